From an optimization exercise on the open Yosys and OpenROAD flow, aimed at small area, a short achievable clock period and few clock cycles per item; shortcuts taken in it are not production practice.
Where RTL was checked, it was by simulation tests only, not by an equivalence proof against the original.
Runs are listed by start time; runs that overlapped did not see each other's results, and the first one shown may already differ from the original design.
Some runs may be left out. An edit can pass the tests and still lose a function that they never use.
For runs 4 to 7, 11 and 15, only the layout was checked, not whether the RTL still works.
No activity file was given, so power comes from the tool's default toggle rates.

==> design.v <==
parameter logic [2:0] MUL    = 3'b000;  
parameter logic [2:0] MULH   = 3'b001;  
parameter logic [2:0] MULHSU = 3'b010;  
parameter logic [2:0] MULHU  = 3'b011;  
parameter logic [2:0] DIV    = 3'b100;  
parameter logic [2:0] DIVU   = 3'b101;  
parameter logic [2:0] REM    = 3'b110;  
parameter logic [2:0] REMU   = 3'b111;  
parameter logic [6:0] OPCODE = 7'b0110011;  
parameter logic [6:0] FUNC7 = 7'b0000001;   
parameter logic [13:0] Q_LOGIC      = 14'd12289;   
parameter logic [6:0] OPCODE_CUSTOM = 7'b0001011;  
parameter logic [2:0] ADDMOD = 3'b000;  
parameter logic [2:0] SUBMOD = 3'b001;  
parameter logic [2:0] MULQ   = 3'b010;  
function logic [6:0] get_ir_opcode(input logic [31:0] ir);
    get_ir_opcode = ir[6:0];
endfunction
function logic [2:0] get_ir_func3(input logic [31:0] ir);
    get_ir_func3 = ir[14:12];
endfunction
function logic [6:0] get_ir_func7(input logic [31:0] ir);
    get_ir_func7 = ir[31:25];
endfunction
function logic is_mult(input logic [2:0] f3);
    is_mult = f3[2]==0;
endfunction
function logic is_div(input logic [2:0] f3);
    is_div = f3[2]==1 && f3[1]==0;
endfunction
function logic is_rem(input logic [2:0] f3);
    is_rem = f3[2]==1 && f3[1]==1;
endfunction
function logic is_negative(input logic [31:0] value);
    is_negative = value[31];
endfunction
module m_alu(
    input logic [1-1:0] mux_div_rem,
    input logic [ 2-1:0] mux_aluout,
    input logic [31:0] R,  
    input logic [62:0] D,  
    input logic [31:0] Z,  
    input logic signed [32:0] A,
    input logic signed [32:0] B,
    output logic sub_neg,
    output logic [31:0] sub_result,
    output logic [31:0] div_rem,
    output logic [31:0] div_rem_neg,
    output logic signed [65:0] alu_out
);
parameter logic [2:0] MUL    = 3'b000;  
parameter logic [2:0] MULH   = 3'b001;  
parameter logic [2:0] MULHSU = 3'b010;  
parameter logic [2:0] MULHU  = 3'b011;  
parameter logic [2:0] DIV    = 3'b100;  
parameter logic [2:0] DIVU   = 3'b101;  
parameter logic [2:0] REM    = 3'b110;  
parameter logic [2:0] REMU   = 3'b111;  
parameter logic [6:0] OPCODE = 7'b0110011;  
parameter logic [6:0] FUNC7 = 7'b0000001;   
parameter logic [13:0] Q_LOGIC      = 14'd12289;   
parameter logic [6:0] OPCODE_CUSTOM = 7'b0001011;  
parameter logic [2:0] ADDMOD = 3'b000;  
parameter logic [2:0] SUBMOD = 3'b001;  
parameter logic [2:0] MULQ   = 3'b010;  
function logic [6:0] get_ir_opcode(input logic [31:0] ir);
    get_ir_opcode = ir[6:0];
endfunction
function logic [2:0] get_ir_func3(input logic [31:0] ir);
    get_ir_func3 = ir[14:12];
endfunction
function logic [6:0] get_ir_func7(input logic [31:0] ir);
    get_ir_func7 = ir[31:25];
endfunction
function logic is_mult(input logic [2:0] f3);
    is_mult = f3[2]==0;
endfunction
function logic is_div(input logic [2:0] f3);
    is_div = f3[2]==1 && f3[1]==0;
endfunction
function logic is_rem(input logic [2:0] f3);
    is_rem = f3[2]==1 && f3[1]==1;
endfunction
function logic is_negative(input logic [31:0] value);
    is_negative = value[31];
endfunction
logic signed [63:0] sub_result_sign;
logic [62:0] sub_a, sub_b;
assign sub_a = {31'd0,R};  
assign sub_b = D;
assign sub_result_sign = sub_a - sub_b;  
assign sub_result = sub_result_sign[31:0];
assign sub_neg = sub_result_sign[63];
logic is_sub;
logic signed [16:0] sum_a, sum_b, sum_Q;
logic signed [17:0] sum;
logic signed [18:0] sum_corrected;
logic sum_greater_Q, sub_custom_neg;
logic signed [65:0] product;
always_comb begin
    sum = '0;  
    is_sub = (mux_aluout==2'd2);
    sum_a = {A[32],A[14:0],is_sub};
    sum_b = {B[32],B[14:0],1'b0};
    sum = sum_a + (is_sub ? ~sum_b : sum_b);
    sum[0] = 1'b1;  
    sum_Q[16:1] = is_sub ? {2'b00, Q_LOGIC} : {2'b11, ~Q_LOGIC};
    sum_Q[0] = ~is_sub;
    sum_corrected = sum + sum_Q; 
    product = A * B;  
    sum_greater_Q = sum[17:1] >= {3'b000, Q_LOGIC};
    sub_custom_neg = sum[17];
    case (mux_aluout)
        2'd0:  alu_out = product;
        2'd1: alu_out = sum_greater_Q  ? {48'd0, sum_corrected[18:1]} : {49'd0, sum[17:1]};
        2'd2: alu_out = sub_custom_neg ? {48'd0, sum_corrected[18:1]} : {49'd0, sum[17:1]};
        default:           alu_out = product;
    endcase
end
always_comb begin
    unique case(mux_div_rem)
        1'd0: div_rem = R;
        1'd1: div_rem = Z;
    endcase
    div_rem_neg = -div_rem;  
end
endmodule
module m_controller(
    input logic clk, resetn,
    input logic pcpi_valid,  
    input logic [31:0] instruction,  
    input logic [31:0] rs1, rs2,  
    input logic [31:0] R,  
    output logic [3-1:0] mux_R,  
    output logic [3-1:0] mux_D,  
    output logic [2-1:0] mux_Z,  
    output logic [2-1:0] mux_A,  
    output logic [2-1:0] mux_B,  
    output logic [1-1:0] mux_div_rem,  
    output logic [2-1:0] mux_aluout,  
    output logic [3-1:0] mux_out,  
    output logic pcpi_ready,
    output logic pcpi_wr,
    output logic pcpi_busy,
    output logic result_signed,
    output logic [31:0] rs1_neg, rs2_neg
);
parameter logic [2:0] MUL    = 3'b000;  
parameter logic [2:0] MULH   = 3'b001;  
parameter logic [2:0] MULHSU = 3'b010;  
parameter logic [2:0] MULHU  = 3'b011;  
parameter logic [2:0] DIV    = 3'b100;  
parameter logic [2:0] DIVU   = 3'b101;  
parameter logic [2:0] REM    = 3'b110;  
parameter logic [2:0] REMU   = 3'b111;  
parameter logic [6:0] OPCODE = 7'b0110011;  
parameter logic [6:0] FUNC7 = 7'b0000001;   
parameter logic [13:0] Q_LOGIC      = 14'd12289;   
parameter logic [6:0] OPCODE_CUSTOM = 7'b0001011;  
parameter logic [2:0] ADDMOD = 3'b000;  
parameter logic [2:0] SUBMOD = 3'b001;  
parameter logic [2:0] MULQ   = 3'b010;  
function logic [6:0] get_ir_opcode(input logic [31:0] ir);
    get_ir_opcode = ir[6:0];
endfunction
function logic [2:0] get_ir_func3(input logic [31:0] ir);
    get_ir_func3 = ir[14:12];
endfunction
function logic [6:0] get_ir_func7(input logic [31:0] ir);
    get_ir_func7 = ir[31:25];
endfunction
function logic is_mult(input logic [2:0] f3);
    is_mult = f3[2]==0;
endfunction
function logic is_div(input logic [2:0] f3);
    is_div = f3[2]==1 && f3[1]==0;
endfunction
function logic is_rem(input logic [2:0] f3);
    is_rem = f3[2]==1 && f3[1]==1;
endfunction
function logic is_negative(input logic [31:0] value);
    is_negative = value[31];
endfunction
logic [4:0] counter;
logic [4:0] counter_next;
logic [2:0] current_func, next_current_func;
logic [6:0] current_opcode, next_opcode;
logic next_result_signed;
logic rs1_smaller_rs2;
logic [31:0] abs_rs1, abs_rs2;
function logic rs1_is_signed(input logic [2:0] cur_func3);
    rs1_is_signed = (cur_func3==MULH || cur_func3==MULHSU || cur_func3==DIV || cur_func3==REM);
endfunction
function logic rs2_is_signed(input logic [2:0] cur_func3);
    rs2_is_signed = (cur_func3==MULH || cur_func3==DIV || cur_func3==REM);
endfunction
typedef enum logic [2:0] {
    IDLE   = 3'b000,
    DIVID  = 3'b001,
    SELECT = 3'b010,
    DONE   = 3'b011,
    MULTIP = 3'b100,
    SELECT_MULQ = 3'b101,
    SELECT_MULQDIV = 3'b110
} state_t;
state_t state, next_state;
assign rs1_neg = -rs1;
assign rs2_neg = -rs2;
always_comb begin
    abs_rs1[31:0] = (is_negative(rs1) && rs1_is_signed((state == DONE) ? current_func : next_current_func)) ? rs1_neg : rs1;
    abs_rs2[31:0] = (is_negative(rs2) && rs2_is_signed((state == DONE) ? current_func : next_current_func)) ? rs2_neg : rs2;
    rs1_smaller_rs2 = abs_rs1 < abs_rs2;
end
always_ff @(posedge clk, negedge resetn)  
begin
    if(~resetn) begin
        state <= IDLE;
        counter <= 5'b00000;
        current_func <= '0;
        current_opcode <= '0;
        result_signed <= '0;
    end
    else begin
        state <= next_state;
        counter <= counter_next;
        current_func <= next_current_func;
        current_opcode <= next_opcode;
        result_signed <= next_result_signed;
    end
end
always_comb
begin
    mux_R = 3'd0;
    mux_D = 3'd0;
    mux_Z = 2'd0;
    mux_A = 2'd3;
    mux_B = 2'd3;
    mux_div_rem = 1'd0;
    mux_out = 3'd0;
    mux_aluout = 2'd0;
    pcpi_ready = '0;
    pcpi_wr = '0;
    pcpi_busy = '0;
    next_current_func = current_func;
    next_opcode = current_opcode;
    counter_next = '0;
    next_result_signed = result_signed;
    next_state = state;
    unique case (state)
        IDLE: begin
            pcpi_ready = 1'b0;
            pcpi_wr = 1'b0;
            pcpi_busy = 1'b0;
            mux_A = 2'd2;
            mux_B = 2'd2;
            counter_next = 'd31;
            next_opcode = get_ir_opcode(instruction);
            next_current_func = get_ir_func3(instruction);
            if (pcpi_valid && (next_opcode == OPCODE) && (get_ir_func7(instruction) == FUNC7)) begin
                mux_Z = 2'd1;    
                if ((next_current_func == DIV || next_current_func == REM) 
                            && is_negative(rs1)) begin
                    mux_R = 3'd2;
                end else begin
                    mux_R = 3'd1;
                end
                if ((next_current_func == DIV || next_current_func == REM) 
                            && is_negative(rs2)) begin
                    mux_D = 3'd2;
                end else begin
                    mux_D = 3'd1;
                end
                if (is_div(next_current_func) || is_rem(next_current_func)) begin
                    if(rs2 == '0 || rs1_smaller_rs2) begin
                        mux_R = 3'd1;
                        next_state = DONE;
                    end else begin
                        next_state = DIVID;
                    end
                end else begin
                    next_state = SELECT;
                end
            end else begin
                if (pcpi_valid && (next_opcode == OPCODE_CUSTOM)) begin
                    mux_R = 3'd1;
                    mux_D = 3'd1;
                    mux_Z = 2'd1;  
                    next_state = SELECT;
                end else begin
                    next_state = IDLE;
                end
            end      
        end
        DIVID: begin
            pcpi_busy = 1'b1;
            mux_R = 3'd3;
            mux_D = 3'd3;
            mux_Z = 2'd2;
            if (counter > '0) begin
                next_state = DIVID;
                counter_next = counter - 5'b00001;
            end else begin
                next_state = (current_opcode == OPCODE_CUSTOM && current_func == MULQ) ? SELECT_MULQ : SELECT;
            end
        end
        SELECT: begin
            pcpi_busy = 1'b1;
            mux_div_rem = is_div(current_func) && (current_opcode == OPCODE) ? 1'd1 : 1'd0;
            if (is_mult(current_func) && (current_opcode == OPCODE)) begin
                unique case(current_func)
                    MULH: begin
                        mux_A = 2'd1;
                        mux_B = 2'd1;
                        next_result_signed = '1;
                    end
                    MULHSU: begin
                        mux_A = 2'd1;
                        mux_B = 2'd0;
                        next_result_signed = '1;
                    end
                    default: begin
                        mux_A = 2'd0;
                        mux_B = 2'd0;
                        next_result_signed = '0;
                    end
                endcase
                next_state = MULTIP;    
            end else begin
                if ((current_func == ADDMOD || current_func == SUBMOD) && current_opcode == OPCODE_CUSTOM) begin
                    mux_A = 2'd1;
                    mux_B = 2'd1;
                    next_state = MULTIP; 
                end else if (current_func == MULQ && current_opcode == OPCODE_CUSTOM) begin
                    mux_A = 2'd0;
                    mux_B = 2'd0;
                    next_state = MULTIP;
                end else begin
                    mux_A = 2'd0;
                    mux_B = 2'd0;
                    next_state = DONE;
                end                
            end
        end
        MULTIP: begin
            pcpi_busy = 1'b1;
            mux_R = 3'd4;
            mux_div_rem = 1'd0;
            if (current_opcode == OPCODE) begin
                if (current_func == MUL) begin
                    mux_R = 3'd4;
                    mux_div_rem = 1'd0;
                end else begin
                    mux_Z = 2'd3;
                    mux_div_rem = 1'd1;
                end
            end
            next_state = DONE;
            if (current_opcode == OPCODE_CUSTOM) begin
                if(current_func == MULQ) begin
                    mux_aluout = 2'd0;
                    mux_R = 3'd4;
                    mux_D = 3'd4;
                    next_state = SELECT_MULQDIV;                    
                end else begin
                    mux_aluout = (current_func == ADDMOD) ? 2'd1 : 2'd2;
                end
            end
        end
        SELECT_MULQDIV: begin
            pcpi_busy = 1'b1;
            if(R[27:0] < {14'd0,Q_LOGIC}) begin
                next_state = DONE;
            end else begin
                next_state = DIVID;
                counter_next = 'd27;
            end
        end
        SELECT_MULQ: begin
            pcpi_busy = 1'b1;
            next_state = DONE;
        end
        DONE: begin
            if (current_opcode == OPCODE_CUSTOM) begin
                mux_div_rem = 1'd0;
                mux_out = 3'd3;
            end else begin
                if (is_mult(current_func)) begin
                    if (current_func == MUL) begin
                        mux_div_rem = 1'd0;
                    end else begin
                        mux_div_rem = 1'd1;
                    end
                    mux_out = 3'd1;
                end else begin
                    mux_div_rem = is_div(current_func) ? 1'd1 : 1'd0;
                    if ((current_func == DIV && (is_negative(rs1) != is_negative(rs2)))
                            || (current_func == REM && is_negative(rs1))) begin
                        mux_out = 3'd2;
                    end else begin
                        mux_out = 3'd1;
                    end
                    if (rs2 == '0) begin  
                        if(is_rem(current_func)) begin
                            mux_out = 3'd1;
                        end else if (current_func == DIV) begin
                            mux_out = 3'd6;
                        end else if (current_func == DIVU) begin
                            mux_out = 3'd5;
                        end
                    end else if(rs1_smaller_rs2) begin
                        mux_out = is_div(current_func) ? 3'd0 : 3'd1;
                    end
                end
            end
            pcpi_ready = 1'b1;
            pcpi_wr = 1'b1;
            pcpi_busy = 1'b0;
            next_state = IDLE;
            next_current_func = '0;
            next_opcode = '0;
        end
        default:
            next_state = IDLE;
    endcase
end
endmodule
module m_registers(
    input logic clk, resetn,
    input logic [2-1:0]   mux_A,
    input logic [2-1:0]   mux_B,
    input logic sub_neg,
    input logic result_signed,
    input logic [3-1:0] mux_R,  
    input logic [3-1:0] mux_D,  
    input logic [2-1:0] mux_Z,  
    input logic [31:0] rs1, rs2,  
    input logic [31:0] rs1_neg, rs2_neg,
    input logic [31:0] sub_result,  
    input logic [65:0] alu_out,
    output logic signed [32:0] A,
    output logic signed [32:0] B,
    output logic [31:0] R,  
    output logic [62:0] D,  
    output logic [31:0] Z   
);
parameter logic [2:0] MUL    = 3'b000;  
parameter logic [2:0] MULH   = 3'b001;  
parameter logic [2:0] MULHSU = 3'b010;  
parameter logic [2:0] MULHU  = 3'b011;  
parameter logic [2:0] DIV    = 3'b100;  
parameter logic [2:0] DIVU   = 3'b101;  
parameter logic [2:0] REM    = 3'b110;  
parameter logic [2:0] REMU   = 3'b111;  
parameter logic [6:0] OPCODE = 7'b0110011;  
parameter logic [6:0] FUNC7 = 7'b0000001;   
parameter logic [13:0] Q_LOGIC      = 14'd12289;   
parameter logic [6:0] OPCODE_CUSTOM = 7'b0001011;  
parameter logic [2:0] ADDMOD = 3'b000;  
parameter logic [2:0] SUBMOD = 3'b001;  
parameter logic [2:0] MULQ   = 3'b010;  
function logic [6:0] get_ir_opcode(input logic [31:0] ir);
    get_ir_opcode = ir[6:0];
endfunction
function logic [2:0] get_ir_func3(input logic [31:0] ir);
    get_ir_func3 = ir[14:12];
endfunction
function logic [6:0] get_ir_func7(input logic [31:0] ir);
    get_ir_func7 = ir[31:25];
endfunction
function logic is_mult(input logic [2:0] f3);
    is_mult = f3[2]==0;
endfunction
function logic is_div(input logic [2:0] f3);
    is_div = f3[2]==1 && f3[1]==0;
endfunction
function logic is_rem(input logic [2:0] f3);
    is_rem = f3[2]==1 && f3[1]==1;
endfunction
function logic is_negative(input logic [31:0] value);
    is_negative = value[31];
endfunction
logic [31:0] next_R;  
logic [62:0] next_D;  
logic [31:0] next_Z;  
logic signed [32:0] next_A, next_B;  
always_ff @(posedge clk)  
begin
    if(~resetn)
    begin
        R <= '0;
        D <= '0;
        Z <= '0;
        A <= '0;
        B <= '0;
    end
    else
    begin
        R <= next_R;
        D <= next_D;
        Z <= next_Z;
        A <= next_A;
        B <= next_B;
    end
end
always_comb
begin
    next_R = R;
    next_D = D;
    next_Z = Z;
    next_A = {1'b0 , R};
    next_B = {1'b0 , D[62:31]};
    unique case (mux_R)
        3'd0:       next_R = R;
        3'd1:          next_R = rs1;
        3'd2:      next_R = rs1_neg;
        3'd3:   next_R = sub_neg ? R : sub_result;
        3'd4: next_R = alu_out[31:0];
    endcase;
    unique case (mux_D)
        3'd0:  next_D = D;
        3'd1:     next_D = {rs2,31'd0};
        3'd2: next_D = {rs2_neg,31'd0};
        3'd3:   next_D = {1'b0,D[62:1]};
        3'd4:     next_D = {22'd0,Q_LOGIC,27'd0};
    endcase
    unique case (mux_Z)
        2'd0:    next_Z = Z;
        2'd1:    next_Z = '0;
        2'd2: next_Z = {Z[30:0],~sub_neg};
        2'd3: next_Z = result_signed ? {alu_out[65], alu_out[62:32]} : alu_out[63:32];
    endcase
    unique case (mux_A)
        2'd0: next_A[32] = 1'b0;   
        2'd1  : next_A[32] = R[31];  
        2'd2      : next_A     = 33'd0;  
        2'd3      : next_A     = A;
    endcase
    unique case (mux_B)
        2'd0: next_B[32] = 1'b0;   
        2'd1  : next_B[32] = D[62];  
        2'd2      : next_B     = 33'd0;  
        2'd3      : next_B     = B;
    endcase
end
endmodule
module riscv_m_unit(
	input logic clk, 
	input logic resetn, 
	input logic valid,
	input logic[31:0] instruction,
	input logic[31:0] rs1,
	input logic[31:0] rs2,
	output logic wr,
	output logic[31:0] rd,
	output logic busy,
	output logic ready
	);
logic [31:0] rs1_neg, rs2_neg;
logic [31:0] R;  
logic [62:0] D;  
logic [31:0] Z;  
logic signed [32:0] A;
logic signed [32:0] B;
logic sub_neg;
logic [31:0] sub_result;   
logic [31:0] div_rem;      
logic [31:0] div_rem_neg;  
logic signed [65:0] alu_out;      
logic [3-1:0] mux_R;
logic [3-1:0] mux_D;
logic [2-1:0] mux_Z;
logic [2-1:0] mux_A;
logic [2-1:0] mux_B;
logic [1-1:0] mux_div_rem;
logic [3-1:0] mux_out;
logic [2-1:0] mux_aluout;
logic result_signed;
m_controller controller (
    .clk(clk), .resetn(resetn), .pcpi_valid(valid),  
    .instruction(instruction), .rs1(rs1), .rs2(rs2), .R(R),  
    .mux_R(mux_R), .mux_D(mux_D), .mux_Z(mux_Z), .mux_A(mux_A), .mux_B(mux_B),  
    .mux_div_rem(mux_div_rem), .mux_aluout(mux_aluout), .mux_out(mux_out), .pcpi_ready(ready), .pcpi_wr(wr), .pcpi_busy(busy),  .result_signed(result_signed), 
    .rs1_neg(rs1_neg), .rs2_neg(rs2_neg)  
);
m_registers registers(
    .clk(clk), .resetn(resetn), .mux_A(mux_A), .mux_B(mux_B), .sub_neg(sub_neg), .mux_R(mux_R), .mux_D(mux_D), .mux_Z(mux_Z), .result_signed(result_signed),  
    .rs1(rs1), .rs2(rs2), .rs1_neg(rs1_neg), .rs2_neg(rs2_neg), .sub_result(sub_result), .alu_out(alu_out),  
    .A(A), .B(B), .R(R), .D(D), .Z(Z)  
);
m_alu alu(
    .mux_div_rem(mux_div_rem), .mux_aluout(mux_aluout),  
    .R(R), .D(D), .Z(Z), .A(A), .B(B),  
    .sub_neg(sub_neg),  
    .sub_result(sub_result), .div_rem(div_rem), .div_rem_neg(div_rem_neg), .alu_out(alu_out)  
);
always_comb begin
    unique case (mux_out)
        3'd0:          rd = '0;
        3'd1:       rd = div_rem;
        3'd2:   rd = div_rem_neg;
        3'd3:  rd = div_rem;
        3'd4:  rd = alu_out[63:32];
        3'd5:          rd = {32{1'b1}};
        3'd6:       rd = -32'd1;
    endcase
end
endmodule
==> run.sh <==
#!/bin/bash
# synth_recipe.tcl (not shown) runs the flow's synth.tcl, then flattens the netlist and writes it again
# the make line also repeats each setting of config.mk as NAME=value (left out here)
make -C /OpenROAD-flow-scripts/flow DESIGN_CONFIG=/design/flow/config.mk WORK_HOME=/design/flow/orfs CLKGATE_MAP_FILE= SYNTH_SCRIPT=/design/flow/synth_recipe.tcl finish
==> config.mk <==
export PLATFORM = sky130hd
export DESIGN_NAME = riscv_m_unit
export DESIGN_NICKNAME = riscv_m_unit
export VERILOG_FILES = /design/flow/design.v
export SDC_FILE = /design/flow/constraint.sdc
export NUM_CORES = 4
export LEC_CHECK = 0
export CAP_MARGIN = 20
export CORE_MARGIN = 2
export CORE_UTILIZATION = 40
export SLEW_MARGIN = 20
==> constraint.sdc <==
create_clock -name core_clock -period 11.0 [get_ports {clk}]
set_input_delay 2.2000 -clock core_clock [delete_from_list [all_inputs] [get_ports {clk}]]
set_output_delay 2.2000 -clock core_clock [all_outputs]
set_load 0.01 [all_outputs]
==> reports/qor.csv, run 1 <==
stage,metric,value,unit
logic_synthesis,"Seq/Total Area, Yosys",7.702,%
sta,worst slew pin tran,1143,ps
die,Initial Utilization,40.33,%
sta,setup violators final,0,
run_status,status,finished clean,
finish,"commonest non-fill, non-tap cell in the layout",inv_1,
pwr,Sw Pwr,2393,uW
pwr,Comb pwr share,57.2,%
finish,most frequent cells in the layout,"inv_1 (1,241), fa_1 (1,146), nand2_1 (825)",
routing,DR DRC count,0,
sta,slew margin rel.,23.38,%
routing,Detailed Route Iter0 Violations,3545,
cts,CTS tree,done,
placed_design,dpl hpwl,138800,um
routing,First-pass DRT Iterations,9,
pwr,Clock power frac,18.3,%
die,row count,137,
worst_hold_path,hold path endpoint,registers.A[22]$_SDFFE_PN0P_,
finish,ant diodes,0,
routing,vias per cell,5.403,
logic_synthesis,flop and latch count out of synthesis,212,
sta,skew final,16.49,ps
worst_setup_path,crit-path max FO,13,
sta,worst hold margin,454.3,ps
worst_hold_path,hold_sp,registers.A[22]$_SDFFE_PN0P_,
die,die width,379.3,um
pwr,sw frac,50.24,%
routing,DR vias,45210,
worst_setup_path,Setup crit end kind,output port,
sta,"Slew Viols, Final",0,
worst_setup_path,Setup CP Type,in -> out,
finish,filler instances,13880,
logic_synthesis,Yosys cell types,94,
placed_design,cell total after placement,8319,
die,Die Y,379.3,um
worst_setup_path,depth of the most critical reg-to-reg path,27,
global_route,initial antenna violation count,4,
finish,fin cells,8368,
routing,"wirelength, routed",173800,um
sta,setup TNS,0,ps
global_route,vias in the first global route,46860,
sta,min Tclk post-route,10780,ps
cts,H-tree Lvls,1,
logic_synthesis,fraction of registers with async set/reset,8.962,%
cts,"Reg clk slew, reported paths",60,ps
pwr,P_int,2370,uW
global_route,largest net degree at the start of global routing,80,
die,placeable core region,139700,sq um
cts,"Clk Latency, worst-skew pair",560,ps
cts,CTS Buffer Depth,3,
die,Top Ports,134,
worst_setup_path,worst path arrival time,8580,ps
global_route,GRT Util Overall,24.73,%
placed_design,PortBufs,118,
placed_design,GP Congestion,0.9179,
pwr,Pleak,0.02984,uW
global_route,grt ovf,0,
flow_run,Max-Cap Viols,0,
routing,Routed wire per std cell,20.77,um
worst_setup_path,CP required,8800,ps
logic_synthesis,Ys Warns,4,
cts,count of hold-fix buffers inserted at cts,0,
worst_setup_path,reg2reg setup slack,1590,ps
pwr,Pwr per Cell Area,78.92,nW/um^2
die,overall die area,143900,sq um
finish,area grow syn2layout,7.120,%
worst_hold_path,HP Class,reg -> reg,
logic_synthesis,Mapped Cells,6579,
sta,post-route clock period utilization,97.95,%
pwr,total power,4763,uW
logic_synthesis,"Top FF cell, synth",dfxtp_1,
logic_synthesis,Synth Cell Area,56340,sq um
cts,TritonCTS buffer count,25,
worst_setup_path,worst r2r src,registers.A[6]$_SDFFE_PN0P_,
worst_hold_path,hold path depth,2,
pwr,Seq pwr share,24.5,%
cts,Clock Sinks,212,
logic_synthesis,Mapped Nets,8144,
pwr,maximum vdd drop,0.1619,mV
logic_synthesis,Post-synth EDFFs,0,
routing,Routed Antenna Nets,0,
sta,final hold violation count,0,
sta,f_max,92.81,MHz
logic_synthesis,Synth Area per Inst,8.563,sq um
global_route,first-pass GRT wire length,276200,um
cts,clock root buffer,clkbuf_16,
worst_setup_path,crit path launch type,primary input,
finish,fin nets,8038,
finish,share of layout cells above drive strength 1,4.020,%
worst_setup_path,worst flop-to-flop path endpoint,registers.Z[31]$_SDFFE_PN0P_,
worst max-delay path by stage:
stage           start      to  depth (start not counted)
2_1_floorplan  rs1[1]  rd[20]                         25
3_3_place_gp   rs2[8]  rd[26]                         20
3_5_place_dp   rs1[0]  rd[26]                         19
4_1_cts        rs1[0]  rd[26]                         19
5_1_grt        rs2[8]  rd[26]                         20
6_report       rs1[0]  rd[26]                         20
per-stage QoR:
stage	instance area [sq um]	util (%)	setup WS (ps)
floorplan	56340	-	1767
global placement	59420	42.54	247.7
detailed placement	59430	42.54	230.3
CTS	60260	43.14	195.7
global route	60350	43.20	-8.107
finish	60350	43.20	225.0
registers in the layout, indices dropped and copies added (netlist names):
| name | flops |
|---|---|
| controller.current_func | 3 |
| registers.Z | 32 |
| registers.A | 33 |
| registers.R | 32 |
| controller.counter | 5 |
| controller.current_opcode | 7 |
| controller.result_signed | 1 |
| registers.D | 63 |
| registers.B | 33 |
| controller.state | 3 |
area by class of cell:
class	count	area, sq um	share of cell area [%]
clock buffer	28	658.1	1.091
clock inverter	18	173.9	0.2882
inverter	1245	4676	7.748
multi-input combinational	4743	45970	76.18
sequential	212	4363	7.230
tap	1876	2347	3.890
timing repair buffer	246	2157	3.574
power by group through the flow:
stage | Sequential, uW | Combinational (uW) | Clock, uW
2_1_floorplan | 985 | 1880 | 0
3_3_place_gp | 1170 | 2620 | 0
3_5_place_dp | 1170 | 2610 | 0
4_1_cts | 1150 | 2630 | 878
5_1_grt | 1170 | 2930 | 910
6_report | 1170 | 2720 | 872
synthesized netlist by cell type (13+ instances only):
master / number / area share [%]
clkbuf_1: 358 / 2.4
nor4_1: 28 / 0.31
o211ai_1: 33 / 0.44
nor2b_1: 30 / 0.33
a21oi_1: 230 / 2.0
a311oi_1: 22 / 0.34
mux2i_1: 45 / 0.80
a22o_1: 14 / 0.22
nand2_1: 827 / 5.5
o21ai_0: 143 / 1.3
inv_1: 1241 / 8.3
nand4_1: 19 / 0.21
or3_1: 38 / 0.42
nand2b_1: 34 / 0.38
nor2_1: 276 / 1.8
o22ai_1: 31 / 0.34
o21bai_1: 20 / 0.27
dfrtp_1: 19 / 0.84
fa_1: 1146 / 41
a211oi_1: 32 / 0.43
xnor2_1: 114 / 1.8
a22oi_1: 56 / 0.75
nand3_1: 97 / 0.86
a221oi_1: 19 / 0.30
o31ai_1: 13 / 0.17
nor3_1: 82 / 0.73
o221ai_1: 19 / 0.30
and3_1: 43 / 0.48
and2_1: 561 / 6.2
dfxtp_1: 193 / 6.9
a21o_1: 75 / 1.0
a31oi_1: 30 / 0.33
o21a_1: 17 / 0.23
a222oi_1: 21 / 0.37
xor2_1: 120 / 1.9
ha_1: 320 / 7.1
cell families (layout without fill, tap and decap cells):
family          Yosys count  count (layout)  synth area share, %
simple gates           2109            2109                18.34
buf+inv                1625            1537                10.89
fa+ha+maj              1466            1466                47.83
compound gates          881             882                10.63
xor+xnor                234             234                3.638
flops                   212             212                7.702
mux                      52              52               0.9594
routing by layer:
layer	vias to the layer above	track usage, %	part of all wire [%]
met2	1656	39.23	45
met5	-	0	0
met3	228	3.535	7.4
met4	0	7.847	3.7
li1	20320	-	-
met1	23010	34.83	44
worst max-delay path, cell delays in order:
cell	delay (ps)
clkdlybuf4s50_1	490
or3_1	400
or3_1	420
nor3_1	280
nand3b_1	170
or3_1	360
or3_1	490
nor3_1	310
nor2_1	90
xor2_1	160
ha_1	310
and4_1	210
nand2_1	70
o41ai_2	370
a21boi_0	170
o32a_1	400
o31ai_4	660
a21boi_0	250
o221ai_1	190
clkdlybuf4s50_1	570
what timing repair did:
action,4_1_cts,5_1_grt
gates resized for setup,0,8
buffers inserted,0,0
setup endpoints to repair,0,31
Testbench counts, summed over its fixed seeds: cycles 57,083, items 4,800.
==> inputs of run 2 (changes only) <==
==> design.v (replaced) <==
module riscv_m_unit(
    input  logic        clk,
    input  logic        resetn,
    input  logic        valid,
    input  logic [31:0] instruction,
    input  logic [31:0] rs1,
    input  logic [31:0] rs2,
    output logic        wr,
    output logic [31:0] rd,
    output logic        busy,
    output logic        ready
);
localparam logic [32:0] QV = 33'd12289;
localparam logic [3:0] S_IDLE  = 4'd0,
                       S_START = 4'd1,
                       S_MUL   = 4'd2,
                       S_MFIN  = 4'd3,
                       S_NEGX  = 4'd4,
                       S_ALIGN = 4'd5,
                       S_DIV   = 4'd6,
                       S_FIN   = 4'd7,
                       S_FIXA  = 4'd8,
                       S_FIXS  = 4'd9,
                       S_MQ3   = 4'd10,
                       S_MQSUB = 4'd11,
                       S_DONE  = 4'd12;
function automatic [4:0] hipos(input logic [31:0] v);
    logic [7:0]  nz;
    logic [15:0] pos;
    logic [2:0]  hn;
    integer i;
    for (i = 0; i < 8; i = i + 1) begin
        nz[i] = |v[4*i +: 4];
        pos[2*i +: 2] = v[4*i+3] ? 2'd3 : v[4*i+2] ? 2'd2 : v[4*i+1] ? 2'd1 : 2'd0;
    end
    hn = 3'd0;
    for (i = 0; i < 8; i = i + 1)
        if (nz[i]) hn = i[2:0];
    hipos = {hn, pos[2*hn +: 2]};
endfunction
function automatic [16:0] div3(input logic [15:0] y);
    logic [1:0]  r;
    logic [2:0]  v;
    logic [14:0] q;
    integer i;
    r = 2'd0;
    q = 15'd0;
    for (i = 15; i >= 0; i = i - 1) begin
        v = {r, y[i]};
        if (v >= 3'd3) begin
            if (i < 15) q[i] = 1'b1;
            r = v - 3'd3;
        end else begin
            r = v[1:0];
        end
    end
    div3 = {r, q};
endfunction
logic [3:0]  st, nst;
logic        rdy_q, busy_q, rsel;
logic [32:0] H, X;
logic [31:0] L;
logic        prev, ext;
logic [4:0]  cnt;
logic [2:0]  f3;
logic        cust;
logic        sn, sd;
wire acc_m  = (instruction[6:0] == 7'b0110011) && (instruction[31:25] == 7'b0000001);
wire acc_c  = (instruction[6:0] == 7'b0001011);
wire accept = valid && (acc_m || acc_c);
wire op_mulq = cust & f3[1];
wire op_addm = cust & ~f3[1] & ~f3[0];
wire op_mul  = ~cust & ~f3[2];
wire op_div  = ~cust & f3[2];
wire div_q   = ~f3[1];           
wire div_sgn = ~f3[0];           
wire mul_lo  = ~cust & (f3 == 3'd0);
logic [34:0] add_a, add_b, S;
logic        add_inv;
wire         s_neg = S[34];
wire [2:0] bd     = {L[1:0], prev};
wire       b_zero = (bd == 3'b000) | (bd == 3'b111);
wire       b_two  = (bd == 3'b011) | (bd == 3'b100);
wire       b_neg  = bd[2];
wire [34:0] xs    = {{2{X[32]}}, X};
wire [34:0] bmul  = b_zero ? 35'd0 : (b_two ? {xs[33:0], 1'b0} : xs);
wire a_s   = ~cust & (f3 != 3'd3);        
wire b_s   = ~cust & ~f3[1];              
wire a_ng  = a_s & H[31];
wire b_ng  = b_s & X[31];
wire [4:0] pa = hipos(H[31:0] ^ {32{a_ng}});
wire [4:0] pb = hipos(X[31:0] ^ {32{b_ng}});
wire swap  = pb > pa;
wire sn_c = div_sgn & H[31];
wire sd_c = div_sgn & X[31];
wire [4:0] ph = hipos(H[31:0]);
wire [4:0] px = hipos(X[31:0]);
wire [5:0] sdiff = {1'b0, ph} - {1'b0, px};
wire dz  = (X[31:0] == 32'd0);
wire qz  = sdiff[5];
wire [31:0] xsh = X[31:0] << sdiff[4:0];
wire need_neg = div_q ? (sn ^ sd) : sn;
wire [8:0] sk   = {L[7:0], prev};
wire [4:0] lim  = op_mulq ? 5'd8 : 5'd16;
wire skip       = ((sk == 9'd0) | (sk == 9'h1ff)) & ({1'b0, cnt} + 6'd4 <= {1'b0, lim});
wire [4:0] cnt_n = cnt + (skip ? 5'd4 : 5'd1);
wire prev_n     = skip ? L[7] : L[1];
wire [16:0] d3 = div3({H[11:0], L[31:28]});
wire sn_e = (st == S_START) ? sn_c : sn;
wire align_now = (st == S_ALIGN) | ((st == S_START) & op_div & ~sn_c & ~sd_c);
always_comb begin
    nst     = st;
    add_a   = {{2{H[32]}}, H};
    add_b   = xs;
    add_inv = 1'b0;
    case (st)
        S_IDLE:  nst = accept ? S_START : S_IDLE;
        S_START: begin
            if (cust & ~f3[1]) begin
                add_inv = ~op_addm;
                nst = op_addm ? S_FIXA : (s_neg ? S_FIXS : S_DONE);
            end else if (~cust & f3[2]) begin
                if (sn_c) begin
                    add_a = 35'd0; add_b = {3'd0, H[31:0]}; add_inv = 1'b1;
                    nst = sd_c ? S_NEGX : S_ALIGN;
                end else if (sd_c) begin
                    add_a = 35'd0; add_b = {3'd0, X[31:0]}; add_inv = 1'b1;
                    nst = S_ALIGN;
                end
            end else begin
                nst = S_MUL;
            end
        end
        S_MUL: begin
            add_b = bmul;
            add_inv = b_neg & ~b_zero;
            if (cnt_n == lim)
                nst = op_mulq ? S_MQ3 : ((~mul_lo & ~ext & prev_n) ? S_MFIN : S_DONE);
        end
        S_MFIN:  nst = S_DONE;
        S_NEGX: begin
            add_a = 35'd0; add_b = {3'd0, X[31:0]}; add_inv = 1'b1;
            nst = S_ALIGN;
        end
        S_DIV: begin
            add_inv = 1'b1;
            if (cnt == 5'd0) nst = need_neg ? S_FIN : S_DONE;
        end
        S_FIN: begin
            add_a = 35'd0; add_b = {3'd0, div_q ? L : H[31:0]}; add_inv = 1'b1;
            nst = S_DONE;
        end
        S_FIXA: begin
            add_inv = 1'b1;
            nst = S_DONE;
        end
        S_FIXS:  nst = s_neg ? S_FIXS : S_DONE;
        S_MQ3:   nst = S_MQSUB;
        S_MQSUB: begin
            add_inv = 1'b1;
            nst = s_neg ? S_FIXS : S_DONE;
        end
        S_DONE:  nst = S_IDLE;
        default: nst = S_IDLE;
    endcase
    if (align_now) begin
        if (dz | qz) nst = (~div_q & sn_e) ? S_FIN : S_DONE;
        else nst = S_DIV;
    end
end
assign S = add_a + (add_b ^ {35{add_inv}}) + {34'd0, add_inv};
always_ff @(posedge clk or negedge resetn) begin
    if (!resetn) begin
        st     <= S_IDLE;
        rdy_q  <= 1'b0;
        busy_q <= 1'b0;
    end else begin
        st     <= nst;
        rdy_q  <= (nst == S_DONE);
        busy_q <= (nst != S_IDLE) && (nst != S_DONE);
    end
end
always_ff @(posedge clk)
    rsel <= mul_lo | (op_div & div_q & (st != S_FIN) & ~(~dz & need_neg & (st == S_DIV)));
always_ff @(posedge clk) begin
    case (st)
        S_IDLE: begin
            H    <= {1'b0, rs1};
            X    <= {1'b0, rs2};
            L    <= rs2;
            f3   <= instruction[14:12];
            cust <= instruction[3];
        end
        S_START: begin
            if (cust & ~f3[1]) begin
                H <= S[32:0];
                X <= QV;
            end else if (~cust & f3[2]) begin
                sn <= sn_c;
                sd <= sd_c;
                if (sn_c)      H <= {1'b0, S[31:0]};
                else if (sd_c) X <= {1'b0, S[31:0]};
            end else begin
                H    <= 33'd0;
                X    <= swap ? {b_ng, X[31:0]} : {a_ng, H[31:0]};
                L    <= swap ? H[31:0] : L;
                ext  <= swap ? a_ng : b_ng;
                prev <= 1'b0;
                cnt  <= 5'd0;
            end
        end
        S_MUL: begin
            cnt  <= cnt_n;
            prev <= prev_n;
            if (skip) begin
                H <= {{8{H[32]}}, H[32:8]};
                L <= {H[7:0], L[31:8]};
            end else begin
                H <= S[34:2];
                L <= {S[1:0], L[31:2]};
            end
        end
        S_MFIN:  H <= S[32:0];
        S_NEGX:  X <= {1'b0, S[31:0]};
        S_DIV: begin
            if (~s_neg) H <= S[32:0];
            L   <= {L[30:0], ~s_neg};
            X   <= {1'b0, X[32:1]};
            cnt <= cnt - 5'd1;
        end
        S_FIN:   H <= S[32:0];
        S_FIXA:  if (~s_neg) H <= S[32:0];
        S_FIXS:  H <= S[32:0];
        S_MQ3: begin
            H <= {19'd0, d3[16:15], L[27:16]};
            X <= {18'd0, d3[14:0]};
        end
        S_MQSUB: begin
            H <= S[32:0];
            X <= QV;
        end
        default: ;
    endcase
    if (align_now) begin
        L <= dz ? 32'hffffffff : 32'd0;
        if (~dz & ~qz) begin
            X   <= {1'b0, xsh};
            cnt <= sdiff[4:0];
        end
    end
end
assign rd    = rsel ? L : H[31:0];
assign ready = rdy_q;
assign wr    = rdy_q;
assign busy  = busy_q;
endmodule
==> run 2 against run 1 <==
  * Critical path type is now reg -> reg
  * Flip-flop and latch count is 94 lower
  * The layout now fails its checks (setup timing)
  * Non-clock buffer count rose by 47
  * Sequential share of layout area rose by 8.6 points
  * Synthesized cell count down 66%
  * Cell area decreased by 67%
  * Final cell count fell by 66%
  * Clock skew rose by 9.5 ps
  * Via count shrank 56%
  * First-iteration DRC count shrank 2.5%
  * Worst hold slack improved by 120 ps
==> reports/qor.csv, run 2 <==
stage,metric,value,unit,change
finish,largest registers,"H (33), X (33), L (32)",,
logic_synthesis,Mapped Cells,2239,,-66%
cts,"Clk Latency, worst-skew pair",470,ps,-90 ps
worst_setup_path,worst r2r src,H[10]$_DFFE_PP_,,
worst_hold_path,hold path endpoint,cnt[3]$_DFF_P_,,
worst_setup_path,crit-path max FO,6,,-7
sta,post-route clock period utilization,111.0,%,+13 points
die,placeable core region,40740,sq um,-71%
worst_setup_path,Crit path largest cell delay,390,ps,-270 ps
placed_design,GP Congestion,1.035,,+13%
cts,CTS Buffer Depth,2,,-1
finish,"commonest non-fill, non-tap cell in the layout",nand2_1,,
finish,most frequent cells in the layout,"nand2_1 (334), a21oi_1 (188), buf_4 (173)",,
finish,fin cells,2882,,-66%
cts,clock root buffer,clkbuf_16,,
logic_synthesis,Post-synth EDFFs,75,,+75
routing,DR vias,20030,,-56%
finish,fin nets,2503,,-69%
global_route,first-pass GRT wire length,121400,um,-56%
worst_setup_path,worst flop-to-flop path endpoint,H[13]$_DFFE_PP_,,
placed_design,PortBufs,118,,unchanged
flow_run,Max-Cap Viols,0,,unchanged
logic_synthesis,Synth top area share,13.70,%,-27 points
routing,"wirelength, routed",83240,um,-52%
run_status,violated checks,setup timing,,
finish,design area,19820,sq um,-67%
sta,final hold violation count,0,,unchanged
worst_setup_path,Setup crit end kind,flip-flop,,
finish,share of layout cells above drive strength 1,15.67,%,+12 points
routing,Detailed Route Iter0 Violations,3457,,-2.5%
sta,"Slew Viols, Final",0,,unchanged
logic_synthesis,Synth Cell Area,16440,sq um,-71%
worst_setup_path,depth of the most critical reg-to-reg path,78,,+190%
global_route,initial antenna violation count,4,,unchanged
die,row count,74,,-46%
logic_synthesis,fraction of registers with async set/reset,5.085,%,-3.9 points
sta,skew final,26.04,ps,+9.548 ps
global_route,grt ovf,0,,unchanged
worst_setup_path,Worst path most repeated cell,buf_4,,
worst_setup_path,worst path arrival time,12480,ps,+3900 ps
placed_design,cell total after placement,2800,,-66%
cts,count of hold-fix buffers inserted at cts,0,,unchanged
routing,Routed wire per std cell,28.88,um,+39%
global_route,largest net degree at the start of global routing,64,,-20%
global_route,vias in the first global route,18830,,-60%
cts,Clock Sinks,118,,-44%
worst_hold_path,hold_sp,cnt[3]$_DFF_P_,,
logic_synthesis,"Top FF cell, synth",edfxtp_1,,
logic_synthesis,Ys Warns,1,,-3
cts,"Reg clk slew, reported paths",60,ps,about the same
worst_setup_path,reg2reg setup slack,-1210,ps,-2800 ps
run_status,status,"complete, but fails checks",,
die,Top Ports,134,,unchanged
logic_synthesis,Synth Area per Inst,7.345,sq um,-14%
worst_setup_path,worst path buffer plus inverter count,22,,+20
worst_setup_path,CP required,11280,ps,+2480 ps
worst_hold_path,HP Class,reg -> reg,,
worst_setup_path,Top Family by Delay on Critical Path,compound AO/OA/AOI/OAI gates,,
logic_synthesis,most frequent cell after synthesis,nand2_1,,
logic_synthesis,flop and latch count out of synthesis,118,,-44%
logic_synthesis,Mapped Nets,2407,,-70%
logic_synthesis,top post-synthesis cells by count,"nand2_1 (337), clkbuf_1 (196), a21oi_1 (189)",,
worst_hold_path,hold path depth,2,,unchanged
die,die width,206.8,um,-45%
routing,vias per cell,6.949,,+29%
worst_setup_path,Slowest cell on crit path,edfxtp_1,,
worst_setup_path,Setup CP Type,reg -> reg,,
cts,CTS tree,done,,
placed_design,Post-DP Area,18700,sq um,-69%
sta,setup violators final,5,,+5
cts,H-tree Lvls,4,,+3
routing,DR DRC count,0,,unchanged
logic_synthesis,Synth area leader,edfxtp_1,,
die,Die Y,206.8,um,-45%
placed_design,dpl hpwl,59880,um,-57%
logic_synthesis,"Seq/Total Area, Yosys",19.11,%,+11 points
sta,slew margin rel.,24.42,%,+1.0 points
routing,Routed Antenna Nets,0,,unchanged
worst_setup_path,crit path launch type,flip-flop,,
logic_synthesis,Synth area leaders,"edfxtp_1 (14%), nand2_1 (7.7%), a21oi_1 (5.8%), a222oi_1 (5.1%), ha_1 (5.1%)",,
routing,First-pass DRT Iterations,10,,+1
logic_synthesis,Yosys cell types,103,,+9.6%
die,overall die area,42750,sq um,-70%
die,Initial Utilization,40.37,%,about the same
global_route,GRT Util Overall,38.42,%,+14 points
sta,RSZ-0062 raised after global routing,yes,,
finish,area grow syn2layout,20.51,%,
sta,"Worst Setup Slack, final",-1206,ps,-1431 ps
cts,TritonCTS buffer count,17,,-32%
sta,worst slew pin tran,1134,ps,-9.603 ps
sta,f_max,81.93,MHz,-12%
sta,min Tclk post-route,12210,ps,+1431 ps
-- run 2: worst max path at each step --
stage | slack [ps] | start | to | cells past startpoint
detailed placement | -1480 | H[10]$_DFFE_PP_ | H[13]$_DFFE_PP_ | 70
finish | -1210 | H[10]$_DFFE_PP_ | H[13]$_DFFE_PP_ | 78
CTS | -1140 | H[9]$_DFFE_PP_ | H[13]$_DFFE_PP_ | 70
floorplan | -1970 | H[10]$_DFFE_PP_ | H[13]$_DFFE_PP_ | 73
global placement | -1100 | H[10]$_DFFE_PP_ | H[13]$_DFFE_PP_ | 70
global route | -1820 | H[10]$_DFFE_PP_ | H[13]$_DFFE_PP_ | 71
-- run 2: metrics by stage --
| stage | util (%) | hold slack, ps | setup TNS, ps | setup WS [ps] |
|---|---|---|---|---|
| detailed placement | 45.91 | 562.8 | -5382 | -1484 |
| floorplan | - | 520.5 | -6907 | -1966 |
| global route | 48.63 | 598.7 | -7366 | -1818 |
| CTS | 48.41 | 571.2 | -4057 | -1138 |
| global placement | 45.91 | 557.7 | -3650 | -1098 |
| finish | 48.65 | 570.5 | -4610 | -1206 |
-- run 2: per-layer routing --
| layer | track usage [%] | vias up | share of wire, % |
|---|---|---|---|
| met1 | 51.15 | 9518 | 39 |
| met2 | 55.83 | 1510 | 41 |
| met3 | 10.88 | 288 | 14 |
| met4 | 21.25 | 4 | 6.1 |
| li1 | - | 8708 | - |
| met5 | 0 | - | 0.032 |
-- run 2: kinds of logic after synthesis --
family | synth area share, %
DFF | 19.11
muxes | 9.047
adders and majority gates | 5.341
and+or+nand+nor | 21.94
AOI/OAI and AO/OA | 34.12
buffers and inverters | 6.445
xor gates and xnor gates | 3.995
-- run 2: repair_timing --
item / 4_1_cts / 5_1_grt
pin swaps: 19 / 10
setup endpoints to repair: 5 / 5
resized for setup: 29 / 9
setup buffers: 42 / 7
-- run 2: cell type report --
cell class / instances / area (sq um)
fill: 4072 / 20920
multi-input combinational: 1843 / 12710
sequential: 118 / 3144
timing repair buffer: 293 / 2502
tap: 532 / 665.6
clock buffer: 22 / 485.5
inverter: 62 / 235.2
clock inverter: 10 / 68.82
antenna: 2 / 5.005
-- run 2: worst reg2reg max path: cells and delay by family (launching register included) --
kind	cells	cell delay, ps
adder cells (fa/ha/maj)	12	2200
AND/OR/NAND/NOR	20	2420
buffers and inverters	22	2030
multiplexers	5	1270
AO/OA/AOI/OAI	19	3710
flip-flops	1	390
Testbench counts for the RTL of run 2, summed over its fixed seeds: cycles 48,987, items 4,800.
Power of run 2 is left out: the tool's default activity adds up to more than one toggle a clock period on the data nets, which glitch-free logic cannot reach.
==> inputs of run 3 (changes only) <==
==> design.v (replaced) <==
module riscv_m_unit(
    input  logic        clk,
    input  logic        resetn,
    input  logic        valid,
    input  logic [31:0] instruction,
    input  logic [31:0] rs1,
    input  logic [31:0] rs2,
    output logic        wr,
    output logic [31:0] rd,
    output logic        busy,
    output logic        ready
);
localparam logic [36:0] QV = 37'd12289;
localparam logic [3:0] S_IDLE  = 4'd0,
                       S_START = 4'd1,
                       S_MUL   = 4'd2,
                       S_MFIN  = 4'd3,
                       S_NEGX  = 4'd4,
                       S_ALIGN = 4'd5,
                       S_DIV   = 4'd6,
                       S_FIN   = 4'd7,
                       S_RFIX  = 4'd8,
                       S_FIXS  = 4'd9,
                       S_MQ3   = 4'd10,
                       S_MQSUB = 4'd11,
                       S_DONE  = 4'd12;
function automatic [4:0] hipos(input logic [31:0] v);
    logic [7:0]  nz;
    logic [15:0] pos;
    logic [2:0]  hn;
    integer i;
    for (i = 0; i < 8; i = i + 1) begin
        nz[i] = |v[4*i +: 4];
        pos[2*i +: 2] = v[4*i+3] ? 2'd3 : v[4*i+2] ? 2'd2 : v[4*i+1] ? 2'd1 : 2'd0;
    end
    hn = 3'd0;
    for (i = 0; i < 8; i = i + 1)
        if (nz[i]) hn = i[2:0];
    hipos = {hn, pos[2*hn +: 2]};
endfunction
function automatic [1:0] m3add(input logic [1:0] a, input logic [1:0] b);
    case ({a, b})
        4'b0000: m3add = 2'd0;
        4'b0001: m3add = 2'd1;
        4'b0010: m3add = 2'd2;
        4'b0100: m3add = 2'd1;
        4'b0101: m3add = 2'd2;
        4'b0110: m3add = 2'd0;
        4'b1000: m3add = 2'd2;
        4'b1001: m3add = 2'd0;
        4'b1010: m3add = 2'd1;
        default: m3add = 2'bxx;
    endcase
endfunction
function automatic [16:0] div3(input logic [15:0] y);
    logic [1:0]  m [0:7];
    logic [1:0]  r [0:8];
    logic [1:0]  m54, m32, m10, m3210;
    logic [3:0]  v;
    logic [15:0] q;
    integer k;
    for (k = 0; k < 8; k = k + 1)
        m[k] = (y[2*k +: 2] == 2'd3) ? 2'd0 : y[2*k +: 2];
    m54   = m3add(m[5], m[4]);
    m32   = m3add(m[3], m[2]);
    m10   = m3add(m[1], m[0]);
    m3210 = m3add(m32, m10);
    r[8] = 2'd0;
    r[7] = m[7];
    r[6] = m3add(m[7], m[6]);
    r[5] = m3add(r[6], m[5]);
    r[4] = m3add(r[6], m54);
    r[3] = m3add(r[4], m[3]);
    r[2] = m3add(r[4], m32);
    r[1] = m3add(r[2], m[1]);
    r[0] = m3add(r[4], m3210);
    for (k = 0; k < 8; k = k + 1) begin
        v = {r[k+1], y[2*k +: 2]};
        case (v)
            4'd0, 4'd1, 4'd2:   q[2*k +: 2] = 2'd0;
            4'd3, 4'd4, 4'd5:   q[2*k +: 2] = 2'd1;
            4'd6, 4'd7, 4'd8:   q[2*k +: 2] = 2'd2;
            4'd9, 4'd10, 4'd11: q[2*k +: 2] = 2'd3;
            default:            q[2*k +: 2] = 2'bxx;
        endcase
    end
    div3 = {r[0], q[14:0]};
endfunction
function automatic [37:0] booth(input logic [2:0] d, input logic [36:0] x);
    logic [36:0] m;
    case (d)
        3'b001, 3'b010: m = x;
        3'b101, 3'b110: m = ~x;
        3'b011:         m = {x[35:0], 1'b0};
        3'b100:         m = ~{x[35:0], 1'b0};
        default:        m = 37'd0;
    endcase
    booth = {(d == 3'b100) | (d == 3'b101) | (d == 3'b110), m};
endfunction
localparam logic [3:0] OP_MUL  = 4'd0,
                       OP_MUL0 = 4'd1,    
                       OP_ADDM = 4'd2,    
                       OP_SUBM = 4'd3,    
                       OP_NEGH = 4'd4,    
                       OP_NEGX = 4'd5,    
                       OP_NEGL = 4'd6,    
                       OP_DIV  = 4'd7,    
                       OP_RFIX = 4'd8,    
                       OP_ADDQ = 4'd9,    
                       OP_MFIN = 4'd10;   
logic [3:0]  st, nst, op_n;
logic        rdy_q, busy_q, rsel;
logic [32:0] H, X;
logic [31:0] L;
logic        prev;
logic [4:0]  cnt;
logic [2:0]  f3;
logic        cust;
logic        sn, sd;
logic        k_mul, k_a0, k_q1, k_x, k_h, k_l, k_q, k_inv, k_div, k_rfix;
wire acc_m  = (instruction[6:0] == 7'b0110011) && (instruction[31:25] == 7'b0000001);
wire acc_c  = (instruction[6:0] == 7'b0001011);
wire accept = valid && (acc_m || acc_c);
wire op_mulq = cust & f3[1];
wire op_mulc = op_mulq | (~cust & ~f3[2]);     
wire op_div  = ~cust & f3[2];
wire div_q   = ~f3[1];           
wire mul_lo  = ~cust & (f3 == 3'd0);
wire mulhu   = ~cust & (f3 == 3'd3);
wire [4:0] ph = hipos(H[31:0]);
wire [4:0] px = hipos(X[31:0]);
wire [5:0] sdiff = {1'b0, ph} - {1'b0, px};
wire dz  = (X[31:0] == 32'd0);
wire qz  = sdiff[5];
wire [31:0] xsh = X[31:0] << sdiff[4:0];
wire need_neg = div_q ? (sn ^ sd) : sn;
wire align_now = (st == S_ALIGN) | ((st == S_START) & op_div & ~sn & ~sd);
wire        mul_now = (st == S_MUL) | ((st == S_START) & op_mulc);
wire [4:0]  lim     = op_mulq ? 5'd4 : 5'd8;
wire [4:0]  cnt_n   = cnt + 5'd1;
wire        mul_end = mul_now & (cnt_n == lim);
wire [36:0] xs      = {{4{X[32]}}, X};
wire [37:0] bt0     = booth({L[1:0], prev}, xs);
wire [37:0] bt1     = booth(L[3:1], xs);
wire [16:0] d3 = div3({H[11:0], L[31:28]});
wire         inv0   = k_inv | (k_div & ~H[32]);
wire         gx     = k_x & (~k_rfix | H[32]);
wire [36:0]  hs     = {{4{H[32]}}, H};
wire [36:0]  b0_plain = (xs & {37{gx}}) | ({5'd0, H[31:0]} & {37{k_h}})
                      | ({5'd0, L} & {37{k_l}}) | (QV & {37{k_q}});
wire [36:0]  add_a  = k_a0 ? 37'd0 : hs;
wire [36:0]  add_b0 = k_mul ? bt0[36:0] : (b0_plain ^ {37{inv0}});
wire [36:0]  add_b1 = k_mul ? {bt1[34:0], {2{bt1[37]}}} : (k_q1 ? ~QV : 37'd0);
wire         c0     = k_mul ? bt0[37] : inv0;
wire         c1     = k_mul ? bt1[37] : k_q1;
wire [36:0]  csa_s  = add_a ^ add_b0 ^ add_b1;
wire [36:0]  csa_c  = (add_a & add_b0) | (add_a & add_b1) | (add_b0 & add_b1);
wire [36:0]  S      = csa_s + {csa_c[35:0], c0} + {36'd0, c1};
wire         s_neg  = S[36];
always_comb begin
    nst = st;
    case (st)
        S_IDLE:  nst = accept ? S_START : S_IDLE;
        S_START: begin
            if (cust & ~f3[1])
                nst = s_neg ? S_FIXS : S_DONE;
            else if (op_div) begin
                if (sn) nst = sd ? S_NEGX : S_ALIGN;
                else if (sd) nst = S_ALIGN;
            end
        end
        S_MFIN:  nst = S_DONE;
        S_NEGX:  nst = S_ALIGN;
        S_DIV:   if (cnt == 5'd0) nst = div_q ? (need_neg ? S_FIN : S_DONE) : S_RFIX;
        S_RFIX:  nst = sn ? S_FIN : S_DONE;
        S_FIN:   nst = S_DONE;
        S_FIXS:  nst = s_neg ? S_FIXS : S_DONE;
        S_MQ3:   nst = S_MQSUB;
        S_MQSUB: nst = s_neg ? S_FIXS : S_DONE;
        S_DONE:  nst = S_IDLE;
        default: nst = S_IDLE;
    endcase
    if (mul_now)
        nst = mul_end ? (op_mulq ? S_MQ3 : ((mulhu & L[3]) ? S_MFIN : S_DONE)) : S_MUL;
    if (align_now) begin
        if (dz | qz) nst = (~div_q & sn) ? S_FIN : S_DONE;
        else nst = S_DIV;
    end
end
always_comb begin
    op_n = OP_ADDQ;
    case (st)
        S_IDLE: begin
            if (instruction[3])
                op_n = instruction[13] ? OP_MUL0 : (instruction[12] ? OP_SUBM : OP_ADDM);
            else if (~instruction[14])
                op_n = OP_MUL0;
            else
                op_n = (rs1[31] & ~instruction[12]) ? OP_NEGH : OP_NEGX;
        end
        S_START: begin
            if (cust & ~f3[1]) op_n = OP_ADDQ;
            else if (op_div)   op_n = (sn & sd) ? OP_NEGX : ((dz | qz) ? OP_NEGH : OP_DIV);
            else               op_n = OP_MUL;
        end
        S_MUL:   op_n = (mul_end & mulhu & L[3]) ? OP_MFIN : OP_MUL;
        S_ALIGN: op_n = (dz | qz) ? OP_NEGH : OP_DIV;
        S_DIV:   op_n = (cnt == 5'd0) ? (div_q ? OP_NEGL : OP_RFIX) : OP_DIV;
        S_RFIX:  op_n = OP_NEGH;
        S_MQ3:   op_n = OP_SUBM;
        default: op_n = OP_ADDQ;
    endcase
end
always_ff @(posedge clk) begin
    k_mul  <= (op_n == OP_MUL) | (op_n == OP_MUL0);
    k_a0   <= (op_n == OP_MUL0) | (op_n == OP_NEGH) | (op_n == OP_NEGX) | (op_n == OP_NEGL);
    k_q1   <= (op_n == OP_ADDM);
    k_x    <= (op_n == OP_ADDM) | (op_n == OP_SUBM) | (op_n == OP_NEGX) | (op_n == OP_DIV)
            | (op_n == OP_RFIX) | (op_n == OP_MFIN);
    k_h    <= (op_n == OP_NEGH);
    k_l    <= (op_n == OP_NEGL);
    k_q    <= (op_n == OP_ADDQ);
    k_inv  <= (op_n == OP_SUBM) | (op_n == OP_NEGH) | (op_n == OP_NEGX) | (op_n == OP_NEGL);
    k_div  <= (op_n == OP_DIV);
    k_rfix <= (op_n == OP_RFIX);
end
always_ff @(posedge clk or negedge resetn) begin
    if (!resetn) begin
        st     <= S_IDLE;
        rdy_q  <= 1'b0;
        busy_q <= 1'b0;
    end else begin
        st     <= nst;
        rdy_q  <= (nst == S_DONE);
        busy_q <= (nst != S_IDLE) && (nst != S_DONE);
    end
end
always_ff @(posedge clk)
    rsel <= mul_lo | (op_div & div_q & (st != S_FIN));
always_ff @(posedge clk) begin
    if (st == S_IDLE) begin
        H    <= {1'b0, rs1};
        X    <= {rs2[31] & ~instruction[14] & ~instruction[13] & ~instruction[3], rs2};
        L    <= rs1;
        f3   <= instruction[14:12];
        cust <= instruction[3];
        sn   <= rs1[31] & ~instruction[12];
        sd   <= rs2[31] & ~instruction[12];
        cnt  <= 5'd0;
        prev <= 1'b0;
    end
    if (mul_now) begin
        cnt  <= cnt_n;
        prev <= L[3];
        H    <= S[36:4];
        L    <= {S[3:0], L[31:4]};
    end
    if (align_now) begin
        L <= dz ? 32'hffffffff : 32'd0;
        if (~dz & ~qz) begin
            X   <= {1'b0, xsh};
            cnt <= sdiff[4:0];
        end
    end
    case (st)
        S_START: begin
            if (cust & ~f3[1])  H <= S[32:0];
            else if (op_div) begin
                if (sn)      H <= {1'b0, S[31:0]};
                else if (sd) X <= {1'b0, S[31:0]};
            end
        end
        S_NEGX:  X <= {1'b0, S[31:0]};
        S_DIV: begin
            H <= S[32:0];
            L <= {L[30:0], ~s_neg};
            if (cnt != 5'd0) begin
                X   <= {1'b0, X[32:1]};
                cnt <= cnt - 5'd1;
            end
        end
        S_MFIN, S_RFIX, S_FIN, S_FIXS, S_MQSUB: H <= S[32:0];
        S_MQ3: begin
            H <= {19'd0, d3[16:15], L[27:16]};
            X <= {18'd0, d3[14:0]};
        end
        default: ;
    endcase
end
assign rd    = rsel ? L : H[31:0];
assign ready = rdy_q;
assign wr    = rdy_q;
assign busy  = busy_q;
endmodule
==> run 3 against run 2 <==
  * The run now finishes clean
  * Non-clock buffer count fell by 126
  * Core utilization decreased by 3.1 points
  * Worst setup slack improved by 5300 ps
  * Critical path type unchanged
  * Critical endpoint is now X[31]$_DFF_P_
==> reports/qor.csv, run 3 <==
stage,metric,value,unit,change
finish,area of the multi-input gates,13050,sq um,+2.7%
worst_setup_path,CP required,11290,ps,about the same
routing,Detailed Route Iter0 Violations,2838,,-18%
logic_synthesis,Post-synth EDFFs,39,,-48%
sta,min Tclk post-route,6864,ps,-5342 ps
global_route,M1 GR Usage,47.12,%,-4.0 points
global_route,initial antenna violation count,2,,-2
global_route,met2 GRT Util,53.93,%,-1.9 points
cts,number of gates resized after CTS,0,,-100%
logic_synthesis,"Top FF cell, synth",dfxtp_1,,
logic_synthesis,"Seq/Total Area, Yosys",17.42,%,-1.7 points
finish,Seq. cell area,2968,sq um,-5.6%
sta,worst hold margin,575.9,ps,+5.411 ps
global_route,largest net degree at the start of global routing,108,,+69%
routing,DR vias,19110,,-4.6%
sta,slew margin rel.,25.87,%,+1.5 points
cts,count of hold-fix buffers inserted at cts,0,,unchanged
logic_synthesis,Yosys cell types,97,,-5.8%
run_status,status,finished clean,,
die,placeable core region,41950,sq um,+3.0%
worst_setup_path,Setup crit end kind,flip-flop,,
routing,vias per cell,6.714,,-3.4%
placed_design,PortBufs,118,,unchanged
die,Initial Utilization,40.55,%,+0.18 points
die,row count,75,,+1.4%
cts,CTS Buffer Depth,2,,unchanged
finish,fin nets,2508,,+0.20%
cts,H-tree Lvls,4,,unchanged
sta,"Slew Viols, Final",0,,unchanged
die,die width,210.2,um,+1.7%
worst_setup_path,worst path arrival time,7160,ps,-5320 ps
global_route,met3 Track Usage GR,7.971,%,-2.9 points
die,Top Ports,134,,unchanged
routing,DR DRC count,0,,unchanged
cts,Clock Sinks,127,,+7.6%
finish,area grow syn2layout,12.30,%,
routing,First-pass DRT Iterations,13,,+3
logic_synthesis,Synth Cell Area,17010,sq um,+3.4%
sta,post-route clock period utilization,62.40,%,-49 points
global_route,vias in the first global route,17930,,-4.8%
logic_synthesis,most frequent cell after synthesis,nand2_1,,
placed_design,GP Congestion,0.9593,,-7.3%
sta,worst slew pin tran,1112,ps,-21.77 ps
global_route,grt ovf,0,,unchanged
finish,ant diodes,0,,-2
logic_synthesis,Synth Area per Inst,7.341,sq um,about the same
die,overall die area,44190,sq um,+3.4%
cts,clock root buffer,clkbuf_16,,
cts,CTS tree,done,,
cts,"Clk Latency, worst-skew pair",480,ps,about the same
worst_hold_path,HP Class,reg -> reg,,
sta,setup violators final,0,,-5
cts,TritonCTS buffer count,17,,unchanged
finish,most frequent cells in the layout,"nand2_1 (381), nor2_1 (173), a21oi_1 (171)",,
sta,f_max,145.7,MHz,+78%
global_route,first-pass GRT wire length,117100,um,-3.6%
sta,final hold violation count,0,,unchanged
logic_synthesis,Synth area leaders,"dfxtp_1 (9.7%), nand2_1 (8.4%), edfxtp_1 (6.9%), ha_1 (5.6%), a21oi_1 (5.1%)",,
routing,Routed wire per std cell,28.10,um,-2.7%
logic_synthesis,fraction of registers with async set/reset,4.724,%,-0.36 points
global_route,busiest grt layer,met2,,
placed_design,dpl hpwl,57530,um,-3.9%
logic_synthesis,Synth top area share,9.651,%,-4.0 points
worst_setup_path,Setup CP Type,reg -> reg,,
finish,filler instances,4265,,+4.7%
worst_setup_path,reg2reg setup slack,4140,ps,+5340 ps
finish,"commonest non-fill, non-tap cell in the layout",nand2_1,,
finish,share of layout cells above drive strength 1,7.326,%,-8.3 points
worst_setup_path,crit path launch type,flip-flop,,
logic_synthesis,Mapped Cells,2317,,+3.5%
logic_synthesis,Ys Warns,3,,+2
flow_run,Max-Cap Viols,0,,unchanged
routing,"wirelength, routed",79970,um,-3.9%
routing,Routed Antenna Nets,0,,unchanged
logic_synthesis,Synth area leader,dfxtp_1,,
logic_synthesis,Mapped Nets,2531,,+5.2%
sta,skew final,18.14,ps,-7.898 ps
logic_synthesis,top post-synthesis cells by count,"nand2_1 (382), nor2_1 (179), clkbuf_1 (173)",,
global_route,GRT Util Overall,35.45,%,-3.0 points
worst_setup_path,crit-path max FO,41,,+35
die,Die Y,210.2,um,+1.7%
finish,largest registers,"H (33), X (33), L (32)",,
cts,"Reg clk slew, reported paths",70,ps,about the same
cts,postcts setup bufs,0,,-100%
sta,setup TNS,0,ps,+4610 ps
logic_synthesis,flop and latch count out of synthesis,127,,+7.6%
sta,RSZ-0062 raised after global routing,no,,
run 3: cell types whose count changed after synthesis, moves of 36 or more:
| cell | change |
|---|---|
| a222oi_1 | -53 |
| dfxtp_1 | +45 |
| nand2_1 | +45 |
| xor2_1 | +40 |
| a311oi_1 | +38 |
| and2_1 | -38 |
| fa_1 | +37 |
| edfxtp_1 | -36 |
run 3: final timing paths:
| check | startpoint | endpoint | depth (start not counted) |
|---|---|---|---|
| worst max-delay path | X[7]$_DFF_P_ | X[31]$_DFF_P_ | 20 |
| worst min-delay path | cnt[4]$_DFF_P_ | cnt[4]$_DFF_P_ | 2 |
| worst max register to register | X[7]$_DFF_P_ | X[31]$_DFF_P_ | 20 |
| worst min register to register | cnt[4]$_DFF_P_ | cnt[4]$_DFF_P_ | 2 |
| max in group asynchronous | resetn | st[1]$_DFF_PN0_ | 1 |
| min in group asynchronous | resetn | st[2]$_DFF_PN0_ | 1 |
run 3: cell families after synthesis:
family / after synthesis / share of synthesized area [%]
compound gates: 774 / 31.04
xor+xnor: 148 / 7.665
fa+ha+maj: 115 / 10.18
buf+inv: 280 / 6.385
flops: 127 / 17.42
mux: 102 / 7.033
simple gates: 771 / 20.27
run 3: worst max-delay path, cell delays in order (launching register included):
cell and delay, ps:
dfxtp_1 790, nor4_1 220, o21ai_0 270, a21oi_1 110
o21ai_1 590, inv_1 240, o311ai_0 410, o211ai_1 160
a221o_1 380, ha_1 240, fa_2 560, buf_4 480
mux2_2 410, o21ai_0 200, o21ai_0 210, mux2i_1 350
nor2_1 70, nor3_1 580, a311oi_1 110, a21oi_1 150
o21ai_0 130
run 3: cell type report:
type / count / share of cell area [%]
multi-input combinational: 1910 / 68.32
clock buffer: 17 / 2.227
sequential: 127 / 15.54
tap: 539 / 3.531
clock inverter: 15 / 0.8843
timing repair buffer: 167 / 8.110
inverter: 71 / 1.395
run 3: stage by stage:
stage | util, % | instance area, sq um | worst slack, ps | instances
after floorplan | - | 17010 | 5825 | 2317
after global placement | 44.12 | 18510 | 4532 | 2814
after detailed placement | 44.12 | 18510 | 4454 | 2814
after CTS | 45.54 | 19100 | 4445 | 2846
after global routing | 45.54 | 19100 | 3904 | 2846
final | 45.54 | 19100 | 4136 | 2846
run 3: per-layer routing:
layer  up-vias  part of all wire (%)  wire length, um
met4         0                   5.3             4253
met5         -                     0                0
met2      1267                    43            34290
met1      9198                    40            31770
met3       230                    12             9661
li1       8413                     -                -
Testbench counts for the RTL of run 3, summed over its fixed seeds: cycles 39,153, items 4,800.
Power of run 3 is left out for the same reason.
==> inputs of run 4 (changes only) <==
==> design.v (replaced) <==
module riscv_m_unit(
    input  logic        clk,
    input  logic        resetn,
    input  logic        valid,
    input  logic [31:0] instruction,
    input  logic [31:0] rs1,
    input  logic [31:0] rs2,
    output logic        wr,
    output logic [31:0] rd,
    output logic        busy,
    output logic        ready
);
localparam logic [36:0] QV = 37'd12289;
localparam logic [3:0] S_IDLE  = 4'd0,
                       S_START = 4'd1,
                       S_MUL   = 4'd2,
                       S_MFIN  = 4'd3,
                       S_NEGX  = 4'd4,
                       S_ALIGN = 4'd5,
                       S_DIV   = 4'd6,
                       S_FIN   = 4'd7,
                       S_RFIX  = 4'd8,
                       S_FIXS  = 4'd9,
                       S_MQ3   = 4'd10,
                       S_MQSUB = 4'd11,
                       S_DONE  = 4'd12;
function automatic [4:0] hipos(input logic [31:0] v);
    logic [7:0]  nz;
    logic [15:0] pos;
    logic [2:0]  hn;
    integer i;
    for (i = 0; i < 8; i = i + 1) begin
        nz[i] = |v[4*i +: 4];
        pos[2*i +: 2] = v[4*i+3] ? 2'd3 : v[4*i+2] ? 2'd2 : v[4*i+1] ? 2'd1 : 2'd0;
    end
    hn = 3'd0;
    for (i = 0; i < 8; i = i + 1)
        if (nz[i]) hn = i[2:0];
    hipos = {hn, pos[2*hn +: 2]};
endfunction
function automatic [2:0] m3add(input logic [2:0] a, input logic [2:0] b);
    m3add[0] = (a[0] & b[0]) | (a[1] & b[2]) | (a[2] & b[1]);
    m3add[1] = (a[0] & b[1]) | (a[1] & b[0]) | (a[2] & b[2]);
    m3add[2] = (a[0] & b[2]) | (a[1] & b[1]) | (a[2] & b[0]);
endfunction
function automatic [16:0] div3(input logic [15:0] y);
    logic [2:0]  m [0:7];
    logic [2:0]  r [0:8];
    logic [2:0]  m54, m32, m10, m3210;
    logic [1:0]  d;
    logic [15:0] q;
    integer k;
    for (k = 0; k < 8; k = k + 1) begin
        d = y[2*k +: 2];
        m[k] = {d == 2'd2, d == 2'd1, (d == 2'd0) | (d == 2'd3)};
    end
    m54   = m3add(m[5], m[4]);
    m32   = m3add(m[3], m[2]);
    m10   = m3add(m[1], m[0]);
    m3210 = m3add(m32, m10);
    r[8] = 3'b001;
    r[7] = m[7];
    r[6] = m3add(m[7], m[6]);
    r[5] = m3add(r[6], m[5]);
    r[4] = m3add(r[6], m54);
    r[3] = m3add(r[4], m[3]);
    r[2] = m3add(r[4], m32);
    r[1] = m3add(r[2], m[1]);
    r[0] = m3add(r[4], m3210);
    for (k = 0; k < 8; k = k + 1) begin
        d = y[2*k +: 2];
        q[2*k+1] = (r[k+1][1] & d[1]) | r[k+1][2];
        q[2*k]   = (r[k+1][0] & (d == 2'd3)) | (r[k+1][1] & ~d[1]) | (r[k+1][2] & (d != 2'd0));
    end
    div3 = {r[0][2], r[0][1], q[14:0]};
endfunction
function automatic [2:0] bsel(input logic [2:0] d);
    case (d)
        3'b001, 3'b010: bsel = 3'b100;
        3'b011:         bsel = 3'b010;
        3'b100:         bsel = 3'b011;
        3'b101, 3'b110: bsel = 3'b101;
        default:        bsel = 3'b000;
    endcase
endfunction
localparam logic [3:0] OP_MUL  = 4'd0,
                       OP_MUL0 = 4'd1,    
                       OP_ADDM = 4'd2,    
                       OP_SUBM = 4'd3,    
                       OP_NEGH = 4'd4,    
                       OP_NEGX = 4'd5,    
                       OP_NEGL = 4'd6,    
                       OP_DIV  = 4'd7,    
                       OP_RFIX = 4'd8,    
                       OP_ADDQ = 4'd9,    
                       OP_MFIN = 4'd10;   
logic [3:0]  st, nst, op_n;
logic        rdy_q, busy_q, rsel;
logic [33:0] H;
logic [32:0] X;
logic [31:0] L;
logic [4:0]  cnt;
logic [2:0]  f3;
logic        cust;
logic        sn, sd, dzq, qzq;
logic        k_dneg;         
logic        k_a0, k_q1, k_x, k_h, k_l, k_q, k_inv;
logic [2:0]  k_b0, k_b1;         
logic [2:0]  b0_n, b1_n;
wire acc_m  = (instruction[6:0] == 7'b0110011) && (instruction[31:25] == 7'b0000001);
wire acc_c  = (instruction[6:0] == 7'b0001011);
wire accept = valid && (acc_m || acc_c);
wire op_mulq = cust & f3[1];
wire op_mulc = op_mulq | (~cust & ~f3[2]);     
wire op_div  = ~cust & f3[2];
wire div_q   = ~f3[1];           
wire mul_lo  = ~cust & (f3 == 3'd0);
wire mulhu   = ~cust & (f3 == 3'd3);
wire [4:0] ph    = hipos(H[31:0] ^ {32{sn}});
wire [4:0] px    = hipos(X[31:0] ^ {32{sd}});
wire [5:0] sdiff = {1'b0, ph} + {5'd0, sn} - {1'b0, px};
wire dz  = (X[31:0] == 32'd0);
wire qz  = sdiff[5];
wire [32:0] xsh = {1'b0, X[31:0]} << cnt;
wire need_neg = div_q ? (sn ^ sd) : sn;
wire dstart = (st == S_START) & op_div;
wire        mul_now = (st == S_MUL) | ((st == S_START) & op_mulc);
wire [4:0]  lim     = op_mulq ? 5'd4 : 5'd8;
wire [4:0]  cnt_n   = cnt + 5'd1;
wire        mul_end = mul_now & (cnt_n == lim);
wire [36:0] xs      = {{4{X[32] & op_mulc}}, X};
wire [16:0] d3 = div3({H[11:0], L[31:28]});
wire         inv0   = k_inv | k_dneg | k_b0[0];
wire         gx     = k_x;
wire [36:0]  hs     = {{3{H[33]}}, H};
wire [36:0]  add_a  = k_a0 ? 37'd0 : hs;
wire [36:0]  add_b0 = ((xs & {37{gx | k_b0[2]}}) | ({xs[35:0], 1'b0} & {37{k_b0[1]}})
                     | ({5'd0, H[31:0]} & {37{k_h}}) | ({5'd0, L} & {37{k_l}})
                     | (QV & {37{k_q}})) ^ {37{inv0}};
wire [36:0]  add_b1 = (({xs[34:0], 2'b00} & {37{k_b1[2]}}) | ({xs[33:0], 3'b000} & {37{k_b1[1]}})
                     | (QV & {37{k_q1}})) ^ {37{k_b1[0] | k_q1}};
wire         c0     = inv0;
wire         c1     = k_b1[0] | k_q1;
wire [36:0]  csa_s  = add_a ^ add_b0 ^ add_b1;
wire [36:0]  csa_c  = (add_a & add_b0) | (add_a & add_b1) | (add_b0 & add_b1);
wire [36:0]  S      = csa_s + {csa_c[35:0], c0} + {36'd0, c1};
wire         s_neg  = S[36];
always_comb begin
    nst = st;
    case (st)
        S_IDLE:  nst = accept ? S_START : S_IDLE;
        S_START: begin
            if (cust & ~f3[1]) nst = s_neg ? S_FIXS : S_DONE;
            else if (op_div)   nst = S_ALIGN;
        end
        S_MFIN:  nst = S_DONE;
        S_ALIGN: nst = (dzq | qzq) ? S_DONE : S_DIV;
        S_DIV:   if (cnt == 5'd0) nst = div_q ? (need_neg ? S_FIN : S_DONE) : S_RFIX;
        S_RFIX:  nst = sn ? S_FIN : S_DONE;
        S_FIN:   nst = S_DONE;
        S_FIXS:  nst = s_neg ? S_FIXS : S_DONE;
        S_MQ3:   nst = S_MQSUB;
        S_MQSUB: nst = s_neg ? S_FIXS : S_DONE;
        S_DONE:  nst = S_IDLE;
        default: nst = S_IDLE;
    endcase
    if (mul_now)
        nst = mul_end ? (op_mulq ? S_MQ3 : ((mulhu & L[3]) ? S_MFIN : S_DONE)) : S_MUL;
end
always_comb begin
    op_n = OP_ADDQ;
    b0_n = 3'b000;
    b1_n = 3'b000;
    case (st)
        S_IDLE: begin
            if (instruction[3] ? instruction[13] : ~instruction[14]) begin
                op_n = OP_MUL0;
                b0_n = bsel({rs1[1:0], 1'b0});
                b1_n = bsel(rs1[3:1]);
            end else if (instruction[3])
                op_n = instruction[12] ? OP_SUBM : OP_ADDM;
            else
                op_n = OP_NEGX;
        end
        S_START: begin
            if (op_div)        op_n = OP_NEGH;
            else if (op_mulc) begin
                op_n = OP_MUL;
                b0_n = bsel(L[5:3]);
                b1_n = bsel(L[7:5]);
            end
        end
        S_MUL: begin
            if (mul_end) op_n = OP_MFIN;
            else begin
                op_n = OP_MUL;
                b0_n = bsel(L[5:3]);
                b1_n = bsel(L[7:5]);
            end
        end
        S_ALIGN: op_n = OP_DIV;
        S_DIV:   op_n = (cnt == 5'd0) ? (div_q ? OP_NEGL : OP_RFIX) : OP_DIV;
        S_RFIX:  op_n = OP_NEGH;
        S_MQ3:   op_n = OP_SUBM;
        default: op_n = OP_ADDQ;
    endcase
end
always_ff @(posedge clk) begin
    k_b0   <= b0_n;
    k_b1   <= b1_n;
    k_a0   <= (op_n == OP_MUL0) | (op_n == OP_NEGH) | (op_n == OP_NEGX) | (op_n == OP_NEGL);
    k_q1   <= (op_n == OP_ADDM);
    k_x    <= (op_n == OP_ADDM) | (op_n == OP_SUBM) | (op_n == OP_NEGX) | (op_n == OP_DIV)
            | ((op_n == OP_RFIX) & s_neg) | (op_n == OP_MFIN);
    k_h    <= (op_n == OP_NEGH);
    k_l    <= (op_n == OP_NEGL);
    k_q    <= (op_n == OP_ADDQ);
    k_inv  <= (op_n == OP_SUBM) | (op_n == OP_NEGH) | (op_n == OP_NEGX) | (op_n == OP_NEGL);
    k_dneg <= (op_n == OP_DIV) & ((st == S_DIV) ? ~s_neg : 1'b1);
end
always_ff @(posedge clk or negedge resetn) begin
    if (!resetn) begin
        st     <= S_IDLE;
        rdy_q  <= 1'b0;
        busy_q <= 1'b0;
    end else begin
        st     <= nst;
        rdy_q  <= (nst == S_DONE);
        busy_q <= (nst != S_IDLE) && (nst != S_DONE);
    end
end
always_ff @(posedge clk)
    rsel <= mul_lo | (op_div & div_q & (st != S_FIN));
always_ff @(posedge clk) begin
    if (st == S_IDLE) begin
        H    <= {2'b00, rs1};
        X    <= {rs2[31] & ~instruction[14] & ~instruction[13] & ~instruction[3], rs2};
        L    <= rs1;
        f3   <= instruction[14:12];
        cust <= instruction[3];
        sn   <= rs1[31] & ~instruction[12];
        sd   <= rs2[31] & ~instruction[12];
        cnt  <= 5'd0;
    end
    if (mul_now) begin
        cnt  <= cnt_n;
        H    <= {S[36], S[36:4]};
        L    <= {S[3:0], L[31:4]};
    end
    if (dstart) begin
        L   <= dz ? 32'hffffffff : 32'd0;
        dzq <= dz;
        qzq <= qz;
        cnt <= sdiff[4:0];
        if (sd) X <= {1'b0, S[31:0]};
    end
    case (st)
        S_START: if (cust & ~f3[1]) H <= S[33:0];
        S_ALIGN: begin
            X <= xsh;
            if (sn & ~dzq & ~qzq) H <= {2'b00, S[31:0]};
        end
        S_DIV: begin
            H <= S[33:0];
            L <= {L[30:0], ~s_neg};
            if (cnt != 5'd0) begin
                X   <= {1'b0, X[32:1]};
                cnt <= cnt - 5'd1;
            end
        end
        S_MFIN, S_RFIX, S_FIN, S_FIXS, S_MQSUB: H <= S[33:0];
        S_MQ3: begin
            H <= {20'd0, d3[16:15], L[27:16]};
            X <= {18'd0, d3[14:0]};
        end
        default: ;
    endcase
end
assign rd    = rsel ? L : H[31:0];
assign ready = rdy_q;
assign wr    = rdy_q;
assign busy  = busy_q;
endmodule
--- a/config.mk
+++ b/config.mk
@@ -6,6 +6,8 @@
 export NUM_CORES = 4
 export LEC_CHECK = 0
-export CAP_MARGIN = 20
+export CAP_MARGIN = 50
 export CORE_MARGIN = 2
 export CORE_UTILIZATION = 40
-export SLEW_MARGIN = 20
+export SETUP_SLACK_MARGIN = 5
+export SLEW_MARGIN = 70
+export TNS_END_PERCENT = 100
==> run 4 against run 3 <==
  * Still clean on timing, DRC and antenna
  * Core utilization grew 2.7 points
  * Synthesized cell count is 3.8% lower
  * Register-to-register slack better by 1300 ps
  * Worst setup slack improved by 1300 ps
  * Synthesized area is 2.8% lower
==> reports/qor.csv, run 4 <==
stage,metric,value,unit,change
global_route,vias in the first global route,16940,,-5.5%
flow_run,Max-Cap Viols,0,,unchanged
cts,"Reg clk slew, reported paths",60,ps,about the same
routing,Detailed Route Iter0 Violations,2766,,-2.5%
worst_setup_path,termination of the worst setup path,L[0]$_DFFE_PP_,,
worst_setup_path,Setup CP Type,reg -> reg,,
worst_setup_path,worst setup path start,k_b0[0]$_DFF_P_,,
sta,setup TNS,0,ps,unchanged
cts,number of gates resized after CTS,0,,unchanged
worst_setup_path,Top Family by Delay on Critical Path,simple AND/OR/NAND/NOR gates,,
logic_synthesis,Mapped Cells,2228,,-3.8%
logic_synthesis,Yosys cell types,83,,-14%
worst_setup_path,reg2reg setup slack,5390,ps,+1260 ps
global_route,initial antenna violation count,2,,unchanged
worst_setup_path,Worst path most repeated cell,fa_1,,
worst_hold_path,HP Class,reg -> reg,,
logic_synthesis,top post-synthesis cells by count,"nand2_1 (384), clkbuf_1 (177), a21oi_1 (172)",,
placed_design,GP Congestion,0.9593,,unchanged
worst_setup_path,crit-path cells,"nor3_1, buf_4, clkinv_1, clkbuf_8, xnor2_1, fa_1, fa_1, inv_1, fa_1, nor2b_1, o31a_1, o31a_1, o22a_1, a22o_1, nand4_1, and3_1, or2_2, a21o_1",,
logic_synthesis,fraction of registers with async set/reset,4.511,%,-0.21 points
finish,filler instances,4030,,-5.5%
placed_design,PortBufs,118,,unchanged
worst_hold_path,hold path depth,2,,unchanged
global_route,GRT Util Overall,33.24,%,-2.2 points
routing,DR DRC count,0,,unchanged
finish,ant diodes,0,,unchanged
run_status,status,finished clean,,
sta,f_max,178.4,MHz,+22%
finish,largest registers,"H (34), X (33), L (32)",,
worst_setup_path,Slowest cell on crit path,fa_1,,
die,overall die area,42970,sq um,-2.8%
finish,area grow syn2layout,19.17,%,
die,Initial Utilization,40.49,%,-0.063 points
sta,final hold violation count,0,,unchanged
die,Top Ports,134,,unchanged
worst_hold_path,hold_sp,H[32]$_DFF_P_,,
sta,skew final,13.68,ps,-4.462 ps
global_route,largest net degree at the start of global routing,64,,-41%
cts,CTS tree,done,,
global_route,first-pass GRT wire length,109600,um,-6.3%
worst_setup_path,Crit path largest cell delay,550,ps,-240 ps
die,row count,74,,-1.3%
sta,post-route clock period utilization,50.96,%,-11 points
routing,vias per cell,6.532,,-2.7%
logic_synthesis,most frequent cell after synthesis,nand2_1,,
finish,Biggest register,H,,
finish,max reg flops,34,,
die,Die Y,207.3,um,-1.4%
finish,"commonest non-fill, non-tap cell in the layout",nand2_1,,
logic_synthesis,Synth Area per Inst,7.420,sq um,+1.1%
cts,Clock Sinks,133,,+4.7%
routing,"wirelength, routed",73360,um,-8.3%
cts,postcts setup bufs,0,,unchanged
finish,fin nets,2458,,-2.0%
routing,Routed wire per std cell,26.34,um,-6.3%
placed_design,dpl hpwl,53930,um,-6.3%
worst_setup_path,worst path arrival time,5810,ps,-1350 ps
logic_synthesis,Mapped Nets,2446,,-3.4%
logic_synthesis,Synth Cell Area,16530,sq um,-2.8%
sta,worst slew pin tran,479.5,ps,-632.5 ps
logic_synthesis,Synth top area share,10.54,%,+0.88 points
cts,count of hold-fix buffers inserted at cts,0,,unchanged
logic_synthesis,"Seq/Total Area, Yosys",18.71,%,+1.3 points
sta,RSZ-0062 raised after global routing,no,,
worst_setup_path,CP required,11210,ps,-80 ps
logic_synthesis,Post-synth EDFFs,40,,+2.6%
cts,CTS Buffer Depth,2,,unchanged
sta,setup violators final,0,,unchanged
worst_setup_path,crit-path max FO,30,,-27%
logic_synthesis,"Top FF cell, synth",dfxtp_1,,
finish,most frequent cells in the layout,"nand2_1 (378), a21oi_1 (167), clkdlybuf4s50_1 (121)",,
global_route,grt ovf,0,,unchanged
worst_setup_path,worst path buffer plus inverter count,4,,+2
worst_setup_path,Setup crit end kind,flip-flop,,
worst_setup_path,crit path launch type,flip-flop,,
routing,Routed Antenna Nets,0,,unchanged
sta,min Tclk post-route,5605,ps,-1258 ps
sta,slew margin rel.,67.82,%,+42 points
logic_synthesis,flop and latch count out of synthesis,133,,+4.7%
sta,"Slew Viols, Final",0,,unchanged
worst_setup_path,worst r2r src,k_b0[0]$_DFF_P_,,
cts,H-tree Lvls,4,,unchanged
routing,DR vias,18190,,-4.8%
worst_setup_path,WP depth,18,,-10%
finish,share of layout cells above drive strength 1,12.38,%,+5.1 points
cts,TritonCTS buffer count,17,,unchanged
logic_synthesis,Ys Warns,3,,unchanged
cts,clock root buffer,clkbuf_16,,
die,die width,207.3,um,-1.4%
worst_setup_path,depth of the most critical reg-to-reg path,18,,-10%
worst_setup_path,worst flop-to-flop path endpoint,L[0]$_DFFE_PP_,,
logic_synthesis,Synth area leaders,"dfxtp_1 (11%), nand2_1 (8.7%), edfxtp_1 (7.3%), ha_1 (6.1%), a21oi_1 (5.2%)",,
logic_synthesis,Synth area leader,dfxtp_1,,
routing,First-pass DRT Iterations,9,,-4
die,placeable core region,40830,sq um,-2.7%
cts,"Clk Latency, worst-skew pair",460,ps,-20 ps
==> run 4: cell types whose count changed after synthesis, sizes merged, moves of 23 or more <==
| cell | before | now |
|---|---|---|
| nand3 | 24 | 56 |
| o21ai | 170 | 130 |
| a222oi | 31 | 54 |
| nor2 | 179 | 116 |
| a31oi | 47 | 24 |
| inv | 70 | 111 |
| mux2i | 61 | 36 |
| a221oi | 41 | 18 |
| xor2 | 84 | 27 |
| a22oi | 21 | 50 |
| xnor2 | 64 | 89 |
==> run 4: cell type report <==
cell class	instances	area, sq um	area share [%]
multi-input combinational	1788	12880	65.38
sequential	133	3153	16.01
timing repair buffer	187	1968	9.991
tap	532	665.6	3.379
clock buffer	21	481.7	2.445
inverter	113	430.4	2.185
clock inverter	11	121.4	0.6161
==> run 4: cells by family (layout without fill, tap and decap cells) <==
logic type	after synthesis	count (layout)	share of synthesized area, %
simple gates	765	765	20.94
mux	87	87	7.221
fa+ha+maj	119	119	10.78
compound gates	701	701	29.19
flops	133	133	18.71
xor+xnor	116	116	6.146
buf+inv	307	332	7.016
==> run 4: worst min path at each step <==
stage	endpoint
3_5_place_dp	H[32]$_DFF_P_
3_3_place_gp	H[32]$_DFF_P_
4_1_cts	H[32]$_DFF_P_
2_1_floorplan	H[32]$_DFF_P_
6_report	H[32]$_DFF_P_
5_1_grt	H[33]$_DFF_P_
==> run 4: tightest hold or removal path: stages (launching register included) <==
cell	delay, ps
dfxtp_1	330
nand3_1	70
o221ai_1	70
==> run 4: metal layers <==
| layer | part of all wire [%] | routed length (um) | global-route usage (%) | vias up |
|---|---|---|---|---|
| li1 | - | - | - | 8133 |
| met1 | 42 | 30750 | 46.82 | 8881 |
| met2 | 43 | 31670 | 49.33 | 1029 |
| met3 | 11 | 7828 | 6.974 | 148 |
| met4 | 4.2 | 3107 | 13.52 | 2 |
| met5 | 0.018 | 13 | 0 | - |
==> run 4: stage by stage <==
stage / std cells / utilization [%] / setup slack [ps] / area, sq um / hold slack (ps)
2_1_floorplan: 2228 / - / 5947 / 16530 / 445.1
3_3_place_gp: 2714 / 43.87 / 5384 / 17910 / 461.6
3_5_place_dp: 2745 / 46.06 / 5639 / 18810 / 480.2
4_1_cts: 2777 / 47.54 / 5621 / 19410 / 502.1
5_1_grt: 2785 / 48.25 / 5189 / 19700 / 527.1
6_report: 2785 / 48.25 / 5395 / 19700 / 505.3
Power of run 4 is left out for the same reason.
==> inputs of run 5 (changes only) <==
--- a/config.mk
+++ b/config.mk
@@ -6,8 +6,8 @@
 export NUM_CORES = 4
 export LEC_CHECK = 0
-export CAP_MARGIN = 50
+export CAP_MARGIN = 20
 export CORE_MARGIN = 2
 export CORE_UTILIZATION = 40
 export SETUP_SLACK_MARGIN = 5
-export SLEW_MARGIN = 70
+export SLEW_MARGIN = 20
 export TNS_END_PERCENT = 100
==> run 5 against run 4 <==
  * Still clean
  * Via count down 1.1%
  * Critical path depth unchanged
  * Synthesized area unchanged
  * First-iteration DRC count down 8.1%
  * Synthesized cell count unchanged
  * Clock skew up 3.7 ps
  * Die area unchanged
  * Global-route usage down 0.37 points
  * Routed wire length down 1.1%
  * Fmax down 2.2%
  * Final cell count down 1.3%
  * Critical path type unchanged
  * Highest routed layer unchanged
==> reports/qor.csv, run 5 <==
stage,metric,value,unit,change
sta,"Worst Setup Slack, final",5269,ps,-125.7 ps
logic_synthesis,top post-synthesis cells by count,"nand2_1 (384), clkbuf_1 (177), a21oi_1 (172)",,
routing,First-pass DRT Iterations,10,,+1
logic_synthesis,Synth top area share,10.54,%,unchanged
worst_setup_path,worst setup path start,k_b0[0]$_DFF_P_,,
cts,postcts setup bufs,0,,unchanged
finish,most frequent cells in the layout,"nand2_1 (382), a21oi_1 (172), clkdlybuf4s50_1 (118)",,
die,overall die area,42970,sq um,unchanged
cts,CTS Buffer Depth,2,,unchanged
finish,area of the multi-input gates,12320,sq um,-4.3%
die,Initial Utilization,40.49,%,unchanged
global_route,first-pass GRT wire length,108600,um,-0.99%
logic_synthesis,Ys Warns,3,,unchanged
finish,Biggest register,H,,
sta,"Slew Viols, Final",0,,unchanged
worst_setup_path,Worst path most repeated cell,fa_1,,
worst_setup_path,CP required,11290,ps,+80 ps
sta,setup violators final,0,,unchanged
logic_synthesis,Post-synth EDFFs,40,,unchanged
routing,Routed Antenna Nets,0,,unchanged
cts,number of gates resized after CTS,0,,unchanged
routing,"wirelength, routed",72520,um,-1.1%
logic_synthesis,flop and latch count out of synthesis,133,,unchanged
sta,f_max,174.5,MHz,-2.2%
logic_synthesis,most frequent cell after synthesis,nand2_1,,
routing,DR DRC count,0,,unchanged
worst_setup_path,Top Family by Delay on Critical Path,compound AO/OA/AOI/OAI gates,,
global_route,grt ovf,0,,unchanged
sta,final hold violation count,0,,unchanged
global_route,initial antenna violation count,3,,+1
logic_synthesis,Yosys cell types,83,,unchanged
cts,TritonCTS buffer count,17,,unchanged
placed_design,GP Congestion,0.9593,,unchanged
cts,"Clk Latency, worst-skew pair",460,ps,about the same
die,Die Y,207.3,um,unchanged
finish,filler instances,4128,,+2.4%
cts,"Reg clk slew, reported paths",70,ps,about the same
finish,largest registers,"H (34), X (33), L (32)",,
sta,RSZ-0062 raised after global routing,no,,
placed_design,PortBufs,118,,unchanged
sta,post-route clock period utilization,52.10,%,+1.1 points
finish,"commonest non-fill, non-tap cell in the layout",nand2_1,,
cts,clock root buffer,clkbuf_16,,
logic_synthesis,Synth area leaders,"dfxtp_1 (11%), nand2_1 (8.7%), edfxtp_1 (7.3%), ha_1 (6.1%), a21oi_1 (5.2%)",,
logic_synthesis,Synth area leader,dfxtp_1,,
worst_hold_path,hold_sp,H[32]$_DFF_P_,,
finish,share of layout cells above drive strength 1,6.772,%,-5.6 points
cts,count of hold-fix buffers inserted at cts,0,,unchanged
logic_synthesis,Synth Area per Inst,7.420,sq um,unchanged
worst_setup_path,crit-path cells,"nor3_1, buf_4, clkinv_1, buf_4, xnor2_1, fa_1, fa_1, inv_1, fa_1, nor2b_1, o31a_1, o31a_1, o22a_1, a22o_1, nand4_1, and3_1, o21ai_0, a21boi_0",,
sta,min Tclk post-route,5731,ps,+125.7 ps
worst_setup_path,Setup CP Type,reg -> reg,,
global_route,vias in the first global route,16670,,-1.6%
placed_design,pre-CTS setup slack,5307,ps,-332.8 ps
cts,CTS tree,done,,
finish,design area,18550,sq um,-5.8%
die,row count,74,,unchanged
logic_synthesis,Synth Cell Area,16530,sq um,unchanged
worst_setup_path,worst r2r src,k_b0[0]$_DFF_P_,,
global_route,largest net degree at the start of global routing,67,,+4.7%
worst_setup_path,Crit path largest cell delay,820,ps,+270 ps
logic_synthesis,Mapped Cells,2228,,unchanged
finish,fin nets,2421,,-1.5%
flow_run,Max-Cap Viols,0,,unchanged
run_status,status,finished clean,,
sta,skew final,17.36,ps,+3.681 ps
worst_setup_path,crit-path max FO,30,,unchanged
placed_design,dpl hpwl,52660,um,-2.4%
logic_synthesis,Mapped Nets,2446,,unchanged
worst_setup_path,worst path buffer plus inverter count,4,,unchanged
finish,Seq. cell area,3097,sq um,-1.8%
cts,H-tree Lvls,4,,unchanged
die,placeable core region,40830,sq um,unchanged
finish,max reg flops,34,,unchanged
worst_setup_path,Slowest cell on crit path,o21ai_0,,
sta,setup TNS,0,ps,unchanged
routing,Detailed Route Iter0 Violations,2541,,-8.1%
finish,area grow syn2layout,12.20,%,
die,Top Ports,134,,unchanged
cts,Clock Sinks,133,,unchanged
die,die width,207.3,um,unchanged
sta,slew margin rel.,26.02,%,-42 points
worst_setup_path,worst path arrival time,6020,ps,+210 ps
routing,Routed wire per std cell,26.39,um,+0.19%
logic_synthesis,fraction of registers with async set/reset,4.511,%,unchanged
worst_setup_path,crit path launch type,flip-flop,,
logic_synthesis,"Top FF cell, synth",dfxtp_1,,
worst_setup_path,Setup crit end kind,flip-flop,,
worst_hold_path,HP Class,reg -> reg,,
routing,DR vias,17990,,-1.1%
global_route,GRT Util Overall,32.87,%,-0.37 points
routing,vias per cell,6.548,,+0.23%
placed_design,Post-DP Area,17940,sq um,-4.6%
sta,worst slew pin tran,1106,ps,+626.1 ps
logic_synthesis,"Seq/Total Area, Yosys",18.71,%,unchanged
[run 5: layout make-up]
| cell class | count | area share [%] |
|---|---|---|
| diodes | 1 | 0.01349 |
| multi-input cells | 1788 | 66.43 |
| well taps | 532 | 3.589 |
| repair buffers | 150 | 7.758 |
| clock inverters | 12 | 0.8365 |
| inverters | 113 | 2.294 |
| clock buffers | 19 | 2.388 |
| flip-flops and latches | 133 | 16.70 |
[run 5: final timing paths]
| kind | end | slack (ps) | cells after the start |
|---|---|---|---|
| hold reg to reg | H[32]$_DFF_P_ | 500 | 2 |
| setup reg to reg | rdy_q$_DFF_PN0_ | 5270 | 18 |
| setup / recovery | rdy_q$_DFF_PN0_ | 5270 | 18 |
| max in group asynchronous | st[1]$_DFF_PN0_ | 8820 | 1 |
| min in group asynchronous | rdy_q$_DFF_PN0_ | 1980 | 1 |
| hold / removal | H[32]$_DFF_P_ | 500 | 2 |
[run 5: per-stage QoR]
stage          util [%]  hold slack [ps]  std cells
2_1_floorplan         -            445.1       2228
3_3_place_gp      43.87            461.6       2714
4_1_cts           45.40            494.0       2746
3_5_place_dp      43.94            477.3       2715
6_report          45.43            495.9       2748
5_1_grt           45.42            515.7       2747
[run 5: tightest hold or removal path: stages, from the launching register on]
cell,delay [ps]
dfxtp_1,330
nand3_1,60
o221ai_1,70
[run 5: cell families (layout without fill, tap and decap cells)]
family                     Yosys count  after routing  share of synthesized area (%)
buffers and inverters              307            294                          7.016
DFF                                133            133                          18.71
adders and majority gates          119            119                          10.78
other                                0              1                              0
xor gates and xnor gates           116            116                          6.146
muxes                               87             87                          7.221
AOI/OAI and AO/OA                  701            701                          29.19
and+or+nand+nor                    765            765                          20.94
[run 5: routing by layer]
layer | vias to the layer above | track usage [%] | share of wire, %
met5 | - | 0 | 0.018
met4 | 2 | 13.69 | 4.1
met3 | 164 | 7.368 | 11
met2 | 1092 | 48.61 | 43
met1 | 8666 | 46.02 | 42
li1 | 8069 | - | -
Power of run 5 is left out for the same reason.
==> inputs of run 6 (changes only) <==
==> flow/run.sh (new file) <==
#!/bin/bash
set -euo pipefail
bash standard.sh SETUP_SLACK_MARGIN=6.5 finish > standard_flow.log 2>&1
==> standard.sh (new file) <==
#!/bin/bash
# synth_recipe.tcl (not shown) runs the flow's synth.tcl, then flattens the netlist and writes it again
# the make line also repeats each setting of config.mk as NAME=value (left out here)
make -C /OpenROAD-flow-scripts/flow DESIGN_CONFIG=/design/flow/config.mk WORK_HOME=/design/flow/orfs CLKGATE_MAP_FILE= SYNTH_SCRIPT=/design/flow/synth_recipe.tcl "${@:-finish}"
--- a/config.mk
+++ b/config.mk
@@ -9,5 +9,4 @@
 export CORE_MARGIN = 2
 export CORE_UTILIZATION = 40
-export SETUP_SLACK_MARGIN = 5
 export SLEW_MARGIN = 20
 export TNS_END_PERCENT = 100
removed: run.sh
==> run 6 against run 5 <==
  * Still clean on timing, DRC and antenna
  * Sequential share of layout area fell by 0.84 points
  * Synthesized cell count is the same
  * First-iteration DRC count is 6.2% lower
  * Fmax up 27%
  * Routed wire length is 4.1% higher
  * Clock skew shrank 5.5 ps
  * Die area unchanged
  * Critical path depth did not move
  * Via count is 2.5% higher
  * Flip-flop and latch count stayed put
  * Worst hold slack better by 11 ps
  * Critical path type unchanged
  * Critical endpoint is now H[30]$_DFF_P_
  * Largest cell class unchanged
==> reports/qor.csv, run 6 <==
stage,metric,value,unit,change
run_status,status,finished clean,,
worst_setup_path,CP required,11320,ps,+30 ps
die,Die Y,207.3,um,unchanged
finish,filler instances,4056,,-1.7%
sta,min Tclk post-route,4525,ps,-1206 ps
routing,max layer used,met5,,
cts,"Clk Latency, worst-skew pair",470,ps,about the same
worst_setup_path,Setup crit end kind,flip-flop,,
die,die width,207.3,um,unchanged
logic_synthesis,Synth Cell Area,16530,sq um,unchanged
finish,design area,19700,sq um,+6.2%
sta,worst slew pin tran,1156,ps,+50.14 ps
worst_setup_path,Top Family by Delay on Critical Path,compound AO/OA/AOI/OAI gates,,
logic_synthesis,Ys Warns,3,,unchanged
finish,largest registers,"H (34), X (33), L (32)",,
logic_synthesis,Mapped Cells,2228,,unchanged
worst_setup_path,worst path buffer plus inverter count,3,,-1
sta,RSZ-0062 raised after global routing,yes,,
sta,setup TNS,0,ps,unchanged
cts,"Reg clk slew, reported paths",70,ps,about the same
flow_run,Max-Cap Viols,0,,unchanged
logic_synthesis,Synth area leaders,"dfxtp_1 (11%), nand2_1 (8.7%), edfxtp_1 (7.3%), ha_1 (6.1%), a21oi_1 (5.2%)",,
die,row count,74,,unchanged
logic_synthesis,flop and latch count out of synthesis,133,,unchanged
worst_hold_path,HP Class,reg -> reg,,
logic_synthesis,Yosys cell types,83,,unchanged
cts,clock root buffer,clkbuf_16,,
logic_synthesis,Synth Area per Inst,7.420,sq um,unchanged
logic_synthesis,"Seq/Total Area, Yosys",18.71,%,unchanged
global_route,first-pass GRT wire length,111400,um,+2.6%
routing,vias per cell,6.601,,+0.82%
cts,Clock Sinks,133,,unchanged
finish,most frequent cells in the layout,"nand2_1 (381), a21oi_1 (164), clkdlybuf4s50_1 (118)",,
finish,share of layout cells above drive strength 1,12.65,%,+5.9 points
sta,"Slew Viols, Final",0,,unchanged
sta,final hold violation count,0,,unchanged
routing,Routed wire per std cell,27.00,um,+2.3%
global_route,largest net degree at the start of global routing,66,,-1.5%
logic_synthesis,Synth top area share,10.54,%,unchanged
sta,skew final,11.89,ps,-5.475 ps
finish,area of the multi-input gates,12920,sq um,+4.9%
worst_setup_path,crit-path max FO,6,,-80%
finish,"commonest non-fill, non-tap cell in the layout",nand2_1,,
logic_synthesis,most frequent cell after synthesis,nand2_1,,
sta,post-route clock period utilization,41.14,%,-11 points
finish,max reg flops,34,,unchanged
cts,CTS Buffer Depth,2,,unchanged
worst_setup_path,Crit path largest cell delay,530,ps,-290 ps
die,Initial Utilization,40.49,%,unchanged
logic_synthesis,fraction of registers with async set/reset,4.511,%,unchanged
logic_synthesis,top post-synthesis cells by count,"nand2_1 (384), clkbuf_1 (177), a21oi_1 (172)",,
global_route,grt ovf,0,,unchanged
placed_design,GP Congestion,0.9855,,+2.7%
finish,fin nets,2466,,+1.9%
placed_design,dpl hpwl,52620,um,about the same
worst_setup_path,crit-path cells,"buf_12, a221o_1, a21oi_2, xnor2_2, fa_1, fa_2, inv_2, fa_2, nor2b_2, o31a_1, o31a_1, o22a_1, a22o_4, o41ai_4, buf_6, o21ai_4, xnor2_4, o221ai_1",,
cts,H-tree Lvls,4,,unchanged
routing,Routed Antenna Nets,0,,unchanged
worst_setup_path,crit path launch type,flip-flop,,
routing,wire length on met2,32300,um,+4.0%
routing,"wirelength, routed",75470,um,+4.1%
die,overall die area,42970,sq um,unchanged
logic_synthesis,"Top FF cell, synth",dfxtp_1,,
sta,setup violators final,0,,unchanged
worst_setup_path,worst path arrival time,4840,ps,-1180 ps
finish,Seq. cell area,3123,sq um,+0.85%
global_route,initial antenna violation count,2,,-1
cts,TritonCTS buffer count,17,,unchanged
cts,CTS tree,done,,
placed_design,PortBufs,118,,unchanged
finish,area grow syn2layout,19.18,%,
worst_setup_path,Slowest cell on crit path,fa_1,,
logic_synthesis,Synth area leader,dfxtp_1,,
cts,count of hold-fix buffers inserted at cts,0,,unchanged
placed_design,cell total after placement,2716,,+0.037%
global_route,GRT Util Overall,33.94,%,+1.1 points
routing,DR vias,18450,,+2.5%
routing,DRT met1 WL,29550,um,-3.9%
routing,Detailed Route Iter0 Violations,2383,,-6.2%
finish,fin cells,2795,,+1.7%
routing,First-pass DRT Iterations,7,,-3
sta,slew margin rel.,22.77,%,-3.3 points
logic_synthesis,Post-synth EDFFs,40,,unchanged
global_route,vias in the first global route,17490,,+4.9%
sta,worst hold margin,506.7,ps,+10.83 ps
finish,Biggest register,H,,
die,Top Ports,134,,unchanged
logic_synthesis,Mapped Nets,2446,,unchanged
routing,DR DRC count,0,,unchanged
placed_design,Post-DP Area,17940,sq um,unchanged
worst_setup_path,Setup CP Type,reg -> reg,,
routing,met3 wire length,9116,um,+18%
die,placeable core region,40830,sq um,unchanged
sta,f_max,221.0,MHz,+27%
run 6: logic make-up after synthesis:
family	count (synthesis)	synth area share [%]
flops	133	18.71
simple gates	765	20.94
xor+xnor	116	6.146
mux	87	7.221
buf+inv	307	7.016
fa+ha+maj	119	10.78
compound gates	701	29.19
run 6: worst register-to-register path, stage by stage, from the launching register on:
cell      delay, ps
dfxtp_4         370
buf_12          150
a221o_1         330
a21oi_2         150
xnor2_2         100
fa_1            530
fa_2            410
inv_2            60
fa_2            210
nor2b_2          50
o31a_1          260
o31a_1          280
o22a_1          240
a22o_4          280
o41ai_4         310
buf_6           180
o21ai_4          80
xnor2_4         250
o221ai_1        160
run 6: stage by stage:
step	util, %	setup WS [ps]
after detailed placement	43.94	5054
after global placement	43.94	5154
after CTS	46.91	6483
after floorplan	-	6518
after global routing	48.24	6329
final	48.25	6475
run 6: final cells by class:
cell class                 instances  share of cell area [%]
antenna                            2                 0.02540
inverter                         113                   2.166
multi-input combinational       1790                   65.57
tap                              532                   3.379
clock inverter                    14                  0.8320
timing repair buffer             193                   9.888
clock buffer                      18                   2.286
sequential                       133                   15.85
run 6: path summary, 6_finish.rpt:
path / startpoint / end / slack (ps) / cells past startpoint
max: k_h$_DFF_P_ / H[30]$_DFF_P_ / 6470 / 18
min in group asynchronous: resetn / busy_q$_DFF_PN0_ / 1970 / 1
min reg2reg: H[33]$_DFF_P_ / H[33]$_DFF_P_ / 510 / 2
min: H[33]$_DFF_P_ / H[33]$_DFF_P_ / 510 / 2
max in group asynchronous: resetn / st[3]$_DFF_PN0_ / 8820 / 1
max reg2reg: k_h$_DFF_P_ / H[30]$_DFF_P_ / 6470 / 18
run 6: routing by layer:
metal / vias to the layer above / GRT usage [%]
li1: 8156 / -
met1: 8885 / 44.63
met2: 1170 / 50.40
met3: 237 / 9.259
met4: 2 / 18.52
met5: - / 0
run 6: what timing repair did:
action / 4_1_cts / 5_1_grt
resized for setup: 67 / 72
setup endpoints to repair: 121 / 50
pin swaps: 23 / 27
endpoints found under the hold margin: 0 / 0
setup buffers: 21 / 17
cloned: 4 / 2
Power of run 6 is left out for the same reason.
==> inputs of run 7 (changes only) <==
==> flow/run.sh (replaced) <==
#!/bin/bash
set -euo pipefail
bash standard.sh SETUP_SLACK_MARGIN=7.5 finish > standard_flow.log 2>&1
==> run 7 against run 6 <==
  * Sequential share of layout area decreased by 0.96 points
  * Synthesized cell count unchanged
  * Flip-flop and latch count is the same
  * Non-clock buffer count increased by 77
  * Highest routed layer unchanged
==> reports/qor.csv, run 7 <==
stage,metric,value,unit,change
run_status,status,finished clean,,
logic_synthesis,"Top FF cell, synth",dfxtp_1,,
logic_synthesis,multiplexer share of the synthesized area,7.221,%,unchanged
worst_setup_path,Setup crit end kind,flip-flop,,
worst_setup_path,crit path launch type,flip-flop,,
routing,vias per cell,6.677,,+1.1%
logic_synthesis,Mapped Cells,2228,,unchanged
worst_setup_path,CP required,11300,ps,-20 ps
worst_setup_path,Setup CP Type,reg -> reg,,
cts,count of hold-fix buffers inserted at cts,0,,unchanged
die,placeable core region,40830,sq um,unchanged
die,Die Y,207.3,um,unchanged
sta,skew final,16.96,ps,+5.077 ps
worst_setup_path,depth of the most critical reg-to-reg path,18,,unchanged
sta,final hold violation count,0,,unchanged
global_route,first-pass GRT wire length,117200,um,+5.2%
routing,DR DRC count,0,,unchanged
sta,RSZ-0062 raised after global routing,yes,,
cts,Clock Sinks,133,,unchanged
global_route,grt ovf,0,,unchanged
sta,f_max,219.8,MHz,-0.56%
logic_synthesis,Synth Area per Inst,7.420,sq um,unchanged
logic_synthesis,most frequent cell after synthesis,nand2_1,,
logic_synthesis,Post-synth EDFFs,40,,unchanged
global_route,largest net degree at the start of global routing,82,,+24%
worst_setup_path,crit-path max FO,15,,+9
routing,Routed Antenna Nets,0,,unchanged
cts,H-tree Lvls,4,,unchanged
global_route,initial antenna violation count,4,,+2
finish,area grow syn2layout,29.94,%,
sta,min Tclk post-route,4551,ps,+25.28 ps
logic_synthesis,"Seq/Total Area, Yosys",18.71,%,unchanged
die,Top Ports,134,,unchanged
finish,most frequent cells in the layout,"nand2_1 (373), a21oi_1 (145), nor2_1 (107)",,
routing,Detailed Route Iter0 Violations,2715,,+14%
sta,slew margin rel.,20.07,%,-2.7 points
worst_hold_path,HP Class,reg -> reg,,
placed_design,PortBufs,118,,unchanged
routing,DR vias,19170,,+3.9%
cts,CTS tree,done,,
die,overall die area,42970,sq um,unchanged
die,row count,74,,unchanged
logic_synthesis,Synth Area in Compound Gates,29.19,%,unchanged
global_route,GRT Util Overall,35.99,%,+2.1 points
sta,worst slew pin tran,1196,ps,+40.38 ps
logic_synthesis,xor and xnor fraction of the mapped netlist area,6.146,%,unchanged
sta,setup violators final,0,,unchanged
finish,fin nets,2543,,+3.1%
routing,Routed wire per std cell,28.08,um,+4.0%
finish,Biggest register,H,,
logic_synthesis,Ys Warns,3,,unchanged
cts,CTS Buffer Depth,2,,unchanged
worst_setup_path,worst path arrival time,4850,ps,about the same
sta,post-route clock period utilization,41.37,%,+0.23 points
logic_synthesis,Post-Synth Adder-Cell Area,10.78,%,unchanged
cts,TritonCTS buffer count,17,,unchanged
logic_synthesis,fraction of registers with async set/reset,4.511,%,unchanged
logic_synthesis,Post-Synth Simple-Gate Area,20.94,%,unchanged
sta,setup TNS,0,ps,unchanged
logic_synthesis,Synth Cell Area,16530,sq um,unchanged
cts,"Reg clk slew, reported paths",70,ps,about the same
logic_synthesis,largest family of logic cells by synthesized area,compound AO/OA/AOI/OAI gates,,
cts,"Clk Latency, worst-skew pair",460,ps,about the same
cts,clock root buffer,clkbuf_16,,
die,Initial Utilization,40.49,%,unchanged
logic_synthesis,Mapped Nets,2446,,unchanged
logic_synthesis,Synth area leader,dfxtp_1,,
logic_synthesis,top post-synthesis cells by count,"nand2_1 (384), clkbuf_1 (177), a21oi_1 (172)",,
logic_synthesis,Yosys cell types,83,,unchanged
finish,max reg flops,34,,unchanged
global_route,vias in the first global route,17630,,+0.78%
finish,share of layout cells above drive strength 1,22.50,%,+9.8 points
logic_synthesis,flop and latch count out of synthesis,133,,unchanged
worst_hold_path,hold path depth,2,,unchanged
routing,First-pass DRT Iterations,10,,+3
die,die width,207.3,um,unchanged
logic_synthesis,Synth area leaders,"dfxtp_1 (11%), nand2_1 (8.7%), edfxtp_1 (7.3%), ha_1 (6.1%), a21oi_1 (5.2%)",,
finish,largest registers,"H (34), X (33), L (32)",,
finish,"commonest non-fill, non-tap cell in the layout",nand2_1,,
sta,"Slew Viols, Final",0,,unchanged
placed_design,dpl hpwl,53500,um,+1.7%
flow_run,Max-Cap Viols,0,,unchanged
routing,"wirelength, routed",80610,um,+6.8%
logic_synthesis,Synth top area share,10.54,%,unchanged
placed_design,GP Congestion,0.9599,,-2.6%
==> run 7: cell counts after synthesis <==
Identical to the previous run, type by type.
==> run 7: path summary, 6_finish.rpt <==
check / startpoint / endpoint / slack (ps)
worst max-delay path: k_inv$_DFF_P_ / H[30]$_DFF_P_ / 6450
max in group asynchronous: resetn / st[3]$_DFF_PN0_ / 8800
worst min-delay path: H[33]$_DFF_P_ / H[33]$_DFF_P_ / 500
worst max register to register: k_inv$_DFF_P_ / H[30]$_DFF_P_ / 6450
min in group asynchronous: resetn / busy_q$_DFF_PN0_ / 1980
worst min register to register: H[33]$_DFF_P_ / H[33]$_DFF_P_ / 500
==> run 7: per-stage QoR <==
stage	cell area (sq um)	std cells	utilization [%]	hold slack (ps)	setup slack, ps
3_5_place_dp	18070	2716	44.26	463.7	5065
6_report	21480	2871	52.60	496.5	6449
3_3_place_gp	18070	2716	44.26	464.5	5162
5_1_grt	21480	2871	52.60	507.4	6390
4_1_cts	20840	2846	51.03	486.2	6415
2_1_floorplan	16760	2228	-	445.1	6769
==> run 7: repair_timing <==
action,4_1_cts,5_1_grt
pin swaps,73,57
setup endpoints to repair,128,119
gates cloned,5,2
resized for setup,442,100
setup buffers,93,21
==> run 7: worst max-delay path, stage by stage, from the launching register on <==
cell,delay [ps]
dfxtp_2,330
nor3_4,230
buf_12,200
clkinv_16,120
xnor2_2,190
fa_1,460
fa_2,390
inv_2,70
fa_2,210
nor2b_2,50
o31a_1,300
o31a_1,310
o22a_2,250
a22o_4,280
o41ai_4,210
buf_4,200
o21ai_2,80
xnor2_2,310
o221ai_1,150
==> run 7: cell families (layout without fill, tap and decap cells) <==
family / count (synthesis) / after routing
and+or+nand+nor: 765 / 766
AOI/OAI and AO/OA: 701 / 701
buffers and inverters: 307 / 416
DFF: 133 / 133
adders and majority gates: 119 / 119
xor gates and xnor gates: 116 / 116
muxes: 87 / 87
other: 0 / 1
==> run 7: area by class of cell <==
cell class | count | area [sq um]
antenna | 1 | 2.502
tap | 532 | 665.6
fill | 3808 | 19350
clock inverter | 15 | 200.2
timing repair buffer | 270 | 2776
timing repair inverter | 1 | 16.27
multi-input combinational | 1789 | 13740
sequential | 133 | 3199
clock buffer | 17 | 425.4
inverter | 113 | 450.4
==> run 7: per-layer routing <==
metal,vias to the layer above,global-route usage (%),part of all wire (%)
met5,-,0,0.030
met4,4,18.10,6.1
met3,230,7.413,12
met2,1318,55.05,43
met1,9305,48.13,39
li1,8312,-,-
Power of run 7 is left out for the same reason.
==> inputs of run 8 (changes only) <==
--- a/design.v
+++ b/design.v
@@ -26,16 +26,8 @@
                        S_DONE  = 4'd12;
 function automatic [4:0] hipos(input logic [31:0] v);
-    logic [7:0]  nz;
-    logic [15:0] pos;
-    logic [2:0]  hn;
     integer i;
-    for (i = 0; i < 8; i = i + 1) begin
-        nz[i] = |v[4*i +: 4];
-        pos[2*i +: 2] = v[4*i+3] ? 2'd3 : v[4*i+2] ? 2'd2 : v[4*i+1] ? 2'd1 : 2'd0;
-    end
-    hn = 3'd0;
-    for (i = 0; i < 8; i = i + 1)
-        if (nz[i]) hn = i[2:0];
-    hipos = {hn, pos[2*hn +: 2]};
+    hipos = 5'd0;
+    for (i = 0; i < 32; i = i + 1)
+        if (v[i]) hipos = i[4:0];
 endfunction
 function automatic [2:0] m3add(input logic [2:0] a, input logic [2:0] b);
@@ -105,5 +97,5 @@
 logic        sn, sd, dzq, qzq;
 logic        k_dneg;         
-logic        k_a0, k_q1, k_x, k_h, k_l, k_q, k_inv;
+logic        k_q1, k_x, k_h, k_l, k_q, k_ainv, k_bn;
 logic [2:0]  k_b0, k_b1;         
 logic [2:0]  b0_n, b1_n;
@@ -131,19 +123,19 @@
 wire [36:0] xs      = {{4{X[32] & op_mulc}}, X};
 wire [16:0] d3 = div3({H[11:0], L[31:28]});
-wire         inv0   = k_inv | k_dneg | k_b0[0];
-wire         gx     = k_x;
+wire         inv0   = k_bn | k_dneg | k_b0[0];
 wire [36:0]  hs     = {{3{H[33]}}, H};
-wire [36:0]  add_a  = k_a0 ? 37'd0 : hs;
-wire [36:0]  add_b0 = ((xs & {37{gx | k_b0[2]}}) | ({xs[35:0], 1'b0} & {37{k_b0[1]}})
-                     | ({5'd0, H[31:0]} & {37{k_h}}) | ({5'd0, L} & {37{k_l}})
+wire [36:0]  add_a  = ((hs & {37{k_h}}) | ({5'd0, L} & {37{k_l}})) ^ {37{k_ainv}};
+wire [36:0]  add_b0 = ((xs & {37{k_x | k_b0[2]}}) | ({xs[35:0], 1'b0} & {37{k_b0[1]}})
                      | (QV & {37{k_q}})) ^ {37{inv0}};
 wire [36:0]  add_b1 = (({xs[34:0], 2'b00} & {37{k_b1[2]}}) | ({xs[33:0], 3'b000} & {37{k_b1[1]}})
                      | (QV & {37{k_q1}})) ^ {37{k_b1[0] | k_q1}};
-wire         c0     = inv0;
+wire         c0     = inv0 | k_ainv;
 wire         c1     = k_b1[0] | k_q1;
 wire [36:0]  csa_s  = add_a ^ add_b0 ^ add_b1;
 wire [36:0]  csa_c  = (add_a & add_b0) | (add_a & add_b1) | (add_b0 & add_b1);
-wire [36:0]  S      = csa_s + {csa_c[35:0], c0} + {36'd0, c1};
+wire [37:0]  sum_x  = {csa_s, c1} + {csa_c[35:0], c0, c1};
+wire [36:0]  S      = sum_x[37:1];
 wire         s_neg  = S[36];
+wire         q_neg  = S[16];
 always_comb begin
     nst = st;
@@ -151,5 +143,5 @@
         S_IDLE:  nst = accept ? S_START : S_IDLE;
         S_START: begin
-            if (cust & ~f3[1]) nst = s_neg ? S_FIXS : S_DONE;
+            if (cust & ~f3[1]) nst = q_neg ? S_FIXS : S_DONE;
             else if (op_div)   nst = S_ALIGN;
         end
@@ -159,7 +151,7 @@
         S_RFIX:  nst = sn ? S_FIN : S_DONE;
         S_FIN:   nst = S_DONE;
-        S_FIXS:  nst = s_neg ? S_FIXS : S_DONE;
+        S_FIXS:  nst = q_neg ? S_FIXS : S_DONE;
         S_MQ3:   nst = S_MQSUB;
-        S_MQSUB: nst = s_neg ? S_FIXS : S_DONE;
+        S_MQSUB: nst = q_neg ? S_FIXS : S_DONE;
         S_DONE:  nst = S_IDLE;
         default: nst = S_IDLE;
@@ -209,12 +201,12 @@
     k_b0   <= b0_n;
     k_b1   <= b1_n;
-    k_a0   <= (op_n == OP_MUL0) | (op_n == OP_NEGH) | (op_n == OP_NEGX) | (op_n == OP_NEGL);
+    k_h    <= (op_n != OP_MUL0) & (op_n != OP_NEGX) & (op_n != OP_NEGL);
     k_q1   <= (op_n == OP_ADDM);
     k_x    <= (op_n == OP_ADDM) | (op_n == OP_SUBM) | (op_n == OP_NEGX) | (op_n == OP_DIV)
             | ((op_n == OP_RFIX) & s_neg) | (op_n == OP_MFIN);
-    k_h    <= (op_n == OP_NEGH);
     k_l    <= (op_n == OP_NEGL);
     k_q    <= (op_n == OP_ADDQ);
-    k_inv  <= (op_n == OP_SUBM) | (op_n == OP_NEGH) | (op_n == OP_NEGX) | (op_n == OP_NEGL);
+    k_ainv <= (op_n == OP_NEGH) | (op_n == OP_NEGL);
+    k_bn   <= (op_n == OP_SUBM) | (op_n == OP_NEGX);
     k_dneg <= (op_n == OP_DIV) & ((st == S_DIV) ? ~s_neg : 1'b1);
 end
==> flow/run.sh (replaced) <==
#!/bin/bash
set -euo pipefail
bash standard.sh SETUP_SLACK_MARGIN=6.5 finish > standard_flow.log 2>&1
--- a/config.mk
+++ b/config.mk
@@ -8,5 +8,5 @@
 export CAP_MARGIN = 20
 export CORE_MARGIN = 2
-export CORE_UTILIZATION = 40
+export CORE_UTILIZATION = 60
 export SLEW_MARGIN = 20
 export TNS_END_PERCENT = 100
==> run 8 against run 7 <==
  * Cell area decreased by 12%
  * Core utilization grew 17 points
  * Final cell count shrank 9.4%
  * Synthesized area hardly changed
  * Register-to-register slack improved by 20 ps
  * Still clean
  * Critical path type unchanged
==> reports/qor.csv, run 8 <==
stage,metric,value,unit,change
run_status,status,finished clean,,
logic_synthesis,"Top FF cell, synth",dfxtp_1,,
routing,DR DRC count,0,,unchanged
sta,f_max,220.8,MHz,+0.47%
finish,filler instances,2286,,-40%
global_route,GRT Util Overall,45.09,%,+9.1 points
logic_synthesis,top post-synthesis cells by count,"nand2_1 (309), clkbuf_1 (166), a21oi_1 (149)",,
routing,DR vias,18750,,-2.2%
sta,skew final,21.22,ps,+4.254 ps
worst_setup_path,crit-path cells,"or2_4, buf_12, buf_12, buf_4, a22oi_1, xnor2_1, fa_1, inv_1, ha_1, nand4_1, nor2_2, buf_4, a221oi_2, o2111ai_2, a31oi_2, o21ba_2, o21bai_1, xnor2_2, o221ai_1",,
finish,most frequent cells in the layout,"nand2_1 (309), a21oi_1 (143), o21ai_0 (140)",,
die,overall die area,28870,sq um,-33%
worst_setup_path,Setup CP Type,reg -> reg,,
sta,"Slew Viols, Final",0,,unchanged
worst_setup_path,worst r2r src,k_x$_DFF_P_,,
sta,post-route clock period utilization,41.17,%,-0.20 points
logic_synthesis,"Seq/Total Area, Yosys",18.73,%,about the same
finish,Biggest register,H,,
logic_synthesis,Synth Cell Area,16520,sq um,about the same
die,die width,169.9,um,-18%
routing,vias per cell,7.210,,+8.0%
finish,share of layout cells above drive strength 1,9.171,%,-13 points
sta,setup TNS,0,ps,unchanged
global_route,grt ovf,0,,unchanged
sta,setup violators final,0,,unchanged
finish,fin nets,2462,,-3.2%
die,placeable core region,27030,sq um,-34%
worst_hold_path,hold path endpoint,H[33]$_DFF_P_,,
placed_design,dpl hpwl,47350,um,-12%
worst_setup_path,crit-path max FO,7,,-8
cts,"Clk Latency, worst-skew pair",440,ps,-20 ps
cts,"Reg clk slew, reported paths",70,ps,about the same
logic_synthesis,most frequent cell after synthesis,nand2_1,,
logic_synthesis,Synth area leader,dfxtp_1,,
cts,CTS Buffer Depth,2,,unchanged
logic_synthesis,Mapped Nets,2471,,+1.0%
finish,"commonest non-fill, non-tap cell in the layout",nand2_1,,
sta,worst slew pin tran,1238,ps,+42.12 ps
global_route,first-pass GRT wire length,99860,um,-15%
routing,Routed wire per std cell,26.04,um,-7.2%
worst_setup_path,Setup crit end kind,flip-flop,,
worst_setup_path,worst path arrival time,4810,ps,-40 ps
logic_synthesis,Yosys cell types,80,,-3.6%
global_route,largest net degree at the start of global routing,83,,+1.2%
worst_setup_path,worst path buffer plus inverter count,5,,+1
worst_setup_path,worst flop-to-flop path endpoint,H[29]$_DFF_P_,,
logic_synthesis,Post-synth EDFFs,40,,unchanged
sta,min Tclk post-route,4529,ps,-21.46 ps
cts,count of hold-fix buffers inserted at cts,0,,unchanged
logic_synthesis,Synth top area share,10.54,%,about the same
global_route,vias in the first global route,16910,,-4.1%
logic_synthesis,flop and latch count out of synthesis,133,,unchanged
die,Die Y,169.9,um,-18%
worst_setup_path,Top Family by Delay on Critical Path,compound AO/OA/AOI/OAI gates,,
die,row count,60,,-19%
sta,final hold violation count,0,,unchanged
placed_design,PortBufs,118,,unchanged
finish,largest registers,"H (34), X (33), L (32)",,
routing,Routed Antenna Nets,0,,unchanged
die,Top Ports,134,,unchanged
sta,slew margin rel.,16.69,%,-3.4 points
worst_setup_path,crit path launch type,flip-flop,,
cts,clock root buffer,clkbuf_16,,
finish,max reg flops,34,,unchanged
cts,CTS tree,done,,
cts,Clock Sinks,133,,unchanged
placed_design,GP Congestion,1.008,,+5.0%
logic_synthesis,Synth Area per Inst,7.331,sq um,-1.2%
flow_run,Max-Cap Viols,0,,unchanged
routing,First-pass DRT Iterations,20,,+10
worst_setup_path,Crit path largest cell delay,530,ps,+70 ps
finish,area grow syn2layout,14.23,%,
logic_synthesis,Ys Warns,3,,unchanged
worst_setup_path,depth of the most critical reg-to-reg path,19,,+1
worst_setup_path,Slowest cell on crit path,fa_1,,
cts,TritonCTS buffer count,17,,unchanged
worst_hold_path,HP Class,reg -> reg,,
cts,H-tree Lvls,4,,unchanged
worst_setup_path,CP required,11280,ps,-20 ps
sta,RSZ-0062 raised after global routing,yes,,
logic_synthesis,Mapped Cells,2253,,+1.1%
logic_synthesis,Synth area leaders,"dfxtp_1 (11%), edfxtp_1 (7.3%), nand2_1 (7.0%), ha_1 (6.1%), xnor2_1 (5.5%)",,
routing,Detailed Route Iter0 Violations,3019,,+11%
routing,"wirelength, routed",67710,um,-16%
global_route,initial antenna violation count,2,,-2
logic_synthesis,fraction of registers with async set/reset,4.511,%,unchanged
die,Initial Utilization,61.12,%,+21 points
worst_hold_path,hold path depth,2,,unchanged
worst_hold_path,hold_sp,H[33]$_DFF_P_,,
worst_setup_path,reg2reg setup slack,6470,ps,+20 ps
-- run 8: what timing repair did --
item                                    4_1_cts  5_1_grt
buffers inserted                              3       14
cloned                                        0        2
resized for setup                            19       69
pin swaps                                     2       10
endpoints found under the setup margin       37       40
-- run 8: layout make-up --
type / instances / area (sq um) / share of cell area, %
repair buffers: 168 / 1660 / 8.800
multi-input cells: 1785 / 12510 / 66.28
clock buffers: 19 / 464.2 / 2.460
flip-flops and latches: 133 / 3123 / 16.55
inverters: 139 / 526.8 / 2.792
diodes: 2 / 5.005 / 0.02653
clock inverters: 13 / 155.1 / 0.8223
well taps: 341 / 426.7 / 2.261
-- run 8: cells by family (layout without fill, tap and decap cells) --
family	Yosys count	count (layout)	synth area share, %
adder cells (fa/ha/maj)	119	119	10.74
AND/OR/NAND/NOR	708	709	19.18
other	0	2	0
flip-flops	133	133	18.73
AO/OA/AOI/OAI	719	719	29.13
XOR/XNOR	153	153	8.113
buffers and inverters	336	339	7.704
multiplexers	85	85	6.401
-- run 8: worst max path at each step --
stage	startpoint	end	slack, ps	cells past startpoint
finish	k_x$_DFF_P_	H[29]$_DFF_P_	6470	19
global route	k_x$_DFF_P_	H[29]$_DFF_P_	6350	19
CTS	X[7]$_DFF_P_	busy_q$_DFF_PN0_	6500	14
detailed placement	k_ainv$_DFF_P_	busy_q$_DFF_PN0_	5720	14
global placement	k_ainv$_DFF_P_	L[0]$_DFFE_PP_	5730	14
floorplan	k_b0[0]$_DFF_P_	H[19]$_DFF_P_	6540	16
-- run 8: metrics by stage --
step	cell area [sq um]	hold slack [ps]	utilization, %	cells	setup WS (ps)
3_5_place_dp	17670	456.3	65.37	2545	5717
2_1_floorplan	16520	432.9	-	2253	6542
4_1_cts	18410	476.4	68.13	2580	6500
3_3_place_gp	17670	446.6	65.37	2545	5731
6_report	18870	482.9	69.81	2600	6471
5_1_grt	18860	532.6	69.79	2598	6354
-- run 8: metal layers --
| metal | GRT usage [%] | vias to the layer above | routed length, um |
|---|---|---|---|
| met5 | 0 | - | 0 |
| met3 | 10.19 | 305 | 9288 |
| met2 | 69.26 | 1531 | 29090 |
| met4 | 21.78 | 0 | 4229 |
| met1 | 60.03 | 8764 | 25110 |
| li1 | - | 8146 | - |
-- run 8: worst reg2reg max path: cells and delay by family (launching register included) --
kind                     cells  cell delay (ps)
flip-flops                   1              360
buffers and inverters        5              590
adder cells (fa/ha/maj)      2              870
AND/OR/NAND/NOR              3              600
AO/OA/AOI/OAI                7             1560
XOR/XNOR                     2              370
Testbench counts for the RTL of run 8, summed over its fixed seeds: cycles 40,021, items 4,800.
Power of run 8 is left out for the same reason.
==> inputs of run 9 (changes only) <==
--- a/config.mk
+++ b/config.mk
@@ -8,5 +8,5 @@
 export CAP_MARGIN = 20
 export CORE_MARGIN = 2
-export CORE_UTILIZATION = 60
+export CORE_UTILIZATION = 40
 export SLEW_MARGIN = 20
 export TNS_END_PERCENT = 100
==> run 9 against run 8 <==
  * Core utilization down 23 points
  * First-iteration DRC count down 27%
  * Global-route usage shrank 14 points
  * Critical endpoint is now L[0]$_DFFE_PP_
  * Highest routed layer unchanged
==> reports/qor.csv, run 9 <==
stage,metric,value,unit,change
run_status,status,finished clean,,
sta,skew final,10.08,ps,-11.14 ps
die,Die Y,207.2,um,+22%
worst_setup_path,worst path buffer plus inverter count,3,,-2
die,placeable core region,40830,sq um,+51%
placed_design,dpl hpwl,50240,um,+6.1%
global_route,vias in the first global route,16530,,-2.3%
worst_setup_path,worst path arrival time,4610,ps,-200 ps
routing,Routed wire per std cell,24.66,um,-5.3%
finish,area grow syn2layout,15.56,%,
cts,"Clk Latency, worst-skew pair",460,ps,+20 ps
flow_run,Max-Cap Viols,0,,unchanged
die,Top Ports,134,,unchanged
finish,Biggest register,H,,
routing,Routed Antenna Nets,0,,unchanged
cts,Clock Sinks,133,,unchanged
cts,H-tree Lvls,4,,unchanged
placed_design,PortBufs,118,,unchanged
logic_synthesis,top post-synthesis cells by count,"nand2_1 (309), clkbuf_1 (166), a21oi_1 (149)",,
logic_synthesis,Yosys cell types,80,,unchanged
sta,min Tclk post-route,4433,ps,-95.69 ps
worst_setup_path,crit-path max FO,7,,unchanged
logic_synthesis,most frequent cell after synthesis,nand2_1,,
global_route,largest net degree at the start of global routing,79,,-4.8%
placed_design,GP Congestion,0.9133,,-9.3%
sta,post-route clock period utilization,40.30,%,-0.87 points
sta,f_max,225.6,MHz,+2.2%
placed_design,Post-DP Area,17900,sq um,+1.3%
cts,CTS Buffer Depth,2,,unchanged
cts,CTS tree,done,,
cts,count of hold-fix buffers inserted at cts,0,,unchanged
logic_synthesis,Synth Area per Inst,7.331,sq um,unchanged
sta,slew margin rel.,25.88,%,+9.2 points
sta,setup TNS,0,ps,unchanged
finish,design area,19090,sq um,+1.2%
routing,First-pass DRT Iterations,8,,-60%
global_route,first-pass GRT wire length,102100,um,+2.3%
worst_setup_path,crit-path cells,"or2_4, buf_4, a22oi_2, xnor2_2, fa_1, inv_2, ha_4, o211ai_1, a21boi_2, o2111ai_2, a31oi_4, a21oi_2, o21ba_2, a21oi_2, a21oi_1, xnor2_1, buf_4, a2bb2oi_1",,
finish,largest registers,"H (34), X (33), L (32)",,
routing,"wirelength, routed",69020,um,+1.9%
cts,"Reg clk slew, reported paths",70,ps,about the same
worst_setup_path,crit path launch type,flip-flop,,
die,overall die area,42930,sq um,+49%
worst_setup_path,Slowest cell on crit path,fa_1,,
logic_synthesis,Mapped Cells,2253,,unchanged
worst_setup_path,Setup CP Type,reg -> reg,,
sta,worst slew pin tran,1100,ps,-138.1 ps
logic_synthesis,Synth area leader,dfxtp_1,,
sta,RSZ-0062 raised after global routing,yes,,
routing,vias per cell,6.460,,-10%
logic_synthesis,"Seq/Total Area, Yosys",18.73,%,unchanged
routing,DR DRC count,0,,unchanged
finish,most frequent cells in the layout,"nand2_1 (308), a21oi_1 (144), o21ai_0 (139)",,
logic_synthesis,Synth Cell Area,16520,sq um,unchanged
cts,TritonCTS buffer count,17,,unchanged
logic_synthesis,Synth top area share,10.54,%,unchanged
routing,Detailed Route Iter0 Violations,2191,,-27%
sta,worst hold margin,477.7,ps,-5.212 ps
routing,DR vias,18080,,-3.5%
finish,fin nets,2470,,+0.32%
die,Initial Utilization,40.45,%,-21 points
worst_setup_path,CP required,11180,ps,-100 ps
logic_synthesis,Post-synth EDFFs,40,,unchanged
global_route,grt ovf,0,,unchanged
worst_hold_path,HP Class,reg -> reg,,
logic_synthesis,Synth area leaders,"dfxtp_1 (11%), edfxtp_1 (7.3%), nand2_1 (7.0%), ha_1 (6.1%), xnor2_1 (5.5%)",,
cts,clock root buffer,clkbuf_16,,
sta,setup violators final,0,,unchanged
worst_setup_path,Crit path largest cell delay,510,ps,-20 ps
worst_setup_path,Top Family by Delay on Critical Path,compound AO/OA/AOI/OAI gates,,
finish,filler instances,4065,,+78%
global_route,GRT Util Overall,30.63,%,-14 points
finish,max reg flops,34,,unchanged
logic_synthesis,Ys Warns,3,,unchanged
die,die width,207.2,um,+22%
die,row count,74,,+23%
finish,share of layout cells above drive strength 1,9.448,%,+0.28 points
logic_synthesis,Mapped Nets,2471,,unchanged
worst_setup_path,Setup crit end kind,flip-flop,,
finish,"commonest non-fill, non-tap cell in the layout",nand2_1,,
sta,"Slew Viols, Final",0,,unchanged
sta,final hold violation count,0,,unchanged
logic_synthesis,"Top FF cell, synth",dfxtp_1,,
logic_synthesis,flop and latch count out of synthesis,133,,unchanged
logic_synthesis,fraction of registers with async set/reset,4.511,%,unchanged
global_route,initial antenna violation count,1,,-1
run 9: logic make-up (layout without fill, tap and decap cells):
kind of cell / after synthesis / in the layout / share of synthesized area, %
AO/OA/AOI/OAI: 719 / 719 / 29.13
XOR/XNOR: 153 / 153 / 8.113
adder cells (fa/ha/maj): 119 / 119 / 10.74
buffers and inverters: 336 / 346 / 7.704
flip-flops: 133 / 133 / 18.73
multiplexers: 85 / 85 / 6.401
other: 0 / 2 / 0
AND/OR/NAND/NOR: 708 / 710 / 19.18
run 9: final timing paths:
| kind | from | slack [ps] | to | cells past startpoint |
|---|---|---|---|---|
| min reg2reg | H[33]$_DFF_P_ | 480 | H[33]$_DFF_P_ | 2 |
| min in group asynchronous | resetn | 1970 | busy_q$_DFF_PN0_ | 1 |
| max | k_x$_DFF_P_ | 6570 | L[0]$_DFFE_PP_ | 18 |
| max reg2reg | k_x$_DFF_P_ | 6570 | L[0]$_DFFE_PP_ | 18 |
| min | H[33]$_DFF_P_ | 480 | H[33]$_DFF_P_ | 2 |
| max in group asynchronous | resetn | 8820 | st[1]$_DFF_PN0_ | 1 |
run 9: area by class of cell:
| type | count | area, sq um | area share [%] |
|---|---|---|---|
| Multi-Input combinational cell | 1786 | 12490 | 65.43 |
| Sequential cell | 133 | 3134 | 16.42 |
| Timing Repair Buffer | 175 | 1677 | 8.784 |
| Tap cell | 532 | 665.6 | 3.487 |
| Inverter | 139 | 524.3 | 2.747 |
| Clock buffer | 20 | 479.2 | 2.511 |
| Clock inverter | 12 | 113.9 | 0.5965 |
| Antenna cell | 2 | 5.005 | 0.02622 |
run 9: what timing repair did:
action / 4_1_cts / 5_1_grt
gates resized for setup: 23 / 61
gates cloned: 0 / 3
pin swaps: 1 / 23
endpoints found under the setup margin: 60 / 35
buffers inserted: 6 / 18
run 9: metrics by stage:
step | util (%) | setup WS, ps | cells
after floorplan | - | 6542 | 2253
after global placement | 43.79 | 5466 | 2733
after detailed placement | 43.84 | 5455 | 2734
after CTS | 45.61 | 6433 | 2772
after global routing | 46.73 | 6446 | 2797
final | 46.75 | 6567 | 2799
run 9: worst reg2reg max path: cells and delay by family (launching register included):
family	cells	cell delay [ps]
DFF	1	380
buffers and inverters	3	400
and+or+nand+nor	1	310
AOI/OAI and AO/OA	10	2060
adders and majority gates	2	790
xor gates and xnor gates	2	240
run 9: layer usage:
layer	wire length (um)	part of all wire [%]	vias up	GRT usage, %
met5	0	0	-	0
met3	5826	8.4	146	4.427
li1	-	-	8174	-
met4	3323	4.8	0	13.67
met2	30290	44	994	46.38
met1	29570	43	8768	43.12
Power of run 9 is left out for the same reason.
==> inputs of run 10 (changes only) <==
==> flow/run.sh (replaced) <==
#!/bin/bash
set -euo pipefail
bash standard.sh SETUP_SLACK_MARGIN=7.0 finish > standard_flow.log 2>&1
==> run 10 against run 9 <==
  * Largest cell class unchanged
  * Clock-buffer cell count is 1 lower
  * Still clean on timing, DRC and antenna
  * Sequential share of layout area is 1.1 points lower
  * Worst hold slack better by 7.8 ps
==> reports/qor.csv, run 10 <==
stage,metric,value,unit,change
logic_synthesis,Mapped Nets,2471,,unchanged
logic_synthesis,Yosys cell types,80,,unchanged
die,Die Y,207.2,um,unchanged
worst_setup_path,worst path arrival time,4480,ps,-130 ps
die,Top Ports,134,,unchanged
cts,"Clk Latency, worst-skew pair",460,ps,about the same
finish,Seq. cell area,3202,sq um,+2.2%
logic_synthesis,"Top FF cell, synth",dfxtp_1,,
worst_setup_path,Top Family by Delay on Critical Path,simple AND/OR/NAND/NOR gates,,
finish,area of the multi-input gates,13480,sq um,+7.9%
placed_design,PortBufs,118,,unchanged
logic_synthesis,flop and latch count out of synthesis,133,,unchanged
worst_setup_path,CP required,11350,ps,+170 ps
placed_design,dpl hpwl,50100,um,-0.27%
global_route,initial antenna violation count,1,,unchanged
routing,DR DRC count,0,,unchanged
sta,setup violators final,0,,unchanged
logic_synthesis,most frequent cell after synthesis,nand2_1,,
cts,Clock Sinks,133,,unchanged
global_route,grt ovf,0,,unchanged
worst_setup_path,WP depth,16,,-2
flow_run,Max-Cap Viols,0,,unchanged
sta,"Slew Viols, Final",0,,unchanged
worst_hold_path,HP Class,reg -> reg,,
global_route,GRT Util Overall,32.11,%,+1.5 points
die,placeable core region,40830,sq um,unchanged
worst_setup_path,crit path launch type,flip-flop,,
sta,min Tclk post-route,4137,ps,-297.0 ps
logic_synthesis,top post-synthesis cells by count,"nand2_1 (309), clkbuf_1 (166), a21oi_1 (149)",,
logic_synthesis,Synth area leader,dfxtp_1,,
routing,Routed Antenna Nets,0,,unchanged
sta,worst hold margin,485.5,ps,+7.789 ps
cts,"Reg clk slew, reported paths",70,ps,about the same
die,die width,207.2,um,unchanged
worst_setup_path,Setup CP Type,reg -> reg,,
logic_synthesis,Post-synth EDFFs,40,,unchanged
finish,Finished Core Util,51.10,%,+4.4 points
worst_setup_path,Crit path largest cell delay,530,ps,+20 ps
logic_synthesis,Mapped Cells,2253,,unchanged
run_status,status,finished clean,,
logic_synthesis,Ys Warns,3,,unchanged
logic_synthesis,"Seq/Total Area, Yosys",18.73,%,unchanged
finish,"commonest non-fill, non-tap cell in the layout",nand2_1,,
cts,clock root buffer,clkbuf_16,,
worst_setup_path,worst path buffer plus inverter count,2,,-1
sta,f_max,241.7,MHz,+7.2%
global_route,first-pass GRT wire length,106700,um,+4.4%
die,row count,74,,unchanged
worst_setup_path,crit-path max FO,6,,-1
sta,RSZ-0062 raised after global routing,yes,,
finish,design area,20870,sq um,+9.3%
routing,vias per cell,6.473,,+0.19%
sta,slew margin rel.,28.02,%,+2.1 points
worst_setup_path,depth of the most critical reg-to-reg path,16,,-2
routing,First-pass DRT Iterations,6,,-2
sta,final hold violation count,0,,unchanged
logic_synthesis,fraction of registers with async set/reset,4.511,%,unchanged
placed_design,GP Congestion,0.9497,,+4.0%
logic_synthesis,Synth area leaders,"dfxtp_1 (11%), edfxtp_1 (7.3%), nand2_1 (7.0%), ha_1 (6.1%), xnor2_1 (5.5%)",,
finish,Biggest register,H,,
routing,"wirelength, routed",72990,um,+5.8%
logic_synthesis,Synth Area per Inst,7.331,sq um,unchanged
routing,DR vias,18530,,+2.4%
cts,TritonCTS buffer count,17,,unchanged
cts,count of hold-fix buffers inserted at cts,0,,unchanged
cts,CTS tree,done,,
finish,area grow syn2layout,26.33,%,
cts,CTS Buffer Depth,2,,unchanged
finish,share of layout cells above drive strength 1,18.12,%,+8.7 points
finish,most frequent cells in the layout,"nand2_1 (303), a21oi_1 (136), nor2_1 (135)",,
die,overall die area,42930,sq um,unchanged
finish,filler instances,3857,,-5.1%
logic_synthesis,Synth Cell Area,16520,sq um,unchanged
worst_setup_path,Setup crit end kind,flip-flop,,
global_route,vias in the first global route,17260,,+4.4%
routing,Detailed Route Iter0 Violations,2105,,-3.9%
logic_synthesis,Synth top area share,10.54,%,unchanged
worst_setup_path,crit-path cells,"or2_4, buf_6, a22oi_2, xnor2_2, fa_1, inv_1, ha_4, and3_4, nand3_1, or3_4, a311oi_4, o31ai_2, nand2b_1, a21oi_2, xnor2_4, a221o_1",,
sta,skew final,17.73,ps,+7.650 ps
finish,max reg flops,34,,unchanged
sta,worst slew pin tran,1068,ps,-31.80 ps
sta,setup TNS,0,ps,unchanged
finish,largest registers,"H (34), X (33), L (32)",,
die,Initial Utilization,40.45,%,unchanged
global_route,largest net degree at the start of global routing,84,,+6.3%
cts,H-tree Lvls,4,,unchanged
sta,post-route clock period utilization,37.60,%,-2.7 points
finish,fin nets,2534,,+2.6%
placed_design,Post-DP Area,17960,sq um,+0.31%
worst_hold_path,hold path depth,2,,unchanged
worst_setup_path,Slowest cell on crit path,fa_1,,
routing,Routed wire per std cell,25.50,um,+3.4%
## run 10: layout make-up
class                      count  area share (%)
inverter                     139           2.548
antenna                        1         0.01199
sequential                   133           15.34
multi-input combinational   1786           64.59
clock buffer                  19           2.177
tap                          532           3.190
clock inverter                13          0.5637
timing repair buffer         239           11.58
## run 10: cell families (layout without fill, tap and decap cells)
group / after synthesis / after routing / share of synthesized area [%]
other cells: 0 / 1 / 0
xor+xnor: 153 / 153 / 8.113
compound gates: 719 / 719 / 29.13
simple gates: 708 / 710 / 19.18
fa+ha+maj: 119 / 119 / 10.74
mux: 85 / 85 / 6.401
buf+inv: 336 / 410 / 7.704
flops: 133 / 133 / 18.73
## run 10: final timing paths
| check | startpoint | endpoint | slack [ps] |
|---|---|---|---|
| hold reg to reg | H[33]$_DFF_P_ | H[33]$_DFF_P_ | 490 |
| setup reg to reg | k_b0[2]$_DFF_P_ | X[26]$_DFF_P_ | 6860 |
| setup / recovery | k_b0[2]$_DFF_P_ | X[26]$_DFF_P_ | 6860 |
| min in group asynchronous | resetn | busy_q$_DFF_PN0_ | 1990 |
| max in group asynchronous | resetn | st[2]$_DFF_PN0_ | 8780 |
| hold / removal | H[33]$_DFF_P_ | H[33]$_DFF_P_ | 490 |
## run 10: metal layers
metal	global-route usage, %	up-vias	share of wire [%]
met1	43.19	8945	40
met2	48.26	1051	44
met5	0	-	0.016
met3	6.277	232	9.9
met4	17.68	2	5.8
li1	-	8295	-
## run 10: timing repair
item                                    in CTS  in global routing
pin swaps                                   53                 74
endpoints found under the setup margin     142                109
resized for setup                          176                169
setup buffers                               41                 48
cloned                                       5                  1
## run 10: worst reg2reg max path: stages (launching register included)
cell and delay [ps]:
dfxtp_4 360, or2_4 320, buf_6 170, a22oi_2 190, xnor2_2 110, fa_1 530
inv_1 70, ha_4 300, and3_4 210, nand3_1 120, or3_4 440, a311oi_4 340
o31ai_2 130, nand2b_1 110, a21oi_2 110, xnor2_4 190, a221o_1 330
## run 10: through the flow
stage          instances  worst slack [ps]
6_report            2862              6863
5_1_grt             2861              6713
3_5_place_dp        2734              5604
3_3_place_gp        2734              5639
4_1_cts             2812              6843
2_1_floorplan       2253              6911
Power of run 10 is left out for the same reason.
==> inputs of run 11 (changes only) <==
--- a/design.v
+++ b/design.v
@@ -17,5 +17,4 @@
                        S_MFIN  = 4'd3,
                        S_NEGX  = 4'd4,
-                       S_ALIGN = 4'd5,
                        S_DIV   = 4'd6,
                        S_FIN   = 4'd7,
@@ -95,5 +94,6 @@
 logic [2:0]  f3;
 logic        cust;
-logic        sn, sd, dzq, qzq;
+logic        sn, sd;
+logic [4:0]  php, pxp;       
 logic        k_dneg;         
 logic        k_q1, k_x, k_h, k_l, k_q, k_ainv, k_bn;
@@ -109,10 +109,10 @@
 wire mul_lo  = ~cust & (f3 == 3'd0);
 wire mulhu   = ~cust & (f3 == 3'd3);
-wire [4:0] ph    = hipos(H[31:0] ^ {32{sn}});
-wire [4:0] px    = hipos(X[31:0] ^ {32{sd}});
-wire [5:0] sdiff = {1'b0, ph} + {5'd0, sn} - {1'b0, px};
+wire sn_i = rs1[31] & ~instruction[12];
+wire sd_i = rs2[31] & ~instruction[12];
+wire [5:0] sdiff = {1'b0, php} + {5'd0, sn} - {1'b0, pxp};
 wire dz  = (X[31:0] == 32'd0);
 wire qz  = sdiff[5];
-wire [32:0] xsh = {1'b0, X[31:0]} << cnt;
+wire [32:0] xsh = X << sdiff[4:0];
 wire need_neg = div_q ? (sn ^ sd) : sn;
 wire dstart = (st == S_START) & op_div;
@@ -144,8 +144,8 @@
         S_START: begin
             if (cust & ~f3[1]) nst = q_neg ? S_FIXS : S_DONE;
-            else if (op_div)   nst = S_ALIGN;
-        end
+            else if (op_div)   nst = (dz | qz) ? S_DONE : (sd ? S_NEGX : S_DIV);
+        end
+        S_NEGX:  nst = S_DIV;
         S_MFIN:  nst = S_DONE;
-        S_ALIGN: nst = (dzq | qzq) ? S_DONE : S_DIV;
         S_DIV:   if (cnt == 5'd0) nst = div_q ? (need_neg ? S_FIN : S_DONE) : S_RFIX;
         S_RFIX:  nst = sn ? S_FIN : S_DONE;
@@ -173,8 +173,8 @@
                 op_n = instruction[12] ? OP_SUBM : OP_ADDM;
             else
-                op_n = OP_NEGX;
+                op_n = OP_NEGH;
         end
         S_START: begin
-            if (op_div)        op_n = OP_NEGH;
+            if (op_div)        op_n = sd ? OP_NEGX : OP_DIV;
             else if (op_mulc) begin
                 op_n = OP_MUL;
@@ -191,5 +191,5 @@
             end
         end
-        S_ALIGN: op_n = OP_DIV;
+        S_NEGX:  op_n = OP_DIV;
         S_DIV:   op_n = (cnt == 5'd0) ? (div_q ? OP_NEGL : OP_RFIX) : OP_DIV;
         S_RFIX:  op_n = OP_NEGH;
@@ -227,10 +227,12 @@
     if (st == S_IDLE) begin
         H    <= {2'b00, rs1};
-        X    <= {rs2[31] & ~instruction[14] & ~instruction[13] & ~instruction[3], rs2};
+        X    <= {rs2[31] & ~instruction[3] & (instruction[14] ? ~instruction[12] : ~instruction[13]), rs2};
+        php  <= hipos(rs1 ^ {32{sn_i}});
+        pxp  <= hipos(rs2 ^ {32{sd_i}});
         L    <= rs1;
         f3   <= instruction[14:12];
         cust <= instruction[3];
-        sn   <= rs1[31] & ~instruction[12];
-        sd   <= rs2[31] & ~instruction[12];
+        sn   <= sn_i;
+        sd   <= sd_i;
         cnt  <= 5'd0;
     end
@@ -242,15 +244,11 @@
     if (dstart) begin
         L   <= dz ? 32'hffffffff : 32'd0;
-        dzq <= dz;
-        qzq <= qz;
         cnt <= sdiff[4:0];
-        if (sd) X <= {1'b0, S[31:0]};
+        X   <= xsh;
+        if (sn & ~dz & ~qz) H <= {2'b00, S[31:0]};
     end
     case (st)
         S_START: if (cust & ~f3[1]) H <= S[33:0];
-        S_ALIGN: begin
-            X <= xsh;
-            if (sn & ~dzq & ~qzq) H <= {2'b00, S[31:0]};
-        end
+        S_NEGX:  X <= S[32:0];
         S_DIV: begin
             H <= S[33:0];
==> flow/run.sh (replaced) <==
#!/bin/bash
set -euo pipefail
bash standard.sh SETUP_SLACK_MARGIN=6.5 finish > standard_flow.log 2>&1
==> run 11 against run 10 <==
  * Routed wire length fell by 1.2%
  * Non-clock buffer count fell by 64
  * Critical path type unchanged
  * Clock skew rose by 7.4 ps
  * Cell area fell by 4.9%
  * Via count fell by 0.71%
  * Clock-buffer cell count fell by 2
  * Worst setup slack got worse by 470 ps
  * Core utilization fell by 4.1 points
  * Highest routed layer is now met4
  * Fmax fell by 10%
  * Final cell count rose by 0.66%
  * Die area rose by 4.0%
  * Register-to-register slack got worse by 470 ps
==> reports/qor.csv, run 11 <==
stage,metric,value,unit,change
worst_hold_path,HP Class,reg -> reg,,
sta,RSZ-0062 raised after global routing,yes,,
worst_setup_path,Worst path most repeated cell,o21ai_2,,
finish,"commonest non-fill, non-tap cell in the layout",nand2_1,,
logic_synthesis,"Top FF cell, synth",dfxtp_1,,
logic_synthesis,most frequent cell after synthesis,nand2_1,,
cts,"Clk Latency, worst-skew pair",480,ps,+20 ps
global_route,initial antenna violation count,0,,-1
global_route,largest net degree at the start of global routing,77,,-8.3%
global_route,first-pass GRT wire length,107400,um,+0.66%
cts,CTS Buffer Depth,2,,unchanged
worst_setup_path,CP required,11220,ps,-130 ps
sta,min Tclk post-route,4608,ps,+471.0 ps
die,die width,211.3,um,+2.0%
placed_design,pre-CTS setup slack,5588,ps,-15.73 ps
worst_setup_path,crit path launch type,flip-flop,,
logic_synthesis,Synth top area share,10.13,%,-0.42 points
finish,fin nets,2547,,+0.51%
logic_synthesis,Post-synth EDFFs,48,,+20%
worst_setup_path,crit-path cells,"nor3_4, clkbuf_16, xnor2_2, fa_1, inv_1, ha_1, o21a_1, o21ai_2, a21boi_2, o2111ai_2, a2111oi_4, nor2_4, o31a_1, o22a_1, a31oi_4, o21ai_2, a31o_1",,
finish,most frequent cells in the layout,"nand2_1 (339), o21ai_0 (147), inv_1 (142)",,
finish,share of layout cells above drive strength 1,8.668,%,-9.5 points
sta,setup violators final,0,,unchanged
logic_synthesis,Ys Warns,3,,unchanged
die,Top Ports,134,,unchanged
routing,"wirelength, routed",72140,um,-1.2%
worst_setup_path,Setup CP Type,reg -> reg,,
placed_design,dpl hpwl,53150,um,+6.1%
placed_design,GP Congestion,0.9482,,-0.16%
die,row count,75,,+1.4%
worst_setup_path,Setup crit end kind,flip-flop,,
cts,clock root buffer,clkbuf_16,,
routing,DR vias,18390,,-0.71%
logic_synthesis,Yosys cell types,83,,+3.8%
worst_setup_path,crit-path max FO,18,,+12
finish,area grow syn2layout,15.43,%,
placed_design,PortBufs,118,,unchanged
sta,worst hold margin,525.1,ps,+39.58 ps
global_route,GRT Util Overall,31.62,%,-0.49 points
global_route,grt ovf,0,,unchanged
cts,CTS tree,done,,
routing,Routed wire per std cell,25.04,um,-1.8%
die,placeable core region,42230,sq um,+3.4%
worst_setup_path,Crit path largest cell delay,590,ps,+60 ps
worst_setup_path,worst path arrival time,4830,ps,+350 ps
routing,First-pass DRT Iterations,7,,+1
sta,setup TNS,0,ps,unchanged
cts,H-tree Lvls,4,,unchanged
logic_synthesis,Synth Cell Area,17200,sq um,+4.1%
routing,DR DRC count,0,,unchanged
sta,"Slew Viols, Final",0,,unchanged
logic_synthesis,Mapped Nets,2548,,+3.1%
routing,vias per cell,6.385,,-1.4%
logic_synthesis,Synth area leader,dfxtp_1,,
sta,worst slew pin tran,1025,ps,-43.17 ps
logic_synthesis,fraction of registers with async set/reset,4.255,%,-0.26 points
run_status,status,finished clean,,
finish,ant diodes,0,,-1
logic_synthesis,flop and latch count out of synthesis,141,,+6.0%
finish,largest registers,"H (34), X (33), L (32)",,
flow_run,Max-Cap Viols,0,,unchanged
global_route,vias in the first global route,17150,,-0.66%
routing,Routed Antenna Nets,0,,unchanged
die,Die Y,211.3,um,+2.0%
sta,"Worst Setup Slack, final",6392,ps,-471.0 ps
finish,Biggest register,H,,
finish,max reg flops,34,,unchanged
die,overall die area,44670,sq um,+4.0%
finish,filler instances,4226,,+9.6%
cts,TritonCTS buffer count,17,,unchanged
cts,Clock Sinks,141,,+6.0%
sta,final hold violation count,0,,unchanged
cts,"Reg clk slew, reported paths",70,ps,about the same
sta,slew margin rel.,31.51,%,+3.5 points
routing,Detailed Route Iter0 Violations,2155,,+2.4%
logic_synthesis,"Seq/Total Area, Yosys",19.38,%,+0.66 points
logic_synthesis,Synth Area per Inst,7.380,sq um,+0.67%
logic_synthesis,Synth area leaders,"dfxtp_1 (10%), edfxtp_1 (8.4%), nand2_1 (7.4%), ha_1 (5.9%), xnor2_1 (5.0%)",,
sta,post-route clock period utilization,41.89,%,+4.3 points
logic_synthesis,Mapped Cells,2330,,+3.4%
worst_setup_path,Slowest cell on crit path,fa_1,,
sta,f_max,217.0,MHz,-10%
logic_synthesis,top post-synthesis cells by count,"nand2_1 (340), clkbuf_1 (162), o21ai_0 (153)",,
die,Initial Utilization,40.72,%,+0.27 points
sta,skew final,25.16,ps,+7.428 ps
## run 11: through the flow
stage                     instances  util [%]  cell area [sq um]
after floorplan                2330         -              17200
after global placement         2826     44.13              18630
after detailed placement       2826     44.13              18630
after CTS                      2862     45.90              19380
after global routing           2881     47.01              19850
final                          2881     47.01              19850
## run 11: critical path: cells and delay by family (launching register included)
family / cells / cell delay (ps)
AOI/OAI and AO/OA: 10 / 2370
adders and majority gates: 2 / 870
and+or+nand+nor: 2 / 340
buffers and inverters: 2 / 330
DFF: 1 / 320
xor gates and xnor gates: 1 / 110
## run 11: cell families (layout without fill, tap and decap cells)
group           count (synthesis)  after routing  share of synthesized area, %
compound gates                764            764                         30.64
xor+xnor                      149            149                         7.589
fa+ha+maj                     119            119                         10.32
buf+inv                       340            352                         7.545
flops                         141            141                         19.38
mux                            84             84                         5.377
simple gates                  733            733                         19.15
## run 11: metal layers
metal | global-route usage (%) | wire (um) | vias to the layer above
li1 | - | - | 8464
met1 | 43.41 | 30290 | 8819
met2 | 48.70 | 31890 | 960
met3 | 5.459 | 6480 | 151
met4 | 13.82 | 3471 | 0
met5 | 0 | 0 | -
## run 11: cell type report
type	instances	area [sq um]	area share, %
multi-input combinational	1849	12920	65.11
sequential	141	3337	16.81
timing repair buffer	175	1767	8.900
tap	539	674.4	3.397
inverter	145	548.0	2.761
clock buffer	17	425.4	2.143
clock inverter	15	173.9	0.8761
## run 11: worst paths after layout
| path | slack [ps] | cells past startpoint | end | from |
|---|---|---|---|---|
| min in group asynchronous | 1960 | 1 | st[1]$_DFF_PN0_ | resetn |
| hold / removal | 530 | 1 | rsel$_DFF_P_ | f3[0]$_DFFE_PP_ |
| setup / recovery | 6390 | 17 | L[0]$_DFFE_PP_ | k_b0[0]$_DFF_P_ |
| hold reg to reg | 530 | 1 | rsel$_DFF_P_ | f3[0]$_DFFE_PP_ |
| setup reg to reg | 6390 | 17 | L[0]$_DFFE_PP_ | k_b0[0]$_DFF_P_ |
| max in group asynchronous | 8840 | 1 | busy_q$_DFF_PN0_ | resetn |
## run 11: timing repair
item / in CTS / in global routing
pin swaps: 7 / 30
setup buffers: 4 / 15
gates resized for setup: 34 / 73
cloned: 0 / 4
setup endpoints to repair: 46 / 50
hold endpoints to repair: 0 / 0
hold buffers: 0 / 0
Power of run 11 is left out for the same reason.
==> inputs of run 12 (changes only) <==
==> design.v: back to that of run 8 <==
==> flow/run.sh (replaced) <==
#!/bin/bash
set -euo pipefail
bash standard.sh 'BUFFER_PORTS_ARGS=-buffer_cell sky130_fd_sc_hd__buf_2' SETUP_SLACK_MARGIN=6.5 finish > standard_flow.log 2>&1
--- a/config.mk
+++ b/config.mk
@@ -9,4 +9,5 @@
 export CORE_MARGIN = 2
 export CORE_UTILIZATION = 40
+export CTS_BUF_LIST = sky130_fd_sc_hd__clkbuf_4 sky130_fd_sc_hd__clkbuf_8
 export SLEW_MARGIN = 20
 export TNS_END_PERCENT = 100
==> run 12 against run 11 <==
  * Register-to-register slack improved by 210 ps
  * First-iteration DRC count increased by 9.4%
  * Critical path type unchanged
  * Final cell count shrank 2.7%
  * Clock skew about the same
  * Global-route usage shrank 0.63 points
  * Fmax is 4.7% higher
  * Flip-flop and latch count shrank 8
  * Die area down 3.9%
  * Still clean
  * Via count down 2.2%
==> reports/qor.csv, run 12 <==
stage,metric,value,unit,change
worst_setup_path,Slowest cell on crit path,fa_1,,
cts,clock root buffer,clkbuf_8,,
worst_setup_path,crit path launch type,flip-flop,,
sta,post-route clock period utilization,40.02,%,-1.9 points
sta,f_max,227.2,MHz,+4.7%
logic_synthesis,Synth Cell Area,16520,sq um,-4.0%
sta,setup TNS,0,ps,unchanged
logic_synthesis,Synth area leaders,"dfxtp_1 (11%), edfxtp_1 (7.3%), nand2_1 (7.0%), ha_1 (6.1%), xnor2_1 (5.5%)",,
logic_synthesis,Post-synth EDFFs,40,,-17%
finish,filler instances,4137,,-2.1%
routing,DR DRC count,0,,unchanged
worst_hold_path,hold_sp,H[33]$_DFF_P_,,
die,row count,74,,-1.3%
placed_design,PortBufs,118,,unchanged
worst_setup_path,Crit path largest cell delay,520,ps,-70 ps
cts,"Clk Latency, worst-skew pair",530,ps,+50 ps
worst_setup_path,Top Family by Delay on Critical Path,compound AO/OA/AOI/OAI gates,,
routing,vias per cell,6.413,,+0.44%
sta,RSZ-0062 raised after global routing,no,,
logic_synthesis,Yosys cell types,80,,-3.6%
sta,skew final,25.29,ps,+0.1382 ps
worst_setup_path,reg2reg setup slack,6600,ps,+210 ps
flow_run,Max-Cap Viols,0,,unchanged
logic_synthesis,"Seq/Total Area, Yosys",18.73,%,-0.66 points
finish,largest registers,"H (34), X (33), L (32)",,
global_route,vias in the first global route,16820,,-2.0%
global_route,first-pass GRT wire length,103200,um,-3.9%
worst_hold_path,hold path depth,2,,+1
global_route,grt ovf,0,,unchanged
global_route,largest net degree at the start of global routing,87,,+13%
cts,Clock Sinks,133,,-5.7%
finish,area grow syn2layout,12.78,%,
logic_synthesis,fraction of registers with async set/reset,4.511,%,+0.26 points
logic_synthesis,flop and latch count out of synthesis,133,,-5.7%
sta,final hold violation count,0,,unchanged
die,overall die area,42930,sq um,-3.9%
worst_setup_path,worst setup path start,k_b0[2]$_DFF_P_,,
logic_synthesis,Synth top area share,10.54,%,+0.42 points
routing,First-pass DRT Iterations,6,,-1
worst_setup_path,worst path buffer plus inverter count,2,,unchanged
routing,Routed Antenna Nets,0,,unchanged
finish,most frequent cells in the layout,"nand2_1 (307), a21oi_1 (143), o21ai_0 (138)",,
logic_synthesis,Synth area leader,dfxtp_1,,
worst_setup_path,Setup crit end kind,flip-flop,,
worst_setup_path,Worst path most repeated cell,o21a_1,,
worst_hold_path,hold path endpoint,H[33]$_DFF_P_,,
finish,share of layout cells above drive strength 1,15.78,%,+7.1 points
finish,"commonest non-fill, non-tap cell in the layout",nand2_1,,
logic_synthesis,"Top FF cell, synth",dfxtp_1,,
worst_setup_path,crit-path cells,"or2_4, buf_6, a22oi_2, xnor2_2, fa_1, inv_1, ha_2, a2111o_1, o21a_1, o31a_1, o41ai_4, o22ai_2, o21a_1, nor2_4, xnor2_4, a221o_1",,
worst_setup_path,Setup CP Type,reg -> reg,,
finish,area of the multi-input gates,12640,sq um,-2.2%
sta,"Slew Viols, Final",0,,unchanged
die,Die Y,207.2,um,-2.0%
die,placeable core region,40830,sq um,-3.3%
routing,Detailed Route Iter0 Violations,2358,,+9.4%
cts,"Reg clk slew, reported paths",100,ps,+30 ps
logic_synthesis,Mapped Nets,2471,,-3.0%
die,Top Ports,134,,unchanged
worst_setup_path,CP required,11400,ps,+180 ps
die,Initial Utilization,40.45,%,-0.27 points
routing,DR vias,17980,,-2.2%
sta,setup violators final,0,,unchanged
worst_setup_path,worst path arrival time,4800,ps,-30 ps
finish,Seq. cell area,3132,sq um,-6.1%
logic_synthesis,top post-synthesis cells by count,"nand2_1 (309), clkbuf_1 (166), a21oi_1 (149)",,
cts,count of hold-fix buffers inserted at cts,0,,unchanged
worst_setup_path,depth of the most critical reg-to-reg path,16,,-1
worst_setup_path,crit-path max FO,8,,-10
sta,min Tclk post-route,4402,ps,-205.6 ps
die,die width,207.2,um,-2.0%
worst_hold_path,HP Class,reg -> reg,,
sta,slew margin rel.,24.80,%,-6.7 points
cts,TritonCTS buffer count,17,,unchanged
run_status,status,finished clean,,
logic_synthesis,Synth Area per Inst,7.331,sq um,-0.67%
sta,worst slew pin tran,1128,ps,+102.8 ps
routing,Routed wire per std cell,24.95,um,-0.35%
cts,CTS Buffer Depth,2,,unchanged
cts,H-tree Lvls,4,,unchanged
cts,CTS tree,done,,
placed_design,dpl hpwl,49790,um,-6.3%
global_route,initial antenna violation count,1,,+1
worst_setup_path,worst r2r src,k_b0[2]$_DFF_P_,,
placed_design,GP Congestion,0.9467,,-0.16%
logic_synthesis,Mapped Cells,2253,,-3.3%
global_route,GRT Util Overall,30.98,%,-0.63 points
finish,max reg flops,34,,unchanged
finish,Biggest register,H,,
routing,"wirelength, routed",69960,um,-3.0%
logic_synthesis,Ys Warns,3,,unchanged
logic_synthesis,most frequent cell after synthesis,nand2_1,,
finish,fin nets,2474,,-2.9%
worst_setup_path,worst flop-to-flop path endpoint,X[23]$_DFF_P_,,
run 12: cell types whose count changed in the layout (fill, tap and decap cells not counted), sizes merged, moves of 11 or more:
cell	change
o221ai	+22
a21oi	+25
nand3	+38
a21o	-33
a221oi	+11
buf	+120
a31oi	+24
o211ai	-11
nand2	-31
o21ai	-14
a311oi	-35
clkdlybuf4s50	-105
run 12: routing by layer:
layer	GRT usage, %	vias to the layer above	part of all wire, %	routed length, um
li1	-	8167	-	-
met4	13.45	0	5.2	3670
met5	0	-	0	0
met2	47.09	1021	44	30470
met3	5.215	172	9.1	6387
met1	43.16	8621	42	29430
run 12: how the worst max path moves through the flow:
| stage | to | slack (ps) | cells after the start |
|---|---|---|---|
| 5_1_grt | X[26]$_DFF_P_ | 6470 | 17 |
| 3_5_place_dp | L[0]$_DFFE_PP_ | 5550 | 16 |
| 4_1_cts | X[23]$_DFF_P_ | 6440 | 16 |
| 6_report | X[23]$_DFF_P_ | 6600 | 16 |
| 2_1_floorplan | H[19]$_DFF_P_ | 6540 | 16 |
| 3_3_place_gp | L[0]$_DFFE_PP_ | 5580 | 16 |
run 12: cell families (layout without fill, tap and decap cells):
family          count (synthesis)  count (layout)  synth area share, %
buf+inv                       336             351                7.704
other cells                     0               3                    0
simple gates                  708             709                19.18
fa+ha+maj                     119             119                10.74
mux                            85              85                6.401
xor+xnor                      153             153                8.113
flops                         133             133                18.73
compound gates                719             719                29.13
run 12: final cells by class:
type                       instances  area share (%)
clock buffer                      19           1.370
antenna                            3         0.04030
inverter                         139           2.814
timing repair buffer             180           6.609
tap                              532           3.573
multi-input combinational       1785           67.87
clock inverter                    13          0.9068
sequential                       133           16.81
run 12: timing repair:
action,CTS,global route
gates resized for setup,28,93
endpoints found under the setup margin,44,38
gates cloned,0,3
hold endpoints to repair,0,0
pin swaps,4,28
buffers inserted,4,21
run 12: worst register-to-register path: cells and delay by family (launching register included):
kind	cells	cell delay, ps
compound gates	8	2290
fa+ha+maj	2	720
simple gates	2	480
flops	1	360
xor+xnor	2	240
buf+inv	2	210
run 12: per-stage QoR:
stage	std cells	util (%)	hold WS [ps]	setup slack, ps	cell area, sq um
final	2804	45.62	481.4	6598	18630
after global routing	2801	45.60	519.5	6467	18620
after floorplan	2253	-	432.9	6542	16520
after CTS	2774	43.99	481.7	6440	17960
after global placement	2737	42.42	449.8	5579	17320
after detailed placement	2738	42.49	453.5	5550	17350
Testbench counts for the RTL of run 12, summed over its fixed seeds: cycles 40,021, items 4,800.
Power of run 12 is left out for the same reason.
==> inputs of run 13 (changes only) <==
--- a/config.mk
+++ b/config.mk
@@ -9,5 +9,4 @@
 export CORE_MARGIN = 2
 export CORE_UTILIZATION = 40
-export CTS_BUF_LIST = sky130_fd_sc_hd__clkbuf_4 sky130_fd_sc_hd__clkbuf_8
 export SLEW_MARGIN = 20
-export TNS_END_PERCENT = 100
+export TNS_END_PERCENT = 10
==> run 13 against run 12 <==
  * Global-route usage hardly changed
  * Worst setup slack worse by 29 ps
  * Routed wire length down 0.56%
  * Critical endpoint is now X[26]$_DFF_P_
==> reports/qor.csv, run 13 <==
stage,metric,value,unit,change
sta,f_max,225.7,MHz,-0.65%
logic_synthesis,Synth Area per Inst,7.331,sq um,unchanged
logic_synthesis,Synth Cell Area,16520,sq um,unchanged
worst_setup_path,reg2reg setup slack,6570,ps,-30 ps
logic_synthesis,"Top FF cell, synth",dfxtp_1,,
die,row count,74,,unchanged
sta,setup violators final,0,,unchanged
routing,First-pass DRT Iterations,10,,+4
logic_synthesis,flop and latch count out of synthesis,133,,unchanged
routing,vias per cell,6.419,,about the same
sta,worst hold margin,472.2,ps,-9.210 ps
cts,TritonCTS buffer count,17,,unchanged
die,overall die area,42930,sq um,unchanged
die,Initial Utilization,40.45,%,unchanged
worst_setup_path,crit-path max FO,15,,+7
sta,worst slew pin tran,1150,ps,+21.54 ps
worst_setup_path,worst path arrival time,4770,ps,-30 ps
finish,area grow syn2layout,12.03,%,
sta,min Tclk post-route,4431,ps,+28.81 ps
sta,RSZ-0062 raised after global routing,yes,,
sta,skew final,21.60,ps,-3.692 ps
sta,post-route clock period utilization,40.28,%,+0.26 points
cts,CTS Buffer Depth,2,,unchanged
run_status,status,finished clean,,
cts,"Reg clk slew, reported paths",70,ps,-30 ps
logic_synthesis,Synth area leader,dfxtp_1,,
worst_setup_path,Setup crit end kind,flip-flop,,
placed_design,PortBufs,118,,unchanged
placed_design,GP Congestion,0.9467,,unchanged
sta,slew margin rel.,23.36,%,-1.4 points
logic_synthesis,fraction of registers with async set/reset,4.511,%,unchanged
placed_design,dpl hpwl,49790,um,unchanged
sta,"Slew Viols, Final",0,,unchanged
logic_synthesis,most frequent cell after synthesis,nand2_1,,
logic_synthesis,top post-synthesis cells by count,"nand2_1 (309), clkbuf_1 (166), a21oi_1 (149)",,
global_route,first-pass GRT wire length,103200,um,about the same
routing,Detailed Route Iter0 Violations,2222,,-5.8%
sta,setup TNS,0,ps,unchanged
worst_setup_path,Slowest cell on crit path,dfxtp_1,,
finish,most frequent cells in the layout,"nand2_1 (307), a21oi_1 (145), o21ai_0 (139)",,
cts,count of hold-fix buffers inserted at cts,0,,unchanged
routing,DR DRC count,0,,unchanged
routing,DR vias,17930,,-0.29%
cts,CTS tree,done,,
cts,H-tree Lvls,4,,unchanged
worst_hold_path,HP Class,reg -> reg,,
worst_setup_path,worst r2r src,X[10]$_DFF_P_,,
worst_setup_path,crit-path cells,"a22oi_1, xnor2_1, nand2b_1, fa_1, inv_1, ha_1, and3_2, nand3_1, or3_1, a311oi_2, o31ai_1, nand2b_1, a21oi_1, xnor2_2, buf_4, a221o_1",,
finish,max reg flops,34,,unchanged
logic_synthesis,Synth top area share,10.54,%,unchanged
worst_setup_path,depth of the most critical reg-to-reg path,16,,unchanged
finish,"commonest non-fill, non-tap cell in the layout",nand2_1,,
die,die width,207.2,um,unchanged
placed_design,cell total after placement,2738,,unchanged
global_route,GRT Util Overall,30.98,%,about the same
finish,share of layout cells above drive strength 1,14.21,%,-1.6 points
logic_synthesis,Ys Warns,3,,unchanged
routing,"wirelength, routed",69570,um,-0.56%
global_route,largest net degree at the start of global routing,87,,unchanged
worst_hold_path,hold path depth,2,,unchanged
flow_run,Max-Cap Viols,0,,unchanged
worst_setup_path,crit path launch type,flip-flop,,
worst_hold_path,hold_sp,H[33]$_DFF_P_,,
routing,Routed wire per std cell,24.91,um,-0.17%
worst_hold_path,hold path endpoint,H[33]$_DFF_P_,,
global_route,initial antenna violation count,0,,-1
die,Die Y,207.2,um,unchanged
die,Top Ports,134,,unchanged
global_route,grt ovf,0,,unchanged
worst_setup_path,Top Family by Delay on Critical Path,compound AO/OA/AOI/OAI gates,,
finish,fin cells,2793,,-0.39%
logic_synthesis,Post-synth EDFFs,40,,unchanged
finish,Biggest register,H,,
finish,largest registers,"H (34), X (33), L (32)",,
cts,clock root buffer,clkbuf_16,,
finish,fin nets,2464,,-0.40%
worst_setup_path,Crit path largest cell delay,660,ps,+140 ps
worst_setup_path,worst flop-to-flop path endpoint,X[26]$_DFF_P_,,
cts,"Clk Latency, worst-skew pair",470,ps,-60 ps
die,placeable core region,40830,sq um,unchanged
logic_synthesis,Mapped Nets,2471,,unchanged
logic_synthesis,Synth area leaders,"dfxtp_1 (11%), edfxtp_1 (7.3%), nand2_1 (7.0%), ha_1 (6.1%), xnor2_1 (5.5%)",,
worst_setup_path,worst path buffer plus inverter count,2,,unchanged
worst_setup_path,Worst path most repeated cell,nand2b_1,,
sta,final hold violation count,0,,unchanged
logic_synthesis,Yosys cell types,80,,unchanged
logic_synthesis,Mapped Cells,2253,,unchanged
cts,Clock Sinks,133,,unchanged
worst_setup_path,Setup CP Type,reg -> reg,,
routing,Routed Antenna Nets,0,,unchanged
logic_synthesis,"Seq/Total Area, Yosys",18.73,%,unchanged
worst_setup_path,CP required,11340,ps,-60 ps
global_route,vias in the first global route,16820,,+0.018%
## run 13: cell counts after synthesis
Identical to the previous run, type by type.
## run 13: logic make-up after synthesis
kind of cell | synth area share (%)
AO/OA/AOI/OAI | 29.13
AND/OR/NAND/NOR | 19.18
buffers and inverters | 7.704
XOR/XNOR | 8.113
flip-flops | 18.73
adder cells (fa/ha/maj) | 10.74
multiplexers | 6.401
## run 13: layout make-up
cell class                 instances  area, sq um
fill                            4139        22330
multi-input combinational       1785        12490
sequential                       133         3122
timing repair buffer             170         1079
tap                              532        665.6
inverter                         139        526.8
clock buffer                      19        442.9
clock inverter                    13        168.9
antenna                            2        5.005
## run 13: routing by layer
| layer | up-vias | wire length [um] | GRT usage (%) |
|---|---|---|---|
| met3 | 135 | 6304 | 5.155 |
| met1 | 8617 | 29550 | 43.01 |
| met4 | 0 | 3115 | 13.97 |
| met5 | - | 0 | 0 |
| met2 | 1017 | 30600 | 47.06 |
| li1 | 8159 | - | - |
## run 13: worst max-delay path by stage
| stage | startpoint | to | cells after the start | slack, ps |
|---|---|---|---|---|
| 6_report | X[10]$_DFF_P_ | X[26]$_DFF_P_ | 16 | 6570 |
| 5_1_grt | X[10]$_DFF_P_ | X[26]$_DFF_P_ | 16 | 6380 |
| 4_1_cts | X[7]$_DFF_P_ | busy_q$_DFF_PN0_ | 15 | 6380 |
| 3_5_place_dp | k_b0[2]$_DFF_P_ | L[0]$_DFFE_PP_ | 16 | 5550 |
| 3_3_place_gp | k_b0[2]$_DFF_P_ | L[0]$_DFFE_PP_ | 16 | 5580 |
| 2_1_floorplan | k_b0[0]$_DFF_P_ | H[19]$_DFF_P_ | 16 | 6540 |
## run 13: repair_timing
action | 4_1_cts | 5_1_grt
gates cloned | 0 | 2
pin swaps | 1 | 16
gates resized for setup | 21 | 60
buffers inserted | 1 | 15
hold endpoints to repair | 0 | 0
endpoints found under the setup margin | 45 | 44
## run 13: worst min-delay path: cells and delay by family, from the launching register on
kind               cells  cell delay, ps
and+or+nand+nor        1              50
AOI/OAI and AO/OA      1              60
DFF                    1             330
## run 13: metrics by stage
| stage | util (%) | instance area (sq um) | setup WS, ps |
|---|---|---|---|
| floorplan | - | 16520 | 6542 |
| global placement | 42.42 | 17320 | 5579 |
| detailed placement | 42.49 | 17350 | 5550 |
| CTS | 44.32 | 18100 | 6384 |
| global route | 45.31 | 18500 | 6377 |
| finish | 45.32 | 18500 | 6569 |
Power of run 13 is left out for the same reason.
==> inputs of run 14 (changes only) <==
--- a/config.mk
+++ b/config.mk
@@ -10,3 +10,3 @@
 export CORE_UTILIZATION = 40
 export SLEW_MARGIN = 20
-export TNS_END_PERCENT = 10
+export TNS_END_PERCENT = 100
==> run 14 against run 13 <==
  * Worst hold slack improved by 1.8 ps
  * Die area did not move
  * Sequential share of layout area barely moved
  * Via count rose by 0.16%
  * Still clean on timing, DRC and antenna
  * Highest routed layer unchanged
==> reports/qor.csv, run 14 <==
stage,metric,value,unit,change
logic_synthesis,"Top FF cell, synth",dfxtp_1,,
run_status,status,finished clean,,
sta,setup violators final,0,,unchanged
logic_synthesis,Synth Cell Area,16520,sq um,unchanged
logic_synthesis,flop and latch count out of synthesis,133,,unchanged
finish,most frequent cells in the layout,"nand2_1 (307), a21oi_1 (144), o21ai_0 (139)",,
die,placeable core region,40830,sq um,unchanged
cts,clock root buffer,clkbuf_16,,
finish,fin nets,2463,,-0.041%
logic_synthesis,Synth area leaders,"dfxtp_1 (11%), edfxtp_1 (7.3%), nand2_1 (7.0%), ha_1 (6.1%), xnor2_1 (5.5%)",,
die,Top Ports,134,,unchanged
routing,DR DRC count,0,,unchanged
placed_design,GP Congestion,0.9467,,unchanged
sta,worst slew pin tran,1154,ps,+4.877 ps
worst_setup_path,crit path launch type,flip-flop,,
worst_setup_path,Setup CP Type,reg -> reg,,
sta,f_max,228.6,MHz,+1.3%
worst_setup_path,Crit path largest cell delay,520,ps,-140 ps
finish,max reg flops,34,,unchanged
logic_synthesis,"Seq/Total Area, Yosys",18.73,%,unchanged
sta,RSZ-0062 raised after global routing,yes,,
logic_synthesis,Synth area leader,dfxtp_1,,
routing,Routed wire per std cell,24.95,um,+0.17%
worst_setup_path,Setup crit end kind,flip-flop,,
finish,"commonest non-fill, non-tap cell in the layout",nand2_1,,
worst_setup_path,depth of the most critical reg-to-reg path,17,,+1
cts,TritonCTS buffer count,17,,unchanged
logic_synthesis,fraction of registers with async set/reset,4.511,%,unchanged
die,Initial Utilization,40.45,%,unchanged
routing,"wirelength, routed",69660,um,+0.13%
logic_synthesis,Synth Area per Inst,7.331,sq um,unchanged
global_route,grt ovf,0,,unchanged
die,Die Y,207.2,um,unchanged
finish,share of layout cells above drive strength 1,14.92,%,+0.71 points
worst_setup_path,crit-path cells,"or2_4, buf_4, a22oi_1, xnor2_1, fa_1, inv_1, ha_2, and2_1, nand3_1, or3_4, a311oi_4, o31ai_1, nand2b_1, a21oi_1, xnor2_2, buf_4, a221o_1",,
finish,area grow syn2layout,12.51,%,
logic_synthesis,Mapped Cells,2253,,unchanged
logic_synthesis,Mapped Nets,2471,,unchanged
global_route,GRT Util Overall,31.01,%,+0.034 points
global_route,largest net degree at the start of global routing,87,,unchanged
finish,largest registers,"H (34), X (33), L (32)",,
die,die width,207.2,um,unchanged
global_route,first-pass GRT wire length,103300,um,about the same
global_route,vias in the first global route,16860,,+0.23%
cts,"Clk Latency, worst-skew pair",460,ps,about the same
routing,Routed Antenna Nets,0,,unchanged
global_route,initial antenna violation count,0,,unchanged
logic_synthesis,Post-synth EDFFs,40,,unchanged
routing,DR vias,17960,,+0.16%
worst_setup_path,CP required,11340,ps,about the same
placed_design,dpl hpwl,49790,um,unchanged
worst_hold_path,HP Class,reg -> reg,,
sta,final hold violation count,0,,unchanged
worst_setup_path,worst path arrival time,4720,ps,-50 ps
worst_setup_path,Worst path most repeated cell,buf_4,,
routing,Detailed Route Iter0 Violations,2253,,+1.4%
finish,Biggest register,H,,
logic_synthesis,Synth top area share,10.54,%,unchanged
cts,CTS tree,done,,
sta,slew margin rel.,23.04,%,-0.33 points
logic_synthesis,Ys Warns,3,,unchanged
routing,vias per cell,6.432,,+0.20%
sta,post-route clock period utilization,39.76,%,-0.52 points
cts,H-tree Lvls,4,,unchanged
worst_setup_path,crit-path max FO,6,,-9
die,overall die area,42930,sq um,unchanged
logic_synthesis,most frequent cell after synthesis,nand2_1,,
die,row count,74,,unchanged
logic_synthesis,Yosys cell types,80,,unchanged
worst_setup_path,Slowest cell on crit path,fa_1,,
sta,"Slew Viols, Final",0,,unchanged
flow_run,Max-Cap Viols,0,,unchanged
sta,skew final,17.98,ps,-3.625 ps
sta,min Tclk post-route,4374,ps,-56.75 ps
cts,CTS Buffer Depth,2,,unchanged
routing,First-pass DRT Iterations,6,,-4
cts,Clock Sinks,133,,unchanged
logic_synthesis,top post-synthesis cells by count,"nand2_1 (309), clkbuf_1 (166), a21oi_1 (149)",,
cts,"Reg clk slew, reported paths",70,ps,about the same
sta,setup TNS,0,ps,unchanged
worst_hold_path,hold path depth,2,,unchanged
placed_design,PortBufs,118,,unchanged
## run 14: cells by family (layout without fill, tap and decap cells)
logic type	Yosys count	count (layout)	share of synthesized area, %
buffers and inverters	336	339	7.704
muxes	85	85	6.401
DFF	133	133	18.73
and+or+nand+nor	708	710	19.18
other	0	2	0
adders and majority gates	119	119	10.74
xor gates and xnor gates	153	153	8.113
AOI/OAI and AO/OA	719	719	29.13
## run 14: worst paths after layout
| kind | to | slack (ps) | startpoint |
|---|---|---|---|
| hold reg to reg | H[33]$_DFF_P_ | 470 | H[33]$_DFF_P_ |
| hold / removal | H[33]$_DFF_P_ | 470 | H[33]$_DFF_P_ |
| max in group asynchronous | st[1]$_DFF_PN0_ | 9300 | resetn |
| setup / recovery | X[26]$_DFF_P_ | 6630 | k_b0[2]$_DFF_P_ |
| min in group asynchronous | rdy_q$_DFF_PN0_ | 1560 | resetn |
| setup reg to reg | X[26]$_DFF_P_ | 6630 | k_b0[2]$_DFF_P_ |
## run 14: worst max-delay path, delay by kind of cell, from the launching register on
kind / cells / cell delay (ps)
DFF: 1 / 370
AOI/OAI and AO/OA: 5 / 1160
xor gates and xnor gates: 2 / 280
and+or+nand+nor: 5 / 1140
adders and majority gates: 2 / 920
buffers and inverters: 3 / 380
## run 14: final cells by class
type                            count  area (sq um)
Tap cell                          532         665.6
Timing Repair Buffer              168          1062
Sequential cell                   133          3127
Multi-Input combinational cell   1786         12590
Clock buffer                       19         442.9
Fill cell                        4124         22250
Inverter                          139         524.3
Clock inverter                     13         168.9
Antenna cell                        2         5.005
## run 14: timing repair
item / in CTS / in global routing
setup buffers: 4 / 10
endpoints found under the setup margin: 45 / 40
hold buffers: 0 / 0
hold endpoints to repair: 0 / 0
gates cloned: 0 / 3
pin swaps: 4 / 15
gates resized for setup: 27 / 78
## run 14: routing by layer
metal / GRT usage, % / routed length, um / share of wire [%] / up-vias
met5: 0 / 0 / 0 / -
met3: 5.488 / 6221 / 8.9 / 152
met1: 42.98 / 29550 / 42 / 8670
met2: 47.08 / 30590 / 44 / 993
met4: 13.72 / 3293 / 4.7 / 0
li1: - / - / - / 8142
## run 14: stage by stage
step	instance area [sq um]	cells	setup WS, ps	hold WS, ps	utilization [%]
detailed placement	17350	2738	5550	453.5	42.49
finish	18580	2792	6626	474.0	45.51
global placement	17320	2737	5579	449.8	42.42
global route	18580	2790	6413	512.6	45.50
CTS	18140	2774	6441	475.1	44.44
floorplan	16520	2253	6542	432.9	-
Power of run 14 is left out for the same reason.
==> inputs of run 15 (changes only) <==
==> design.v: back to that of run 11 <==
==> run 15 against run 14 <==
  * Still clean on timing, DRC and antenna
  * Final cell count is 2.9% higher
  * Clock-buffer cell count stayed put
  * Fmax is 2.5% lower
  * Worst setup slack worse by 110 ps
  * Via count is 3.0% higher
  * Sequential share of layout area is 0.51 points higher
  * First-iteration DRC count is 7.0% lower
  * Die area is 4.0% higher
  * Synthesized cell count is 3.4% higher
  * Worst hold slack better by 39 ps
  * Flip-flop and latch count is 8 higher
  * Critical path type unchanged
  * Critical endpoint is now L[0]$_DFFE_PP_
==> reports/qor.csv, run 15 <==
stage,metric,value,unit,change
run_status,status,finished clean,,
sta,min Tclk post-route,4487,ps,+113.3 ps
finish,max reg flops,34,,unchanged
worst_setup_path,Setup crit end kind,flip-flop,,
logic_synthesis,Mapped Cells,2330,,+3.4%
sta,f_max,222.9,MHz,-2.5%
cts,count of hold-fix buffers inserted at cts,0,,unchanged
routing,Routed wire per std cell,24.93,um,about the same
logic_synthesis,"Seq/Total Area, Yosys",19.38,%,+0.66 points
logic_synthesis,fraction of registers with async set/reset,4.255,%,-0.26 points
logic_synthesis,top post-synthesis cells by count,"nand2_1 (340), clkbuf_1 (162), o21ai_0 (153)",,
cts,"Clk Latency, worst-skew pair",460,ps,about the same
die,Initial Utilization,40.72,%,+0.27 points
worst_setup_path,crit-path max FO,8,,+2
routing,Detailed Route Iter0 Violations,2096,,-7.0%
logic_synthesis,Yosys cell types,83,,+3.8%
worst_setup_path,crit path launch type,flip-flop,,
finish,filler instances,4286,,+3.9%
logic_synthesis,Post-synth EDFFs,48,,+20%
logic_synthesis,"Top FF cell, synth",dfxtp_1,,
worst_setup_path,worst path arrival time,4690,ps,-30 ps
finish,fin nets,2540,,+3.1%
placed_design,dpl hpwl,53450,um,+7.3%
worst_hold_path,HP Class,reg -> reg,,
global_route,first-pass GRT wire length,106800,um,+3.4%
die,Die Y,211.3,um,+2.0%
die,placeable core region,42230,sq um,+3.4%
placed_design,PortBufs,118,,unchanged
routing,max layer used,met4,,
sta,skew final,15.88,ps,-2.093 ps
finish,area grow syn2layout,11.95,%,
placed_design,GP Congestion,0.9863,,+4.2%
routing,wire length on met2,31720,um,+3.7%
routing,DRT met1 WL,29900,um,+1.2%
finish,share of layout cells above drive strength 1,13.45,%,-1.5 points
cts,Clock Sinks,141,,+6.0%
worst_setup_path,Setup CP Type,reg -> reg,,
cts,H-tree Lvls,4,,unchanged
routing,DR vias,18500,,+3.0%
die,row count,75,,+1.4%
finish,Finished Core Util,45.59,%,+0.080 points
logic_synthesis,flop and latch count out of synthesis,141,,+6.0%
sta,final hold violation count,0,,unchanged
sta,RSZ-0062 raised after global routing,yes,,
cts,TritonCTS buffer count,17,,unchanged
logic_synthesis,Synth area leaders,"dfxtp_1 (10%), edfxtp_1 (8.4%), nand2_1 (7.4%), ha_1 (5.9%), xnor2_1 (5.0%)",,
sta,setup violators final,0,,unchanged
global_route,initial antenna violation count,0,,unchanged
finish,Biggest register,H,,
finish,design area,19250,sq um,+3.6%
cts,clock root buffer,clkbuf_16,,
cts,CTS tree,done,,
logic_synthesis,Synth top area share,10.13,%,-0.42 points
die,Top Ports,134,,unchanged
sta,worst hold margin,512.6,ps,+38.60 ps
placed_design,Post-DP Area,18030,sq um,+3.9%
finish,largest registers,"H (34), X (33), L (32)",,
sta,worst slew pin tran,1035,ps,-119.5 ps
logic_synthesis,Synth Cell Area,17200,sq um,+4.1%
sta,post-route clock period utilization,40.79,%,+1.0 points
logic_synthesis,Synth Area per Inst,7.380,sq um,+0.67%
routing,First-pass DRT Iterations,6,,unchanged
cts,"Reg clk slew, reported paths",60,ps,about the same
routing,vias per cell,6.437,,about the same
routing,met3 wire length,6552,um,+5.3%
sta,"Slew Viols, Final",0,,unchanged
global_route,grt ovf,0,,unchanged
logic_synthesis,Mapped Nets,2548,,+3.1%
sta,setup TNS,0,ps,unchanged
flow_run,Max-Cap Viols,0,,unchanged
global_route,vias in the first global route,17050,,+1.2%
logic_synthesis,Synth area leader,dfxtp_1,,
worst_setup_path,CP required,11210,ps,-130 ps
die,overall die area,44670,sq um,+4.0%
global_route,largest net degree at the start of global routing,76,,-13%
routing,"wirelength, routed",71640,um,+2.8%
routing,DR DRC count,0,,unchanged
logic_synthesis,most frequent cell after synthesis,nand2_1,,
sta,slew margin rel.,30.86,%,+7.8 points
finish,most frequent cells in the layout,"nand2_1 (339), o21ai_0 (148), inv_1 (143)",,
logic_synthesis,Ys Warns,3,,unchanged
cts,CTS Buffer Depth,2,,unchanged
global_route,GRT Util Overall,31.58,%,+0.57 points
routing,Routed Antenna Nets,0,,unchanged
worst_setup_path,reg2reg setup slack,6510,ps,-110 ps
die,die width,211.3,um,+2.0%
finish,"commonest non-fill, non-tap cell in the layout",nand2_1,,
finish,ant diodes,0,,-2
run 15: cell types whose count changed after synthesis, moves of 11 or more:
cell | previous run | this run
nand3_1 | 92 | 54
a311oi_1 | 4 | 39
a21o_1 | 23 | 56
nand2_1 | 309 | 340
a31oi_1 | 43 | 18
a21oi_1 | 149 | 125
o221ai_1 | 33 | 11
a221oi_1 | 29 | 17
o211ai_1 | 23 | 34
o21ai_0 | 142 | 153
run 15: cell families after synthesis:
family                     after synthesis  synth area share (%)
AOI/OAI and AO/OA                      764                 30.64
and+or+nand+nor                        733                 19.15
xor gates and xnor gates               149                 7.589
adders and majority gates              119                 10.32
muxes                                   84                 5.377
buffers and inverters                  340                 7.545
DFF                                    141                 19.38
run 15: worst paths after layout:
check | end | start | cells past startpoint
min in group asynchronous | st[3]$_DFF_PN0_ | resetn | 1
min | rsel$_DFF_P_ | f3[0]$_DFFE_PP_ | 1
max | L[0]$_DFFE_PP_ | X[0]$_DFF_P_ | 17
min reg2reg | rsel$_DFF_P_ | f3[0]$_DFFE_PP_ | 1
max reg2reg | L[0]$_DFFE_PP_ | X[0]$_DFF_P_ | 17
max in group asynchronous | busy_q$_DFF_PN0_ | resetn | 1
run 15: per-stage QoR:
step	cells	setup WS, ps
finish	2874	6513
global route	2874	6368
CTS	2866	6446
detailed placement	2824	5917
global placement	2824	5932
floorplan	2330	6505
run 15: critical path, cell delays in order, from the launching register on:
cell       delay (ps)
dfxtp_1           720
a21oi_4           130
xnor2_2           160
fa_1              530
inv_1              50
ha_1              260
o21a_1            130
o21ai_2            70
a21boi_2          250
o2111ai_4         180
a2111oi_4         360
buf_4             200
nor2_4             60
o31a_1            290
o22a_1            240
a31oi_4           240
o21ai_2            90
a31o_1            250
run 15: final cells by class:
cell class	instances	area [sq um]	share of cell area (%)
clock inverters	13	188.9	0.9813
well taps	539	674.4	3.503
clock buffers	19	432.9	2.249
flip-flops and latches	141	3338	17.34
multi-input cells	1849	12980	67.41
inverters	145	548.0	2.847
repair buffers	168	1092	5.674
run 15: timing repair:
item                       4_1_cts  5_1_grt
resized for setup               31       53
buffers inserted                 8        8
pin swaps                       14       28
setup endpoints to repair       46       47
gates cloned                     2        0
run 15: layer usage:
layer | GRT usage, % | up-vias
li1 | - | 8436
met3 | 5.993 | 155
met1 | 42.29 | 8911
met2 | 49.01 | 999
met5 | 0 | -
met4 | 14.96 | 0
Power of run 15 is left out for the same reason.
==> inputs of run 16 (changes only) <==
==> design.v: back to that of run 8 <==
--- a/config.mk
+++ b/config.mk
@@ -6,7 +6,7 @@
 export NUM_CORES = 4
 export LEC_CHECK = 0
-export CAP_MARGIN = 20
+export CAP_MARGIN = 0
 export CORE_MARGIN = 2
 export CORE_UTILIZATION = 40
-export SLEW_MARGIN = 20
+export SLEW_MARGIN = 0
 export TNS_END_PERCENT = 100
==> run 16 against run 15 <==
  * Non-clock buffer count grew 16
  * Critical path type unchanged
  * Clock skew shrank 1.1 ps
  * Global-route usage shrank 0.26 points
  * Sequential share of layout area shrank 0.62 points
  * First-iteration DRC count grew 14%
  * Flip-flop and latch count shrank 8
==> reports/qor.csv, run 16 <==
stage,metric,value,unit,change
cts,count of hold-fix buffers inserted at cts,0,,unchanged
logic_synthesis,Ys Warns,3,,unchanged
die,row count,74,,-1.3%
finish,share of layout cells above drive strength 1,15.44,%,+2.0 points
logic_synthesis,Synth Cell Area,16520,sq um,-4.0%
finish,most frequent cells in the layout,"nand2_1 (307), a21oi_1 (144), o21ai_0 (140)",,
finish,Finished Core Util,45.76,%,+0.17 points
sta,"Slew Viols, Final",0,,unchanged
cts,CTS Buffer Depth,2,,unchanged
worst_setup_path,Slowest cell on crit path,dfxtp_1,,
finish,Biggest register,H,,
sta,min Tclk post-route,4461,ps,-26.13 ps
worst_setup_path,worst path arrival time,4790,ps,+100 ps
routing,DR DRC count,0,,unchanged
worst_setup_path,Crit path largest cell delay,670,ps,-50 ps
die,Top Ports,134,,unchanged
global_route,GRT Util Overall,31.33,%,-0.26 points
logic_synthesis,fraction of registers with async set/reset,4.511,%,+0.26 points
routing,"wirelength, routed",69760,um,-2.6%
placed_design,pre-CTS setup slack,5552,ps,-365.4 ps
sta,f_max,224.2,MHz,+0.59%
logic_synthesis,"Seq/Total Area, Yosys",18.73,%,-0.66 points
worst_setup_path,CP required,11330,ps,+120 ps
cts,clock root buffer,clkbuf_16,,
logic_synthesis,Synth Area per Inst,7.331,sq um,-0.67%
worst_setup_path,worst path buffer plus inverter count,1,,-1
logic_synthesis,"Top FF cell, synth",dfxtp_1,,
routing,Detailed Route Iter0 Violations,2394,,+14%
placed_design,PortBufs,118,,unchanged
cts,Clock Sinks,133,,-5.7%
placed_design,GP Congestion,0.9467,,-4.0%
sta,"Worst Setup Slack, final",6539,ps,+26.13 ps
worst_setup_path,Setup CP Type,reg -> reg,,
logic_synthesis,Post-synth EDFFs,40,,-17%
routing,First-pass DRT Iterations,6,,unchanged
flow_run,Max-Cap Viols,0,,unchanged
cts,TritonCTS buffer count,17,,unchanged
sta,setup violators final,0,,unchanged
logic_synthesis,Mapped Nets,2471,,-3.0%
logic_synthesis,Synth top area share,10.54,%,+0.42 points
worst_setup_path,Worst path most repeated cell,o31a_1,,
global_route,initial antenna violation count,3,,+3
sta,post-route clock period utilization,40.56,%,-0.24 points
logic_synthesis,Yosys cell types,80,,-3.6%
routing,Routed Antenna Nets,0,,unchanged
logic_synthesis,top post-synthesis cells by count,"nand2_1 (309), clkbuf_1 (166), a21oi_1 (149)",,
die,placeable core region,40830,sq um,-3.3%
logic_synthesis,flop and latch count out of synthesis,133,,-5.7%
cts,"Reg clk slew, reported paths",70,ps,about the same
logic_synthesis,Synth area leader,dfxtp_1,,
worst_setup_path,Top Family by Delay on Critical Path,compound AO/OA/AOI/OAI gates,,
worst_setup_path,Setup crit end kind,flip-flop,,
logic_synthesis,Mapped Cells,2253,,-3.3%
die,Initial Utilization,40.45,%,-0.27 points
worst_setup_path,crit-path cells,"a22oi_2, xnor2_2, fa_1, inv_1, ha_1, nor2b_1, o31a_1, o21a_2, o31a_1, o41ai_4, o22ai_2, o21a_1, nor2_4, xnor2_4, a221o_1",,
global_route,largest net degree at the start of global routing,87,,+14%
run_status,status,finished clean,,
die,Die Y,207.2,um,-2.0%
sta,final hold violation count,0,,unchanged
sta,skew final,14.76,ps,-1.130 ps
die,die width,207.2,um,-2.0%
global_route,vias in the first global route,16870,,-1.1%
logic_synthesis,Synth area leaders,"dfxtp_1 (11%), edfxtp_1 (7.3%), nand2_1 (7.0%), ha_1 (6.1%), xnor2_1 (5.5%)",,
sta,slew margin rel.,19.23,%,-12 points
sta,worst hold margin,476.3,ps,-36.29 ps
routing,DR vias,18030,,-2.5%
finish,filler instances,4143,,-3.3%
finish,area grow syn2layout,13.12,%,
placed_design,dpl hpwl,49770,um,-6.9%
finish,max reg flops,34,,unchanged
global_route,grt ovf,0,,unchanged
routing,Routed wire per std cell,24.84,um,-0.34%
finish,"commonest non-fill, non-tap cell in the layout",nand2_1,,
finish,fin nets,2479,,-2.4%
die,overall die area,42930,sq um,-3.9%
cts,"Clk Latency, worst-skew pair",460,ps,about the same
global_route,first-pass GRT wire length,103900,um,-2.7%
cts,H-tree Lvls,4,,unchanged
sta,RSZ-0062 raised after global routing,yes,,
cts,CTS tree,done,,
sta,worst slew pin tran,1210,ps,+175.2 ps
finish,largest registers,"H (34), X (33), L (32)",,
worst_hold_path,HP Class,reg -> reg,,
logic_synthesis,most frequent cell after synthesis,nand2_1,,
worst_setup_path,crit-path max FO,9,,+1
worst_setup_path,crit path launch type,flip-flop,,
routing,vias per cell,6.422,,-0.24%
sta,setup TNS,0,ps,unchanged
-- run 16: path summary, 6_finish.rpt --
path	slack [ps]	startpoint	endpoint	cells past startpoint
max	6540	X[0]$_DFF_P_	X[23]$_DFF_P_	15
min	480	H[33]$_DFF_P_	H[33]$_DFF_P_	2
max reg2reg	6540	X[0]$_DFF_P_	X[23]$_DFF_P_	15
min reg2reg	480	H[33]$_DFF_P_	H[33]$_DFF_P_	2
max in group asynchronous	9300	resetn	st[1]$_DFF_PN0_	1
min in group asynchronous	1560	resetn	rdy_q$_DFF_PN0_	1
-- run 16: cell type report --
class	count	area, sq um	share of cell area, %
clock inverter	13	125.1	0.6697
inverter	139	524.3	2.806
tap	532	665.6	3.563
multi-input combinational	1786	12620	67.52
sequential	133	3123	16.71
timing repair buffer	184	1192	6.382
clock buffer	19	432.9	2.317
antenna	2	5.005	0.02679
-- run 16: through the flow --
step,cell area [sq um],std cells
after floorplan,16520,2253
after global routing,18680,2806
final,18680,2808
after global placement,17320,2737
after detailed placement,17320,2737
after CTS,18120,2776
-- run 16: metal layers --
metal | up-vias | wire (um) | track usage [%] | share of wire [%]
li1 | 8182 | - | - | -
met1 | 8631 | 28840 | 43.36 | 41
met2 | 1062 | 30680 | 47.01 | 44
met3 | 156 | 6946 | 5.973 | 10
met4 | 2 | 3283 | 14.48 | 4.7
met5 | - | 13 | 0 | 0.019
-- run 16: cells by family after synthesis --
kind of cell,after synthesis,synth area share (%)
AO/OA/AOI/OAI,719,29.13
XOR/XNOR,153,8.113
adder cells (fa/ha/maj),119,10.74
buffers and inverters,336,7.704
flip-flops,133,18.73
multiplexers,85,6.401
AND/OR/NAND/NOR,708,19.18
-- run 16: tightest hold or removal path, delay by kind of cell (launching register included) --
kind               cells  cell delay [ps]
AOI/OAI and AO/OA      1               60
DFF                    1              330
and+or+nand+nor        1               60
-- run 16: what timing repair did --
item,in CTS,in global routing
setup endpoints to repair,45,40
cloned,1,3
pin swaps,5,18
resized for setup,30,74
buffers inserted,6,27
hold endpoints to repair,0,0
Testbench counts for the RTL of run 16, summed over its fixed seeds: cycles 40,021, items 4,800.
Power of run 16 is left out for the same reason.
==> inputs of run 17 (changes only) <==
==> flow/run.sh (replaced) <==
#!/bin/bash
set -euo pipefail
bash standard.sh 'BUFFER_PORTS_ARGS=-buffer_cell sky130_fd_sc_hd__buf_1' SETUP_SLACK_MARGIN=6.5 finish > standard_flow.log 2>&1
--- a/config.mk
+++ b/config.mk
@@ -6,7 +6,7 @@
 export NUM_CORES = 4
 export LEC_CHECK = 0
-export CAP_MARGIN = 0
+export CAP_MARGIN = 20
 export CORE_MARGIN = 2
 export CORE_UTILIZATION = 40
-export SLEW_MARGIN = 0
+export SLEW_MARGIN = 20
 export TNS_END_PERCENT = 100
==> run 17 against run 16 <==
  * Worst setup slack gained 65 ps
  * Die area unchanged
  * Largest cell class unchanged
  * Clock-buffer cell count is 2 higher
  * Synthesized area unchanged
  * First-iteration DRC count is 9.8% lower
  * Final cell count shrank 0.43%
  * Still clean on timing, DRC and antenna
  * Register-to-register slack better by 60 ps
  * Via count down 0.12%
  * Non-clock buffer count is 10 lower
  * Routed wire length decreased by 0.72%
==> reports/qor.csv, run 17 <==
stage,metric,value,unit,change
run_status,status,finished clean,,
logic_synthesis,Synth Cell Area,16520,sq um,unchanged
sta,final hold violation count,0,,unchanged
finish,Biggest register,H,,
die,row count,74,,unchanged
finish,largest registers,"H (34), X (33), L (32)",,
placed_design,PortBufs,118,,unchanged
cts,clock root buffer,clkbuf_16,,
worst_setup_path,Setup crit end kind,flip-flop,,
finish,"commonest non-fill, non-tap cell in the layout",nand2_1,,
logic_synthesis,Yosys cell types,80,,unchanged
cts,CTS Buffer Depth,2,,unchanged
routing,Detailed Route Iter0 Violations,2160,,-9.8%
worst_setup_path,Crit path largest cell delay,520,ps,-150 ps
routing,"wirelength, routed",69250,um,-0.72%
global_route,vias in the first global route,16730,,-0.80%
sta,slew margin rel.,23.99,%,+4.8 points
logic_synthesis,Synth Area per Inst,7.331,sq um,unchanged
worst_setup_path,Setup CP Type,reg -> reg,,
sta,post-route clock period utilization,39.97,%,-0.59 points
logic_synthesis,Synth area leaders,"dfxtp_1 (11%), edfxtp_1 (7.3%), nand2_1 (7.0%), ha_1 (6.1%), xnor2_1 (5.5%)",,
cts,CTS tree,done,,
cts,"Reg clk slew, reported paths",70,ps,about the same
cts,"Clk Latency, worst-skew pair",460,ps,about the same
worst_setup_path,Slowest cell on crit path,fa_1,,
logic_synthesis,flop and latch count out of synthesis,133,,unchanged
cts,Clock Sinks,133,,unchanged
worst_setup_path,crit path launch type,flip-flop,,
sta,setup violators final,0,,unchanged
sta,min Tclk post-route,4396,ps,-64.99 ps
logic_synthesis,Synth area leader,dfxtp_1,,
logic_synthesis,Post-synth EDFFs,40,,unchanged
global_route,largest net degree at the start of global routing,87,,unchanged
logic_synthesis,Ys Warns,3,,unchanged
placed_design,Post-DP Area,17180,sq um,-0.81%
global_route,initial antenna violation count,3,,unchanged
logic_synthesis,Mapped Cells,2253,,unchanged
logic_synthesis,"Seq/Total Area, Yosys",18.73,%,unchanged
logic_synthesis,most frequent cell after synthesis,nand2_1,,
routing,Routed wire per std cell,24.77,um,-0.30%
die,Top Ports,134,,unchanged
global_route,first-pass GRT wire length,102500,um,-1.4%
finish,fin nets,2469,,-0.40%
cts,H-tree Lvls,4,,unchanged
logic_synthesis,top post-synthesis cells by count,"nand2_1 (309), clkbuf_1 (166), a21oi_1 (149)",,
die,placeable core region,40830,sq um,unchanged
die,overall die area,42930,sq um,unchanged
global_route,GRT Util Overall,30.85,%,-0.48 points
sta,RSZ-0062 raised after global routing,yes,,
routing,Routed Antenna Nets,0,,unchanged
worst_setup_path,crit-path max FO,6,,-3
finish,ant diodes,0,,-2
sta,worst hold margin,474.6,ps,-1.735 ps
worst_hold_path,HP Class,reg -> reg,,
finish,share of layout cells above drive strength 1,10.03,%,-5.4 points
finish,area grow syn2layout,12.02,%,
placed_design,dpl hpwl,49460,um,-0.61%
worst_setup_path,CP required,11170,ps,-160 ps
sta,setup TNS,0,ps,unchanged
finish,most frequent cells in the layout,"nand2_1 (307), a21oi_1 (145), o21ai_0 (138)",,
routing,DR DRC count,0,,unchanged
sta,skew final,15.95,ps,+1.199 ps
cts,TritonCTS buffer count,17,,unchanged
cts,count of hold-fix buffers inserted at cts,0,,unchanged
routing,vias per cell,6.442,,+0.31%
logic_synthesis,Mapped Nets,2471,,unchanged
die,die width,207.2,um,unchanged
sta,worst slew pin tran,1140,ps,-70.04 ps
worst_setup_path,crit-path cells,"or2_4, buf_4, a22oi_1, xnor2_1, fa_1, inv_1, ha_1, o21ai_0, a21oi_1, o41ai_4, a31oi_4, a21oi_4, o21ba_2, a21oi_4, a21oi_1, xnor2_1, buf_4, a2bb2oi_1",,
sta,f_max,227.5,MHz,+1.5%
placed_design,GP Congestion,0.9726,,+2.7%
placed_design,pre-CTS setup slack,5711,ps,+158.6 ps
die,Die Y,207.2,um,unchanged
logic_synthesis,fraction of registers with async set/reset,4.511,%,unchanged
global_route,grt ovf,0,,unchanged
routing,DR vias,18010,,-0.12%
flow_run,Max-Cap Viols,0,,unchanged
logic_synthesis,"Top FF cell, synth",dfxtp_1,,
sta,"Worst Setup Slack, final",6604,ps,+64.99 ps
finish,max reg flops,34,,unchanged
logic_synthesis,Synth top area share,10.54,%,unchanged
worst_setup_path,worst path arrival time,4570,ps,-220 ps
finish,design area,18500,sq um,-0.97%
routing,First-pass DRT Iterations,9,,+3
sta,"Slew Viols, Final",0,,unchanged
die,Initial Utilization,40.45,%,unchanged
==> run 17: cell counts after synthesis <==
Identical to the previous run, type by type.
==> run 17: critical path: cells and delay by family (launching register included) <==
kind,cells,cell delay [ps]
xor+xnor,2,250
simple gates,1,320
compound gates,10,1870
flops,1,370
buf+inv,3,410
fa+ha+maj,2,890
==> run 17: per-stage QoR <==
stage,instances,util (%)
4_1_cts,2776,44.07
6_report,2796,45.31
5_1_grt,2796,45.31
3_3_place_gp,2738,42.08
2_1_floorplan,2253,-
3_5_place_dp,2738,42.08
==> run 17: final timing paths <==
| check | from | end | slack [ps] | cells past startpoint |
|---|---|---|---|---|
| worst min-delay path | H[33]$_DFF_P_ | H[33]$_DFF_P_ | 470 | 2 |
| worst min register to register | H[33]$_DFF_P_ | H[33]$_DFF_P_ | 470 | 2 |
| worst max register to register | k_b0[2]$_DFF_P_ | L[0]$_DFFE_PP_ | 6600 | 18 |
| worst max-delay path | k_b0[2]$_DFF_P_ | L[0]$_DFFE_PP_ | 6600 | 18 |
| min in group asynchronous | resetn | rdy_q$_DFF_PN0_ | 1610 | 1 |
| max in group asynchronous | resetn | st[0]$_DFF_PN0_ | 9140 | 1 |
==> run 17: repair_timing <==
item                       in CTS  in global routing
pin swaps                       3                 18
resized for setup              26                 82
gates cloned                    1                  3
setup endpoints to repair      44                 47
setup buffers                   5                 14
==> run 17: cells by family (layout without fill, tap and decap cells) <==
| family | Yosys count | in the layout | synth area share [%] |
|---|---|---|---|
| buffers and inverters | 336 | 345 | 7.704 |
| muxes | 85 | 85 | 6.401 |
| AOI/OAI and AO/OA | 719 | 719 | 29.13 |
| adders and majority gates | 119 | 119 | 10.74 |
| xor gates and xnor gates | 153 | 153 | 8.113 |
| and+or+nand+nor | 708 | 710 | 19.18 |
| DFF | 133 | 133 | 18.73 |
==> run 17: routing by layer <==
layer | part of all wire (%) | vias up | GRT usage (%) | wire length [um]
li1 | - | 8134 | - | -
met3 | 9.9 | 178 | 4.958 | 6854
met4 | 5.4 | 4 | 15.96 | 3718
met5 | 0.042 | - | 0 | 29
met2 | 43 | 1102 | 46.08 | 29990
met1 | 41 | 8593 | 42.82 | 28660
==> run 17: area by class of cell <==
| class | instances | area, sq um |
|---|---|---|
| multi-input cells | 1786 | 12610 |
| clock buffers | 21 | 503.0 |
| repair buffers | 174 | 942.2 |
| clock inverters | 11 | 130.1 |
| inverters | 139 | 524.3 |
| fillers | 4153 | 22330 |
| well taps | 532 | 665.6 |
| flip-flops and latches | 133 | 3124 |
Power of run 17 is left out for the same reason.
==> inputs of run 18 (changes only) <==
==> flow/run.sh (replaced) <==
#!/bin/bash
set -euo pipefail
bash standard.sh 'BUFFER_PORTS_ARGS=-buffer_cell sky130_fd_sc_hd__buf_1' SETUP_SLACK_MARGIN=6.75 finish > standard_flow.log 2>&1
==> run 18 against run 17 <==
  * Core utilization rose by 1.5 points
  * Largest cell class unchanged
  * Clock skew shrank 1.1 ps
  * Non-clock buffer count is 26 higher
  * Synthesized cell count did not move
  * Die area stayed put
  * Critical endpoint is now H[18]$_DFF_P_
  * Routed wire length increased by 1.8%
  * Synthesized area did not move
==> reports/qor.csv, run 18 <==
stage,metric,value,unit,change
routing,"wirelength, routed",70530,um,+1.8%
routing,Routed Antenna Nets,0,,unchanged
worst_setup_path,crit-path cells,"clkbuf_8, xor2_1, fa_1, inv_1, ha_2, a21o_1, a21o_1, a21oi_4, a31oi_4, buf_4, inv_1, o21ai_0, xnor2_1, o32a_1, o21ai_0",,
routing,DR vias,18320,,+1.7%
cts,CTS Buffer Depth,2,,unchanged
logic_synthesis,Synth Cell Area,16520,sq um,unchanged
cts,clock root buffer,clkbuf_16,,
finish,area grow syn2layout,15.76,%,
finish,ant diodes,0,,unchanged
worst_setup_path,Top Family by Delay on Critical Path,compound AO/OA/AOI/OAI gates,,
sta,worst slew pin tran,1072,ps,-68.01 ps
worst_setup_path,crit-path max FO,35,,+29
finish,"commonest non-fill, non-tap cell in the layout",nand2_1,,
placed_design,dpl hpwl,49600,um,+0.27%
logic_synthesis,fraction of registers with async set/reset,4.511,%,unchanged
worst_setup_path,worst flop-to-flop path endpoint,H[18]$_DFF_P_,,
worst_hold_path,HP Class,reg -> reg,,
logic_synthesis,Synth area leader,dfxtp_1,,
routing,Detailed Route Iter0 Violations,2330,,+7.9%
finish,fin nets,2495,,+1.1%
sta,f_max,234.9,MHz,+3.3%
die,overall die area,42930,sq um,unchanged
worst_setup_path,termination of the worst setup path,H[18]$_DFF_P_,,
logic_synthesis,Synth area leaders,"dfxtp_1 (11%), edfxtp_1 (7.3%), nand2_1 (7.0%), ha_1 (6.1%), xnor2_1 (5.5%)",,
sta,"Slew Viols, Final",0,,unchanged
die,Die Y,207.2,um,unchanged
die,Top Ports,134,,unchanged
run_status,status,finished clean,,
finish,max reg flops,34,,unchanged
finish,largest registers,"H (34), X (33), L (32)",,
flow_run,Max-Cap Viols,0,,unchanged
finish,Biggest register,H,,
worst_setup_path,reg2reg setup slack,6740,ps,+140 ps
sta,setup violators final,0,,unchanged
global_route,first-pass GRT wire length,103900,um,+1.4%
cts,"Clk Latency, worst-skew pair",470,ps,about the same
worst_setup_path,worst path buffer plus inverter count,4,,+1
logic_synthesis,Synth Area per Inst,7.331,sq um,unchanged
worst_setup_path,worst path arrival time,4570,ps,about the same
logic_synthesis,most frequent cell after synthesis,nand2_1,,
routing,Routed wire per std cell,24.99,um,+0.91%
sta,final hold violation count,0,,unchanged
sta,post-route clock period utilization,38.70,%,-1.3 points
worst_setup_path,WP depth,15,,-3
cts,Clock Sinks,133,,unchanged
cts,"Reg clk slew, reported paths",70,ps,about the same
cts,count of hold-fix buffers inserted at cts,0,,unchanged
die,placeable core region,40830,sq um,unchanged
finish,Finished Core Util,46.83,%,+1.5 points
logic_synthesis,Yosys cell types,80,,unchanged
logic_synthesis,"Seq/Total Area, Yosys",18.73,%,unchanged
cts,H-tree Lvls,4,,unchanged
sta,slew margin rel.,28.26,%,+4.3 points
logic_synthesis,top post-synthesis cells by count,"nand2_1 (309), clkbuf_1 (166), a21oi_1 (149)",,
die,row count,74,,unchanged
logic_synthesis,flop and latch count out of synthesis,133,,unchanged
worst_setup_path,Slowest cell on crit path,xnor2_1,,
cts,CTS tree,done,,
routing,First-pass DRT Iterations,7,,-2
routing,vias per cell,6.492,,+0.78%
cts,TritonCTS buffer count,17,,unchanged
finish,share of layout cells above drive strength 1,13.28,%,+3.2 points
sta,RSZ-0062 raised after global routing,yes,,
global_route,vias in the first global route,16850,,+0.71%
die,die width,207.2,um,unchanged
worst_setup_path,Crit path largest cell delay,720,ps,+200 ps
worst_setup_path,Setup CP Type,reg -> reg,,
worst_setup_path,depth of the most critical reg-to-reg path,15,,-3
global_route,GRT Util Overall,31.29,%,+0.44 points
worst_setup_path,CP required,11310,ps,+140 ps
die,Initial Utilization,40.45,%,unchanged
logic_synthesis,Post-synth EDFFs,40,,unchanged
logic_synthesis,Synth top area share,10.54,%,unchanged
placed_design,GP Congestion,0.9282,,-4.6%
worst_setup_path,worst r2r src,k_ainv$_DFF_P_,,
logic_synthesis,Ys Warns,3,,unchanged
finish,most frequent cells in the layout,"nand2_1 (308), a21oi_1 (142), nor2_1 (136), inv_1 (136), o21ai_0 (133)",,
global_route,initial antenna violation count,0,,-3
placed_design,PortBufs,118,,unchanged
worst_setup_path,crit path launch type,flip-flop,,
global_route,largest net degree at the start of global routing,84,,-3.4%
sta,setup TNS,0,ps,unchanged
worst_setup_path,Setup crit end kind,flip-flop,,
logic_synthesis,Mapped Nets,2471,,unchanged
logic_synthesis,"Top FF cell, synth",dfxtp_1,,
worst_setup_path,worst setup path start,k_ainv$_DFF_P_,,
global_route,grt ovf,0,,unchanged
sta,min Tclk post-route,4258,ps,-138.6 ps
logic_synthesis,Mapped Cells,2253,,unchanged
routing,DR DRC count,0,,unchanged
sta,skew final,14.82,ps,-1.132 ps
run 18: cells by family (layout without fill, tap and decap cells):
logic type	count (synthesis)	in the layout	synth area share, %
AOI/OAI and AO/OA	719	719	29.13
DFF	133	133	18.73
buffers and inverters	336	371	7.704
xor gates and xnor gates	153	153	8.113
adders and majority gates	119	119	10.74
and+or+nand+nor	708	710	19.18
muxes	85	85	6.401
run 18: area by class of cell:
type | instances | area, sq um
clock buffers | 20 | 489.2
clock inverters | 12 | 103.9
fillers | 4056 | 21710
inverters | 139 | 526.8
multi-input cells | 1786 | 12930
flip-flops and latches | 133 | 3157
well taps | 532 | 665.6
repair buffers | 200 | 1250
run 18: stage by stage:
step                cell area (sq um)  hold slack [ps]  cells  setup slack [ps]
floorplan                       16520            432.9   2253              6753
global placement                17210            446.5   2741              5493
detailed placement              17220            457.5   2742              5719
CTS                             18440            476.1   2795              6667
global route                    19120            532.0   2822              6639
finish                          19120            480.7   2822              6742
run 18: worst min path at each step:
stage	endpoint	from	slack (ps)	cells past startpoint
6_report	H[33]$_DFF_P_	H[33]$_DFF_P_	480	2
5_1_grt	H[32]$_DFF_P_	H[32]$_DFF_P_	530	2
4_1_cts	H[33]$_DFF_P_	H[33]$_DFF_P_	480	2
3_5_place_dp	H[33]$_DFF_P_	H[33]$_DFF_P_	460	2
3_3_place_gp	H[33]$_DFF_P_	H[33]$_DFF_P_	450	2
2_1_floorplan	H[33]$_DFF_P_	H[33]$_DFF_P_	430	2
run 18: worst reg2reg max path, stage by stage (launching register included):
cell      delay, ps
dfxtp_2         320
clkbuf_8        350
xor2_1          350
fa_1            470
inv_1            70
ha_2            300
a21o_1          230
a21o_1          240
a21oi_4         230
a31oi_4         180
buf_4           190
inv_1            40
o21ai_0          80
xnor2_1         720
o32a_1          280
o21ai_0          70
run 18: per-layer routing:
layer / vias to the layer above / track usage [%] / wire length [um]
met1: 8800 / 43.03 / 29220
li1: 8214 / - / -
met3: 179 / 4.867 / 6492
met4: 0 / 13.77 / 3412
met2: 1127 / 48.43 / 31410
met5: - / 0 / 0
run 18: repair_timing:
action | 4_1_cts | 5_1_grt
setup buffers | 17 | 24
gates resized for setup | 95 | 103
cloned | 4 | 2
endpoints found under the hold margin | 0 | 0
pin swaps | 29 | 44
setup endpoints to repair | 62 | 53
Power of run 18 is left out for the same reason.

[separate check: timing with driven ports]
The flow's constraints put no driver on any port. The routed layouts listed below were extracted and timed again, unchanged, in two steps.
Step 1: set_driving_cell puts a clkbuf_16 on clk and a buf_2 on each other input, an assumption about the parent block.
Step 2 adds t to the input delays and takes it off the output delays; t is the mean of the earliest and latest rising clock arrival at the registers after step 1. Input paths then give back, and output paths get back, about the clock's delay inside the block.
Three values: ideal, step 1, step 2; two values: the first two.
| run | t, ns | slack for setup (ns) | pins driven straight from the clock port |
|---|---|---|---|
| run 1 | 0.607 | 0.225 / 0.204 / 0.204 | 1 |
| run 2 | 0.511 | -1.206 / -1.206 / -1.206 | 1 |
| run 3 | 0.526 | 4.136 / 4.136 / 4.136 | 1 |
| run 4 | 0.504 | 5.395 / 5.395 / 5.395 | 1 |
| run 5 | 0.508 | 5.269 / 5.269 / 5.269 | 1 |
| run 6 | 0.514 | 6.475 / 6.475 / 6.475 | 1 |
| run 7 | 0.502 | 6.449 / 6.449 / 6.449 | 1 |
| run 8 | 0.488 | 6.471 / 6.471 / 6.471 | 1 |
| run 9 | 0.510 | 6.567 / 6.567 / 6.542 | 1 |
| run 10 | 0.508 | 6.863 / 6.863 / 6.582 | 1 |
| run 11 | 0.516 | 6.392 / 6.392 / 6.179 | 1 |
| run 12 | 0.566 | 6.598 / 6.598 / 6.598 | 1 |
| run 13 | 0.510 | 6.569 / 6.569 / 6.569 | 1 |
| run 14 | 0.506 | 6.626 / 6.626 / 6.626 | 1 |
| run 15 | 0.501 | 6.513 / 6.513 / 6.219 | 1 |
| run 16 | 0.508 | 6.539 / 6.539 / 6.539 | 1 |
| run 17 | 0.511 | 6.604 / 6.604 / 6.604 | 1 |
| run 18 | 0.518 | 6.742 / 6.742 / 6.742 | 1 |
For run 15, which loses most, drivers alone change the setup slack by 0.000 ns; drivers and shift together by -0.294 ns.
